Background: an optimization exercise with open tools, aiming at small area and a short achievable clock period. Do not read the settings as production practice.
Only simulation tests tie the RTL to the original design; equivalence was not proved.
Runs are listed by start time; runs that overlapped did not see each other's results, and the first one shown may already differ from the original design.
Not every run is shown, and edits may drop behaviour that the tests do not exercise.

**config.mk**
```make
export PLATFORM = sky130hd
export DESIGN_NAME = top
export DESIGN_NICKNAME = top
export VERILOG_FILES = /design/flow/design.v
export SDC_FILE = /design/flow/constraint.sdc
export NUM_CORES = 4
export LEC_CHECK = 0
export CAP_MARGIN = 20
export CORE_MARGIN = 2
export CORE_UTILIZATION = 40
export SLEW_MARGIN = 20
```
**constraint.sdc**
```tcl
create_clock -name core_clock -period 20.0 [get_ports {clk}]
set_input_delay 4.0000 -clock core_clock [delete_from_list [all_inputs] [get_ports {clk}]]
set_output_delay 4.0000 -clock core_clock [all_outputs]
set_load 0.01 [all_outputs]
```
**design.v**
```verilog
`timescale 1ns / 1ps
module top(
    input clk,
    input reset,
    input [17:0] U0, 
    input [17:0] U1,
    input [17:0] U2,
    output [17:0] Y0,
    output [17:0] Y1
    );
wire [6:0] idx0,idx1,idx2,idx3;
reg [1:0] n;
reg [17:0] x0,x1,x2,x3;
reg [17:0] tanh[127:0];
reg [17:0] b[11:0];
reg [17:0] c[7:0];
reg [17:0] w[63:0];
wire [17:0] m00,m01,m02,m03;
wire [17:0] m10,m11,m12,m13;
wire [17:0] m20,m21,m22,m23;
wire [17:0] m30,m31,m32,m33;
wire [17:0] mx00,mx01,mx02;
wire [17:0] mx10,mx11,mx12;
wire [17:0] mx20,mx21,mx22;
wire [17:0] mx30,mx31,mx32;
wire [17:0] my00,my01,my02,my03;
wire [17:0] my10,my11,my12,my13;
wire [17:0] w00,w01,w02,w03;
wire [17:0] w10,w11,w12,w13;
wire [17:0] w20,w21,w22,w23;
wire [17:0] w30,w31,w32,w33;
initial
begin
	$readmemb("nn_tanh.mem",tanh);
	$readmemb("nn_b.mem",b);
	$readmemb("nn_c.mem",c);
	$readmemb("nn_w.mem",w);
end
assign w00 = (n == 0) ? 18'd0 : w[{n,4'd0}];
assign w01 = (n == 0) ? 18'd0 : w[{n,4'd4}];
assign w02 = (n == 0) ? 18'd0 : w[{n,4'd8}];
assign w03 = (n == 0) ? 18'd0 : w[{n,4'd12}];
assign w10 = (n == 0) ? 18'd0 : w[{n,4'd1}];
assign w11 = (n == 0) ? 18'd0 : w[{n,4'd5}];
assign w12 = (n == 0) ? 18'd0 : w[{n,4'd9}];
assign w13 = (n == 0) ? 18'd0 : w[{n,4'd13}];
assign w20 = (n == 0) ? 18'd0 : w[{n,4'd2}];
assign w21 = (n == 0) ? 18'd0 : w[{n,4'd6}];
assign w22 = (n == 0) ? 18'd0 : w[{n,4'd10}];
assign w23 = (n == 0) ? 18'd0 : w[{n,4'd14}];
assign w30 = (n == 0) ? 18'd0 : w[{n,4'd3}];
assign w31 = (n == 0) ? 18'd0 : w[{n,4'd7}];
assign w32 = (n == 0) ? 18'd0 : w[{n,4'd11}];
assign w33 = (n == 0) ? 18'd0 : w[{n,4'd15}];
assign m00 = ({18'd0,w00} * {18'd0,x0}) >> 12;
assign m01 = ({18'd0,w01} * {18'd0,x1}) >> 12;
assign m02 = ({18'd0,w02} * {18'd0,x2}) >> 12;
assign m03 = ({18'd0,w03} * {18'd0,x3}) >> 12;
assign m10 = ({18'd0,w10} * {18'd0,x0}) >> 12;
assign m11 = ({18'd0,w11} * {18'd0,x1}) >> 12;
assign m12 = ({18'd0,w12} * {18'd0,x2}) >> 12;
assign m13 = ({18'd0,w13} * {18'd0,x3}) >> 12;
assign m20 = ({18'd0,w20} * {18'd0,x0}) >> 12;
assign m21 = ({18'd0,w21} * {18'd0,x1}) >> 12;
assign m22 = ({18'd0,w22} * {18'd0,x2}) >> 12;
assign m23 = ({18'd0,w23} * {18'd0,x3}) >> 12;
assign m30 = ({18'd0,w30} * {18'd0,x0}) >> 12;
assign m31 = ({18'd0,w31} * {18'd0,x1}) >> 12;
assign m32 = ({18'd0,w32} * {18'd0,x2}) >> 12;
assign m33 = ({18'd0,w33} * {18'd0,x3}) >> 12;
assign mx30 = ({18'd0,b[3]} *{18'd0,U0}) >> 12;
assign mx31 = ({18'd0,b[7]} *{18'd0,U1}) >> 12;
assign mx32 = ({18'd0,b[11]}*{18'd0,U2}) >> 12;
assign mx20 = ({18'd0,b[2]} *{18'd0,U0}) >> 12;
assign mx21 = ({18'd0,b[6]} *{18'd0,U1}) >> 12;
assign mx22 = ({18'd0,b[10]}*{18'd0,U2}) >> 12;
assign mx10 = ({18'd0,b[1]} *{18'd0,U0}) >> 12;
assign mx11 = ({18'd0,b[5]} *{18'd0,U1}) >> 12;
assign mx12 = ({18'd0,b[9]} *{18'd0,U2}) >> 12;
assign mx00 = ({18'd0,b[0]} *{18'd0,U0}) >> 12;
assign mx01 = ({18'd0,b[4]} *{18'd0,U1}) >> 12;
assign mx02 = ({18'd0,b[8]} *{18'd0,U2}) >> 12;
assign idx0 = (m00 + m01 + m02 + m03) >> 11;
assign idx1 = (m10 + m11 + m12 + m13) >> 11;
assign idx2 = (m20 + m21 + m22 + m23) >> 11;
assign idx3 = (m30 + m31 + m32 + m33) >> 11;
always@(posedge clk)
begin
	if(reset)
	begin
		x3 <= 0;
		x2 <= 0;
		x1 <= 0;
		x0 <= 0;
		n  <= 0;
	end
	else
	begin
		if(n == 0)begin
			x0 <= mx00 + mx01 + mx02;
			x1 <= mx10 + mx11 + mx12;
			x2 <= mx20 + mx21 + mx22;
			x3 <= mx30 + mx31 + mx32;
		end
		else
		begin
			x0 <= tanh[idx0]+ mx00 + mx01 + mx02;
			x1 <= tanh[idx1]+ mx10 + mx11 + mx12;
			x2 <= tanh[idx2]+ mx20 + mx21 + mx22;
			x3 <= tanh[idx3]+ mx30 + mx31 + mx32;
		end
		if(n == 3)begin
			n <= 0;
		end
		else
		begin
			n <= n + 1;
		end
	end
end
assign my00 = ({18'd0,c[0]}*{18'd0,x0}) >> 12;
assign my01 = ({18'd0,c[2]}*{18'd0,x1}) >> 12;
assign my02 = ({18'd0,c[4]}*{18'd0,x2}) >> 12;
assign my03 = ({18'd0,c[6]}*{18'd0,x3}) >> 12;
assign my10 = ({18'd0,c[1]}*{18'd0,x0}) >> 12;
assign my11 = ({18'd0,c[3]}*{18'd0,x1}) >> 12;
assign my12 = ({18'd0,c[5]}*{18'd0,x2}) >> 12;
assign my13 = ({18'd0,c[7]}*{18'd0,x3}) >> 12;
assign Y0 = (my00 + my01 + my02 + my03);
assign Y1 = (my10 + my11 + my12 + my13);
endmodule
```
**nn_b.mem**
```
000000110100001001
000000111001111110
000000001000001000
000000111010011101
000000101000011110
000000000110001111
000000010001110100
000000100011000000
000000111101010001
000000111101110000
000000001010000101
000000111110000111
```
**nn_c.mem**
```
000011110000011001
000100011101000101
000001010001101000
000100110010111110
000010100001111010
000010101111000110
000011011111101101
000000101100010111
```
**nn_tanh.mem**
```
000000000000000000
000000001111101011
000000011101100100
000000101000101001
000000110000101111
000000110110010010
000000111001111011
000000111100001111
000000111101101100
000000111110100101
000000111111001001
000000111111011110
000000111111101011
000000111111110011
000000111111111000
000000111111111011
000000111111111101
000000111111111110
000000111111111110
000000111111111111
000000111111111111
000000111111111111
000000111111111111
000000111111111111
000000111111111111
000000111111111111
000000111111111111
000000111111111111
000000111111111111
000000111111111111
000000111111111111
000000111111111111
000000111111111111
000000111111111111
000000111111111111
000000111111111111
000000111111111111
000000111111111111
000000111111111111
000000111111111111
000000111111111111
000000111111111111
000000111111111111
000000111111111111
000000111111111111
000000111111111111
000000111111111111
000000111111111111
000000111111111111
000000111111111111
000000111111111111
000000111111111111
000000111111111111
000000111111111111
000000111111111111
000000111111111111
000000111111111111
000000111111111111
000000111111111111
000000111111111111
000000111111111111
000000111111111111
000000111111111111
000000111111111111
000000111111111111
000000111111111111
000000111111111111
000000111111111111
000000111111111111
000000111111111111
000000111111111111
000000111111111111
000000111111111111
000000111111111111
000000111111111111
000000111111111111
000000111111111111
000001000000000000
000001000000000000
000001000000000000
000001000000000000
000001000000000000
000001000000000000
000001000000000000
000001000000000000
000001000000000000
000001000000000000
000001000000000000
000001000000000000
000001000000000000
000001000000000000
000001000000000000
000001000000000000
000001000000000000
000001000000000000
000001000000000000
000001000000000000
000001000000000000
000001000000000000
000001000000000000
000001000000000000
000001000000000000
000001000000000000
000001000000000000
000001000000000000
000001000000000000
000001000000000000
000001000000000000
000001000000000000
000001000000000000
000001000000000000
000001000000000000
000001000000000000
000001000000000000
000001000000000000
000001000000000000
000001000000000000
000001000000000000
000001000000000000
000001000000000000
000001000000000000
000001000000000000
000001000000000000
000001000000000000
000001000000000000
000001000000000000
000001000000000000
000001000000000000
```
**nn_w.mem**
```
000000000000000000
000000000000000000
000000000000000000
000000000000000000
000000000000000000
000000000000000000
000000000000000000
000000000000000000
000000000000000000
000000000000000000
000000000000000000
000000000000000000
000000000000000000
000000000000000000
000000000000000000
000000000000000000
001001100100100101
000100110110101000
001000000000001011
000001011010110011
000100001101111011
001001001010000100
000111111011000000
001001100110000100
000110100011101011
000000010110110110
001000011111011100
001001010101110000
000110110010011000
000111100100111101
000111011011100110
000011111011000001
000110100011100000
000001101101100011
000111000011110111
000000010100010111
000010110001001110
000000011101100011
000000111110001010
001000001111000000
000110111100101100
000011001010111100
001001100000001001
000000010110000010
000100011000110010
000011110100001100
000111101001111011
000111111100111011
000001110111100110
000100111001011100
000100011101001011
000110011101101000
000111000101111111
000111100010111111
000010110000101001
000110110011000000
000110100011010000
000001101000000100
000001001100001010
000100111110111100
001001100110001111
000011011001110110
000101110110100100
000010001111001111
```
**run.sh**
```bash
#!/bin/bash
# synth_recipe.tcl (not shown) runs the flow's synth.tcl, then flattens the netlist and writes it again
# the make line also repeats each setting of config.mk as NAME=value (left out here)
make -C /OpenROAD-flow-scripts/flow DESIGN_CONFIG=/design/flow/config.mk WORK_HOME=/design/flow/orfs CLKGATE_MAP_FILE= SYNTH_SCRIPT=/design/flow/synth_recipe.tcl finish
```
==> impl_results.md, run 1 <==
- Hpwl dp: 630600 um
- Sequential share of the synthesized area: 0.008908
- Most common cell in the netlist: inv_1
- Vias in the first global route: 145900
- Clock latency (worst-skew pair): 0.42 ns
- Grt met3 use: 0.05996
- Mapped Cells: 20040
- HP Class: flip-flop to flip-flop
- Fin nets: 28320
- Avg Inst Size Synth: 9.535 um2
- Final setup vio count: 0
- Critical path's slowest cell: mux2i_1
- Clock tree buffer depth: 2
- Layout cells sized above 1: 0.02247
- Post-synthesis compound-gate area fraction: 0.05709
- Busiest layer in global routing: met2
- Die Y: 695.1 um
- Warnings, synthesis: 1
- Synth async-reset ratio: 0
- GRT Overall Usage: 0.2950
- Max Cap Viol: 0
- CP Launch Type: flip-flop
- Top cells by area, synth: fa_1, ha_1, inv_1, xnor2_1, xor2_1
- Reg2reg path depth: 52
- Adder-Cell Fraction of Synth Area: 0.6942
- Synth Cell Area: 191000 um2
- RePlAce Congestion: 1.041
- Num rows: 253
- Post-synth top cells: inv_1, fa_1, ha_1
- Largest family of logic cells by synthesized area: adder cells
- Via density per instance: 5.130
- Fin crit share: 0.9246
- Final Skew: 0.03711 ns
- Run status: complete, no violations
- Final-report hold violation count: 0
- Largest net degree at the start of global routing: 73
- Critical Path Max Stage Delay: 0.94 ns
- XOR/XNOR share of the synthesized area: 0.04509
- Number of port buffers: 91
- Die W: 695.1 um
- M2 GR Usage: 0.4573
- Clock Tree Root: clkbuf_16
- Grt ovf: 0
- TritonCTS clock tree: built
- Routed WL per cell: 26.44 um
- Relative slew slack: 0.1314
- Final TNS setup: 0 ns
- P&R area growth vs syn: 5.556%
- F_max: 54.08 MHz
- EDFF count, synth: 0
- Syn_nets: 28200
- Inserted Clock Buffers: 9
- DRT Wirelength: 701600 um
- PostCTS Resize Cnt: 0
- First-pass GRT wire length: 1020000 um
- Post-synthesis mux area share: 0.001592
- Filler Cell Count: 46910
- Antenna viol nets, final: 0
- Synth Flop Type: dfxtp_1
- Initial Util: 0.4021
- CTS Sinks: 85
- Clk slew on worst S/H paths: 0.10 ns
- H-tree Lvls: 3
- Die area: 483100 um2
- Critical path required time: 20.28 ns
- Initial antenna violation count: 26
- Flop and latch count out of synthesis: 85
- Hold buffers post-CTS: 0
- Max-slew violation count: 0
- Core area: 475100 um2
- DRT iter0 DRCs: 10210
- # IOs: 92
- Minimum clock period: 18.49 ns
- RSZ-0062 raised after global routing: no
- Setup bufs post-CTS: 0
- WS Path Type: flip-flop to flip-flop
- Residual DRC: 0
- Global routing met1 resource utilization: 0.3877
- Synth top area share: 0.4342
- Hold path depth: 1
- Cell taking the most area after synthesis: fa_1
- Via Count: 136100
- Detailed Routing Iterations Pass 1: 6
- Post-Synth Simple-Gate Area: 0.06381
- Most used cell, CP: fa_1
- Actual slew at the worst max-slew pin: 1.294 ns
- Crit path DAT: 18.77 ns
- CP Max Fanout: 54
- Post-synth cell types: 94
- Critical Path End Type: flip-flop
-- logic make-up after synthesis --
logic type	Yosys count
xor gates and xnor gates	963
and+or+nand+nor	2585
muxes	30
adders and majority gates	8113
DFF	85
buffers and inverters	6576
AOI/OAI and AO/OA	1683
-- metal layers --
metal  wire length [um]  vias up
li1                   -    60890
met4              48510       16
met3              56540     1049
met5                386        -
met1             289200    69450
met2             307000     4731
-- layout make-up --
cell class                 count  area (um2)  share of cell area
multi-input combinational  13370      165100              0.8187
timing repair buffer         311        2633             0.01306
tap                         6375        7976             0.03956
antenna                        7       17.52          0.00008687
sequential                    85        1709            0.008476
inverter                    6371       23910              0.1186
clock buffer                   9       225.2            0.001117
clock inverter                 7       87.58           0.0004343
-- layout by cell type, fill, tap and decap left out, drive strengths merged, types with 38 or more instances in the layout --
cell type      instances
nand2b                88
ha                  3970
nand3                137
o21ai                299
dfxtp                 85
o21a                 137
nor2b                153
xor2                 357
and2                 228
nand4                 38
fa                  4143
inv                 6366
a211oi                54
clkdlybuf4s50         90
nor2                 671
nor3                 165
and3                  67
or2                  107
a21oi                511
a21o                 226
nand2                805
a31oi                 64
o21bai                75
xnor2                593
buf                  221
or3                   64
-- stage by stage --
stage          utilization  setup WS, ns  hold WS (ns)  std cells  cell area [um2]
3_5_place_dp        0.4236         1.864        0.4575      26520           201300
3_3_place_gp        0.4234         1.557        0.4588      26520           201200
5_1_grt             0.4244        0.9855        0.5076      26530           201600
2_1_floorplan            -         5.828        0.4173      20040           191000
6_report            0.4244         1.508        0.4793      26540           201600
4_1_cts             0.4242         1.782        0.4709      26530           201600
-- worst max-delay path, delay by kind of cell (launching register included) --
family                   cells  cell delay [ns]
AND/OR/NAND/NOR             10             3.35
buffers and inverters        4             0.99
adder cells (fa/ha/maj)     14             5.60
flip-flops                   1             0.37
AO/OA/AOI/OAI               18             4.49
multiplexers                 1             0.94
XOR/XNOR                     5             2.42
-- worst paths after layout --
| kind | from | endpoint | slack, ns |
|---|---|---|---|
| max reg2reg | n[0]$_SDFF_PP0_ | x1[17]$_SDFF_PP0_ | 1.51 |
| min | n[0]$_SDFF_PP0_ | flip-flop | 0.48 |
| min reg2reg | n[0]$_SDFF_PP0_ | flip-flop | 0.48 |
| max | n[0]$_SDFF_PP0_ | x1[17]$_SDFF_PP0_ | 1.51 |
Power of run 1 is not shown: default switching activity piles up to over one toggle a cycle in this logic, so the estimate is an artifact.
==> run 2: too many edits to list; what changed since run 1 <==
design.v: 131 -> 10960 lines; modules unchanged: 0
  top: edited, 130 -> 10817 lines, shown in part
  xadd: new, 3 lines
  fa: new, 4 lines
  tanh_rom: new, 136 lines
  code outside the modules changed too, not shown
==> module top, changes in run 2, first 69 of 10933 lines <==
@@ -3,3 +3,3 @@
     input reset,
-    input [17:0] U0, 
+    input [17:0] U0,
     input [17:0] U1,
@@ -9,122 +9,10809 @@
     );
-wire [6:0] idx0,idx1,idx2,idx3;
 reg [1:0] n;
-reg [17:0] x0,x1,x2,x3;
-reg [17:0] tanh[127:0];
-reg [17:0] b[11:0];
-reg [17:0] c[7:0];
-reg [17:0] w[63:0];
-wire [17:0] m00,m01,m02,m03;
-wire [17:0] m10,m11,m12,m13;
-wire [17:0] m20,m21,m22,m23;
-wire [17:0] m30,m31,m32,m33;
-wire [17:0] mx00,mx01,mx02;
-wire [17:0] mx10,mx11,mx12;
-wire [17:0] mx20,mx21,mx22;
-wire [17:0] mx30,mx31,mx32;
-wire [17:0] my00,my01,my02,my03;
-wire [17:0] my10,my11,my12,my13;
-wire [17:0] w00,w01,w02,w03;
-wire [17:0] w10,w11,w12,w13;
-wire [17:0] w20,w21,w22,w23;
-wire [17:0] w30,w31,w32,w33;
-initial
-begin
-	$readmemb("nn_tanh.mem",tanh);
-	$readmemb("nn_b.mem",b);
-	$readmemb("nn_c.mem",c);
-	$readmemb("nn_w.mem",w);
+reg [17:0] x0, x1, x2, x3;
+reg n_is1, n_is2, n_is3, n_not3, n_nz;
+wire n0 = n[0];
+wire n1 = n[1];
+wire w1 = x0[0] & n_is1;
+wire w2 = x0[1] & n_is1;
+wire w3 = x0[2] & n_is1;
+wire w4 = x0[3] & n_is1;
+wire w5 = x0[4] & n_is1;
+wire w6 = x0[5] & n_is1;
+wire w7 = x0[6] & n_is1;
+wire w8 = x0[7] & n_is1;
+wire w9 = x0[8] & n_is1;
+wire w10 = x0[9] & n_is1;
+wire w11 = x0[10] & n_is1;
+wire w12 = x0[11] & n_is1;
+wire w13 = x0[12] & n_is1;
+wire w14 = x0[13] & n_is1;
+wire w15 = x0[14] & n_is1;
+wire w16 = x0[15] & n_is1;
+wire w17 = x0[16] & n_is1;
+wire w18 = x0[17] & n_is1;
+wire w19 = x0[0] & n_is3;
+wire w20 = x0[1] & n_is3;
+wire w21 = x0[2] & n_is3;
+wire w22 = x0[3] & n_is3;
+wire w23 = x0[4] & n_is3;
+wire w24 = x0[5] & n_is3;
+wire w25 = x0[6] & n_is3;
+wire w26 = x0[7] & n_is3;
+wire w27 = x0[8] & n_is3;
+wire w28 = x0[9] & n_is3;
+wire w29 = x0[10] & n_is3;
+wire w30 = x0[11] & n_is3;
+wire w31 = x0[12] & n_is3;
==> module xadd as of run 2 <==
module xadd(input [17:0] a, input [12:0] b, output [17:0] s);
assign s = a + {5'd0, b};
endmodule
==> module fa as of run 2 <==
module fa(input a, input b, input c, output s, output co);
assign s = a ^ b ^ c;
assign co = (a & b) | (a & c) | (b & c);
endmodule
==> module tanh_rom as of run 2 <==
module tanh_rom(input [6:0] i, input en, output reg [12:0] o);
always @* begin
    case (i)
    7'd0: o = 13'd0;
    7'd1: o = 13'd1003;
    7'd2: o = 13'd1892;
    7'd3: o = 13'd2601;
    7'd4: o = 13'd3119;
    7'd5: o = 13'd3474;
    7'd6: o = 13'd3707;
    7'd7: o = 13'd3855;
    7'd8: o = 13'd3948;
    7'd9: o = 13'd4005;
    7'd10: o = 13'd4041;
    7'd11: o = 13'd4062;
    7'd12: o = 13'd4075;
    7'd13: o = 13'd4083;
    7'd14: o = 13'd4088;
    7'd15: o = 13'd4091;
    7'd16: o = 13'd4093;
    7'd17: o = 13'd4094;
    7'd18: o = 13'd4094;
    7'd19: o = 13'd4095;
    7'd20: o = 13'd4095;
    7'd21: o = 13'd4095;
    7'd22: o = 13'd4095;
    7'd23: o = 13'd4095;
    7'd24: o = 13'd4095;
    7'd25: o = 13'd4095;
    7'd26: o = 13'd4095;
    7'd27: o = 13'd4095;
    7'd28: o = 13'd4095;
    7'd29: o = 13'd4095;
    7'd30: o = 13'd4095;
    7'd31: o = 13'd4095;
    7'd32: o = 13'd4095;
    7'd33: o = 13'd4095;
    7'd34: o = 13'd4095;
    7'd35: o = 13'd4095;
    7'd36: o = 13'd4095;
    7'd37: o = 13'd4095;
    7'd38: o = 13'd4095;
    7'd39: o = 13'd4095;
    7'd40: o = 13'd4095;
    7'd41: o = 13'd4095;
    7'd42: o = 13'd4095;
    7'd43: o = 13'd4095;
    7'd44: o = 13'd4095;
    7'd45: o = 13'd4095;
    7'd46: o = 13'd4095;
    7'd47: o = 13'd4095;
    7'd48: o = 13'd4095;
    7'd49: o = 13'd4095;
    7'd50: o = 13'd4095;
    7'd51: o = 13'd4095;
    7'd52: o = 13'd4095;
    7'd53: o = 13'd4095;
    7'd54: o = 13'd4095;
    7'd55: o = 13'd4095;
    7'd56: o = 13'd4095;
    7'd57: o = 13'd4095;
    7'd58: o = 13'd4095;
    7'd59: o = 13'd4095;
    7'd60: o = 13'd4095;
    7'd61: o = 13'd4095;
    7'd62: o = 13'd4095;
    7'd63: o = 13'd4095;
    7'd64: o = 13'd4095;
    7'd65: o = 13'd4095;
    7'd66: o = 13'd4095;
    7'd67: o = 13'd4095;
    7'd68: o = 13'd4095;
    7'd69: o = 13'd4095;
    7'd70: o = 13'd4095;
    7'd71: o = 13'd4095;
    7'd72: o = 13'd4095;
    7'd73: o = 13'd4095;
    7'd74: o = 13'd4095;
    7'd75: o = 13'd4095;
    7'd76: o = 13'd4095;
    7'd77: o = 13'd4096;
    7'd78: o = 13'd4096;
    7'd79: o = 13'd4096;
    7'd80: o = 13'd4096;
    7'd81: o = 13'd4096;
    7'd82: o = 13'd4096;
    7'd83: o = 13'd4096;
    7'd84: o = 13'd4096;
    7'd85: o = 13'd4096;
    7'd86: o = 13'd4096;
    7'd87: o = 13'd4096;
    7'd88: o = 13'd4096;
    7'd89: o = 13'd4096;
    7'd90: o = 13'd4096;
    7'd91: o = 13'd4096;
    7'd92: o = 13'd4096;
    7'd93: o = 13'd4096;
    7'd94: o = 13'd4096;
    7'd95: o = 13'd4096;
    7'd96: o = 13'd4096;
    7'd97: o = 13'd4096;
    7'd98: o = 13'd4096;
    7'd99: o = 13'd4096;
    7'd100: o = 13'd4096;
    7'd101: o = 13'd4096;
    7'd102: o = 13'd4096;
    7'd103: o = 13'd4096;
    7'd104: o = 13'd4096;
    7'd105: o = 13'd4096;
    7'd106: o = 13'd4096;
    7'd107: o = 13'd4096;
    7'd108: o = 13'd4096;
    7'd109: o = 13'd4096;
    7'd110: o = 13'd4096;
    7'd111: o = 13'd4096;
    7'd112: o = 13'd4096;
    7'd113: o = 13'd4096;
    7'd114: o = 13'd4096;
    7'd115: o = 13'd4096;
    7'd116: o = 13'd4096;
    7'd117: o = 13'd4096;
    7'd118: o = 13'd4096;
    7'd119: o = 13'd4096;
    7'd120: o = 13'd4096;
    7'd121: o = 13'd4096;
    7'd122: o = 13'd4096;
    7'd123: o = 13'd4096;
    7'd124: o = 13'd4096;
    7'd125: o = 13'd4096;
    7'd126: o = 13'd4096;
    7'd127: o = 13'd4096;
    default: o = 13'd0;
    endcase
    if (!en) o = 13'd0;
end
endmodule
removed: nn_b.mem
removed: nn_c.mem
removed: nn_tanh.mem
removed: nn_w.mem
--- a/config.mk
+++ b/config.mk
@@ -9,3 +9,6 @@
 export CORE_MARGIN = 2
-export CORE_UTILIZATION = 40
+export CORE_UTILIZATION = 50
+export CTS_CLUSTER_DIAMETER = 40
+export CTS_CLUSTER_SIZE = 6
 export SLEW_MARGIN = 20
+export SYNTH_HIERARCHICAL = 1
==> impl_results.md, run 2 <==
- Clk slew on worst S/H paths: 0.11 ns (about the same)
- DRT Wirelength: 606700 um (-14%)
- CP Max Fanout: 43 (-20%)
- Critical R2R Capture: x3[5]$_SDFF_PP0_
- Cell taking the most area after synthesis: fa_1
- Avg Inst Size Synth: 13.44 um2 (+41%)
- Final-report hold violation count: 0 (unchanged)
- Syn_nets: 12330 (-56%)
- Top cells by area, synth: fa_1, ha_1, inv_1, dfxtp_1, nor2b_1
- Relative slew slack: 0.06737 (-0.06404)
- Max Cap Viol: 0 (unchanged)
- Worst setup margin: 6.205 ns (+4.698 ns)
- Minimum clock period: 13.79 ns (-4.698 ns)
- FF-to-FF Start: n_is2$_SDFF_PP0_
- Vias in the first global route: 83630 (-43%)
- RePlAce Congestion: 1.218 (+17%)
- Synth top area share: 0.6719 (+0.2377)
- Via Count: 79160 (-42%)
- Synth async-reset ratio: 0 (unchanged)
- Reg-to-reg setup timing slack: 6.21 ns (+4.70 ns)
- WHS Endpoint: n[0]$_SDFF_PP0_
- Crit path DAT: 14.06 ns (-4.71 ns)
- Initial Util: 0.5028 (+0.1007)
- Final setup vio count: 0 (unchanged)
- Die W: 454.6 um (-35%)
- Routed WL per cell: 57.12 um (+120%)
- CP Launch Type: flip-flop
- Mapped Cells: 7555 (-62%)
- Filler Cell Count: 16770 (-64%)
- H-tree Lvls: 3 (unchanged)
- DP Worst Slack: 7.048 ns (+5.184 ns)
- TritonCTS clock tree: built
- Residual DRC: 0 (unchanged)
- Hold path depth: 1 (unchanged)
- Flop and latch count out of synthesis: 79 (-7.1%)
- Post-synth cell types: 81 (-14%)
- Clock Tree Root: clkbuf_16
- Post-synth top cells: fa_1, ha_1, inv_1
- # IOs: 92 (unchanged)
- Detailed Routing Iterations Pass 1: 10 (+4)
- CTS Sinks: 79 (-7.1%)
- PostCTS Resize Cnt: 0 (unchanged)
- Num rows: 165 (-35%)
- Reg2reg path depth: 28 (-46%)
- Hpwl dp: 500100 um (-21%)
- Max-slew violation count: 0 (unchanged)
- Critical Path End Type: flip-flop
- Via density per instance: 7.453 (+45%)
- Antenna viol nets, final: 0 (unchanged)
- Most used cell, CP: fa_1
- Sequential share of the synthesized area: 0.01558 (+0.006672)
- Leading cell type in the layout, fill and taps excluded: fa_1
- Number of port buffers: 91 (unchanged)
- Fin crit share: 0.6897 (-0.2349)
- Clock tree buffer depth: 2 (unchanged)
- Commonest cells after routing, fill and taps aside: fa_1, ha_1, inv_1, buf_4, nor2_1
- Critical path required time: 20.27 ns (about the same)
- DRT iter0 DRCs: 12980 (+27%)
- Critical path's slowest cell: ha_1
- Actual slew at the worst max-slew pin: 1.399 ns (+0.1048 ns)
- Critical Path Max Stage Delay: 0.96 ns (+0.02 ns)
- Synth Flop Type: dfxtp_1
- Clock latency (worst-skew pair): 0.45 ns (+0.03 ns)
- Layout cells sized above 1: 0.05530 (+0.03283)
- First-pass GRT wire length: 804900 um (-21%)
- Die area: 206700 um2 (-57%)
- Setup bufs post-CTS: 0 (unchanged)
- Hold buffers post-CTS: 0 (unchanged)
- Warnings, synthesis: 8 (+7)
- Final Skew: 0.04638 ns (+0.009269 ns)
- RSZ-0062 raised after global routing: no
- P&R area growth vs syn: 6.764%
- GRT Overall Usage: 0.6071 (+0.3121)
- Die Y: 454.6 um (-35%)
- EDFF count, synth: 0 (unchanged)
- Hold Startpoint: n[0]$_SDFF_PP0_
- Run status: complete, no violations
- Initial antenna violation count: 64 (+150%)
- Synth Cell Area: 101500 um2 (-47%)
- Grt ovf: 0 (unchanged)
- HP Class: flip-flop to flip-flop
- Fin nets: 12660 (-55%)
- Final Util: 0.5368 (+0.1124)
- Final TNS setup: 0 ns (unchanged)
- Inserted Clock Buffers: 9 (unchanged)
- Core area: 201900 um2 (-58%)
- F_max: 72.49 MHz (+34%)
- WS Path Type: flip-flop to flip-flop
- Most common cell in the netlist: fa_1
- Largest net degree at the start of global routing: 95 (+30%)
==> run 2: cell types whose count changed after synthesis, sizes merged, moves of 266 or more <==
| cell | previous run | this run |
|---|---|---|
| inv | 6362 | 597 |
| fa | 4143 | 3407 |
| xnor2 | 593 | 108 |
| xor2 | 357 | 59 |
| nor2 | 671 | 290 |
| nand2 | 805 | 151 |
| a21oi | 511 | 245 |
| ha | 3970 | 1314 |
==> run 2: area by class of cell <==
| cell class | count | area [um2] | share of cell area |
|---|---|---|---|
| flip-flops and latches | 79 | 1614 | 0.01489 |
| multi-input cells | 6798 | 97410 | 0.8988 |
| repair buffers | 394 | 3288 | 0.03034 |
| clock buffers | 11 | 254.0 | 0.002344 |
| inverters | 597 | 2242 | 0.02069 |
| clock inverters | 5 | 61.31 | 0.0005657 |
| well taps | 2672 | 3343 | 0.03085 |
| diodes | 66 | 165.2 | 0.001524 |
==> run 2: through the flow <==
stage / hold WS, ns / instance area [um2] / std cells
6_report: 0.6539 / 108400 / 10620
5_1_grt: 0.6703 / 108200 / 10570
3_5_place_dp: 0.6371 / 107800 / 10540
3_3_place_gp: 0.6153 / 107700 / 10530
2_1_floorplan: 0.8992 / 101500 / 7555
4_1_cts: 0.6577 / 108100 / 10550
==> run 2: worst max-delay path, delay by kind of cell, from the launching register on <==
kind,cells,cell delay [ns]
fa+ha+maj,12,5.75
compound gates,6,2.42
simple gates,6,1.86
buf+inv,2,1.37
xor+xnor,2,1.06
flops,1,0.94
==> run 2: worst max path at each step <==
stage,to,start
global route,x3[16]$_SDFF_PP0_,n_is2$_SDFF_PP0_
floorplan,x0[16]$_SDFF_PP0_,n_is3$_SDFF_PP0_
finish,x3[5]$_SDFF_PP0_,n_is2$_SDFF_PP0_
detailed placement,x2[14]$_SDFF_PP0_,n[1]$_SDFF_PP0_
CTS,x2[14]$_SDFF_PP0_,n[1]$_SDFF_PP0_
global placement,x3[5]$_SDFF_PP0_,n_is2$_SDFF_PP0_
==> run 2: metal layers <==
| layer | wire (um) | GRT usage | vias up |
|---|---|---|---|
| met4 | 78820 | 0.5597 | 72 |
| met3 | 101200 | 0.4073 | 3408 |
| met5 | 1490 | 0.07673 | - |
| met1 | 183900 | 0.6270 | 41360 |
| li1 | - | - | 25390 |
| met2 | 241200 | 0.8124 | 8934 |
==> run 2: cells by family (layout without fill, tap and decap cells) <==
group,count (synthesis),in the layout,synth area share
AOI/OAI and AO/OA,844,844,0.05513
other,0,66,0
DFF,79,79,0.01558
muxes,5,5,0.0004930
xor gates and xnor gates,167,167,0.01441
buffers and inverters,678,1007,0.02597
adders and majority gates,4721,4721,0.8338
and+or+nand+nor,1061,1061,0.05459
==> run 2: per-module statistics from Yosys (local to each module, per instance) <==
module / flops+latches / times used / cells / area, um2
tanh_rom: 0 / 4 / 72 / 471.7
xadd: 0 / 4 / 122 / 877.1
top: 79 / 1 / 3382 / 28110
fa: 0 / 3397 / 1 / 20.02
Power of run 2 is left out for the same reason.
## Run 3: large edit since run 2, in outline
design.v: 10960 -> 10970 lines; modules unchanged: 3
  top: edited, 10817 -> 10827 lines, shown in part
==> module top, changes in run 3, first 42 of 20190 lines <==
@@ -172,53 +172,53 @@
 wire w158 = x0[14] & n_not3;
-wire w159 = w3 ^ w20;
-wire w160 = w3 & w20;
+wire w159, w160;
+fa u_fa1 (.a(w3), .b(w20), .c(w37), .s(w159), .co(w160));
 wire w161, w162;
-fa u_fa1 (.a(w4), .b(w21), .c(w38), .s(w161), .co(w162));
+fa u_fa2 (.a(w4), .b(w21), .c(w38), .s(w161), .co(w162));
 wire w163, w164;
-fa u_fa2 (.a(w5), .b(w22), .c(w39), .s(w163), .co(w164));
+fa u_fa3 (.a(w5), .b(w22), .c(w39), .s(w163), .co(w164));
 wire w165, w166;
-fa u_fa3 (.a(n1), .b(w6), .c(w23), .s(w165), .co(w166));
+fa u_fa4 (.a(n1), .b(w6), .c(w23), .s(w165), .co(w166));
 wire w167, w168;
-fa u_fa4 (.a(w40), .b(w55), .c(w164), .s(w167), .co(w168));
+fa u_fa5 (.a(w40), .b(w55), .c(w164), .s(w167), .co(w168));
 wire w169, w170;
-fa u_fa5 (.a(w7), .b(w24), .c(w41), .s(w169), .co(w170));
+fa u_fa6 (.a(w7), .b(w24), .c(w41), .s(w169), .co(w170));
 wire w171, w172;
-fa u_fa6 (.a(w56), .b(w166), .c(w169), .s(w171), .co(w172));
+fa u_fa7 (.a(w56), .b(w166), .c(w169), .s(w171), .co(w172));
 wire w173, w174;
-fa u_fa7 (.a(w8), .b(w25), .c(w42), .s(w173), .co(w174));
+fa u_fa8 (.a(w8), .b(w25), .c(w42), .s(w173), .co(w174));
 wire w175, w176;
-fa u_fa8 (.a(w57), .b(w170), .c(w173), .s(w175), .co(w176));
+fa u_fa9 (.a(w57), .b(w170), .c(w173), .s(w175), .co(w176));
 wire w177, w178;
-fa u_fa9 (.a(w9), .b(w26), .c(w43), .s(w177), .co(w178));
+fa u_fa10 (.a(w9), .b(w26), .c(w43), .s(w177), .co(w178));
 wire w179, w180;
-fa u_fa10 (.a(w58), .b(w73), .c(w174), .s(w179), .co(w180));
-wire w181 = w177 ^ w176;
-wire w182 = w177 & w176;
+fa u_fa11 (.a(w58), .b(w73), .c(w174), .s(w179), .co(w180));
+wire w181, w182;
+fa u_fa12 (.a(w177), .b(w176), .c(w179), .s(w181), .co(w182));
 wire w183, w184;
-fa u_fa11 (.a(n_is3), .b(w10), .c(w27), .s(w183), .co(w184));
==> impl_results.md, run 3 <==
- Run status: stopped before the end
- Stop stage: 5_1_grt
- Err: [ERROR GRT-0116] Global routing finished with congestion. Check the congestion regions in the DRC Viewer.
- Inserted Clock Buffers: 9 (unchanged)
- PostCTS Resize Cnt: 0 (unchanged)
- Clock Tree Root: clkbuf_16
- Top cells by area, synth: fa_1, ha_1, inv_1, dfxtp_1, nor2b_1
- Flop and latch count out of synthesis: 79 (unchanged)
- Die W: 451.5 um (-0.68%)
- Largest net degree at the start of global routing: 112
- Post-synth top cells: fa_1, ha_1, inv_1
- Warnings, synthesis: 8 (unchanged)
- Post-synth cell types: 84 (+3.7%)
- Hpwl dp: 474500 um (-5.1%)
- Clock tree buffer depth: 2 (unchanged)
- Synth top area share: 0.6941 (+0.02227)
- Cell taking the most area after synthesis: fa_1
- Syn_nets: 12030 (-2.5%)
- CTS Sinks: 79 (unchanged)
- Number of port buffers: 91 (unchanged)
- Sequential share of the synthesized area: 0.01579 (+0.0002151)
- Mapped Cells: 7328 (-3.0%)
- H-tree Lvls: 3 (unchanged)
- # IOs: 92 (unchanged)
- Setup bufs post-CTS: 0 (unchanged)
- Initial Util: 0.5020 (-0.0007436)
- Avg Inst Size Synth: 13.66 um2 (+1.7%)
- Synth async-reset ratio: 0 (unchanged)
- Die Y: 451.5 um (-0.68%)
- Num rows: 164 (-0.61%)
- Most common cell in the netlist: fa_1
- EDFF count, synth: 0 (unchanged)
- Synth Flop Type: dfxtp_1
- RePlAce Congestion: 1.276 (+4.7%)
- Synth Cell Area: 100100 um2 (-1.4%)
- Hold buffers post-CTS: 0 (unchanged)
[run 3: how the worst max path moves through the flow]
stage	start	to	slack [ns]
after floorplan	n_is3$_SDFF_PP0_	x2[16]$_SDFF_PP0_	7.44
after global placement	n_is1$_SDFF_PP0_	x2[16]$_SDFF_PP0_	7.25
after detailed placement	n_is1$_SDFF_PP0_	x3[14]$_SDFF_PP0_	7.43
after CTS	n_is1$_SDFF_PP0_	x3[14]$_SDFF_PP0_	7.39
[run 3: kinds of logic after synthesis]
logic type | share of synthesized area
muxes | 0.00009997
adders and majority gates | 0.8407
DFF | 0.01579
AOI/OAI and AO/OA | 0.04924
and+or+nand+nor | 0.05246
buffers and inverters | 0.02682
xor gates and xnor gates | 0.01487
[run 3: Yosys stat by module, one instance, submodules excluded]
module	flops+latches	copies in the design	cells	cell area, um2
xadd	0	4	122	877.1
fa	0	3465	1	20.02
tanh_rom	0	4	71	481.7
top	79	1	3091	25330
[run 3: per-stage QoR]
step	setup WS, ns	hold slack, ns	std cells	instance area [um2]
after CTS	7.387	0.8174	10320	106600
after floorplan	7.441	0.8821	7328	100100
after detailed placement	7.431	0.8054	10300	106400
after global placement	7.250	0.8102	10300	106300
==> run 4, diff against run 3 <==
--- a/design.v
+++ b/design.v
@@ -12,2 +12,3 @@
 reg n_is1, n_is2, n_is3, n_not3, n_nz;
+reg n_13, n_23;
 wire n0 = n[0];
@@ -50,38 +51,38 @@
 wire w36 = x0[17] & n_is3;
-wire w37 = x0[0] & n0;
-wire w38 = x0[1] & n0;
-wire w39 = x0[2] & n0;
-wire w40 = x0[3] & n0;
-wire w41 = x0[4] & n0;
-wire w42 = x0[5] & n0;
-wire w43 = x0[6] & n0;
-wire w44 = x0[7] & n0;
-wire w45 = x0[8] & n0;
-wire w46 = x0[9] & n0;
-wire w47 = x0[10] & n0;
-wire w48 = x0[11] & n0;
-wire w49 = x0[12] & n0;
-wire w50 = x0[13] & n0;
-wire w51 = x0[14] & n0;
-wire w52 = x0[15] & n0;
-wire w53 = x0[16] & n0;
-wire w54 = x0[17] & n0;
-wire w55 = (x0[0] ^ n1);
-wire w56 = (x0[1] ^ n1);
-wire w57 = (x0[2] ^ n1);
-wire w58 = (x0[3] ^ n1);
-wire w59 = (x0[4] ^ n1);
-wire w60 = (x0[5] ^ n1);
-wire w61 = (x0[6] ^ n1);
-wire w62 = (x0[7] ^ n1);
-wire w63 = (x0[8] ^ n1);
-wire w64 = (x0[9] ^ n1);
-wire w65 = (x0[10] ^ n1);
-wire w66 = (x0[11] ^ n1);
-wire w67 = (x0[12] ^ n1);
-wire w68 = (x0[13] ^ n1);
-wire w69 = (x0[14] ^ n1);
-wire w70 = (x0[15] ^ n1);
-wire w71 = (x0[16] ^ n1);
-wire w72 = (x0[17] ^ n1);
+wire w37 = x0[0] & n_13;
+wire w38 = x0[1] & n_13;
+wire w39 = x0[2] & n_13;
+wire w40 = x0[3] & n_13;
+wire w41 = x0[4] & n_13;
+wire w42 = x0[5] & n_13;
+wire w43 = x0[6] & n_13;
+wire w44 = x0[7] & n_13;
+wire w45 = x0[8] & n_13;
+wire w46 = x0[9] & n_13;
+wire w47 = x0[10] & n_13;
+wire w48 = x0[11] & n_13;
+wire w49 = x0[12] & n_13;
+wire w50 = x0[13] & n_13;
+wire w51 = x0[14] & n_13;
+wire w52 = x0[15] & n_13;
+wire w53 = x0[16] & n_13;
+wire w54 = x0[17] & n_13;
+wire w55 = (x0[0] ^ n_23);
+wire w56 = (x0[1] ^ n_23);
+wire w57 = (x0[2] ^ n_23);
+wire w58 = (x0[3] ^ n_23);
+wire w59 = (x0[4] ^ n_23);
+wire w60 = (x0[5] ^ n_23);
+wire w61 = (x0[6] ^ n_23);
+wire w62 = (x0[7] ^ n_23);
+wire w63 = (x0[8] ^ n_23);
+wire w64 = (x0[9] ^ n_23);
+wire w65 = (x0[10] ^ n_23);
+wire w66 = (x0[11] ^ n_23);
+wire w67 = (x0[12] ^ n_23);
+wire w68 = (x0[13] ^ n_23);
+wire w69 = (x0[14] ^ n_23);
+wire w70 = (x0[15] ^ n_23);
+wire w71 = (x0[16] ^ n_23);
+wire w72 = (x0[17] ^ n_23);
 wire w73 = x0[0] & n_not3;
@@ -179,3 +180,3 @@
 wire w165, w166;
-fa u_fa4 (.a(n1), .b(w6), .c(w23), .s(w165), .co(w166));
+fa u_fa4 (.a(n_23), .b(w6), .c(w23), .s(w165), .co(w166));
 wire w167, w168;
@@ -223,20 +224,20 @@
 wire [12:0] w209 = {1'b0, w198, w190, w182, w181, w172, w168, w165, w162, w160, w159, w2, w1} + {1'b0, w207, w197, w189, 1'b0, w175, w171, w167, w163, w161, 1'b0, w19, 1'b0};
-wire w210 = x1[0] & n0;
-wire w211 = x1[1] & n0;
-wire w212 = x1[2] & n0;
-wire w213 = x1[3] & n0;
-wire w214 = x1[4] & n0;
-wire w215 = x1[5] & n0;
-wire w216 = x1[6] & n0;
-wire w217 = x1[7] & n0;
-wire w218 = x1[8] & n0;
-wire w219 = x1[9] & n0;
-wire w220 = x1[10] & n0;
-wire w221 = x1[11] & n0;
-wire w222 = x1[12] & n0;
-wire w223 = x1[13] & n0;
-wire w224 = x1[14] & n0;
-wire w225 = x1[15] & n0;
-wire w226 = x1[16] & n0;
-wire w227 = x1[17] & n0;
+wire w210 = x1[0] & n_13;
+wire w211 = x1[1] & n_13;
+wire w212 = x1[2] & n_13;
+wire w213 = x1[3] & n_13;
+wire w214 = x1[4] & n_13;
+wire w215 = x1[5] & n_13;
+wire w216 = x1[6] & n_13;
+wire w217 = x1[7] & n_13;
+wire w218 = x1[8] & n_13;
+wire w219 = x1[9] & n_13;
+wire w220 = x1[10] & n_13;
+wire w221 = x1[11] & n_13;
+wire w222 = x1[12] & n_13;
+wire w223 = x1[13] & n_13;
+wire w224 = x1[14] & n_13;
+wire w225 = x1[15] & n_13;
+wire w226 = x1[16] & n_13;
+wire w227 = x1[17] & n_13;
 wire w228 = ~x1[0];
@@ -313,20 +314,20 @@
 wire w299 = x1[17] & n_is2;
-wire w300 = ~x1[0] & n0;
-wire w301 = ~x1[1] & n0;
-wire w302 = ~x1[2] & n0;
-wire w303 = ~x1[3] & n0;
-wire w304 = ~x1[4] & n0;
-wire w305 = ~x1[5] & n0;
-wire w306 = ~x1[6] & n0;
-wire w307 = ~x1[7] & n0;
-wire w308 = ~x1[8] & n0;
-wire w309 = ~x1[9] & n0;
-wire w310 = ~x1[10] & n0;
-wire w311 = ~x1[11] & n0;
-wire w312 = ~x1[12] & n0;
-wire w313 = ~x1[13] & n0;
-wire w314 = ~x1[14] & n0;
-wire w315 = ~x1[15] & n0;
-wire w316 = ~x1[16] & n0;
-wire w317 = ~x1[17] & n0;
+wire w300 = ~x1[0] & n_13;
+wire w301 = ~x1[1] & n_13;
+wire w302 = ~x1[2] & n_13;
+wire w303 = ~x1[3] & n_13;
+wire w304 = ~x1[4] & n_13;
+wire w305 = ~x1[5] & n_13;
+wire w306 = ~x1[6] & n_13;
+wire w307 = ~x1[7] & n_13;
+wire w308 = ~x1[8] & n_13;
+wire w309 = ~x1[9] & n_13;
+wire w310 = ~x1[10] & n_13;
+wire w311 = ~x1[11] & n_13;
+wire w312 = ~x1[12] & n_13;
+wire w313 = ~x1[13] & n_13;
+wire w314 = ~x1[14] & n_13;
+wire w315 = ~x1[15] & n_13;
+wire w316 = ~x1[16] & n_13;
+wire w317 = ~x1[17] & n_13;
 wire w318 = ~x1[0] & n_is3;
@@ -367,20 +368,20 @@
 wire w353 = (x1[17] ^ n_is2);
-wire w354 = ~x1[0] & n1;
-wire w355 = ~x1[1] & n1;
-wire w356 = ~x1[2] & n1;
-wire w357 = ~x1[3] & n1;
-wire w358 = ~x1[4] & n1;
-wire w359 = ~x1[5] & n1;
-wire w360 = ~x1[6] & n1;
-wire w361 = ~x1[7] & n1;
-wire w362 = ~x1[8] & n1;
-wire w363 = ~x1[9] & n1;
-wire w364 = ~x1[10] & n1;
-wire w365 = ~x1[11] & n1;
-wire w366 = ~x1[12] & n1;
-wire w367 = ~x1[13] & n1;
-wire w368 = ~x1[14] & n1;
-wire w369 = ~x1[15] & n1;
-wire w370 = ~x1[16] & n1;
-wire w371 = ~x1[17] & n1;
+wire w354 = ~x1[0] & n_23;
+wire w355 = ~x1[1] & n_23;
+wire w356 = ~x1[2] & n_23;
+wire w357 = ~x1[3] & n_23;
+wire w358 = ~x1[4] & n_23;
+wire w359 = ~x1[5] & n_23;
+wire w360 = ~x1[6] & n_23;
+wire w361 = ~x1[7] & n_23;
+wire w362 = ~x1[8] & n_23;
+wire w363 = ~x1[9] & n_23;
+wire w364 = ~x1[10] & n_23;
+wire w365 = ~x1[11] & n_23;
+wire w366 = ~x1[12] & n_23;
+wire w367 = ~x1[13] & n_23;
+wire w368 = ~x1[14] & n_23;
+wire w369 = ~x1[15] & n_23;
+wire w370 = ~x1[16] & n_23;
+wire w371 = ~x1[17] & n_23;
 wire w372 = ~x1[0] & n_not3;
@@ -442,3 +443,3 @@
 wire w428, w429;
-fa u_fa37 (.a(n0), .b(w217), .c(w234), .s(w428), .co(w429));
+fa u_fa37 (.a(n_13), .b(w217), .c(w234), .s(w428), .co(w429));
 wire w430, w431;
@@ -546,20 +547,20 @@
 wire w532 = (x2[17] ^ n_is3);
-wire w533 = (x2[0] ^ n0);
-wire w534 = (x2[1] ^ n0);
-wire w535 = (x2[2] ^ n0);
-wire w536 = (x2[3] ^ n0);
-wire w537 = (x2[4] ^ n0);
-wire w538 = (x2[5] ^ n0);
-wire w539 = (x2[6] ^ n0);
-wire w540 = (x2[7] ^ n0);
-wire w541 = (x2[8] ^ n0);
-wire w542 = (x2[9] ^ n0);
-wire w543 = (x2[10] ^ n0);
-wire w544 = (x2[11] ^ n0);
-wire w545 = (x2[12] ^ n0);
-wire w546 = (x2[13] ^ n0);
-wire w547 = (x2[14] ^ n0);
-wire w548 = (x2[15] ^ n0);
-wire w549 = (x2[16] ^ n0);
-wire w550 = (x2[17] ^ n0);
+wire w533 = (x2[0] ^ n_13);
+wire w534 = (x2[1] ^ n_13);
+wire w535 = (x2[2] ^ n_13);
+wire w536 = (x2[3] ^ n_13);
+wire w537 = (x2[4] ^ n_13);
+wire w538 = (x2[5] ^ n_13);
+wire w539 = (x2[6] ^ n_13);
+wire w540 = (x2[7] ^ n_13);
+wire w541 = (x2[8] ^ n_13);
+wire w542 = (x2[9] ^ n_13);
+wire w543 = (x2[10] ^ n_13);
+wire w544 = (x2[11] ^ n_13);
+wire w545 = (x2[12] ^ n_13);
+wire w546 = (x2[13] ^ n_13);
+wire w547 = (x2[14] ^ n_13);
+wire w548 = (x2[15] ^ n_13);
+wire w549 = (x2[16] ^ n_13);
+wire w550 = (x2[17] ^ n_13);
 wire w551 = (x2[0] ^ n_is2);
@@ -582,20 +583,20 @@
 wire w568 = (x2[17] ^ n_is2);
-wire w569 = ~x2[0] & n0;
-wire w570 = ~x2[1] & n0;
-wire w571 = ~x2[2] & n0;
-wire w572 = ~x2[3] & n0;
-wire w573 = ~x2[4] & n0;
-wire w574 = ~x2[5] & n0;
-wire w575 = ~x2[6] & n0;
-wire w576 = ~x2[7] & n0;
-wire w577 = ~x2[8] & n0;
-wire w578 = ~x2[9] & n0;
-wire w579 = ~x2[10] & n0;
-wire w580 = ~x2[11] & n0;
-wire w581 = ~x2[12] & n0;
-wire w582 = ~x2[13] & n0;
-wire w583 = ~x2[14] & n0;
-wire w584 = ~x2[15] & n0;
-wire w585 = ~x2[16] & n0;
-wire w586 = ~x2[17] & n0;
+wire w569 = ~x2[0] & n_13;
+wire w570 = ~x2[1] & n_13;
+wire w571 = ~x2[2] & n_13;
+wire w572 = ~x2[3] & n_13;
+wire w573 = ~x2[4] & n_13;
+wire w574 = ~x2[5] & n_13;
+wire w575 = ~x2[6] & n_13;
+wire w576 = ~x2[7] & n_13;
+wire w577 = ~x2[8] & n_13;
+wire w578 = ~x2[9] & n_13;
+wire w579 = ~x2[10] & n_13;
+wire w580 = ~x2[11] & n_13;
+wire w581 = ~x2[12] & n_13;
+wire w582 = ~x2[13] & n_13;
+wire w583 = ~x2[14] & n_13;
+wire w584 = ~x2[15] & n_13;
+wire w585 = ~x2[16] & n_13;
+wire w586 = ~x2[17] & n_13;
 wire w587 = ~x2[0];
@@ -642,3 +643,3 @@
 wire w628, w629;
-fa u_fa64 (.a(n0), .b(w484), .c(w500), .s(w628), .co(w629));
+fa u_fa64 (.a(n_13), .b(w484), .c(w500), .s(w628), .co(w629));
 wire w630, w631;
@@ -684,3 +685,3 @@
 wire w670, w671;
-fa u_fa81 (.a(n0), .b(w490), .c(w506), .s(w670), .co(w671));
+fa u_fa81 (.a(n_13), .b(w490), .c(w506), .s(w670), .co(w671));
 wire w672, w673;
@@ -784,56 +785,56 @@
 wire w770 = x3[17] & n_is2;
-wire w771 = (x3[0] ^ n_is3) & n0;
-wire w772 = (x3[1] ^ n_is3) & n0;
-wire w773 = (x3[2] ^ n_is3) & n0;
-wire w774 = (x3[3] ^ n_is3) & n0;
-wire w775 = (x3[4] ^ n_is3) & n0;
-wire w776 = (x3[5] ^ n_is3) & n0;
-wire w777 = (x3[6] ^ n_is3) & n0;
-wire w778 = (x3[7] ^ n_is3) & n0;
-wire w779 = (x3[8] ^ n_is3) & n0;
-wire w780 = (x3[9] ^ n_is3) & n0;
-wire w781 = (x3[10] ^ n_is3) & n0;
-wire w782 = (x3[11] ^ n_is3) & n0;
-wire w783 = (x3[12] ^ n_is3) & n0;
-wire w784 = (x3[13] ^ n_is3) & n0;
-wire w785 = (x3[14] ^ n_is3) & n0;
-wire w786 = (x3[15] ^ n_is3) & n0;
-wire w787 = (x3[16] ^ n_is3) & n0;
-wire w788 = (x3[17] ^ n_is3) & n0;
-wire w789 = ~x3[0] & n1;
-wire w790 = ~x3[1] & n1;
-wire w791 = ~x3[2] & n1;
-wire w792 = ~x3[3] & n1;
-wire w793 = ~x3[4] & n1;
-wire w794 = ~x3[5] & n1;
-wire w795 = ~x3[6] & n1;
-wire w796 = ~x3[7] & n1;
-wire w797 = ~x3[8] & n1;
-wire w798 = ~x3[9] & n1;
-wire w799 = ~x3[10] & n1;
-wire w800 = ~x3[11] & n1;
-wire w801 = ~x3[12] & n1;
-wire w802 = ~x3[13] & n1;
-wire w803 = ~x3[14] & n1;
-wire w804 = ~x3[15] & n1;
-wire w805 = ~x3[16] & n1;
-wire w806 = ~x3[17] & n1;
-wire w807 = x3[0] & n0;
-wire w808 = x3[1] & n0;
-wire w809 = x3[2] & n0;
-wire w810 = x3[3] & n0;
-wire w811 = x3[4] & n0;
-wire w812 = x3[5] & n0;
-wire w813 = x3[6] & n0;
-wire w814 = x3[7] & n0;
-wire w815 = x3[8] & n0;
-wire w816 = x3[9] & n0;
-wire w817 = x3[10] & n0;
-wire w818 = x3[11] & n0;
-wire w819 = x3[12] & n0;
-wire w820 = x3[13] & n0;
-wire w821 = x3[14] & n0;
-wire w822 = x3[15] & n0;
-wire w823 = x3[16] & n0;
-wire w824 = x3[17] & n0;
+wire w771 = (x3[0] ^ n_is3) & n_13;
+wire w772 = (x3[1] ^ n_is3) & n_13;
+wire w773 = (x3[2] ^ n_is3) & n_13;
+wire w774 = (x3[3] ^ n_is3) & n_13;
+wire w775 = (x3[4] ^ n_is3) & n_13;
+wire w776 = (x3[5] ^ n_is3) & n_13;
+wire w777 = (x3[6] ^ n_is3) & n_13;
+wire w778 = (x3[7] ^ n_is3) & n_13;
+wire w779 = (x3[8] ^ n_is3) & n_13;
+wire w780 = (x3[9] ^ n_is3) & n_13;
+wire w781 = (x3[10] ^ n_is3) & n_13;
+wire w782 = (x3[11] ^ n_is3) & n_13;
+wire w783 = (x3[12] ^ n_is3) & n_13;
+wire w784 = (x3[13] ^ n_is3) & n_13;
+wire w785 = (x3[14] ^ n_is3) & n_13;
+wire w786 = (x3[15] ^ n_is3) & n_13;
+wire w787 = (x3[16] ^ n_is3) & n_13;
+wire w788 = (x3[17] ^ n_is3) & n_13;
+wire w789 = ~x3[0] & n_23;
+wire w790 = ~x3[1] & n_23;
+wire w791 = ~x3[2] & n_23;
+wire w792 = ~x3[3] & n_23;
+wire w793 = ~x3[4] & n_23;
+wire w794 = ~x3[5] & n_23;
+wire w795 = ~x3[6] & n_23;
+wire w796 = ~x3[7] & n_23;
+wire w797 = ~x3[8] & n_23;
+wire w798 = ~x3[9] & n_23;
+wire w799 = ~x3[10] & n_23;
+wire w800 = ~x3[11] & n_23;
+wire w801 = ~x3[12] & n_23;
+wire w802 = ~x3[13] & n_23;
+wire w803 = ~x3[14] & n_23;
+wire w804 = ~x3[15] & n_23;
+wire w805 = ~x3[16] & n_23;
+wire w806 = ~x3[17] & n_23;
+wire w807 = x3[0] & n_13;
+wire w808 = x3[1] & n_13;
+wire w809 = x3[2] & n_13;
+wire w810 = x3[3] & n_13;
+wire w811 = x3[4] & n_13;
+wire w812 = x3[5] & n_13;
+wire w813 = x3[6] & n_13;
+wire w814 = x3[7] & n_13;
+wire w815 = x3[8] & n_13;
+wire w816 = x3[9] & n_13;
+wire w817 = x3[10] & n_13;
+wire w818 = x3[11] & n_13;
+wire w819 = x3[12] & n_13;
+wire w820 = x3[13] & n_13;
+wire w821 = x3[14] & n_13;
+wire w822 = x3[15] & n_13;
+wire w823 = x3[16] & n_13;
+wire w824 = x3[17] & n_13;
 wire w825 = (x3[0] ^ n_is3);
@@ -856,19 +857,19 @@
 wire w842 = (x3[17] ^ n_is3);
-wire w843 = x3[0] & n0;
-wire w844 = x3[1] & n0;
-wire w845 = x3[2] & n0;
-wire w846 = x3[3] & n0;
-wire w847 = x3[4] & n0;
-wire w848 = x3[5] & n0;
-wire w849 = x3[6] & n0;
-wire w850 = x3[7] & n0;
-wire w851 = x3[8] & n0;
-wire w852 = x3[9] & n0;
-wire w853 = x3[10] & n0;
-wire w854 = x3[11] & n0;
-wire w855 = x3[12] & n0;
-wire w856 = x3[13] & n0;
-wire w857 = x3[14] & n0;
-wire w858 = x3[15] & n0;
-wire w859 = x3[16] & n0;
+wire w843 = x3[0] & n_13;
+wire w844 = x3[1] & n_13;
+wire w845 = x3[2] & n_13;
+wire w846 = x3[3] & n_13;
+wire w847 = x3[4] & n_13;
+wire w848 = x3[5] & n_13;
+wire w849 = x3[6] & n_13;
+wire w850 = x3[7] & n_13;
+wire w851 = x3[8] & n_13;
+wire w852 = x3[9] & n_13;
+wire w853 = x3[10] & n_13;
+wire w854 = x3[11] & n_13;
+wire w855 = x3[12] & n_13;
+wire w856 = x3[13] & n_13;
+wire w857 = x3[14] & n_13;
+wire w858 = x3[15] & n_13;
+wire w859 = x3[16] & n_13;
 wire w860 = ~x3[0] & n_not3;
@@ -939,3 +940,3 @@
 wire w925, w926;
-fa u_fa102 (.a(n1), .b(w690), .c(w707), .s(w925), .co(w926));
+fa u_fa102 (.a(n_23), .b(w690), .c(w707), .s(w925), .co(w926));
 wire w927, w928;
@@ -1384,3 +1385,3 @@
 wire w1370, w1371;
-fa u_fa323 (.a(n0), .b(w36), .c(w53), .s(w1370), .co(w1371));
+fa u_fa323 (.a(n_13), .b(w36), .c(w53), .s(w1370), .co(w1371));
 wire w1372, w1373;
@@ -1528,3 +1529,3 @@
 wire w1514, w1515;
-fa u_fa394 (.a(n0), .b(w70), .c(w85), .s(w1514), .co(w1515));
+fa u_fa394 (.a(n_13), .b(w70), .c(w85), .s(w1514), .co(w1515));
 wire w1516, w1517;
@@ -1592,3 +1593,3 @@
 wire w1578, w1579;
-fa u_fa426 (.a(n1), .b(w71), .c(w86), .s(w1578), .co(w1579));
+fa u_fa426 (.a(n_23), .b(w71), .c(w86), .s(w1578), .co(w1579));
 wire w1580, w1581;
@@ -1804,3 +1805,3 @@
 wire w1790, w1791;
-fa u_fa531 (.a(n1), .b(w90), .c(w107), .s(w1790), .co(w1791));
+fa u_fa531 (.a(n_23), .b(w90), .c(w107), .s(w1790), .co(w1791));
 wire w1792, w1793;
@@ -1991,20 +1992,20 @@
 wire w1977 = ~x0[17] & n_is2;
-wire w1978 = ~x0[0] & n1;
-wire w1979 = ~x0[1] & n1;
-wire w1980 = ~x0[2] & n1;
-wire w1981 = ~x0[3] & n1;
-wire w1982 = ~x0[4] & n1;
-wire w1983 = ~x0[5] & n1;
-wire w1984 = ~x0[6] & n1;
-wire w1985 = ~x0[7] & n1;
-wire w1986 = ~x0[8] & n1;
-wire w1987 = ~x0[9] & n1;
-wire w1988 = ~x0[10] & n1;
-wire w1989 = ~x0[11] & n1;
-wire w1990 = ~x0[12] & n1;
-wire w1991 = ~x0[13] & n1;
-wire w1992 = ~x0[14] & n1;
-wire w1993 = ~x0[15] & n1;
-wire w1994 = ~x0[16] & n1;
-wire w1995 = ~x0[17] & n1;
+wire w1978 = ~x0[0] & n_23;
+wire w1979 = ~x0[1] & n_23;
+wire w1980 = ~x0[2] & n_23;
+wire w1981 = ~x0[3] & n_23;
+wire w1982 = ~x0[4] & n_23;
+wire w1983 = ~x0[5] & n_23;
+wire w1984 = ~x0[6] & n_23;
+wire w1985 = ~x0[7] & n_23;
+wire w1986 = ~x0[8] & n_23;
+wire w1987 = ~x0[9] & n_23;
+wire w1988 = ~x0[10] & n_23;
+wire w1989 = ~x0[11] & n_23;
+wire w1990 = ~x0[12] & n_23;
+wire w1991 = ~x0[13] & n_23;
+wire w1992 = ~x0[14] & n_23;
+wire w1993 = ~x0[15] & n_23;
+wire w1994 = ~x0[16] & n_23;
+wire w1995 = ~x0[17] & n_23;
 wire w1996 = x0[0] & n_not3;
@@ -2027,20 +2028,20 @@
 wire w2013 = x0[17] & n_not3;
-wire w2014 = (x0[0] ^ n1);
-wire w2015 = (x0[1] ^ n1);
-wire w2016 = (x0[2] ^ n1);
-wire w2017 = (x0[3] ^ n1);
-wire w2018 = (x0[4] ^ n1);
-wire w2019 = (x0[5] ^ n1);
-wire w2020 = (x0[6] ^ n1);
-wire w2021 = (x0[7] ^ n1);
-wire w2022 = (x0[8] ^ n1);
-wire w2023 = (x0[9] ^ n1);
-wire w2024 = (x0[10] ^ n1);
-wire w2025 = (x0[11] ^ n1);
-wire w2026 = (x0[12] ^ n1);
-wire w2027 = (x0[13] ^ n1);
-wire w2028 = (x0[14] ^ n1);
-wire w2029 = (x0[15] ^ n1);
-wire w2030 = (x0[16] ^ n1);
-wire w2031 = (x0[17] ^ n1);
+wire w2014 = (x0[0] ^ n_23);
+wire w2015 = (x0[1] ^ n_23);
+wire w2016 = (x0[2] ^ n_23);
+wire w2017 = (x0[3] ^ n_23);
+wire w2018 = (x0[4] ^ n_23);
+wire w2019 = (x0[5] ^ n_23);
+wire w2020 = (x0[6] ^ n_23);
+wire w2021 = (x0[7] ^ n_23);
+wire w2022 = (x0[8] ^ n_23);
+wire w2023 = (x0[9] ^ n_23);
+wire w2024 = (x0[10] ^ n_23);
+wire w2025 = (x0[11] ^ n_23);
+wire w2026 = (x0[12] ^ n_23);
+wire w2027 = (x0[13] ^ n_23);
+wire w2028 = (x0[14] ^ n_23);
+wire w2029 = (x0[15] ^ n_23);
+wire w2030 = (x0[16] ^ n_23);
+wire w2031 = (x0[17] ^ n_23);
 wire w2032 = (x0[0] ^ n_not3);
@@ -2063,20 +2064,20 @@
 wire w2049 = (x0[17] ^ n_not3);
-wire w2050 = x0[0] & n0;
-wire w2051 = x0[1] & n0;
-wire w2052 = x0[2] & n0;
-wire w2053 = x0[3] & n0;
-wire w2054 = x0[4] & n0;
-wire w2055 = x0[5] & n0;
-wire w2056 = x0[6] & n0;
-wire w2057 = x0[7] & n0;
-wire w2058 = x0[8] & n0;
-wire w2059 = x0[9] & n0;
-wire w2060 = x0[10] & n0;
-wire w2061 = x0[11] & n0;
-wire w2062 = x0[12] & n0;
-wire w2063 = x0[13] & n0;
-wire w2064 = x0[14] & n0;
-wire w2065 = x0[15] & n0;
-wire w2066 = x0[16] & n0;
-wire w2067 = x0[17] & n0;
+wire w2050 = x0[0] & n_13;
+wire w2051 = x0[1] & n_13;
+wire w2052 = x0[2] & n_13;
+wire w2053 = x0[3] & n_13;
+wire w2054 = x0[4] & n_13;
+wire w2055 = x0[5] & n_13;
+wire w2056 = x0[6] & n_13;
+wire w2057 = x0[7] & n_13;
+wire w2058 = x0[8] & n_13;
+wire w2059 = x0[9] & n_13;
+wire w2060 = x0[10] & n_13;
+wire w2061 = x0[11] & n_13;
+wire w2062 = x0[12] & n_13;
+wire w2063 = x0[13] & n_13;
+wire w2064 = x0[14] & n_13;
+wire w2065 = x0[15] & n_13;
+wire w2066 = x0[16] & n_13;
+wire w2067 = x0[17] & n_13;
 wire w2068 = ~x0[0];
@@ -2099,20 +2100,20 @@
 wire w2085 = ~x0[17];
-wire w2086 = ~x0[0] & n0;
-wire w2087 = ~x0[1] & n0;
-wire w2088 = ~x0[2] & n0;
-wire w2089 = ~x0[3] & n0;
-wire w2090 = ~x0[4] & n0;
-wire w2091 = ~x0[5] & n0;
-wire w2092 = ~x0[6] & n0;
-wire w2093 = ~x0[7] & n0;
-wire w2094 = ~x0[8] & n0;
-wire w2095 = ~x0[9] & n0;
-wire w2096 = ~x0[10] & n0;
-wire w2097 = ~x0[11] & n0;
-wire w2098 = ~x0[12] & n0;
-wire w2099 = ~x0[13] & n0;
-wire w2100 = ~x0[14] & n0;
-wire w2101 = ~x0[15] & n0;
-wire w2102 = ~x0[16] & n0;
-wire w2103 = ~x0[17] & n0;
+wire w2086 = ~x0[0] & n_13;
+wire w2087 = ~x0[1] & n_13;
+wire w2088 = ~x0[2] & n_13;
+wire w2089 = ~x0[3] & n_13;
+wire w2090 = ~x0[4] & n_13;
+wire w2091 = ~x0[5] & n_13;
+wire w2092 = ~x0[6] & n_13;
+wire w2093 = ~x0[7] & n_13;
+wire w2094 = ~x0[8] & n_13;
+wire w2095 = ~x0[9] & n_13;
+wire w2096 = ~x0[10] & n_13;
+wire w2097 = ~x0[11] & n_13;
+wire w2098 = ~x0[12] & n_13;
+wire w2099 = ~x0[13] & n_13;
+wire w2100 = ~x0[14] & n_13;
+wire w2101 = ~x0[15] & n_13;
+wire w2102 = ~x0[16] & n_13;
+wire w2103 = ~x0[17] & n_13;
 wire w2104 = x0[0];
@@ -2134,20 +2135,20 @@
 wire w2120 = x0[16];
-wire w2121 = x0[0] & n0;
-wire w2122 = x0[1] & n0;
-wire w2123 = x0[2] & n0;
-wire w2124 = x0[3] & n0;
-wire w2125 = x0[4] & n0;
-wire w2126 = x0[5] & n0;
-wire w2127 = x0[6] & n0;
-wire w2128 = x0[7] & n0;
-wire w2129 = x0[8] & n0;
-wire w2130 = x0[9] & n0;
-wire w2131 = x0[10] & n0;
-wire w2132 = x0[11] & n0;
-wire w2133 = x0[12] & n0;
-wire w2134 = x0[13] & n0;
-wire w2135 = x0[14] & n0;
-wire w2136 = x0[15] & n0;
+wire w2121 = x0[0] & n_13;
+wire w2122 = x0[1] & n_13;
+wire w2123 = x0[2] & n_13;
+wire w2124 = x0[3] & n_13;
+wire w2125 = x0[4] & n_13;
+wire w2126 = x0[5] & n_13;
+wire w2127 = x0[6] & n_13;
+wire w2128 = x0[7] & n_13;
+wire w2129 = x0[8] & n_13;
+wire w2130 = x0[9] & n_13;
+wire w2131 = x0[10] & n_13;
+wire w2132 = x0[11] & n_13;
+wire w2133 = x0[12] & n_13;
+wire w2134 = x0[13] & n_13;
+wire w2135 = x0[14] & n_13;
+wire w2136 = x0[15] & n_13;
 wire w2137, w2138;
-fa u_fa613 (.a(n1), .b(w1962), .c(w1978), .s(w2137), .co(w2138));
+fa u_fa613 (.a(n_23), .b(w1962), .c(w1978), .s(w2137), .co(w2138));
 wire w2139, w2140;
@@ -2157,3 +2158,3 @@
 wire w2143, w2144;
-fa u_fa616 (.a(n1), .b(w1965), .c(w1981), .s(w2143), .co(w2144));
+fa u_fa616 (.a(n_23), .b(w1965), .c(w1981), .s(w2143), .co(w2144));
 wire w2145, w2146;
@@ -2206,20 +2207,20 @@
 wire [12:0] w2192 = {1'b0, w2181, w2170, w2162, w2159, w2150, w2146, w2143, w2140, w2138, w2137, w1961, n_is2} + {1'b0, w2190, w2180, w2169, w2161, w2155, w2149, w2145, w2141, w2139, 1'b0, 1'b0, w1960};
-wire w2193 = ~x1[0] & n1;
-wire w2194 = ~x1[1] & n1;
-wire w2195 = ~x1[2] & n1;
-wire w2196 = ~x1[3] & n1;
-wire w2197 = ~x1[4] & n1;
-wire w2198 = ~x1[5] & n1;
-wire w2199 = ~x1[6] & n1;
-wire w2200 = ~x1[7] & n1;
-wire w2201 = ~x1[8] & n1;
-wire w2202 = ~x1[9] & n1;
-wire w2203 = ~x1[10] & n1;
-wire w2204 = ~x1[11] & n1;
-wire w2205 = ~x1[12] & n1;
-wire w2206 = ~x1[13] & n1;
-wire w2207 = ~x1[14] & n1;
-wire w2208 = ~x1[15] & n1;
-wire w2209 = ~x1[16] & n1;
-wire w2210 = ~x1[17] & n1;
+wire w2193 = ~x1[0] & n_23;
+wire w2194 = ~x1[1] & n_23;
+wire w2195 = ~x1[2] & n_23;
+wire w2196 = ~x1[3] & n_23;
+wire w2197 = ~x1[4] & n_23;
+wire w2198 = ~x1[5] & n_23;
+wire w2199 = ~x1[6] & n_23;
+wire w2200 = ~x1[7] & n_23;
+wire w2201 = ~x1[8] & n_23;
+wire w2202 = ~x1[9] & n_23;
+wire w2203 = ~x1[10] & n_23;
+wire w2204 = ~x1[11] & n_23;
+wire w2205 = ~x1[12] & n_23;
+wire w2206 = ~x1[13] & n_23;
+wire w2207 = ~x1[14] & n_23;
+wire w2208 = ~x1[15] & n_23;
+wire w2209 = ~x1[16] & n_23;
+wire w2210 = ~x1[17] & n_23;
 wire w2211 = x1[0] & n_not3;
@@ -2314,20 +2315,20 @@
 wire w2300 = x1[17] & n_is1;
-wire w2301 = ~x1[0] & n1;
-wire w2302 = ~x1[1] & n1;
-wire w2303 = ~x1[2] & n1;
-wire w2304 = ~x1[3] & n1;
-wire w2305 = ~x1[4] & n1;
-wire w2306 = ~x1[5] & n1;
-wire w2307 = ~x1[6] & n1;
-wire w2308 = ~x1[7] & n1;
-wire w2309 = ~x1[8] & n1;
-wire w2310 = ~x1[9] & n1;
-wire w2311 = ~x1[10] & n1;
-wire w2312 = ~x1[11] & n1;
-wire w2313 = ~x1[12] & n1;
-wire w2314 = ~x1[13] & n1;
-wire w2315 = ~x1[14] & n1;
-wire w2316 = ~x1[15] & n1;
-wire w2317 = ~x1[16] & n1;
-wire w2318 = ~x1[17] & n1;
+wire w2301 = ~x1[0] & n_23;
+wire w2302 = ~x1[1] & n_23;
+wire w2303 = ~x1[2] & n_23;
+wire w2304 = ~x1[3] & n_23;
+wire w2305 = ~x1[4] & n_23;
+wire w2306 = ~x1[5] & n_23;
+wire w2307 = ~x1[6] & n_23;
+wire w2308 = ~x1[7] & n_23;
+wire w2309 = ~x1[8] & n_23;
+wire w2310 = ~x1[9] & n_23;
+wire w2311 = ~x1[10] & n_23;
+wire w2312 = ~x1[11] & n_23;
+wire w2313 = ~x1[12] & n_23;
+wire w2314 = ~x1[13] & n_23;
+wire w2315 = ~x1[14] & n_23;
+wire w2316 = ~x1[15] & n_23;
+wire w2317 = ~x1[16] & n_23;
+wire w2318 = ~x1[17] & n_23;
 wire w2319 = x1[0] & n_not3;
@@ -2350,17 +2351,17 @@
 wire w2336 = x1[17] & n_not3;
-wire w2337 = x1[0] & n0;
-wire w2338 = x1[1] & n0;
-wire w2339 = x1[2] & n0;
-wire w2340 = x1[3] & n0;
-wire w2341 = x1[4] & n0;
-wire w2342 = x1[5] & n0;
-wire w2343 = x1[6] & n0;
-wire w2344 = x1[7] & n0;
-wire w2345 = x1[8] & n0;
-wire w2346 = x1[9] & n0;
-wire w2347 = x1[10] & n0;
-wire w2348 = x1[11] & n0;
-wire w2349 = x1[12] & n0;
-wire w2350 = x1[13] & n0;
-wire w2351 = x1[14] & n0;
+wire w2337 = x1[0] & n_13;
+wire w2338 = x1[1] & n_13;
+wire w2339 = x1[2] & n_13;
+wire w2340 = x1[3] & n_13;
+wire w2341 = x1[4] & n_13;
+wire w2342 = x1[5] & n_13;
+wire w2343 = x1[6] & n_13;
+wire w2344 = x1[7] & n_13;
+wire w2345 = x1[8] & n_13;
+wire w2346 = x1[9] & n_13;
+wire w2347 = x1[10] & n_13;
+wire w2348 = x1[11] & n_13;
+wire w2349 = x1[12] & n_13;
+wire w2350 = x1[13] & n_13;
+wire w2351 = x1[14] & n_13;
 wire w2352, w2353;
@@ -2400,3 +2401,3 @@
 wire w2386, w2387;
-fa u_fa655 (.a(n1), .b(w2204), .c(w2220), .s(w2386), .co(w2387));
+fa u_fa655 (.a(n_23), .b(w2204), .c(w2220), .s(w2386), .co(w2387));
 wire w2388, w2389;
@@ -2409,3 +2410,3 @@
 fa u_fa659 (.a(w2383), .b(w2390), .c(w2392), .s(w2394), .co(w2395));
-wire [12:0] w2396 = {1'b0, w2385, w2377, w2369, w2366, w2357, w2356, w2229, w2197, w2196, w2195, w2194, n1} + {1'b0, w2394, w2384, w2376, w2368, w2362, 1'b0, w2352, w2213, w2212, w2211, 1'b0, w2193};
+wire [12:0] w2396 = {1'b0, w2385, w2377, w2369, w2366, w2357, w2356, w2229, w2197, w2196, w2195, w2194, n_23} + {1'b0, w2394, w2384, w2376, w2368, w2362, 1'b0, w2352, w2213, w2212, w2211, 1'b0, w2193};
 wire w2397 = x2[0] & n_is1;
@@ -2518,38 +2519,38 @@
 wire w2504 = (x2[17] ^ n_is1);
-wire w2505 = x2[0] & n0;
-wire w2506 = x2[1] & n0;
-wire w2507 = x2[2] & n0;
-wire w2508 = x2[3] & n0;
-wire w2509 = x2[4] & n0;
-wire w2510 = x2[5] & n0;
-wire w2511 = x2[6] & n0;
-wire w2512 = x2[7] & n0;
-wire w2513 = x2[8] & n0;
-wire w2514 = x2[9] & n0;
-wire w2515 = x2[10] & n0;
-wire w2516 = x2[11] & n0;
-wire w2517 = x2[12] & n0;
-wire w2518 = x2[13] & n0;
-wire w2519 = x2[14] & n0;
-wire w2520 = x2[15] & n0;
-wire w2521 = x2[16] & n0;
-wire w2522 = x2[17] & n0;
-wire w2523 = x2[0] & n1;
-wire w2524 = x2[1] & n1;
-wire w2525 = x2[2] & n1;
-wire w2526 = x2[3] & n1;
-wire w2527 = x2[4] & n1;
-wire w2528 = x2[5] & n1;
-wire w2529 = x2[6] & n1;
-wire w2530 = x2[7] & n1;
-wire w2531 = x2[8] & n1;
-wire w2532 = x2[9] & n1;
-wire w2533 = x2[10] & n1;
-wire w2534 = x2[11] & n1;
-wire w2535 = x2[12] & n1;
-wire w2536 = x2[13] & n1;
-wire w2537 = x2[14] & n1;
-wire w2538 = x2[15] & n1;
-wire w2539 = x2[16] & n1;
-wire w2540 = x2[17] & n1;
+wire w2505 = x2[0] & n_13;
+wire w2506 = x2[1] & n_13;
+wire w2507 = x2[2] & n_13;
+wire w2508 = x2[3] & n_13;
+wire w2509 = x2[4] & n_13;
+wire w2510 = x2[5] & n_13;
+wire w2511 = x2[6] & n_13;
+wire w2512 = x2[7] & n_13;
+wire w2513 = x2[8] & n_13;
+wire w2514 = x2[9] & n_13;
+wire w2515 = x2[10] & n_13;
+wire w2516 = x2[11] & n_13;
+wire w2517 = x2[12] & n_13;
+wire w2518 = x2[13] & n_13;
+wire w2519 = x2[14] & n_13;
+wire w2520 = x2[15] & n_13;
+wire w2521 = x2[16] & n_13;
+wire w2522 = x2[17] & n_13;
+wire w2523 = x2[0] & n_23;
+wire w2524 = x2[1] & n_23;
+wire w2525 = x2[2] & n_23;
+wire w2526 = x2[3] & n_23;
+wire w2527 = x2[4] & n_23;
+wire w2528 = x2[5] & n_23;
+wire w2529 = x2[6] & n_23;
+wire w2530 = x2[7] & n_23;
+wire w2531 = x2[8] & n_23;
+wire w2532 = x2[9] & n_23;
+wire w2533 = x2[10] & n_23;
+wire w2534 = x2[11] & n_23;
+wire w2535 = x2[12] & n_23;
+wire w2536 = x2[13] & n_23;
+wire w2537 = x2[14] & n_23;
+wire w2538 = x2[15] & n_23;
+wire w2539 = x2[16] & n_23;
+wire w2540 = x2[17] & n_23;
 wire w2541 = x2[0] & n_is2;
@@ -2682,20 +2683,20 @@
 wire w2668 = (x3[17] ^ n_is3);
-wire w2669 = (x3[0] ^ n0);
-wire w2670 = (x3[1] ^ n0);
-wire w2671 = (x3[2] ^ n0);
-wire w2672 = (x3[3] ^ n0);
-wire w2673 = (x3[4] ^ n0);
-wire w2674 = (x3[5] ^ n0);
-wire w2675 = (x3[6] ^ n0);
-wire w2676 = (x3[7] ^ n0);
-wire w2677 = (x3[8] ^ n0);
-wire w2678 = (x3[9] ^ n0);
-wire w2679 = (x3[10] ^ n0);
-wire w2680 = (x3[11] ^ n0);
-wire w2681 = (x3[12] ^ n0);
-wire w2682 = (x3[13] ^ n0);
-wire w2683 = (x3[14] ^ n0);
-wire w2684 = (x3[15] ^ n0);
-wire w2685 = (x3[16] ^ n0);
-wire w2686 = (x3[17] ^ n0);
+wire w2669 = (x3[0] ^ n_13);
+wire w2670 = (x3[1] ^ n_13);
+wire w2671 = (x3[2] ^ n_13);
+wire w2672 = (x3[3] ^ n_13);
+wire w2673 = (x3[4] ^ n_13);
+wire w2674 = (x3[5] ^ n_13);
+wire w2675 = (x3[6] ^ n_13);
+wire w2676 = (x3[7] ^ n_13);
+wire w2677 = (x3[8] ^ n_13);
+wire w2678 = (x3[9] ^ n_13);
+wire w2679 = (x3[10] ^ n_13);
+wire w2680 = (x3[11] ^ n_13);
+wire w2681 = (x3[12] ^ n_13);
+wire w2682 = (x3[13] ^ n_13);
+wire w2683 = (x3[14] ^ n_13);
+wire w2684 = (x3[15] ^ n_13);
+wire w2685 = (x3[16] ^ n_13);
+wire w2686 = (x3[17] ^ n_13);
 wire w2687 = x3[0] & n_is1;
@@ -2790,18 +2791,18 @@
 wire w2776 = ~x3[17];
-wire w2777 = ~x3[0] & n1;
-wire w2778 = ~x3[1] & n1;
-wire w2779 = ~x3[2] & n1;
-wire w2780 = ~x3[3] & n1;
-wire w2781 = ~x3[4] & n1;
-wire w2782 = ~x3[5] & n1;
-wire w2783 = ~x3[6] & n1;
-wire w2784 = ~x3[7] & n1;
-wire w2785 = ~x3[8] & n1;
-wire w2786 = ~x3[9] & n1;
-wire w2787 = ~x3[10] & n1;
-wire w2788 = ~x3[11] & n1;
-wire w2789 = ~x3[12] & n1;
-wire w2790 = ~x3[13] & n1;
-wire w2791 = ~x3[14] & n1;
-wire w2792 = ~x3[15] & n1;
+wire w2777 = ~x3[0] & n_23;
+wire w2778 = ~x3[1] & n_23;
+wire w2779 = ~x3[2] & n_23;
+wire w2780 = ~x3[3] & n_23;
+wire w2781 = ~x3[4] & n_23;
+wire w2782 = ~x3[5] & n_23;
+wire w2783 = ~x3[6] & n_23;
+wire w2784 = ~x3[7] & n_23;
+wire w2785 = ~x3[8] & n_23;
+wire w2786 = ~x3[9] & n_23;
+wire w2787 = ~x3[10] & n_23;
+wire w2788 = ~x3[11] & n_23;
+wire w2789 = ~x3[12] & n_23;
+wire w2790 = ~x3[13] & n_23;
+wire w2791 = ~x3[14] & n_23;
+wire w2792 = ~x3[15] & n_23;
 wire w2793 = x3[0];
@@ -2824,3 +2825,3 @@
 wire w2810, w2811;
-fa u_fa686 (.a(n0), .b(w2618), .c(w2635), .s(w2810), .co(w2811));
+fa u_fa686 (.a(n_13), .b(w2618), .c(w2635), .s(w2810), .co(w2811));
 wire w2812, w2813;
@@ -2898,3 +2899,3 @@
 wire w2884, w2885;
-fa u_fa721 (.a(n0), .b(w1972), .c(w1988), .s(w2884), .co(w2885));
+fa u_fa721 (.a(n_13), .b(w1972), .c(w1988), .s(w2884), .co(w2885));
 wire w2886, w2887;
@@ -3018,3 +3019,3 @@
 wire w3004, w3005;
-fa u_fa781 (.a(n1), .b(w1974), .c(w1990), .s(w3004), .co(w3005));
+fa u_fa781 (.a(n_23), .b(w1974), .c(w1990), .s(w3004), .co(w3005));
 wire w3006, w3007;
@@ -3378,3 +3379,3 @@
 wire w3364, w3365;
-fa u_fa960 (.a(n1), .b(w1995), .c(w2012), .s(w3364), .co(w3365));
+fa u_fa960 (.a(n_23), .b(w1995), .c(w2012), .s(w3364), .co(w3365));
 wire w3366, w3367;
@@ -3448,3 +3449,3 @@
 wire w3434, w3435;
-fa u_fa995 (.a(n1), .b(w2013), .c(w2029), .s(w3434), .co(w3435));
+fa u_fa995 (.a(n_23), .b(w2013), .c(w2029), .s(w3434), .co(w3435));
 wire w3436, w3437;
@@ -3512,3 +3513,3 @@
 wire w3498, w3499;
-fa u_fa1027 (.a(n0), .b(w2030), .c(w2046), .s(w3498), .co(w3499));
+fa u_fa1027 (.a(n_13), .b(w2030), .c(w2046), .s(w3498), .co(w3499));
 wire w3500, w3501;
@@ -3680,3 +3681,3 @@
 wire w3666, w3667;
-fa u_fa1110 (.a(n1), .b(w2049), .c(w2065), .s(w3666), .co(w3667));
+fa u_fa1110 (.a(n_23), .b(w2049), .c(w2065), .s(w3666), .co(w3667));
 wire w3668, w3669;
@@ -3808,3 +3809,3 @@
 wire w3794, w3795;
-fa u_fa1171 (.a(n1), .b(w2085), .c(w2101), .s(w3794), .co(w3795));
+fa u_fa1171 (.a(n_23), .b(w2085), .c(w2101), .s(w3794), .co(w3795));
 wire w3796, w3797;
@@ -3866,3 +3867,3 @@
 wire w3852, w3853;
-fa u_fa1200 (.a(n1), .b(w2103), .c(w2120), .s(w3852), .co(w3853));
+fa u_fa1200 (.a(n_23), .b(w2103), .c(w2120), .s(w3852), .co(w3853));
 wire w3854, w3855;
@@ -3960,20 +3961,20 @@
 wire w3946 = x0[17] & n_is3;
-wire w3947 = (x0[0] ^ n_is3) & n1;
-wire w3948 = (x0[1] ^ n_is3) & n1;
-wire w3949 = (x0[2] ^ n_is3) & n1;
-wire w3950 = (x0[3] ^ n_is3) & n1;
-wire w3951 = (x0[4] ^ n_is3) & n1;
-wire w3952 = (x0[5] ^ n_is3) & n1;
-wire w3953 = (x0[6] ^ n_is3) & n1;
-wire w3954 = (x0[7] ^ n_is3) & n1;
-wire w3955 = (x0[8] ^ n_is3) & n1;
-wire w3956 = (x0[9] ^ n_is3) & n1;
-wire w3957 = (x0[10] ^ n_is3) & n1;
-wire w3958 = (x0[11] ^ n_is3) & n1;
-wire w3959 = (x0[12] ^ n_is3) & n1;
-wire w3960 = (x0[13] ^ n_is3) & n1;
-wire w3961 = (x0[14] ^ n_is3) & n1;
-wire w3962 = (x0[15] ^ n_is3) & n1;
-wire w3963 = (x0[16] ^ n_is3) & n1;
-wire w3964 = (x0[17] ^ n_is3) & n1;
+wire w3947 = (x0[0] ^ n_is3) & n_23;
+wire w3948 = (x0[1] ^ n_is3) & n_23;
+wire w3949 = (x0[2] ^ n_is3) & n_23;
+wire w3950 = (x0[3] ^ n_is3) & n_23;
+wire w3951 = (x0[4] ^ n_is3) & n_23;
+wire w3952 = (x0[5] ^ n_is3) & n_23;
+wire w3953 = (x0[6] ^ n_is3) & n_23;
+wire w3954 = (x0[7] ^ n_is3) & n_23;
+wire w3955 = (x0[8] ^ n_is3) & n_23;
+wire w3956 = (x0[9] ^ n_is3) & n_23;
+wire w3957 = (x0[10] ^ n_is3) & n_23;
+wire w3958 = (x0[11] ^ n_is3) & n_23;
+wire w3959 = (x0[12] ^ n_is3) & n_23;
+wire w3960 = (x0[13] ^ n_is3) & n_23;
+wire w3961 = (x0[14] ^ n_is3) & n_23;
+wire w3962 = (x0[15] ^ n_is3) & n_23;
+wire w3963 = (x0[16] ^ n_is3) & n_23;
+wire w3964 = (x0[17] ^ n_is3) & n_23;
 wire w3965 = x0[0] & n_is3;
@@ -4132,20 +4133,20 @@
 wire w4118 = x1[17] & n_is2;
-wire w4119 = x1[0] & n1;
-wire w4120 = x1[1] & n1;
-wire w4121 = x1[2] & n1;
-wire w4122 = x1[3] & n1;
-wire w4123 = x1[4] & n1;
-wire w4124 = x1[5] & n1;
-wire w4125 = x1[6] & n1;
-wire w4126 = x1[7] & n1;
-wire w4127 = x1[8] & n1;
-wire w4128 = x1[9] & n1;
-wire w4129 = x1[10] & n1;
-wire w4130 = x1[11] & n1;
-wire w4131 = x1[12] & n1;
-wire w4132 = x1[13] & n1;
-wire w4133 = x1[14] & n1;
-wire w4134 = x1[15] & n1;
-wire w4135 = x1[16] & n1;
-wire w4136 = x1[17] & n1;
+wire w4119 = x1[0] & n_23;
+wire w4120 = x1[1] & n_23;
+wire w4121 = x1[2] & n_23;
+wire w4122 = x1[3] & n_23;
+wire w4123 = x1[4] & n_23;
+wire w4124 = x1[5] & n_23;
+wire w4125 = x1[6] & n_23;
+wire w4126 = x1[7] & n_23;
+wire w4127 = x1[8] & n_23;
+wire w4128 = x1[9] & n_23;
+wire w4129 = x1[10] & n_23;
+wire w4130 = x1[11] & n_23;
+wire w4131 = x1[12] & n_23;
+wire w4132 = x1[13] & n_23;
+wire w4133 = x1[14] & n_23;
+wire w4134 = x1[15] & n_23;
+wire w4135 = x1[16] & n_23;
+wire w4136 = x1[17] & n_23;
 wire w4137 = x1[0] & n_is3;
@@ -4240,20 +4241,20 @@
 wire w4226 = ~x1[17] & n_is3;
-wire w4227 = x1[0] & n1;
-wire w4228 = x1[1] & n1;
-wire w4229 = x1[2] & n1;
-wire w4230 = x1[3] & n1;
-wire w4231 = x1[4] & n1;
-wire w4232 = x1[5] & n1;
-wire w4233 = x1[6] & n1;
-wire w4234 = x1[7] & n1;
-wire w4235 = x1[8] & n1;
-wire w4236 = x1[9] & n1;
-wire w4237 = x1[10] & n1;
-wire w4238 = x1[11] & n1;
-wire w4239 = x1[12] & n1;
-wire w4240 = x1[13] & n1;
-wire w4241 = x1[14] & n1;
-wire w4242 = x1[15] & n1;
-wire w4243 = x1[16] & n1;
-wire w4244 = x1[17] & n1;
+wire w4227 = x1[0] & n_23;
+wire w4228 = x1[1] & n_23;
+wire w4229 = x1[2] & n_23;
+wire w4230 = x1[3] & n_23;
+wire w4231 = x1[4] & n_23;
+wire w4232 = x1[5] & n_23;
+wire w4233 = x1[6] & n_23;
+wire w4234 = x1[7] & n_23;
+wire w4235 = x1[8] & n_23;
+wire w4236 = x1[9] & n_23;
+wire w4237 = x1[10] & n_23;
+wire w4238 = x1[11] & n_23;
+wire w4239 = x1[12] & n_23;
+wire w4240 = x1[13] & n_23;
+wire w4241 = x1[14] & n_23;
+wire w4242 = x1[15] & n_23;
+wire w4243 = x1[16] & n_23;
+wire w4244 = x1[17] & n_23;
 wire w4245 = x1[0] & n_is3;
@@ -4375,20 +4376,20 @@
 wire w4361 = ~x2[17] & n_is2;
-wire w4362 = ~x2[0] & n1;
-wire w4363 = ~x2[1] & n1;
-wire w4364 = ~x2[2] & n1;
-wire w4365 = ~x2[3] & n1;
-wire w4366 = ~x2[4] & n1;
-wire w4367 = ~x2[5] & n1;
-wire w4368 = ~x2[6] & n1;
-wire w4369 = ~x2[7] & n1;
-wire w4370 = ~x2[8] & n1;
-wire w4371 = ~x2[9] & n1;
-wire w4372 = ~x2[10] & n1;
-wire w4373 = ~x2[11] & n1;
-wire w4374 = ~x2[12] & n1;
-wire w4375 = ~x2[13] & n1;
-wire w4376 = ~x2[14] & n1;
-wire w4377 = ~x2[15] & n1;
-wire w4378 = ~x2[16] & n1;
-wire w4379 = ~x2[17] & n1;
+wire w4362 = ~x2[0] & n_23;
+wire w4363 = ~x2[1] & n_23;
+wire w4364 = ~x2[2] & n_23;
+wire w4365 = ~x2[3] & n_23;
+wire w4366 = ~x2[4] & n_23;
+wire w4367 = ~x2[5] & n_23;
+wire w4368 = ~x2[6] & n_23;
+wire w4369 = ~x2[7] & n_23;
+wire w4370 = ~x2[8] & n_23;
+wire w4371 = ~x2[9] & n_23;
+wire w4372 = ~x2[10] & n_23;
+wire w4373 = ~x2[11] & n_23;
+wire w4374 = ~x2[12] & n_23;
+wire w4375 = ~x2[13] & n_23;
+wire w4376 = ~x2[14] & n_23;
+wire w4377 = ~x2[15] & n_23;
+wire w4378 = ~x2[16] & n_23;
+wire w4379 = ~x2[17] & n_23;
 wire w4380 = x2[0];
@@ -4501,20 +4502,20 @@
 wire w4487 = x2[17];
-wire w4488 = x2[0] & n1;
-wire w4489 = x2[1] & n1;
-wire w4490 = x2[2] & n1;
-wire w4491 = x2[3] & n1;
-wire w4492 = x2[4] & n1;
-wire w4493 = x2[5] & n1;
-wire w4494 = x2[6] & n1;
-wire w4495 = x2[7] & n1;
-wire w4496 = x2[8] & n1;
-wire w4497 = x2[9] & n1;
-wire w4498 = x2[10] & n1;
-wire w4499 = x2[11] & n1;
-wire w4500 = x2[12] & n1;
-wire w4501 = x2[13] & n1;
-wire w4502 = x2[14] & n1;
-wire w4503 = x2[15] & n1;
-wire w4504 = x2[16] & n1;
-wire w4505 = x2[17] & n1;
+wire w4488 = x2[0] & n_23;
+wire w4489 = x2[1] & n_23;
+wire w4490 = x2[2] & n_23;
+wire w4491 = x2[3] & n_23;
+wire w4492 = x2[4] & n_23;
+wire w4493 = x2[5] & n_23;
+wire w4494 = x2[6] & n_23;
+wire w4495 = x2[7] & n_23;
+wire w4496 = x2[8] & n_23;
+wire w4497 = x2[9] & n_23;
+wire w4498 = x2[10] & n_23;
+wire w4499 = x2[11] & n_23;
+wire w4500 = x2[12] & n_23;
+wire w4501 = x2[13] & n_23;
+wire w4502 = x2[14] & n_23;
+wire w4503 = x2[15] & n_23;
+wire w4504 = x2[16] & n_23;
+wire w4505 = x2[17] & n_23;
 wire w4506 = x2[0] & n_not3;
@@ -4535,3 +4536,3 @@
 wire w4521, w4522;
-fa u_fa1264 (.a(n1), .b(w4345), .c(w4362), .s(w4521), .co(w4522));
+fa u_fa1264 (.a(n_23), .b(w4345), .c(w4362), .s(w4521), .co(w4522));
 wire w4523, w4524;
@@ -4657,20 +4658,20 @@
 wire w4643 = (x3[17] ^ n_is2);
-wire w4644 = x3[0] & n0;
-wire w4645 = x3[1] & n0;
-wire w4646 = x3[2] & n0;
-wire w4647 = x3[3] & n0;
-wire w4648 = x3[4] & n0;
-wire w4649 = x3[5] & n0;
-wire w4650 = x3[6] & n0;
-wire w4651 = x3[7] & n0;
-wire w4652 = x3[8] & n0;
-wire w4653 = x3[9] & n0;
-wire w4654 = x3[10] & n0;
-wire w4655 = x3[11] & n0;
-wire w4656 = x3[12] & n0;
-wire w4657 = x3[13] & n0;
-wire w4658 = x3[14] & n0;
-wire w4659 = x3[15] & n0;
-wire w4660 = x3[16] & n0;
-wire w4661 = x3[17] & n0;
+wire w4644 = x3[0] & n_13;
+wire w4645 = x3[1] & n_13;
+wire w4646 = x3[2] & n_13;
+wire w4647 = x3[3] & n_13;
+wire w4648 = x3[4] & n_13;
+wire w4649 = x3[5] & n_13;
+wire w4650 = x3[6] & n_13;
+wire w4651 = x3[7] & n_13;
+wire w4652 = x3[8] & n_13;
+wire w4653 = x3[9] & n_13;
+wire w4654 = x3[10] & n_13;
+wire w4655 = x3[11] & n_13;
+wire w4656 = x3[12] & n_13;
+wire w4657 = x3[13] & n_13;
+wire w4658 = x3[14] & n_13;
+wire w4659 = x3[15] & n_13;
+wire w4660 = x3[16] & n_13;
+wire w4661 = x3[17] & n_13;
 wire w4662 = x3[0] & n_is1;
@@ -4711,20 +4712,20 @@
 wire w4697 = (x3[17] ^ n_is3);
-wire w4698 = (x3[0] ^ n0);
-wire w4699 = (x3[1] ^ n0);
-wire w4700 = (x3[2] ^ n0);
-wire w4701 = (x3[3] ^ n0);
-wire w4702 = (x3[4] ^ n0);
-wire w4703 = (x3[5] ^ n0);
-wire w4704 = (x3[6] ^ n0);
-wire w4705 = (x3[7] ^ n0);
-wire w4706 = (x3[8] ^ n0);
-wire w4707 = (x3[9] ^ n0);
-wire w4708 = (x3[10] ^ n0);
-wire w4709 = (x3[11] ^ n0);
-wire w4710 = (x3[12] ^ n0);
-wire w4711 = (x3[13] ^ n0);
-wire w4712 = (x3[14] ^ n0);
-wire w4713 = (x3[15] ^ n0);
-wire w4714 = (x3[16] ^ n0);
-wire w4715 = (x3[17] ^ n0);
+wire w4698 = (x3[0] ^ n_13);
+wire w4699 = (x3[1] ^ n_13);
+wire w4700 = (x3[2] ^ n_13);
+wire w4701 = (x3[3] ^ n_13);
+wire w4702 = (x3[4] ^ n_13);
+wire w4703 = (x3[5] ^ n_13);
+wire w4704 = (x3[6] ^ n_13);
+wire w4705 = (x3[7] ^ n_13);
+wire w4706 = (x3[8] ^ n_13);
+wire w4707 = (x3[9] ^ n_13);
+wire w4708 = (x3[10] ^ n_13);
+wire w4709 = (x3[11] ^ n_13);
+wire w4710 = (x3[12] ^ n_13);
+wire w4711 = (x3[13] ^ n_13);
+wire w4712 = (x3[14] ^ n_13);
+wire w4713 = (x3[15] ^ n_13);
+wire w4714 = (x3[16] ^ n_13);
+wire w4715 = (x3[17] ^ n_13);
 wire w4716 = ~x3[0] & n_not3;
@@ -4812,3 +4813,3 @@
 wire w4798, w4799;
-fa u_fa1314 (.a(n0), .b(w4599), .c(w4616), .s(w4798), .co(w4799));
+fa u_fa1314 (.a(n_13), .b(w4599), .c(w4616), .s(w4798), .co(w4799));
 wire w4800, w4801;
@@ -5329,3 +5330,3 @@
 wire w5315, w5316;
-fa u_fa1571 (.a(n1), .b(w3927), .c(w3942), .s(w5315), .co(w5316));
+fa u_fa1571 (.a(n_23), .b(w3927), .c(w3942), .s(w5315), .co(w5316));
 wire w5317, w5318;
@@ -5397,3 +5398,3 @@
 wire w5383, w5384;
-fa u_fa1604 (.a(n1), .b(w3928), .c(w3943), .s(w5383), .co(w5384));
+fa u_fa1604 (.a(n_23), .b(w3928), .c(w3943), .s(w5383), .co(w5384));
 wire w5385, w5386;
@@ -5520,3 +5521,3 @@
 wire w5506, w5507;
-fa u_fa1665 (.a(n0), .b(w3945), .c(w3961), .s(w5506), .co(w5507));
+fa u_fa1665 (.a(n_13), .b(w3945), .c(w3961), .s(w5506), .co(w5507));
 wire w5508, w5509;
@@ -5576,3 +5577,3 @@
 wire w5562, w5563;
-fa u_fa1692 (.a(n1), .b(w3946), .c(w3962), .s(w5562), .co(w5563));
+fa u_fa1692 (.a(n_23), .b(w3946), .c(w3962), .s(w5562), .co(w5563));
 wire w5564, w5565;
@@ -5715,3 +5716,3 @@
 wire w5701, w5702;
-fa u_fa1760 (.a(n1), .b(w3980), .c(w3997), .s(w5701), .co(w5702));
+fa u_fa1760 (.a(n_23), .b(w3980), .c(w3997), .s(w5701), .co(w5702));
 wire w5703, w5704;
@@ -5751,3 +5752,3 @@
 wire w5737, w5738;
-fa u_fa1777 (.a(n1), .b(w3981), .c(w3998), .s(w5737), .co(w5738));
+fa u_fa1777 (.a(n_23), .b(w3981), .c(w3998), .s(w5737), .co(w5738));
 wire w5739, w5740;
@@ -5887,38 +5888,38 @@
 wire w5873 = (x0[17] ^ n_not3);
-wire w5874 = x0[0] & n1;
-wire w5875 = x0[1] & n1;
-wire w5876 = x0[2] & n1;
-wire w5877 = x0[3] & n1;
-wire w5878 = x0[4] & n1;
-wire w5879 = x0[5] & n1;
-wire w5880 = x0[6] & n1;
-wire w5881 = x0[7] & n1;
-wire w5882 = x0[8] & n1;
-wire w5883 = x0[9] & n1;
-wire w5884 = x0[10] & n1;
-wire w5885 = x0[11] & n1;
-wire w5886 = x0[12] & n1;
-wire w5887 = x0[13] & n1;
-wire w5888 = x0[14] & n1;
-wire w5889 = x0[15] & n1;
-wire w5890 = x0[16] & n1;
-wire w5891 = x0[17] & n1;
-wire w5892 = (x0[0] ^ n_is1) & n0;
-wire w5893 = (x0[1] ^ n_is1) & n0;
-wire w5894 = (x0[2] ^ n_is1) & n0;
-wire w5895 = (x0[3] ^ n_is1) & n0;
-wire w5896 = (x0[4] ^ n_is1) & n0;
-wire w5897 = (x0[5] ^ n_is1) & n0;
-wire w5898 = (x0[6] ^ n_is1) & n0;
-wire w5899 = (x0[7] ^ n_is1) & n0;
-wire w5900 = (x0[8] ^ n_is1) & n0;
-wire w5901 = (x0[9] ^ n_is1) & n0;
-wire w5902 = (x0[10] ^ n_is1) & n0;
-wire w5903 = (x0[11] ^ n_is1) & n0;
-wire w5904 = (x0[12] ^ n_is1) & n0;
-wire w5905 = (x0[13] ^ n_is1) & n0;
-wire w5906 = (x0[14] ^ n_is1) & n0;
-wire w5907 = (x0[15] ^ n_is1) & n0;
-wire w5908 = (x0[16] ^ n_is1) & n0;
-wire w5909 = (x0[17] ^ n_is1) & n0;
+wire w5874 = x0[0] & n_23;
+wire w5875 = x0[1] & n_23;
+wire w5876 = x0[2] & n_23;
+wire w5877 = x0[3] & n_23;
+wire w5878 = x0[4] & n_23;
+wire w5879 = x0[5] & n_23;
+wire w5880 = x0[6] & n_23;
+wire w5881 = x0[7] & n_23;
+wire w5882 = x0[8] & n_23;
+wire w5883 = x0[9] & n_23;
+wire w5884 = x0[10] & n_23;
+wire w5885 = x0[11] & n_23;
+wire w5886 = x0[12] & n_23;
+wire w5887 = x0[13] & n_23;
+wire w5888 = x0[14] & n_23;
+wire w5889 = x0[15] & n_23;
+wire w5890 = x0[16] & n_23;
+wire w5891 = x0[17] & n_23;
+wire w5892 = (x0[0] ^ n_is1) & n_13;
+wire w5893 = (x0[1] ^ n_is1) & n_13;
+wire w5894 = (x0[2] ^ n_is1) & n_13;
+wire w5895 = (x0[3] ^ n_is1) & n_13;
+wire w5896 = (x0[4] ^ n_is1) & n_13;
+wire w5897 = (x0[5] ^ n_is1) & n_13;
+wire w5898 = (x0[6] ^ n_is1) & n_13;
+wire w5899 = (x0[7] ^ n_is1) & n_13;
+wire w5900 = (x0[8] ^ n_is1) & n_13;
+wire w5901 = (x0[9] ^ n_is1) & n_13;
+wire w5902 = (x0[10] ^ n_is1) & n_13;
+wire w5903 = (x0[11] ^ n_is1) & n_13;
+wire w5904 = (x0[12] ^ n_is1) & n_13;
+wire w5905 = (x0[13] ^ n_is1) & n_13;
+wire w5906 = (x0[14] ^ n_is1) & n_13;
+wire w5907 = (x0[15] ^ n_is1) & n_13;
+wire w5908 = (x0[16] ^ n_is1) & n_13;
+wire w5909 = (x0[17] ^ n_is1) & n_13;
 wire w5910 = (x0[0] ^ n_is2);
@@ -5977,19 +5978,19 @@
 wire w5963 = (x0[17] ^ n_is1);
-wire w5964 = x0[0] & n0;
-wire w5965 = x0[1] & n0;
-wire w5966 = x0[2] & n0;
-wire w5967 = x0[3] & n0;
-wire w5968 = x0[4] & n0;
-wire w5969 = x0[5] & n0;
-wire w5970 = x0[6] & n0;
-wire w5971 = x0[7] & n0;
-wire w5972 = x0[8] & n0;
-wire w5973 = x0[9] & n0;
-wire w5974 = x0[10] & n0;
-wire w5975 = x0[11] & n0;
-wire w5976 = x0[12] & n0;
-wire w5977 = x0[13] & n0;
-wire w5978 = x0[14] & n0;
-wire w5979 = x0[15] & n0;
-wire w5980 = x0[16] & n0;
+wire w5964 = x0[0] & n_13;
+wire w5965 = x0[1] & n_13;
+wire w5966 = x0[2] & n_13;
+wire w5967 = x0[3] & n_13;
+wire w5968 = x0[4] & n_13;
+wire w5969 = x0[5] & n_13;
+wire w5970 = x0[6] & n_13;
+wire w5971 = x0[7] & n_13;
+wire w5972 = x0[8] & n_13;
+wire w5973 = x0[9] & n_13;
+wire w5974 = x0[10] & n_13;
+wire w5975 = x0[11] & n_13;
+wire w5976 = x0[12] & n_13;
+wire w5977 = x0[13] & n_13;
+wire w5978 = x0[14] & n_13;
+wire w5979 = x0[15] & n_13;
+wire w5980 = x0[16] & n_13;
 wire w5981 = x0[0] & n_is3;
@@ -6096,20 +6097,20 @@
 wire w6082 = x1[17] & n_is1;
-wire w6083 = x1[0] & n1;
-wire w6084 = x1[1] & n1;
-wire w6085 = x1[2] & n1;
-wire w6086 = x1[3] & n1;
-wire w6087 = x1[4] & n1;
-wire w6088 = x1[5] & n1;
-wire w6089 = x1[6] & n1;
-wire w6090 = x1[7] & n1;
-wire w6091 = x1[8] & n1;
-wire w6092 = x1[9] & n1;
-wire w6093 = x1[10] & n1;
-wire w6094 = x1[11] & n1;
-wire w6095 = x1[12] & n1;
-wire w6096 = x1[13] & n1;
-wire w6097 = x1[14] & n1;
-wire w6098 = x1[15] & n1;
-wire w6099 = x1[16] & n1;
-wire w6100 = x1[17] & n1;
+wire w6083 = x1[0] & n_23;
+wire w6084 = x1[1] & n_23;
+wire w6085 = x1[2] & n_23;
+wire w6086 = x1[3] & n_23;
+wire w6087 = x1[4] & n_23;
+wire w6088 = x1[5] & n_23;
+wire w6089 = x1[6] & n_23;
+wire w6090 = x1[7] & n_23;
+wire w6091 = x1[8] & n_23;
+wire w6092 = x1[9] & n_23;
+wire w6093 = x1[10] & n_23;
+wire w6094 = x1[11] & n_23;
+wire w6095 = x1[12] & n_23;
+wire w6096 = x1[13] & n_23;
+wire w6097 = x1[14] & n_23;
+wire w6098 = x1[15] & n_23;
+wire w6099 = x1[16] & n_23;
+wire w6100 = x1[17] & n_23;
 wire w6101 = (x1[0] ^ n_not3);
@@ -6150,20 +6151,20 @@
 wire w6136 = ~x1[17] & n_is1;
-wire w6137 = (x1[0] ^ n0);
-wire w6138 = (x1[1] ^ n0);
-wire w6139 = (x1[2] ^ n0);
-wire w6140 = (x1[3] ^ n0);
-wire w6141 = (x1[4] ^ n0);
-wire w6142 = (x1[5] ^ n0);
-wire w6143 = (x1[6] ^ n0);
-wire w6144 = (x1[7] ^ n0);
-wire w6145 = (x1[8] ^ n0);
-wire w6146 = (x1[9] ^ n0);
-wire w6147 = (x1[10] ^ n0);
-wire w6148 = (x1[11] ^ n0);
-wire w6149 = (x1[12] ^ n0);
-wire w6150 = (x1[13] ^ n0);
-wire w6151 = (x1[14] ^ n0);
-wire w6152 = (x1[15] ^ n0);
-wire w6153 = (x1[16] ^ n0);
-wire w6154 = (x1[17] ^ n0);
+wire w6137 = (x1[0] ^ n_13);
+wire w6138 = (x1[1] ^ n_13);
+wire w6139 = (x1[2] ^ n_13);
+wire w6140 = (x1[3] ^ n_13);
+wire w6141 = (x1[4] ^ n_13);
+wire w6142 = (x1[5] ^ n_13);
+wire w6143 = (x1[6] ^ n_13);
+wire w6144 = (x1[7] ^ n_13);
+wire w6145 = (x1[8] ^ n_13);
+wire w6146 = (x1[9] ^ n_13);
+wire w6147 = (x1[10] ^ n_13);
+wire w6148 = (x1[11] ^ n_13);
+wire w6149 = (x1[12] ^ n_13);
+wire w6150 = (x1[13] ^ n_13);
+wire w6151 = (x1[14] ^ n_13);
+wire w6152 = (x1[15] ^ n_13);
+wire w6153 = (x1[16] ^ n_13);
+wire w6154 = (x1[17] ^ n_13);
 wire w6155 = ~x1[0] & n_is3;
@@ -6227,3 +6228,3 @@
 wire w6213, w6214;
-fa u_fa1854 (.a(n0), .b(w6073), .c(w6087), .s(w6213), .co(w6214));
+fa u_fa1854 (.a(n_13), .b(w6073), .c(w6087), .s(w6213), .co(w6214));
 wire w6215, w6216;
@@ -6365,20 +6366,20 @@
 wire w6351 = x2[17] & n_not3;
-wire w6352 = x2[0] & n0;
-wire w6353 = x2[1] & n0;
-wire w6354 = x2[2] & n0;
-wire w6355 = x2[3] & n0;
-wire w6356 = x2[4] & n0;
-wire w6357 = x2[5] & n0;
-wire w6358 = x2[6] & n0;
-wire w6359 = x2[7] & n0;
-wire w6360 = x2[8] & n0;
-wire w6361 = x2[9] & n0;
-wire w6362 = x2[10] & n0;
-wire w6363 = x2[11] & n0;
-wire w6364 = x2[12] & n0;
-wire w6365 = x2[13] & n0;
-wire w6366 = x2[14] & n0;
-wire w6367 = x2[15] & n0;
-wire w6368 = x2[16] & n0;
-wire w6369 = x2[17] & n0;
+wire w6352 = x2[0] & n_13;
+wire w6353 = x2[1] & n_13;
+wire w6354 = x2[2] & n_13;
+wire w6355 = x2[3] & n_13;
+wire w6356 = x2[4] & n_13;
+wire w6357 = x2[5] & n_13;
+wire w6358 = x2[6] & n_13;
+wire w6359 = x2[7] & n_13;
+wire w6360 = x2[8] & n_13;
+wire w6361 = x2[9] & n_13;
+wire w6362 = x2[10] & n_13;
+wire w6363 = x2[11] & n_13;
+wire w6364 = x2[12] & n_13;
+wire w6365 = x2[13] & n_13;
+wire w6366 = x2[14] & n_13;
+wire w6367 = x2[15] & n_13;
+wire w6368 = x2[16] & n_13;
+wire w6369 = x2[17] & n_13;
 wire w6370 = x2[0] & n_is3;
@@ -6473,20 +6474,20 @@
 wire [12:0] w6459 = {1'b0, w6448, w6447, w6430, w6422, w6421, w6412, w6411, w6405, w6402, w6401, w6226, 1'b0} + {1'b0, w6457, 1'b0, w6437, w6429, 1'b0, w6415, 1'b0, w6407, w6403, 1'b0, 1'b0, 1'b0};
-wire w6460 = (x3[0] ^ n1);
-wire w6461 = (x3[1] ^ n1);
-wire w6462 = (x3[2] ^ n1);
-wire w6463 = (x3[3] ^ n1);
-wire w6464 = (x3[4] ^ n1);
-wire w6465 = (x3[5] ^ n1);
-wire w6466 = (x3[6] ^ n1);
-wire w6467 = (x3[7] ^ n1);
-wire w6468 = (x3[8] ^ n1);
-wire w6469 = (x3[9] ^ n1);
-wire w6470 = (x3[10] ^ n1);
-wire w6471 = (x3[11] ^ n1);
-wire w6472 = (x3[12] ^ n1);
-wire w6473 = (x3[13] ^ n1);
-wire w6474 = (x3[14] ^ n1);
-wire w6475 = (x3[15] ^ n1);
-wire w6476 = (x3[16] ^ n1);
-wire w6477 = (x3[17] ^ n1);
+wire w6460 = (x3[0] ^ n_23);
+wire w6461 = (x3[1] ^ n_23);
+wire w6462 = (x3[2] ^ n_23);
+wire w6463 = (x3[3] ^ n_23);
+wire w6464 = (x3[4] ^ n_23);
+wire w6465 = (x3[5] ^ n_23);
+wire w6466 = (x3[6] ^ n_23);
+wire w6467 = (x3[7] ^ n_23);
+wire w6468 = (x3[8] ^ n_23);
+wire w6469 = (x3[9] ^ n_23);
+wire w6470 = (x3[10] ^ n_23);
+wire w6471 = (x3[11] ^ n_23);
+wire w6472 = (x3[12] ^ n_23);
+wire w6473 = (x3[13] ^ n_23);
+wire w6474 = (x3[14] ^ n_23);
+wire w6475 = (x3[15] ^ n_23);
+wire w6476 = (x3[16] ^ n_23);
+wire w6477 = (x3[17] ^ n_23);
 wire w6478 = ~x3[0] & n_is2;
@@ -6527,20 +6528,20 @@
 wire w6513 = x3[17] & n_is3;
-wire w6514 = (x3[0] ^ n0);
-wire w6515 = (x3[1] ^ n0);
-wire w6516 = (x3[2] ^ n0);
-wire w6517 = (x3[3] ^ n0);
-wire w6518 = (x3[4] ^ n0);
-wire w6519 = (x3[5] ^ n0);
-wire w6520 = (x3[6] ^ n0);
-wire w6521 = (x3[7] ^ n0);
-wire w6522 = (x3[8] ^ n0);
-wire w6523 = (x3[9] ^ n0);
-wire w6524 = (x3[10] ^ n0);
-wire w6525 = (x3[11] ^ n0);
-wire w6526 = (x3[12] ^ n0);
-wire w6527 = (x3[13] ^ n0);
-wire w6528 = (x3[14] ^ n0);
-wire w6529 = (x3[15] ^ n0);
-wire w6530 = (x3[16] ^ n0);
-wire w6531 = (x3[17] ^ n0);
+wire w6514 = (x3[0] ^ n_13);
+wire w6515 = (x3[1] ^ n_13);
+wire w6516 = (x3[2] ^ n_13);
+wire w6517 = (x3[3] ^ n_13);
+wire w6518 = (x3[4] ^ n_13);
+wire w6519 = (x3[5] ^ n_13);
+wire w6520 = (x3[6] ^ n_13);
+wire w6521 = (x3[7] ^ n_13);
+wire w6522 = (x3[8] ^ n_13);
+wire w6523 = (x3[9] ^ n_13);
+wire w6524 = (x3[10] ^ n_13);
+wire w6525 = (x3[11] ^ n_13);
+wire w6526 = (x3[12] ^ n_13);
+wire w6527 = (x3[13] ^ n_13);
+wire w6528 = (x3[14] ^ n_13);
+wire w6529 = (x3[15] ^ n_13);
+wire w6530 = (x3[16] ^ n_13);
+wire w6531 = (x3[17] ^ n_13);
 wire w6532 = ~x3[0] & n_not3;
@@ -6598,18 +6599,18 @@
 wire w6584 = ~x3[16] & n_is3;
-wire w6585 = ~x3[0] & n0;
-wire w6586 = ~x3[1] & n0;
-wire w6587 = ~x3[2] & n0;
-wire w6588 = ~x3[3] & n0;
-wire w6589 = ~x3[4] & n0;
-wire w6590 = ~x3[5] & n0;
-wire w6591 = ~x3[6] & n0;
-wire w6592 = ~x3[7] & n0;
-wire w6593 = ~x3[8] & n0;
-wire w6594 = ~x3[9] & n0;
-wire w6595 = ~x3[10] & n0;
-wire w6596 = ~x3[11] & n0;
-wire w6597 = ~x3[12] & n0;
-wire w6598 = ~x3[13] & n0;
-wire w6599 = ~x3[14] & n0;
-wire w6600 = ~x3[15] & n0;
+wire w6585 = ~x3[0] & n_13;
+wire w6586 = ~x3[1] & n_13;
+wire w6587 = ~x3[2] & n_13;
+wire w6588 = ~x3[3] & n_13;
+wire w6589 = ~x3[4] & n_13;
+wire w6590 = ~x3[5] & n_13;
+wire w6591 = ~x3[6] & n_13;
+wire w6592 = ~x3[7] & n_13;
+wire w6593 = ~x3[8] & n_13;
+wire w6594 = ~x3[9] & n_13;
+wire w6595 = ~x3[10] & n_13;
+wire w6596 = ~x3[11] & n_13;
+wire w6597 = ~x3[12] & n_13;
+wire w6598 = ~x3[13] & n_13;
+wire w6599 = ~x3[14] & n_13;
+wire w6600 = ~x3[15] & n_13;
 wire w6601 = x3[0];
@@ -6638,3 +6639,3 @@
 wire w6624, w6625;
-fa u_fa1890 (.a(n0), .b(w6466), .c(w6482), .s(w6624), .co(w6625));
+fa u_fa1890 (.a(n_13), .b(w6466), .c(w6482), .s(w6624), .co(w6625));
 wire w6626, w6627;
@@ -6673,3 +6674,3 @@
 fa u_fa1906 (.a(w6654), .b(w6649), .c(w6656), .s(w6658), .co(w6659));
-wire [12:0] w6660 = {1'b0, w6651, w6643, w6640, w6631, w6627, w6624, w6621, w6619, w6617, w6616, w6461, n1} + {1'b0, w6658, w6650, w6642, w6636, w6630, w6626, w6622, w6620, w6618, 1'b0, 1'b0, w6460};
+wire [12:0] w6660 = {1'b0, w6651, w6643, w6640, w6631, w6627, w6624, w6621, w6619, w6617, w6616, w6461, n_23} + {1'b0, w6658, w6650, w6642, w6636, w6630, w6626, w6622, w6620, w6618, 1'b0, 1'b0, w6460};
 wire w6661, w6662;
@@ -6781,3 +6782,3 @@
 wire w6767, w6768;
-fa u_fa1959 (.a(n0), .b(w5834), .c(w5850), .s(w6767), .co(w6768));
+fa u_fa1959 (.a(n_13), .b(w5834), .c(w5850), .s(w6767), .co(w6768));
 wire w6769, w6770;
@@ -7047,3 +7048,3 @@
 wire w7033, w7034;
-fa u_fa2090 (.a(n0), .b(w5854), .c(w5871), .s(w7033), .co(w7034));
+fa u_fa2090 (.a(n_13), .b(w5854), .c(w5871), .s(w7033), .co(w7034));
 wire w7035, w7036;
@@ -7308,3 +7309,3 @@
 wire w7294, w7295;
-fa u_fa2219 (.a(n1), .b(w5891), .c(w5908), .s(w7294), .co(w7295));
+fa u_fa2219 (.a(n_23), .b(w5891), .c(w5908), .s(w7294), .co(w7295));
 wire w7296, w7297;
@@ -7467,3 +7468,3 @@
 wire w7453, w7454;
-fa u_fa2297 (.a(n0), .b(w5927), .c(w5944), .s(w7453), .co(w7454));
+fa u_fa2297 (.a(n_13), .b(w5927), .c(w5944), .s(w7453), .co(w7454));
 wire w7455, w7456;
@@ -8071,4 +8072,3 @@
 wire [17:0] w8049 = {w8043, w8037, w8028, w8018, w8003, w7988, w7971, w7952, w7931, w7930, w7885, w7863, w7839, w7815, w7791, w7767, w7766, w7740} + {w8047, w8042, w8036, w8027, w8017, w8002, w7987, w7970, w7951, 1'b0, w7907, w7884, w7862, w7838, w7814, w7790, 1'b0, w7742};
-wire [17:0] w8050;
-xadd u_xadd0 (.a(w8049), .b(tg0), .s(w8050));
+wire [17:0] w8050 = w8049 + {5'd0, tg0};
 wire w8051 = ~U0[0];
@@ -8472,4 +8472,3 @@
 wire [17:0] w8449 = {w8443, w8438, w8434, w8426, w8415, w8400, w8385, w8371, w8354, w8337, w8321, w8302, w8284, w8266, w8248, w8230, w8229, w8148[12]} + {w8447, w8442, w8437, w8433, w8425, w8414, w8399, w8384, w8370, w8353, w8336, w8320, w8301, w8283, w8265, w8247, 1'b0, w8211};
-wire [17:0] w8450;
-xadd u_xadd1 (.a(w8449), .b(tg1), .s(w8450));
+wire [17:0] w8450 = w8449 + {5'd0, tg1};
 wire [12:0] w8451 = {1'b0, U0[8], U0[7], U0[6], U0[5], U0[4], U0[3], U0[2], U0[1], U0[0], 1'b0, 1'b0, 1'b0} + {1'b0, U0[2], U0[1], U0[0], 1'b0, 1'b0, 1'b0, 1'b0, 1'b0, 1'b0, 1'b0, 1'b0, 1'b0};
@@ -8743,4 +8742,3 @@
 wire [17:0] w8719 = {1'b1, w8716, w8711, w8704, w8695, w8684, w8673, w8662, w8650, w8636, w8620, w8604, w8588, w8572, w8556, w8540, w8524, w8523} + {w8718, w8717, w8715, w8710, w8703, w8694, w8683, w8672, w8661, w8649, w8635, w8619, w8603, w8587, w8571, w8555, w8539, 1'b0};
-wire [17:0] w8720;
-xadd u_xadd2 (.a(w8719), .b(tg2), .s(w8720));
+wire [17:0] w8720 = w8719 + {5'd0, tg2};
 wire w8721 = ~U0[0];
@@ -9192,4 +9190,3 @@
 wire [17:0] w9167 = {w9161, w9154, w9148, w9139, w9129, w9115, w9098, w9079, w9060, w9059, w9017, w9016, w8972, w8950, w8928, w8906, w8905, w8795[12]} + {w9165, w9160, w9153, w9147, w9138, w9128, w9114, w9097, w9078, 1'b0, w9039, 1'b0, w8993, w8971, w8949, w8927, 1'b0, w8883};
-wire [17:0] w9168;
-xadd u_xadd3 (.a(w9167), .b(tg3), .s(w9168));
+wire [17:0] w9168 = w9167 + {5'd0, tg3};
 wire w9169 = ~x0[0];
@@ -10814,2 +10811,3 @@
         n_is1 <= 1'b0; n_is2 <= 1'b0; n_is3 <= 1'b0; n_not3 <= 1'b1; n_nz <= 1'b0;
+        n_13 <= 1'b1; n_23 <= 1'b1;
     end else begin
@@ -10822,2 +10820,3 @@
         n_not3 <= (n != 2'd2); n_nz <= (n != 2'd3);
+        n_13 <= (n != 2'd1); n_23 <= (n != 2'd0);
     end
@@ -10827,5 +10826,2 @@
 endmodule
-module xadd(input [17:0] a, input [12:0] b, output [17:0] s);
-assign s = a + {5'd0, b};
-endmodule
 module fa(input a, input b, input c, output s, output co);
==> flow/run.sh (new file) <==
#!/bin/bash
export SETUP_SLACK_MARGIN=8
bash standard.sh > standard.log 2>&1
==> standard.sh (new file) <==
#!/bin/bash
# synth_recipe.tcl (not shown) runs the flow's synth.tcl, then flattens the netlist and writes it again
# the make line also repeats each setting of config.mk as NAME=value (left out here)
make -C /OpenROAD-flow-scripts/flow DESIGN_CONFIG=/design/flow/config.mk WORK_HOME=/design/flow/orfs CLKGATE_MAP_FILE= SYNTH_SCRIPT=/design/flow/synth_recipe.tcl "${@:-finish}"
--- a/config.mk
+++ b/config.mk
@@ -9,5 +9,3 @@
 export CORE_MARGIN = 2
-export CORE_UTILIZATION = 50
-export CTS_CLUSTER_DIAMETER = 40
-export CTS_CLUSTER_SIZE = 6
+export CORE_UTILIZATION = 48
 export SLEW_MARGIN = 20
removed: run.sh
==> impl_results.md, run 4 <==
- Run status: complete, no violations
- Actual slew at the worst max-slew pin: 1.292 ns
- Clock latency (worst-skew pair): 0.46 ns
- Post-synth top cells: fa_1, ha_1, inv_1
- Die W: 457.6 um (+1.3%)
- Layout cells sized above 1: 0.09578
- Clk slew on worst S/H paths: 0.07 ns
- Final Skew: 0.05749 ns
- Vias in the first global route: 76720
- Die Y: 457.6 um (+1.3%)
- Post-synthesis compound-gate area fraction: 0.04079 (-0.008452)
- Hold buffers post-CTS: 0 (unchanged)
- Reg-to-reg setup timing slack: 7.98 ns
- Num rows: 166 (+1.2%)
- P&R area growth vs syn: 9.383%
- HP Class: flip-flop to flip-flop
- DRT Wirelength: 579000 um
- CP endpoint: x0[15]$_SDFF_PP0_
- Grt ovf: 0
- Filler Cell Count: 17210
- EDFF count, synth: 0 (unchanged)
- WS Path Type: flip-flop to flip-flop
- Post-synthesis mux area share: 0.001191 (+0.001091)
- RSZ-0062 raised after global routing: yes
- Critical Path Max Stage Delay: 0.70 ns
- Critical path's slowest cell: fa_1
- Mapped Cells: 7031 (-4.1%)
- Cell taking the most area after synthesis: fa_1
- Largest net degree at the start of global routing: 85
- Number of port buffers: 91 (unchanged)
- Warnings, synthesis: 8 (unchanged)
- Final Non-Filler Cells: 10220
- Fin nets: 12180
- Max Cap Viol: 0
- Initial antenna violation count: 67
- Top cells by area, synth: fa_1, ha_1, inv_1, nor2b_1, dfxtp_1
- Final-report hold violation count: 0
- Fin crit share: 0.6009
- F_max: 83.20 MHz
- FF-to-FF Start: x0[7]$_SDFF_PP0_
- Final TNS setup: 0 ns
- Clock Tree Root: clkbuf_16
- Inserted Clock Buffers: 9 (unchanged)
- TritonCTS clock tree: built
- Residual DRC: 0
- Synth async-reset ratio: 0 (unchanged)
- Setup crit start: x0[7]$_SDFF_PP0_
- Via density per instance: 7.129
- Relative slew slack: 0.1369
- Stages on worst setup path: 37
- Initial Util: 0.4828 (-0.01929)
- Adder-Cell Fraction of Synth Area: 0.8576 (+0.01690)
- Synth Cell Area: 98760 um2 (-1.4%)
- Critical R2R Capture: x0[15]$_SDFF_PP0_
- DRT iter0 DRCs: 10850
- Antenna viol nets, final: 0
- Die area: 209400 um2
- Most used cell, CP: fa_1
- CTS Sinks: 81 (+2.5%)
- Synth Flop Type: dfxtp_1
- Avg Inst Size Synth: 14.05 um2 (+2.8%)
- Dpl cells: 10020 (-2.7%)
- Critical Path End Type: flip-flop
- Final setup vio count: 0
- Max-slew violation count: 0
- Clock tree buffer depth: 2 (unchanged)
- Flop and latch count out of synthesis: 81 (+2.5%)
- # IOs: 92 (unchanged)
- Minimum clock period: 12.02 ns
- Commonest cells after routing, fill and taps aside: fa_1, ha_1, inv_1, buf_4, nor2b_1
- CP Max Fanout: 6
- Via Count: 72830
- XOR/XNOR share of the synthesized area: 0.008957 (-0.005913)
- First-pass GRT wire length: 752200 um
- Critical path required time: 20.31 ns
- Detailed Routing Iterations Pass 1: 7
- Crit path DAT: 12.33 ns
- Largest family of logic cells by synthesized area: adder cells
- GRT Overall Usage: 0.5645
- Routed WL per cell: 56.68 um
- Leading cell type in the layout, fill and taps excluded: fa_1
- Reg2reg path depth: 37
- Hpwl dp: 482200 um (+1.6%)
- WP buf/inv: 8
- Core area: 204600 um2
- H-tree Lvls: 3 (unchanged)
- Sequential share of the synthesized area: 0.01642 (+0.0006243)
- Area of the multi-input gates: 95290 um2
- Crit-path leading delay family: adder cells
- Post-Synth Simple-Gate Area: 0.04746 (-0.004999)
- Register area: 1664 um2
- Syn_nets: 11750 (-2.3%)
- CP Launch Type: flip-flop
- Post-synth cell types: 81 (-3.6%)
- Most common cell in the netlist: fa_1
- RePlAce Congestion: 1.242 (-2.6%)
- Synth top area share: 0.7127 (+0.01854)
## run 4: cell types whose count changed after synthesis, moves of 21 or more
cell | previous run | this run
nor2_1 | 307 | 160
and2_1 | 73 | 134
xnor2_1 | 116 | 64
nor2b_1 | 214 | 264
fa_1 | 3472 | 3516
inv_1 | 598 | 633
nand2_1 | 138 | 105
ha_1 | 1173 | 1144
a31oi_1 | 74 | 46
a21oi_1 | 191 | 165
nand4_1 | 33 | 9
nand3_1 | 54 | 33
## run 4: final cells by class
| cell class | instances | share of cell area |
|---|---|---|
| clock buffers | 9 | 0.002085 |
| diodes | 63 | 0.001459 |
| well taps | 2688 | 0.03113 |
| multi-input cells | 6244 | 0.8821 |
| inverters | 637 | 0.02366 |
| clock inverters | 7 | 0.0007297 |
| repair buffers | 487 | 0.04347 |
| flip-flops and latches | 81 | 0.01540 |
## run 4: modules after synthesis (local to each module, per instance)
module | flip-flops and latches | area, um2
fa | 0 | 20.02
top | 81 | 27480
tanh_rom | 0 | 479.2
## run 4: how the worst min path moves through the flow
stage                      end  depth (start not counted)            start  slack [ns]
2_1_floorplan  n[0]$_SDFF_PP0_                          1  n[0]$_SDFF_PP0_        0.43
3_3_place_gp   n[0]$_SDFF_PP0_                          1  n[0]$_SDFF_PP0_        0.45
3_5_place_dp   n[0]$_SDFF_PP0_                          1  n[0]$_SDFF_PP0_        0.46
4_1_cts        n[0]$_SDFF_PP0_                          1  n[0]$_SDFF_PP0_        0.47
5_1_grt        n[0]$_SDFF_PP0_                          1  n[0]$_SDFF_PP0_        0.52
6_report       n[0]$_SDFF_PP0_                          1  n[0]$_SDFF_PP0_        0.47
## run 4: logic make-up (layout without fill, tap and decap cells)
group / after synthesis / in the layout
AOI/OAI and AO/OA: 616 / 616
xor gates and xnor gates: 101 / 101
adders and majority gates: 4660 / 4660
buffers and inverters: 706 / 1140
DFF: 81 / 81
muxes: 11 / 11
other: 0 / 63
and+or+nand+nor: 856 / 856
## run 4: timing repair
item / in CTS / in global routing
setup endpoints to repair: 73 / 55
pin swaps: 2 / 5
buffers inserted: 25 / 89
gates cloned: 1 / 2
resized for setup: 162 / 227
## run 4: metal layers
metal / wire length (um) / track usage
met3: 93220 / 0.3414
met5: 2967 / 0.09392
met1: 189800 / 0.6362
met2: 222800 / 0.7362
met4: 70190 / 0.4921
## run 4: metrics by stage
step,util,hold WS [ns],setup slack [ns],area (um2)
3_3_place_gp,0.5127,0.4459,6.404,104900
3_5_place_dp,0.5128,0.4579,6.369,104900
4_1_cts,0.5186,0.4749,8.003,106100
6_report,0.5280,0.4747,7.981,108000
5_1_grt,0.5275,0.5186,7.902,107900
2_1_floorplan,-,0.4332,8.188,98770
Power of run 4 is left out for the same reason.
--- run 5: outline of the changes from run 4 ---
design.v: 10966 -> 10976 lines; modules unchanged: 2
  top: edited, 10826 -> 10836 lines, shown in part
==> module top, changes in run 5, first 67 of 4558 lines <==
@@ -11,4 +11,6 @@
 reg [17:0] x0, x1, x2, x3;
+reg [17:0] x0n, x1n, x2n, x3n;
 reg n_is1, n_is2, n_is3, n_not3, n_nz;
 reg n_13, n_23;
+reg n_is1b, n_is2b, n_is3b, n_12;
 wire n0 = n[0];
@@ -105,20 +107,20 @@
 wire w90 = x0[17] & n_not3;
-wire w91 = ~x0[0] & n_is3;
-wire w92 = ~x0[1] & n_is3;
-wire w93 = ~x0[2] & n_is3;
-wire w94 = ~x0[3] & n_is3;
-wire w95 = ~x0[4] & n_is3;
-wire w96 = ~x0[5] & n_is3;
-wire w97 = ~x0[6] & n_is3;
-wire w98 = ~x0[7] & n_is3;
-wire w99 = ~x0[8] & n_is3;
-wire w100 = ~x0[9] & n_is3;
-wire w101 = ~x0[10] & n_is3;
-wire w102 = ~x0[11] & n_is3;
-wire w103 = ~x0[12] & n_is3;
-wire w104 = ~x0[13] & n_is3;
-wire w105 = ~x0[14] & n_is3;
-wire w106 = ~x0[15] & n_is3;
-wire w107 = ~x0[16] & n_is3;
-wire w108 = ~x0[17] & n_is3;
+wire w91 = x0n[0] & n_is3;
+wire w92 = x0n[1] & n_is3;
+wire w93 = x0n[2] & n_is3;
+wire w94 = x0n[3] & n_is3;
+wire w95 = x0n[4] & n_is3;
+wire w96 = x0n[5] & n_is3;
+wire w97 = x0n[6] & n_is3;
+wire w98 = x0n[7] & n_is3;
+wire w99 = x0n[8] & n_is3;
+wire w100 = x0n[9] & n_is3;
+wire w101 = x0n[10] & n_is3;
+wire w102 = x0n[11] & n_is3;
+wire w103 = x0n[12] & n_is3;
+wire w104 = x0n[13] & n_is3;
+wire w105 = x0n[14] & n_is3;
+wire w106 = x0n[15] & n_is3;
+wire w107 = x0n[16] & n_is3;
+wire w108 = x0n[17] & n_is3;
 wire w109 = (x0[0] ^ n_is1) & n_not3;
@@ -242,38 +244,38 @@
 wire w227 = x1[17] & n_13;
-wire w228 = ~x1[0];
-wire w229 = ~x1[1];
-wire w230 = ~x1[2];
-wire w231 = ~x1[3];
-wire w232 = ~x1[4];
-wire w233 = ~x1[5];
-wire w234 = ~x1[6];
-wire w235 = ~x1[7];
-wire w236 = ~x1[8];
-wire w237 = ~x1[9];
-wire w238 = ~x1[10];
-wire w239 = ~x1[11];
-wire w240 = ~x1[12];
-wire w241 = ~x1[13];
-wire w242 = ~x1[14];
-wire w243 = ~x1[15];
-wire w244 = ~x1[16];
-wire w245 = ~x1[17];
-wire w246 = ~x1[0] & n_is1;
==> impl_results.md, run 5 <==
- Sequential share of the synthesized area: 0.03205 (+0.01563)
- Synth Cell Area: 98060 um2 (-0.71%)
- Detailed Routing Iterations Pass 1: 8 (+1)
- Largest net degree at the start of global routing: 80 (-5.9%)
- WHS Endpoint: n[0]$_SDFF_PP0_
- Synth async-reset ratio: 0 (unchanged)
- Fin nets: 11670 (-4.2%)
- M2 GR Usage: 0.7497 (+0.01357)
- Die W: 456.0 um (-0.35%)
- H-tree Lvls: 4 (+1)
- DRT iter0 DRCs: 12060 (+11%)
- Clock latency (worst-skew pair): 0.52 ns (+0.06 ns)
- Most used cell, CP: fa_1
- Vias in the first global route: 78740 (+2.6%)
- Top cells by area, synth: fa_1, ha_1, and2_1, dfxtp_1, inv_1
- Via density per instance: 7.443 (+4.4%)
- GRT Overall Usage: 0.5897 (+0.02516)
- Core area: 202500 um2 (-1.0%)
- Antenna viol nets, final: 0 (unchanged)
- Flop and latch count out of synthesis: 157 (+94%)
- Clock tree buffer depth: 2 (unchanged)
- Inserted Clock Buffers: 17 (+8)
- Most common cell in the netlist: fa_1
- Critical path's slowest cell: dfxtp_2
- Residual DRC: 0 (unchanged)
- Minimum clock period: 12.05 ns (+0.02968 ns)
- Post-synth top cells: fa_1, ha_1, and2_1
- Critical R2R Capture: x3[17]$_SDFF_PP0_
- Warnings, synthesis: 8 (unchanged)
- Grt ovf: 0 (unchanged)
- Hpwl dp: 508000 um (+5.4%)
- P&R area growth vs syn: 8.264%
- WS Path Type: flip-flop to flip-flop
- Hold path depth: 3 (+2)
- Reg-to-reg setup timing slack: 7.95 ns (-0.03 ns)
- EDFF count, synth: 0 (unchanged)
- Max Cap Viol: 0 (unchanged)
- Initial Util: 0.4842 (+0.001446)
- HP Class: flip-flop to flip-flop
- Actual slew at the worst max-slew pin: 1.232 ns (-0.06008 ns)
- Clock Tree Root: clkbuf_16
- Hold buffers post-CTS: 0 (unchanged)
- Fin crit share: 0.6024 (+0.001484)
- Critical Path Max Stage Delay: 0.59 ns (-0.11 ns)
- Synth Flop Type: dfxtp_1
- Busiest layer in global routing: met2
- Leading cell type in the layout, fill and taps excluded: fa_1
- Initial antenna violation count: 79 (+18%)
- DRT Wirelength: 602300 um (+4.0%)
- Num rows: 165 (-0.60%)
- Reg2reg path depth: 31 (-16%)
- Hold Startpoint: n[0]$_SDFF_PP0_
- CP Max Fanout: 13 (+7)
- Routed WL per cell: 60.16 um (+6.1%)
- Crit path DAT: 12.44 ns (+0.11 ns)
- Final setup vio count: 0 (unchanged)
- Post-synth cell types: 75 (-7.4%)
- Global routing met1 resource utilization: 0.6542 (+0.01801)
- Critical path required time: 20.40 ns (+0.09 ns)
- Hold_ws: 0.7902 ns (+0.3156 ns)
- Filler Cell Count: 16680 (-3.1%)
- Final TNS setup: 0 ns (unchanged)
- Die area: 207900 um2 (-0.70%)
- Relative slew slack: 0.1729 (+0.03592)
- Layout cells sized above 1: 0.08844 (-0.007342)
- Cell taking the most area after synthesis: fa_1
- RePlAce Congestion: 1.223 (-1.5%)
- First-pass GRT wire length: 777300 um (+3.3%)
- TritonCTS clock tree: built
- Commonest cells after routing, fill and taps aside: fa_1, ha_1, and2_1, inv_1, buf_4
- Via Count: 74510 (+2.3%)
- # IOs: 92 (unchanged)
- Grt met3 use: 0.3956 (+0.05418)
- F_max: 83.00 MHz (-0.25%)
- CTS Sinks: 157 (+94%)
- Synth top area share: 0.7178 (+0.005092)
- RSZ-0062 raised after global routing: yes
- Number of port buffers: 91 (unchanged)
- Die Y: 456.0 um (-0.35%)
- Avg Inst Size Synth: 14.15 um2 (+0.72%)
- Final Skew: 0.02489 ns (-0.03261 ns)
- Clk slew on worst S/H paths: 0.07 ns (about the same)
- Mapped Cells: 6931 (-1.4%)
- FF-to-FF Start: x0[10]$_SDFF_PP0_
- Syn_nets: 11360 (-3.3%)
- Critical Path End Type: flip-flop
- Final-report hold violation count: 0 (unchanged)
- CP Launch Type: flip-flop
- Max-slew violation count: 0 (unchanged)
- Run status: complete, no violations
run 5: area by class of cell:
cell class | instances | area [um2] | area share
Tap cell | 2672 | 3343 | 0.03149
Multi-Input combinational cell | 6306 | 93860 | 0.8840
Antenna cell | 91 | 227.7 | 0.002145
Inverter | 367 | 1389 | 0.01308
Clock buffer | 18 | 450.4 | 0.004243
Clock inverter | 13 | 126.4 | 0.001190
Sequential cell | 157 | 3232 | 0.03044
Timing Repair Buffer | 387 | 3543 | 0.03338
run 5: stage by stage:
step | cells | cell area (um2) | worst slack (ns) | utilization
floorplan | 6931 | 98060 | 8.484 | -
global placement | 9856 | 103900 | 6.229 | 0.5130
detailed placement | 9857 | 103900 | 6.477 | 0.5132
CTS | 9901 | 105200 | 8.004 | 0.5192
global route | 9937 | 106000 | 7.816 | 0.5233
finish | 10010 | 106200 | 7.952 | 0.5242
run 5: logic make-up (layout without fill, tap and decap cells):
| family | count (synthesis) | in the layout | share of synthesized area |
|---|---|---|---|
| adder cells (fa/ha/maj) | 4373 | 4373 | 0.8271 |
| AND/OR/NAND/NOR | 1161 | 1161 | 0.06736 |
| AO/OA/AOI/OAI | 618 | 618 | 0.04052 |
| buffers and inverters | 468 | 785 | 0.01909 |
| flip-flops | 157 | 157 | 0.03205 |
| XOR/XNOR | 148 | 148 | 0.01322 |
| multiplexers | 6 | 6 | 0.0006380 |
| other | 0 | 91 | 0 |
run 5: Yosys stat by module, one instance, submodules excluded:
module / cell area (um2) / cells inside
top: 26710 / 3178
tanh_rom: 496.7 / 72
fa: 20.02 / 1
run 5: per-layer routing:
layer / vias to the layer above / wire (um)
met5: - / 1787
met4: 46 / 74240
met3: 2815 / 106300
met2: 8962 / 227300
met1: 39630 / 192700
li1: 23050 / -
run 5: repair_timing:
item	4_1_cts	5_1_grt
setup buffers	12	18
resized for setup	139	195
endpoints found under the setup margin	123	93
hold endpoints to repair	0	0
pin swaps	0	6
gates cloned	1	1
run 5: worst max-delay path: cells and delay by family, from the launching register on:
| kind | cells | cell delay, ns |
|---|---|---|
| AO/OA/AOI/OAI | 8 | 2.28 |
| adder cells (fa/ha/maj) | 13 | 5.96 |
| buffers and inverters | 1 | 0.40 |
| flip-flops | 1 | 0.59 |
| AND/OR/NAND/NOR | 9 | 2.63 |
run 5: worst max-delay path by stage:
stage	end	startpoint	slack, ns	depth (start not counted)
floorplan	x0n[14]$_SDFF_PP1_	n_is3b$_SDFF_PP1_	8.48	33
global placement	x2[12]$_SDFF_PP0_	x0[8]$_SDFF_PP0_	6.23	30
detailed placement	x0n[16]$_SDFF_PP1_	n_is2$_SDFF_PP0_	6.48	28
CTS	x3[17]$_SDFF_PP0_	n_is1$_SDFF_PP0_	8.00	33
global route	x1[17]$_SDFF_PP0_	x0[13]$_SDFF_PP0_	7.82	35
finish	x3[17]$_SDFF_PP0_	x0[10]$_SDFF_PP0_	7.95	31
Power of run 5 is left out for the same reason.
==> run 6, diff against run 5 <==
--- a/config.mk
+++ b/config.mk
@@ -9,3 +9,3 @@
 export CORE_MARGIN = 2
-export CORE_UTILIZATION = 48
+export CORE_UTILIZATION = 50
 export SLEW_MARGIN = 20
==> impl_results.md, run 6 <==
- Actual slew at the worst max-slew pin: 1.397 ns (+0.1649 ns)
- WS Path Type: flip-flop to flip-flop
- Detailed Routing Iterations Pass 1: 12 (+4)
- GRT Overall Usage: 0.6120 (+0.02235)
- Final Non-Filler Cells: 10040 (+0.31%)
- Syn_nets: 11360 (unchanged)
- Antenna viol nets, final: 0 (unchanged)
- Initial antenna violation count: 101 (+28%)
- Vias in the first global route: 78810 (+0.094%)
- CP Launch Type: flip-flop
- Max-slew violation count: 0 (unchanged)
- Critical Path Max Stage Delay: 0.86 ns (+0.27 ns)
- Clock tree buffer depth: 2 (unchanged)
- Mapped Cells: 6931 (unchanged)
- # IOs: 92 (unchanged)
- F_max: 82.71 MHz (-0.35%)
- Critical path required time: 20.36 ns (-0.04 ns)
- Inserted Clock Buffers: 17 (unchanged)
- Via Count: 77620 (+4.2%)
- Final setup vio count: 0 (unchanged)
- Clock latency (worst-skew pair): 0.48 ns (-0.04 ns)
- Via density per instance: 7.729 (+3.8%)
- Initial Util: 0.5029 (+0.01871)
- Dpl cells: 9822 (-0.36%)
- Core area: 195000 um2 (-3.7%)
- Crit-path leading delay family: adder cells
- Post-synth cell types: 75 (unchanged)
- Largest net degree at the start of global routing: 56 (-30%)
- Most common cell in the netlist: fa_1
- DRT iter0 DRCs: 14080 (+17%)
- Warnings, synthesis: 8 (unchanged)
- Leading cell type in the layout, fill and taps excluded: fa_1
- Number of port buffers: 91 (unchanged)
- Post-synth top cells: fa_1, ha_1, and2_1
- Synth Cell Area: 98060 um2 (unchanged)
- CTS Sinks: 157 (unchanged)
- Most used cell, CP: fa_1
- Final-report hold violation count: 0 (unchanged)
- Final Skew: 0.02474 ns (-0.0001415 ns)
- RSZ-0062 raised after global routing: yes
- Residual DRC: 0 (unchanged)
- Synth Flop Type: dfxtp_1
- Hold buffers post-CTS: 0 (unchanged)
- Run status: complete, no violations
- Fin nets: 11680 (+0.10%)
- Synth async-reset ratio: 0 (unchanged)
- Final TNS setup: 0 ns (unchanged)
- Crit path DAT: 12.45 ns (about the same)
- Max Cap Viol: 0 (unchanged)
- First-pass GRT wire length: 768900 um (-1.1%)
- Fin crit share: 0.6046 (+0.002131)
- Layout cells sized above 1: 0.08911 (+0.0006680)
- Critical path's slowest cell: fa_1
- P&R area growth vs syn: 8.559%
- H-tree Lvls: 4 (unchanged)
- Sequential share of the synthesized area: 0.03205 (unchanged)
- WP buf/inv: 6 (+5)
- Clock Tree Root: clkbuf_16
- Synth top area share: 0.7178 (unchanged)
- Top cells by area, synth: fa_1, ha_1, and2_1, dfxtp_1, inv_1
- Flop and latch count out of synthesis: 157 (unchanged)
- CP Max Fanout: 12 (-1)
- Clk slew on worst S/H paths: 0.07 ns (about the same)
- Grt ovf: 0 (unchanged)
- EDFF count, synth: 0 (unchanged)
- HP Class: flip-flop to flip-flop
- Die W: 446.9 um (-2.0%)
- Commonest cells after routing, fill and taps aside: fa_1, ha_1, and2_1, inv_1, buf_4
- Die area: 199700 um2 (-4.0%)
- RePlAce Congestion: 1.294 (+5.8%)
- Relative slew slack: 0.06323 (-0.1096)
- Routed WL per cell: 59.44 um (-1.2%)
- Avg Inst Size Synth: 14.15 um2 (unchanged)
- Filler Cell Count: 15840 (-5.0%)
- TritonCTS clock tree: built
- Minimum clock period: 12.09 ns (+0.04262 ns)
- Cell taking the most area after synthesis: fa_1
- DRT Wirelength: 596900 um (-0.89%)
- DP Worst Slack: 6.440 ns (-0.03741 ns)
- Hpwl dp: 496100 um (-2.4%)
- Num rows: 162 (-1.8%)
- Worst setup margin: 7.909 ns (-0.04262 ns)
- Die Y: 446.9 um (-2.0%)
- Critical Path End Type: flip-flop
-- run 6: cell count changes in the layout (fill, tap and decap cells not counted), sizes merged, moves of 2 or more --
cell,previous run,this run
diode,91,157
buf,295,304
inv,371,375
clkbuf,19,22
clkinvlp,5,2
clkinv,3,5
-- run 6: area by class of cell --
cell class,instances,area [um2],share of cell area
antenna,157,392.9,0.003691
clock buffer,17,425.4,0.003996
clock inverter,15,166.4,0.001563
inverter,367,1381,0.01298
multi-input combinational,6306,93920,0.8823
sequential,157,3217,0.03022
tap,2624,3283,0.03084
timing repair buffer,399,3666,0.03444
-- run 6: per-module statistics from Yosys (local to each module, per instance) --
| module | flip-flops and latches | area (um2) |
|---|---|---|
| fa | 0 | 20.02 |
| top | 157 | 26710 |
| tanh_rom | 0 | 496.7 |
-- run 6: timing repair --
item,4_1_cts,5_1_grt
buffers inserted,8,20
setup endpoints to repair,124,106
resized for setup,139,214
pin swaps,3,3
gates cloned,0,3
-- run 6: cell families (layout without fill, tap and decap cells) --
family	after synthesis	in the layout	synth area share
adders and majority gates	4373	4373	0.8271
and+or+nand+nor	1161	1161	0.06736
AOI/OAI and AO/OA	618	618	0.04052
buffers and inverters	468	798	0.01909
DFF	157	157	0.03205
xor gates and xnor gates	148	148	0.01322
muxes	6	6	0.0006380
other	0	157	0
-- run 6: through the flow --
stage / hold WS [ns] / instance area, um2 / util
6_report: 0.5869 / 106500 / 0.5460
5_1_grt: 0.5853 / 106200 / 0.5446
4_1_cts: 0.5759 / 105100 / 0.5389
3_5_place_dp: 0.5542 / 103900 / 0.5329
3_3_place_gp: 0.5422 / 103900 / 0.5328
2_1_floorplan: 0.8631 / 98060 / -
-- run 6: worst paths after layout --
check | startpoint | endpoint | slack (ns) | cells after the start
worst max-delay path | x1[12]$_SDFF_PP0_ | x1[17]$_SDFF_PP0_ | 7.91 | 36
worst max register to register | x1[12]$_SDFF_PP0_ | x1[17]$_SDFF_PP0_ | 7.91 | 36
worst min register to register | n[0]$_SDFF_PP0_ | n[0]$_SDFF_PP0_ | 0.59 | 1
worst min-delay path | n[0]$_SDFF_PP0_ | n[0]$_SDFF_PP0_ | 0.59 | 1
-- run 6: routing by layer --
metal	wire length, um	share of wire	track usage	up-vias
met5	5145	0.0086	0.1880	-
met4	72460	0.12	0.5201	108
met3	111600	0.19	0.4686	3545
met2	218600	0.37	0.7479	10140
met1	189100	0.32	0.6651	40650
li1	-	-	-	23170
Power of run 6 is left out for the same reason.

-- separate check: timing with driven ports --
Ports are ideal in the flow. The routed layouts listed here were re-timed in OpenROAD. Step 1: set_driving_cell puts a clkbuf_16 on clk and a buf_2 on each other input, an assumption about the parent block. Step 2 moves the port delays by t, midway between the first and last clock arrival at a register: inputs arrive t later, outputs are due t later. That takes back most of the time a late clock gives input paths. Slacks: ideal ports / drivers / drivers and shift; pairs: ideal ports / drivers.
run | t (ns) | setup WS [ns] | worst setup path after step 2 | clock arrival spread, ns | cell pins on the clock port's net
run 1 | 0.481 | 1.508 / 1.508 / 1.508 | register to register | 0.038 / 0.037 | 1
run 2 | 0.511 | 6.205 / 6.205 / 6.205 | register to register | 0.046 / 0.046 | 1
run 4 | 0.500 | 7.981 / 7.981 / 7.981 | register to register | 0.057 / 0.058 | 1
run 5 | 0.557 | 7.952 / 7.952 / 7.952 | register to register | 0.025 / 0.025 | 1
run 6 | 0.542 | 7.909 / 7.909 / 7.909 | register to register | 0.024 / 0.024 | 1
After both steps setup and hold are still met in every run listed.
